What follows belongs to an exercise in optimizing a design on an open flow for small area; a production flow would make more cautious choices.
RTL that was checked went through simulation tests only; none was proved equivalent to the original.
Runs are listed by start time; runs that overlapped did not see each other's results, and the first one shown may already differ from the original design.
Not every run is shown, and edits may drop behaviour that the tests do not exercise.
The RTL of run 1 was laid out without a check of its function.

==> flow/design.v <==
module distortion_correction #(
    parameter DATA_WIDTH = 16,
    parameter H_RES = 1280,
    parameter V_RES = 720
)(
    input clk,
    input rst_n,
    input [15:0] fx, fy,       
    input [15:0] cx, cy,       
    input [15:0] k1, k2, k3,   
    input valid_params,
    input [DATA_WIDTH-1:0] vin_data,
    input vin_de, vin_vs, vin_hs,
    input [9:0] pixel_x, pixel_y,
    output reg [DATA_WIDTH-1:0] vout_data,
    output reg vout_de, vout_vs, vout_hs,
    input [15:0] ram_rd_data,
    output reg [19:0] ram_rd_addr,
    output reg ram_rd_en
);
    localparam IDLE = 2'b00;
    localparam CALC = 2'b01;
    localparam WAIT = 2'b10;
    localparam OUT  = 2'b11;
    reg [1:0] state, next_state;
    reg signed [15:0] x_norm, y_norm;       
    reg signed [31:0] x2, y2, r2;           
    reg signed [31:0] r4, r6;               
    reg signed [31:0] distortion_factor;    
    reg signed [15:0] x_distorted, y_distorted;   
    reg [9:0] corrected_x, corrected_y;     
    reg [9:0] px_d1, py_d1, px_d2, py_d2;
    reg de_d1, vs_d1, hs_d1;
    reg de_d2, vs_d2, hs_d2;
    reg de_d3, vs_d3, hs_d3;
    reg [2:0] calc_cnt;
    always @(posedge clk or negedge rst_n) begin
        if (!rst_n) begin
            state <= IDLE;
        end else begin
            state <= next_state;
        end
    end
    always @(*) begin
        case (state)
            IDLE: next_state = (vin_de && valid_params) ? CALC : IDLE;
            CALC: next_state = (calc_cnt == 3'd4) ? WAIT : CALC;
            WAIT: next_state = OUT;
            OUT:  next_state = IDLE;
            default: next_state = IDLE;
        endcase
    end
    always @(posedge clk or negedge rst_n) begin
        if (!rst_n) begin
            calc_cnt <= 0;
            x_norm <= 0; y_norm <= 0;
            x2 <= 0; y2 <= 0; r2 <= 0;
            r4 <= 0; r6 <= 0;
            distortion_factor <= 0;
            x_distorted <= 0; y_distorted <= 0;
            corrected_x <= 0; corrected_y <= 0;
        end else begin
            case (state)
                IDLE: begin
                    calc_cnt <= 0;
                    if (vin_de && valid_params) begin
                        x_norm <= (pixel_x - cx);
                        y_norm <= (pixel_y - cy);
                    end
                end
                CALC: begin
                    calc_cnt <= calc_cnt + 1;
                    case (calc_cnt)
                        3'd0: begin
                            x2 <= x_norm * x_norm;
                            y2 <= y_norm * y_norm;
                        end
                        3'd1: begin
                            r2 <= x2 + y2;
                        end
                        3'd2: begin
                            r4 <= (r2 * r2) >> 16;   
                            r6 <= (r2 * r2 * r2) >> 24;
                        end
                        3'd3: begin
                            distortion_factor <= 32'h10000 + 
                                               ((k1 * r2) >> 8) + 
                                               ((k2 * r4) >> 8) + 
                                               ((k3 * r6) >> 8);
                        end
                        3'd4: begin
                            x_distorted <= (x_norm * distortion_factor) >> 16;
                            y_distorted <= (y_norm * distortion_factor) >> 16;
                        end
                    endcase
                end
                WAIT: begin
                    corrected_x <= cx + x_distorted;
                    corrected_y <= cy + y_distorted;
                end
                default: begin
                    calc_cnt <= 0;
                end
            endcase
        end
    end
    wire in_bounds = (corrected_x < H_RES) && (corrected_y < V_RES) && 
                    (corrected_x >= 0) && (corrected_y >= 0);
    always @(posedge clk or negedge rst_n) begin
        if (!rst_n) begin
            px_d1 <= 0; py_d1 <= 0; px_d2 <= 0; py_d2 <= 0;
            de_d1 <= 0; vs_d1 <= 0; hs_d1 <= 0;
            de_d2 <= 0; vs_d2 <= 0; hs_d2 <= 0;
            de_d3 <= 0; vs_d3 <= 0; hs_d3 <= 0;
            ram_rd_addr <= 0;
            ram_rd_en <= 0;
            vout_data <= 0;
            vout_de <= 0; vout_vs <= 0; vout_hs <= 0;
        end else begin
            px_d1 <= pixel_x; py_d1 <= pixel_y;
            px_d2 <= px_d1;   py_d2 <= py_d1;
            de_d1 <= vin_de; vs_d1 <= vin_vs; hs_d1 <= vin_hs;
            de_d2 <= de_d1;  vs_d2 <= vs_d1;  hs_d2 <= hs_d1;
            de_d3 <= de_d2;  vs_d3 <= vs_d2;  hs_d3 <= hs_d2;
            if (state == OUT) begin
                if (valid_params && de_d3 && in_bounds) begin
                    ram_rd_addr <= corrected_y * H_RES + corrected_x;
                    ram_rd_en <= 1'b1;
                end else begin
                    ram_rd_addr <= py_d2 * H_RES + px_d2;
                    ram_rd_en <= de_d3;
                end
            end else begin
                ram_rd_en <= 1'b0;
            end
            vout_data <= ram_rd_data;
            vout_de <= de_d3;
            vout_vs <= vs_d3;
            vout_hs <= hs_d3;
        end
    end
endmodule
==> flow/config.mk <==
export PLATFORM = sky130hd
export DESIGN_NAME = distortion_correction
export DESIGN_NICKNAME = distortion_correction
export VERILOG_FILES = /design/flow/design.v
export SDC_FILE = /design/flow/constraint.sdc
export NUM_CORES = 4
export LEC_CHECK = 0
export CAP_MARGIN = 20
export CORE_MARGIN = 2
export CORE_UTILIZATION = 40
export SLEW_MARGIN = 20
==> flow/run.sh <==
#!/bin/bash
# synth_recipe.tcl (not shown) runs the flow's synth.tcl, then flattens the netlist and writes it again
# the make line also repeats each setting of config.mk as NAME=value (left out here)
make -C /OpenROAD-flow-scripts/flow DESIGN_CONFIG=/design/flow/config.mk WORK_HOME=/design/flow/orfs CLKGATE_MAP_FILE= SYNTH_SCRIPT=/design/flow/synth_recipe.tcl finish
==> flow/constraint.sdc <==
create_clock -name core_clock -period 20.0 [get_ports {clk}]
set_input_delay 4.0000 -clock core_clock [delete_from_list [all_inputs] [get_ports {clk}]]
set_output_delay 4.0000 -clock core_clock [all_outputs]
set_load 0.01 [all_outputs]
==> results.cfg, run 1 <==
[worst_setup_path]
r2r_end = r6[7]
cp-start-kind = register
startpoint = r2[2]
slowest_stage = dfrtp_2
rr_startpoint = r2[2]
reg2regPathDepth = 51
arrival_ns = 17.00
cp_common_cell = fa_1
ff2ff_setup_slack_ns = 3.51
max_stage_delay_ns = 0.82
cp_max_fo = 47
cp_data_required_time_ns = 20.51
worst-setup-path-type = reg2reg
endpoint_kind = register

[sta]
finalWorstSetupSlack_ns = 3.506
relSlewSlack_pct = 21.45
whs_ns = 0.3373
tightest_slew_ns = 1.175
setup_violations = 0
min_period_ns = 16.49
fin_skew_ns = 0.04508
clock.fmax_mhz = 60.63
tns_ns = 0
slew_violations = 0
rsz0062_at_grt = false
period_share_pct = 82.47
hold_violations = 0

[logic_synthesis]
seq_area_frac_synth_pct = 7.697
synth_top_flop_cell = dfrtp_1
ys_ff_latch = 310
synth_edf_count = 0
async_flop_share_pct = 100.0
syn_area_per_cell_um2 = 9.100
yosys_warnings = 1
synthesis.instances = 11080
syn_area_mm2 = 0.1008
synth.distinct_cells = 65

[routing]
wl_per_cell_um = 18.25
drc = 0
dr.pass1.iters = 6
vias_per_cell = 4.975
drt-total-wl_mm = 261.4
num_vias = 71250
ant_nets = 0
drt_iter0_drc = 4122

[grt]
gr-usage-all-layers_pct = 21.21
grt_pass1_vias = 79800
grt_max_degree = 91
grt_pass1_wl_mm = 433.4
antenna_found_initial = 13
overflow = 0

[die]
core_mm2 = 0.2509
io_pins = 210
die_w_um = 506.0
dieArea_mm2 = 0.2560
initial_core_util_pct = 40.16
die_y_um = 506.0
num_rows = 184

[placed_design]
portBuffers = 161
place.gp.congestion = 0.8770
post-place-ws_ns = 3.598
dp_hpwl_mm = 205.2

[cts]
clockBufferDepth = 3
cts_sinks = 310
cts_hold_buf = 0
clock_latency_ns = 0.67
cts_tree = done
cts-htree-levels = 2
path_clk_slew_ns = 0.06
cts_resized = 0
root_buffer = clkbuf_16
cts_setup_buffers = 0
cts_buffers = 43

[layout]
drive_gt1_share_pct = 2.680
mostFrequentLayoutCells = 2761 x inv_1, 2271 x fa_1, 1670 x nand2_1
nets = 14330
area_delta_synth_final_pct = 6.599
final_common_cell = inv_1

[hold_path]
hp-class = reg2reg
min_path_cells = 0
holdPathEnd = hs_d3
hold_start = hs_d2

[flow_run]
cap_violations = 0

[run_status]
status = timing/DRC/antenna clean
[synth_stat cells, types with 137 or more instances]
cell type     n  area share, %
nand2_1    1672            6.2
xnor2_1     292            2.5
clkbuf_1    474            1.8
and2_1      881            5.5
o21ai_0     265            1.3
nor2_1      169           0.63
fa_1       2271             45
xor2_1      137            1.2
a21oi_1     175           0.87
ha_1        954             12
inv_1      2761             10
dfrtp_1     310            7.7
[registers in the layout, indices dropped and copies added, names as in the netlist, 20 cells and up, named ones only]
| signal | flops |
|---|---|
| ram_rd_addr | 20 |
| x2 | 31 |
| r2 | 32 |
| distortion_factor | 26 |
| y2 | 31 |
[metal layers]
metal | vias up | share of wire, % | global-route usage [%]
met3 | 421 | 5.6 | 2.560
li1 | 32020 | - | -
met5 | - | 0.031 | 0
met2 | 1849 | 50 | 36.86
met1 | 36940 | 42 | 27.86
met4 | 12 | 3.0 | 5.821
[cell families after synthesis]
family / count (synthesis) / synth area share [%]
compound gates: 769 / 4.708
fa+ha+maj: 3225 / 56.95
simple gates: 3047 / 14.28
buf+inv: 3253 / 12.12
flops: 310 / 7.697
mux: 36 / 0.3861
xor+xnor: 435 / 3.862
[metrics by stage]
stage,cells,cell area (µm²),util [%]
2_1_floorplan,11080,100800,-
4_1_cts,14320,107400,42.81
3_3_place_gp,14240,105900,42.21
5_1_grt,14320,107400,42.81
6_report,14320,107400,42.81
3_5_place_dp,14240,105900,42.21
[worst max-delay path, delay by kind of cell (launching register included)]
family / cells / cell delay [ns]
compound gates: 7 / 1.66
xor+xnor: 13 / 3.45
fa+ha+maj: 17 / 7.79
buf+inv: 10 / 1.28
flops: 1 / 0.82
simple gates: 4 / 1.31
[cell type report]
class | count | area, µm²
Sequential cell | 310 | 7780
Multi-Input combinational cell | 7512 | 80870
Clock buffer | 50 | 1112
Antenna cell | 4 | 10.01
Tap cell | 3348 | 4189
Inverter | 2762 | 10370
Fill cell | 24540 | 143500
Timing Repair Buffer | 306 | 2705
Clock inverter | 30 | 394.1
[how the worst max path moves through the flow]
stage	to	slack, ns	cells after the start
floorplan	r6[7]	6.08	50
global placement	r6[7]	3.74	51
detailed placement	r6[7]	3.60	51
CTS	r6[7]	3.55	51
global route	r6[7]	2.81	51
finish	r6[7]	3.51	51
Power of run 1 is left out: the tool's default activity adds up to more than one toggle a clock period on the data nets, which glitch-free logic cannot reach.
==> inputs of run 2 (changes only) <==
==> flow/design.v (replaced) <==
module distortion_correction #(
    parameter DATA_WIDTH = 16,
    parameter H_RES = 1280,
    parameter V_RES = 720
)(
    input clk,
    input rst_n,
    input [15:0] fx, fy,
    input [15:0] cx, cy,
    input [15:0] k1, k2, k3,
    input valid_params,
    input [DATA_WIDTH-1:0] vin_data,
    input vin_de, vin_vs, vin_hs,
    input [9:0] pixel_x, pixel_y,
    output reg [DATA_WIDTH-1:0] vout_data,
    output reg vout_de, vout_vs, vout_hs,
    input [15:0] ram_rd_data,
    output reg [19:0] ram_rd_addr,
    output reg ram_rd_en
);
    reg [2:0] cnt;
    wire start = vin_de && valid_params;
    always @(posedge clk or negedge rst_n) begin
        if (!rst_n) cnt <= 3'd0;
        else if (cnt != 3'd0 || start) cnt <= cnt + 3'd1;
    end
    wire s0 = (cnt == 3'd0);
    wire s1 = (cnt == 3'd1);
    wire s2 = (cnt == 3'd2);
    wire s3 = (cnt == 3'd3);
    wire s4 = (cnt == 3'd4);
    wire s5 = (cnt == 3'd5);
    wire s6 = (cnt == 3'd6);
    wire s7 = (cnt == 3'd7);
    reg [15:0] xr, yr;      
    reg [31:0] ra;          
    reg [31:0] sa;          
    wire [15:0] xin = pixel_x - cx;
    wire [15:0] yin = pixel_y - cy;
    wire [15:0] ra_lo = ra[15:0];
    wire [15:0] ra_hi = ra[31:16];
    wire [15:0] vp = s5 ? {8'd0, sa[7:0]} : ra_hi;
    wire [15:0] vq = s5 ? k3 : sa[15:0];
    wire [23:0] vadd = s5 ? ra[23:0] : 24'd0;
    wire [7:0]  vlo_hi = vp[15:8] * vq[7:0];
    wire [33:0] vsum = vp[7:0] * vq + {vlo_hi, 8'd0} + {vadd, 8'd0} + {s5, 24'd0};
    reg  [15:0] up;
    reg  [31:0] uq;
    reg  [33:0] uadd;
    reg         usg;
    always @(*) begin
        up = 16'd0; uq = 32'd0; uadd = 34'd0; usg = 1'b0;
        case (cnt)
            3'd0: begin up = xin; uq = {{16{xin[15]}}, xin}; usg = 1'b1; end           
            3'd1: begin up = yr;  uq = {{16{yr[15]}}, yr}; usg = 1'b1; uadd = {2'b0, ra}; end   
            3'd2: begin up = ra_lo; uq = {ra[30:16], 1'b0, ra_lo}; end                 
            3'd3: begin up = ra_lo; uq = sa; uadd = {2'b0, vsum[15:0], 16'd0}; end     
            3'd4: begin up = k1; uq = ra; end                                         
            3'd5: begin up = k2; uq = {16'd0, sa[31:16]}; uadd = {vsum[33:8], 8'd0}; end  
            3'd6: begin up = xr; uq = ra; usg = 1'b1; end                             
            3'd7: begin up = yr; uq = ra; usg = 1'b1; end                             
        endcase
    end
    wire [31:0] urow15 = up[15] ? ({15'd0, uq[16:0] ^ {17{usg}}} << 15) : 32'd0;
    wire [31:0] uprod = up[14:0] * uq;
    wire [33:0] usum = uprod + urow15 + {up[15] & usg, 15'd0} + uadd;
    wire [9:0] cxo = cx[9:0] + usum[25:16];
    wire [9:0] cyo = cy[9:0] + usum[25:16];
    always @(posedge clk) begin
        if (s0) begin
            xr <= xin;
            yr <= yin;
        end
        if (s0 | s1) ra <= usum[31:0];
        else if (s4) ra <= {8'd0, usum[31:8]};
        else if (s5) ra <= {6'd0, usum[33:8]};
        if (s2) sa <= usum[31:0];
        else if (s3) sa[7:0] <= usum[31:24];
        else if (s5) sa[31:12] <= {pixel_y, pixel_x};
        else if (s6) sa[9:0] <= cxo;
    end
    wire sel = valid_params && de_d3 && (cyo < V_RES);
    wire [9:0] ysel = sel ? cyo : sa[31:22];
    wire [9:0] xsel = sel ? sa[9:0] : sa[21:12];
    wire [11:0] ahi = {ysel, 2'b00} + {2'b00, ysel} + {10'd0, xsel[9:8]};
    reg de_d1, vs_d1, hs_d1;
    reg de_d2, vs_d2, hs_d2;
    reg de_d3, vs_d3, hs_d3;
    always @(posedge clk or negedge rst_n) begin
        if (!rst_n) begin
            de_d1 <= 0; vs_d1 <= 0; hs_d1 <= 0;
            de_d2 <= 0; vs_d2 <= 0; hs_d2 <= 0;
            de_d3 <= 0; vs_d3 <= 0; hs_d3 <= 0;
            ram_rd_addr <= 0;
            ram_rd_en <= 0;
            vout_data <= 0;
            vout_de <= 0; vout_vs <= 0; vout_hs <= 0;
        end else begin
            de_d1 <= vin_de; vs_d1 <= vin_vs; hs_d1 <= vin_hs;
            de_d2 <= de_d1;  vs_d2 <= vs_d1;  hs_d2 <= hs_d1;
            de_d3 <= de_d2;  vs_d3 <= vs_d2;  hs_d3 <= hs_d2;
            if (s7) ram_rd_addr <= {ahi, xsel[7:0]};
            ram_rd_en <= s7 & de_d3;
            vout_data <= ram_rd_data;
            vout_de <= de_d3;
            vout_vs <= vs_d3;
            vout_hs <= hs_d3;
        end
    end
endmodule
==> run 2 against run 1 <==
Still clean. Synthesized cell count is 69% lower. Wire length is 61% lower. Die area is 70% lower. Flip-flop and latch count is 162 lower. Highest routed layer unchanged.
==> results.cfg, run 2 <==
[run_status]
status = timing/DRC/antenna clean

[sta]
fin_skew_ns = 0.01672
slew_violations = 0
finalWorstSetupSlack_ns = 0.7876
tns_ns = 0
hold_violations = 0
setup_violations = 0
relSlewSlack_pct = 27.03
period_share_pct = 96.06
clock.fmax_mhz = 52.05
tightest_slew_ns = 1.064
min_period_ns = 19.21
rsz0062_at_grt = false

[routing]
vias_per_cell = 5.611
dr.pass1.iters = 9
drt-total-wl_mm = 102.5
num_vias = 25350
wl_per_cell_um = 22.69
ant_nets = 0
drt_iter0_drc = 2806
drc = 0

[logic_synthesis]
synth_top_flop_cell = edfxtp_1
synth_area_leaders = fa_1 29%, ha_1 11%, edfxtp_1 9.8%
async_flop_share_pct = 35.14
yosys_warnings = 1
synth_commonest_cells = 547 x inv_1, 496 x nand2_1, 433 x fa_1
synth.distinct_cells = 92
synth_edf_count = 96
synth_most_common_cell = inv_1
syn_area_mm2 = 0.02953
ys_ff_latch = 148
seq_area_frac_synth_pct = 14.17
synth_top_area_share_pct = 29.35
synthesis.instances = 3404
synth_top_area_cell = fa_1
syn_area_per_cell_um2 = 8.675

[die]
die_y_um = 275.7
initial_core_util_pct = 40.41
num_rows = 99
die_w_um = 275.7
io_pins = 210
core_mm2 = 0.07308
dieArea_mm2 = 0.07602

[layout]
nets = 4417
drive_gt1_share_pct = 5.932
mostFrequentLayoutCells = 546 x inv_1, 496 x nand2_1, 433 x fa_1
final_common_cell = inv_1
nFillCells = 7279
largest_registers = ra (32), sa (32), ram_rd_addr (20)
area_delta_synth_final_pct = 12.65

[flow_run]
cap_violations = 0

[cts]
cts_sinks = 148
cts_hold_buf = 0
path_clk_slew_ns = 0.08
cts-htree-levels = 4
clock_latency_ns = 0.45
cts_tree = done
clockBufferDepth = 2
root_buffer = clkbuf_16
cts_buffers = 17

[worst_setup_path]
rr_startpoint = cnt[2]
reg2regPathDepth = 61
endpoint_kind = register
max_stage_delay_ns = 0.62
ff2ff_setup_slack_ns = 4.14
cp_data_required_time_ns = 20.35
arrival_ns = 19.57
cp-start-kind = primary input
r2r_end = ram_rd_addr[19]
slowest_stage = clkdlybuf4s50_1
worst-setup-path-type = in2reg
cp_max_fo = 9

[grt]
grt_pass1_vias = 25150
gr-usage-all-layers_pct = 27.50
grt_pass1_wl_mm = 156.6
grt_max_degree = 72
overflow = 0
antenna_found_initial = 1

[hold_path]
min_path_cells = 0
holdPathEnd = hs_d2
hold_start = hs_d1
hp-class = reg2reg

[placed_design]
post-place-ws_ns = 0.1782
portBuffers = 161
dp_hpwl_mm = 83.24
place.gp.congestion = 0.9863
run 2: timing repair:
action	in CTS	in global routing
setup endpoints to repair	0	8
setup buffers	0	4
resized for setup	0	13
run 2: per-stage QoR:
step	util [%]	std cells	instance area [µm²]	hold slack, ns
after floorplan	-	3404	29530	0.3312
after global placement	44.56	4480	32570	0.3328
after detailed placement	44.56	4480	32570	0.3371
after CTS	45.39	4512	33180	0.3526
after global routing	45.51	4516	33260	0.3533
final	45.52	4517	33270	0.3503
run 2: worst max-delay path, delay by kind of cell:
family,cells,cell delay (ns)
buffers and inverters,13,1.84
AOI/OAI and AO/OA,23,5.10
and+or+nand+nor,9,1.41
adders and majority gates,14,5.78
xor gates and xnor gates,4,1.12
muxes,1,0.35
run 2: worst max path at each step:
stage	startpoint	endpoint	slack, ns	depth (start not counted)
6_report	cx[0]	ram_rd_addr[19]	0.79	64
3_3_place_gp	pixel_x[0]	ram_rd_addr[18]	0.23	65
4_1_cts	pixel_x[0]	ram_rd_addr[18]	0.57	65
5_1_grt	cx[0]	ram_rd_addr[17]	0.03	63
2_1_floorplan	pixel_x[0]	ram_rd_addr[18]	1.65	62
3_5_place_dp	pixel_x[0]	ram_rd_addr[18]	0.18	65
run 2: layout make-up:
type / instances / area (µm²) / area share (%)
flip-flops and latches: 148 / 4184 / 12.58
well taps: 959 / 1200 / 3.607
clock inverters: 15 / 183.9 / 0.5529
inverters: 549 / 2061 / 6.195
repair buffers: 254 / 2333 / 7.015
clock buffers: 17 / 425.4 / 1.279
multi-input cells: 2574 / 22880 / 68.77
diodes: 1 / 2.502 / 0.007522
run 2: per-layer routing:
metal / GRT usage [%] / part of all wire, %
met5: 0 / 0.0098
met4: 9.126 / 4.1
met3: 4.228 / 9.9
met2: 42.57 / 44
met1: 39.33 / 42
run 2: logic make-up (layout without fill, tap and decap cells):
| group | after synthesis | count (layout) | synth area share (%) |
|---|---|---|---|
| compound gates | 519 | 519 | 12.06 |
| xor+xnor | 167 | 167 | 5.241 |
| buf+inv | 682 | 835 | 8.703 |
| other cells | 0 | 1 | 0 |
| mux | 71 | 71 | 2.576 |
| fa+ha+maj | 704 | 704 | 40.83 |
| flops | 148 | 148 | 14.17 |
| simple gates | 1113 | 1113 | 16.42 |
Power of run 2 is left out for the same reason.
==> inputs of run 3 (changes only) <==
==> flow/design.v (replaced) <==
module distortion_correction #(
    parameter DATA_WIDTH = 16,
    parameter H_RES = 1280,
    parameter V_RES = 720
)(
    input clk,
    input rst_n,
    input [15:0] fx, fy,
    input [15:0] cx, cy,
    input [15:0] k1, k2, k3,
    input valid_params,
    input [DATA_WIDTH-1:0] vin_data,
    input vin_de, vin_vs, vin_hs,
    input [9:0] pixel_x, pixel_y,
    output reg [DATA_WIDTH-1:0] vout_data,
    output reg vout_de, vout_vs, vout_hs,
    input [15:0] ram_rd_data,
    output reg [19:0] ram_rd_addr,
    output reg ram_rd_en
);
    reg [2:0] cnt;
    wire start = vin_de && valid_params;
    always @(posedge clk or negedge rst_n) begin
        if (!rst_n) cnt <= 3'd0;
        else if (cnt != 3'd0 || start) cnt <= cnt + 3'd1;
    end
    wire s0 = (cnt == 3'd0);
    wire s1 = (cnt == 3'd1);
    wire s2 = (cnt == 3'd2);
    wire s3 = (cnt == 3'd3);
    wire s4 = (cnt == 3'd4);
    wire s5 = (cnt == 3'd5);
    wire s6 = (cnt == 3'd6);
    wire s7 = (cnt == 3'd7);
    reg [9:0]  pxr, pyr;    
    reg [31:0] ra;          
    reg [31:0] sa;          
    wire        suby = s1 | s6;
    wire [9:0]  sp = s0 ? pixel_x : (suby ? pyr : pxr);
    wire [15:0] sc = suby ? cy : cx;
    wire [15:0] dxy = {6'd0, sp} - sc;
    wire [15:0] ra_lo = ra[15:0];
    wire [15:0] vp = {ra[31:24] & {8{~s4}}, s4 ? sa[7:0] : ra[23:16]};
    wire [15:0] vq = s4 ? k3 : sa[15:0];
wire vt_1, vt_2, vt_3, vt_4, vt_5, vt_6, vt_7, vt_8, vt_9, vt_10, vt_11, vt_12, vt_13, vt_14, vt_15, vt_16, vt_17, vt_18, vt_19, vt_20, vt_21, vt_22, vt_23, vt_24, vt_25, vt_26, vt_27, vt_28, vt_29, vt_30, vt_31, vt_32, vt_33, vt_34, vt_35, vt_36, vt_37, vt_38, vt_39, vt_40, vt_41, vt_42, vt_43, vt_44, vt_45, vt_46, vt_47, vt_48, vt_49, vt_50, vt_51, vt_52, vt_53, vt_54, vt_55, vt_56, vt_57, vt_58, vt_59, vt_60, vt_61, vt_62, vt_63, vt_64, vt_65, vt_66, vt_67, vt_68, vt_69, vt_70, vt_71, vt_72, vt_73, vt_74, vt_75, vt_76, vt_77, vt_78, vt_79, vt_80, vt_81, vt_82, vt_83, vt_84, vt_85, vt_86, vt_87, vt_88, vt_89, vt_90, vt_91, vt_92, vt_93, vt_94, vt_95, vt_96, vt_97, vt_98, vt_99, vt_100, vt_101, vt_102, vt_103, vt_104, vt_105, vt_106, vt_107, vt_108, vt_109, vt_110, vt_111, vt_112, vt_113, vt_114, vt_115, vt_116, vt_117, vt_118, vt_119, vt_120, vt_121, vt_122, vt_123, vt_124, vt_125, vt_126, vt_127, vt_128, vt_129, vt_130, vt_131, vt_132, vt_133, vt_134, vt_135, vt_136, vt_137, vt_138, vt_139, vt_140, vt_141, vt_142, vt_143, vt_144, vt_145, vt_146, vt_147, vt_148, vt_149, vt_150, vt_151, vt_152, vt_153, vt_154, vt_155, vt_156, vt_157, vt_158, vt_159, vt_160, vt_161, vt_162, vt_163, vt_164, vt_165, vt_166, vt_167, vt_168, vt_169, vt_170, vt_171, vt_172, vt_173, vt_174, vt_175, vt_176, vt_177, vt_178, vt_179, vt_180, vt_181, vt_182, vt_183, vt_184, vt_185, vt_186, vt_187, vt_188, vt_189, vt_190, vt_191, vt_192, vt_193, vt_194, vt_195, vt_196, vt_197, vt_198, vt_199, vt_200, vt_201, vt_202, vt_203, vt_204, vt_205, vt_206, vt_207, vt_208, vt_209, vt_210, vt_211, vt_212, vt_213, vt_214, vt_215, vt_216, vt_217, vt_218, vt_219, vt_220, vt_221, vt_222, vt_223, vt_224, vt_225, vt_226, vt_227, vt_228, vt_229, vt_230, vt_231, vt_232, vt_233, vt_234, vt_235, vt_236, vt_237, vt_238, vt_239, vt_240, vt_241, vt_242, vt_243, vt_244, vt_245, vt_246, vt_247, vt_248, vt_249, vt_250, vt_251, vt_252, vt_253, vt_254, vt_255, vt_256, vt_257, vt_258, vt_259, vt_260, vt_261, vt_262, vt_263, vt_264, vt_265, vt_266, vt_267, vt_268, vt_269, vt_270, vt_271, vt_272, vt_273, vt_274;
dc_ha_n vt_c0 (.an(~(vp[0] & vq[13])), .bn(~(vp[1] & vq[12])), .sn(vt_1), .con(vt_2));
dc_fa vt_c1 (.a(~(vp[0] & vq[14])), .b(~(vp[1] & vq[13])), .c(~(vp[2] & vq[12])), .s(vt_3), .co(vt_4));
dc_ha_n vt_c2 (.an(~(vp[3] & vq[11])), .bn(~(vp[4] & vq[10])), .sn(vt_5), .con(vt_6));
dc_fa vt_c3 (.a(~(vp[0] & vq[15])), .b(~(vp[1] & vq[14])), .c(~(vp[2] & vq[13])), .s(vt_7), .co(vt_8));
dc_fa vt_c4 (.a(~(vp[3] & vq[12])), .b(~(vp[4] & vq[11])), .c(~(vp[5] & vq[10])), .s(vt_9), .co(vt_10));
dc_ha_n vt_c5 (.an(~(vp[6] & vq[9])), .bn(~(vp[7] & vq[8])), .sn(vt_11), .con(vt_12));
dc_ha_n vt_c6 (.an(~(vp[0] & vq[9])), .bn(~(vp[1] & vq[8])), .sn(vt_13), .con(vt_14));
dc_fa vt_c7 (.a(~(vp[0] & vq[10])), .b(~(vp[1] & vq[9])), .c(~(vp[2] & vq[8])), .s(vt_15), .co(vt_16));
dc_ha_n vt_c8 (.an(~(vp[3] & vq[7])), .bn(~(vp[4] & vq[6])), .sn(vt_17), .con(vt_18));
dc_fa vt_c9 (.a(~(vp[0] & vq[11])), .b(~(vp[1] & vq[10])), .c(~(vp[2] & vq[9])), .s(vt_19), .co(vt_20));
dc_fa vt_c10 (.a(~(vp[3] & vq[8])), .b(~(vp[4] & vq[7])), .c(~(vp[5] & vq[6])), .s(vt_21), .co(vt_22));
dc_ha_n vt_c11 (.an(~(vp[6] & vq[5])), .bn(~(vp[7] & vq[4])), .sn(vt_23), .con(vt_24));
dc_fa vt_c12 (.a(~(vp[0] & vq[12])), .b(~(vp[1] & vq[11])), .c(~(vp[2] & vq[10])), .s(vt_25), .co(vt_26));
dc_fa vt_c13 (.a(~(vp[3] & vq[9])), .b(~(vp[4] & vq[8])), .c(~(vp[5] & vq[7])), .s(vt_27), .co(vt_28));
dc_fa vt_c14 (.a(~(vp[6] & vq[6])), .b(~(vp[7] & vq[5])), .c(~(vp[8] & vq[4])), .s(vt_29), .co(vt_30));
dc_ha_n vt_c15 (.an(~(vp[9] & vq[3])), .bn(~(vp[10] & vq[2])), .sn(vt_31), .con(vt_32));
dc_fa vt_c16 (.a(~(vp[2] & vq[11])), .b(~(vp[3] & vq[10])), .c(~(vp[4] & vq[9])), .s(vt_33), .co(vt_34));
dc_fa vt_c17 (.a(~(vp[5] & vq[8])), .b(~(vp[6] & vq[7])), .c(~(vp[7] & vq[6])), .s(vt_35), .co(vt_36));
dc_fa vt_c18 (.a(~(vp[8] & vq[5])), .b(~(vp[9] & vq[4])), .c(~(vp[10] & vq[3])), .s(vt_37), .co(vt_38));
dc_fa vt_c19 (.a(~(vp[11] & vq[2])), .b(~(vp[12] & vq[1])), .c(~(vp[13] & vq[0])), .s(vt_39), .co(vt_40));
dc_fa vt_c20 (.a(~(vp[5] & vq[9])), .b(~(vp[6] & vq[8])), .c(~(vp[7] & vq[7])), .s(vt_41), .co(vt_42));
dc_fa vt_c21 (.a(~(vp[8] & vq[6])), .b(~(vp[9] & vq[5])), .c(~(vp[10] & vq[4])), .s(vt_43), .co(vt_44));
dc_fa vt_c22 (.a(~(vp[11] & vq[3])), .b(~(vp[12] & vq[2])), .c(~(vp[13] & vq[1])), .s(vt_45), .co(vt_46));
dc_fa vt_c23 (.a(~(vp[14] & vq[0])), .b(vt_3), .c(vt_5), .s(vt_47), .co(vt_48));
dc_fa vt_c24 (.a(~(vp[8] & vq[7])), .b(~(vp[9] & vq[6])), .c(~(vp[10] & vq[5])), .s(vt_49), .co(vt_50));
dc_fa vt_c25 (.a(~(vp[11] & vq[4])), .b(~(vp[12] & vq[3])), .c(~(vp[13] & vq[2])), .s(vt_51), .co(vt_52));
dc_fa vt_c26 (.a(~(vp[14] & vq[1])), .b(~(vp[15] & vq[0])), .c(vt_7), .s(vt_53), .co(vt_54));
dc_fa vt_c27 (.a(vt_9), .b(vt_11), .c(vt_4), .s(vt_55), .co(vt_56));
dc_fa vt_c28 (.a(~(vp[1] & vq[15])), .b(~(vp[2] & vq[14])), .c(~(vp[3] & vq[13])), .s(vt_57), .co(vt_58));
dc_fa vt_c29 (.a(~(vp[4] & vq[12])), .b(~(vp[5] & vq[11])), .c(~(vp[6] & vq[10])), .s(vt_59), .co(vt_60));
dc_ha_n vt_c30 (.an(~(vp[7] & vq[9])), .bn(vt_8), .sn(vt_61), .con(vt_62));
dc_ha_n vt_c31 (.an(~(vp[0] & vq[6])), .bn(~(vp[1] & vq[5])), .sn(vt_63), .con(vt_64));
dc_fa vt_c32 (.a(~(vp[0] & vq[7])), .b(~(vp[1] & vq[6])), .c(~(vp[2] & vq[5])), .s(vt_65), .co(vt_66));
dc_ha_n vt_c33 (.an(~(vp[3] & vq[4])), .bn(~(vp[4] & vq[3])), .sn(vt_67), .con(vt_68));
dc_fa vt_c34 (.a(~(vp[0] & vq[8])), .b(~(vp[1] & vq[7])), .c(~(vp[2] & vq[6])), .s(vt_69), .co(vt_70));
dc_fa vt_c35 (.a(~(vp[3] & vq[5])), .b(~(vp[4] & vq[4])), .c(~(vp[5] & vq[3])), .s(vt_71), .co(vt_72));
dc_ha_n vt_c36 (.an(~(vp[6] & vq[2])), .bn(~(vp[7] & vq[1])), .sn(vt_73), .con(vt_74));
dc_fa vt_c37 (.a(~(vp[2] & vq[7])), .b(~(vp[3] & vq[6])), .c(~(vp[4] & vq[5])), .s(vt_75), .co(vt_76));
dc_fa vt_c38 (.a(~(vp[5] & vq[4])), .b(~(vp[6] & vq[3])), .c(~(vp[7] & vq[2])), .s(vt_77), .co(vt_78));
dc_fa vt_c39 (.a(~(vp[8] & vq[1])), .b(~(vp[9] & vq[0])), .c(vt_13), .s(vt_79), .co(vt_80));
dc_fa vt_c40 (.a(~(vp[5] & vq[5])), .b(~(vp[6] & vq[4])), .c(~(vp[7] & vq[3])), .s(vt_81), .co(vt_82));
dc_fa vt_c41 (.a(~(vp[8] & vq[2])), .b(~(vp[9] & vq[1])), .c(~(vp[10] & vq[0])), .s(vt_83), .co(vt_84));
dc_fa vt_c42 (.a(vt_15), .b(vt_17), .c(vt_14), .s(vt_85), .co(vt_86));
dc_fa vt_c43 (.a(~(vp[8] & vq[3])), .b(~(vp[9] & vq[2])), .c(~(vp[10] & vq[1])), .s(vt_87), .co(vt_88));
dc_fa vt_c44 (.a(~(vp[11] & vq[0])), .b(vt_19), .c(vt_21), .s(vt_89), .co(vt_90));
dc_fa vt_c45 (.a(vt_23), .b(vt_16), .c(vt_18), .s(vt_91), .co(vt_92));
dc_fa vt_c46 (.a(~(vp[11] & vq[1])), .b(~(vp[12] & vq[0])), .c(vt_25), .s(vt_93), .co(vt_94));
dc_fa vt_c47 (.a(vt_27), .b(vt_29), .c(vt_31), .s(vt_95), .co(vt_96));
dc_fa vt_c48 (.a(vt_20), .b(vt_22), .c(vt_24), .s(vt_97), .co(vt_98));
dc_fa vt_c49 (.a(vt_1), .b(vt_33), .c(vt_35), .s(vt_99), .co(vt_100));
dc_fa vt_c50 (.a(vt_37), .b(vt_39), .c(vt_26), .s(vt_101), .co(vt_102));
dc_fa vt_c51 (.a(vt_28), .b(vt_30), .c(vt_32), .s(vt_103), .co(vt_104));
dc_fa vt_c52 (.a(vt_2), .b(vt_41), .c(vt_43), .s(vt_105), .co(vt_106));
dc_fa vt_c53 (.a(vt_45), .b(vt_47), .c(vt_34), .s(vt_107), .co(vt_108));
dc_fa vt_c54 (.a(vt_36), .b(vt_38), .c(vt_40), .s(vt_109), .co(vt_110));
dc_fa vt_c55 (.a(vt_6), .b(vt_49), .c(vt_51), .s(vt_111), .co(vt_112));
dc_fa vt_c56 (.a(vt_53), .b(vt_55), .c(vt_42), .s(vt_113), .co(vt_114));
dc_fa vt_c57 (.a(vt_44), .b(vt_46), .c(vt_48), .s(vt_115), .co(vt_116));
dc_fa vt_c58 (.a(vt_10), .b(vt_12), .c(vt_57), .s(vt_117), .co(vt_118));
dc_fa vt_c59 (.a(vt_59), .b(vt_61), .c(vt_50), .s(vt_119), .co(vt_120));
dc_fa vt_c60 (.a(vt_52), .b(vt_54), .c(vt_56), .s(vt_121), .co(vt_122));
dc_fa vt_c61 (.a(~(vp[2] & vq[15])), .b(~(vp[3] & vq[14])), .c(~(vp[4] & vq[13])), .s(vt_123), .co(vt_124));
dc_fa vt_c62 (.a(~(vp[5] & vq[12])), .b(~(vp[6] & vq[11])), .c(~(vp[7] & vq[10])), .s(vt_125), .co(vt_126));
dc_fa vt_c63 (.a(vt_58), .b(vt_60), .c(vt_62), .s(vt_127), .co(vt_128));
dc_fa vt_c64 (.a(~(vp[3] & vq[15])), .b(~(vp[4] & vq[14])), .c(~(vp[5] & vq[13])), .s(vt_129), .co(vt_130));
dc_ha_n vt_c65 (.an(~(vp[0] & vq[4])), .bn(~(vp[1] & vq[3])), .sn(vt_131), .con(vt_132));
dc_fa vt_c66 (.a(~(vp[0] & vq[5])), .b(~(vp[1] & vq[4])), .c(~(vp[2] & vq[3])), .s(vt_133), .co(vt_134));
dc_ha_n vt_c67 (.an(~(vp[3] & vq[2])), .bn(~(vp[4] & vq[1])), .sn(vt_135), .con(vt_136));
dc_fa vt_c68 (.a(~(vp[2] & vq[4])), .b(~(vp[3] & vq[3])), .c(~(vp[4] & vq[2])), .s(vt_137), .co(vt_138));
dc_fa vt_c69 (.a(~(vp[5] & vq[1])), .b(~(vp[6] & vq[0])), .c(vt_63), .s(vt_139), .co(vt_140));
dc_fa vt_c70 (.a(~(vp[5] & vq[2])), .b(~(vp[6] & vq[1])), .c(~(vp[7] & vq[0])), .s(vt_141), .co(vt_142));
dc_fa vt_c71 (.a(vt_65), .b(vt_67), .c(vt_64), .s(vt_143), .co(vt_144));
dc_fa vt_c72 (.a(~(vp[8] & vq[0])), .b(vt_69), .c(vt_71), .s(vt_145), .co(vt_146));
dc_fa vt_c73 (.a(vt_73), .b(vt_66), .c(vt_68), .s(vt_147), .co(vt_148));
dc_fa vt_c74 (.a(vt_75), .b(vt_77), .c(vt_79), .s(vt_149), .co(vt_150));
dc_fa vt_c75 (.a(vt_70), .b(vt_72), .c(vt_74), .s(vt_151), .co(vt_152));
dc_fa vt_c76 (.a(vt_81), .b(vt_83), .c(vt_85), .s(vt_153), .co(vt_154));
dc_fa vt_c77 (.a(vt_76), .b(vt_78), .c(vt_80), .s(vt_155), .co(vt_156));
dc_fa vt_c78 (.a(vt_87), .b(vt_89), .c(vt_91), .s(vt_157), .co(vt_158));
dc_fa vt_c79 (.a(vt_82), .b(vt_84), .c(vt_86), .s(vt_159), .co(vt_160));
dc_fa vt_c80 (.a(vt_93), .b(vt_95), .c(vt_97), .s(vt_161), .co(vt_162));
dc_fa vt_c81 (.a(vt_88), .b(vt_90), .c(vt_92), .s(vt_163), .co(vt_164));
dc_fa vt_c82 (.a(vt_99), .b(vt_101), .c(vt_103), .s(vt_165), .co(vt_166));
dc_fa vt_c83 (.a(vt_94), .b(vt_96), .c(vt_98), .s(vt_167), .co(vt_168));
dc_fa vt_c84 (.a(vt_105), .b(vt_107), .c(vt_109), .s(vt_169), .co(vt_170));
dc_fa vt_c85 (.a(vt_100), .b(vt_102), .c(vt_104), .s(vt_171), .co(vt_172));
dc_fa vt_c86 (.a(vt_111), .b(vt_113), .c(vt_115), .s(vt_173), .co(vt_174));
dc_fa vt_c87 (.a(vt_106), .b(vt_108), .c(vt_110), .s(vt_175), .co(vt_176));
dc_fa vt_c88 (.a(vt_117), .b(vt_119), .c(vt_121), .s(vt_177), .co(vt_178));
dc_fa vt_c89 (.a(vt_112), .b(vt_114), .c(vt_116), .s(vt_179), .co(vt_180));
dc_fa vt_c90 (.a(vt_123), .b(vt_125), .c(vt_127), .s(vt_181), .co(vt_182));
dc_fa vt_c91 (.a(vt_118), .b(vt_120), .c(vt_122), .s(vt_183), .co(vt_184));
dc_fa vt_c92 (.a(~(vp[6] & vq[12])), .b(~(vp[7] & vq[11])), .c(vt_129), .s(vt_185), .co(vt_186));
dc_fa vt_c93 (.a(vt_124), .b(vt_126), .c(vt_128), .s(vt_187), .co(vt_188));
dc_fa vt_c94 (.a(~(vp[4] & vq[15])), .b(~(vp[5] & vq[14])), .c(~(vp[6] & vq[13])), .s(vt_189), .co(vt_190));
dc_ha_n vt_c95 (.an(~(vp[7] & vq[12])), .bn(vt_130), .sn(vt_191), .con(vt_192));
dc_ha_n vt_c96 (.an(~(vp[5] & vq[15])), .bn(~(vp[6] & vq[14])), .sn(vt_193), .con(vt_194));
dc_ha_n vt_c97 (.an(~(vp[0] & vq[3])), .bn(~(vp[1] & vq[2])), .sn(vt_195), .con(vt_196));
dc_fa vt_c98 (.a(~(vp[2] & vq[2])), .b(~(vp[3] & vq[1])), .c(~(vp[4] & vq[0])), .s(vt_197), .co(vt_198));
dc_fa vt_c99 (.a(~(vp[5] & vq[0])), .b(vt_133), .c(vt_135), .s(vt_199), .co(vt_200));
dc_fa vt_c100 (.a(vt_137), .b(vt_139), .c(vt_134), .s(vt_201), .co(vt_202));
dc_fa vt_c101 (.a(vt_141), .b(vt_143), .c(vt_138), .s(vt_203), .co(vt_204));
dc_fa vt_c102 (.a(vt_145), .b(vt_147), .c(vt_142), .s(vt_205), .co(vt_206));
dc_fa vt_c103 (.a(vt_149), .b(vt_151), .c(vt_146), .s(vt_207), .co(vt_208));
dc_fa vt_c104 (.a(vt_153), .b(vt_155), .c(vt_150), .s(vt_209), .co(vt_210));
dc_fa vt_c105 (.a(vt_157), .b(vt_159), .c(vt_154), .s(vt_211), .co(vt_212));
dc_fa vt_c106 (.a(vt_161), .b(vt_163), .c(vt_158), .s(vt_213), .co(vt_214));
dc_fa vt_c107 (.a(vt_165), .b(vt_167), .c(vt_162), .s(vt_215), .co(vt_216));
dc_fa vt_c108 (.a(vt_169), .b(vt_171), .c(vt_166), .s(vt_217), .co(vt_218));
dc_fa vt_c109 (.a(vt_173), .b(vt_175), .c(vt_170), .s(vt_219), .co(vt_220));
dc_fa vt_c110 (.a(vt_177), .b(vt_179), .c(vt_174), .s(vt_221), .co(vt_222));
dc_fa vt_c111 (.a(vt_181), .b(vt_183), .c(vt_178), .s(vt_223), .co(vt_224));
dc_fa vt_c112 (.a(vt_185), .b(vt_187), .c(vt_182), .s(vt_225), .co(vt_226));
dc_fa vt_c113 (.a(vt_189), .b(vt_191), .c(vt_186), .s(vt_227), .co(vt_228));
dc_fa vt_c114 (.a(~(vp[7] & vq[13])), .b(vt_193), .c(vt_190), .s(vt_229), .co(vt_230));
dc_ha_n vt_c115 (.an(~(vp[6] & vq[15])), .bn(~(vp[7] & vq[14])), .sn(vt_231), .con(vt_232));
dc_ha_n vt_c116 (.an(~(vp[0] & vq[2])), .bn(~(vp[1] & vq[1])), .sn(vt_233), .con(vt_234));
dc_fa vt_c117 (.a(~(vp[2] & vq[1])), .b(~(vp[3] & vq[0])), .c(vt_195), .s(vt_235), .co(vt_236));
dc_fa vt_c118 (.a(vt_131), .b(vt_197), .c(vt_196), .s(vt_237), .co(vt_238));
dc_fa vt_c119 (.a(vt_132), .b(vt_199), .c(vt_198), .s(vt_239), .co(vt_240));
dc_fa vt_c120 (.a(vt_136), .b(vt_201), .c(vt_200), .s(vt_241), .co(vt_242));
dc_fa vt_c121 (.a(vt_140), .b(vt_203), .c(vt_202), .s(vt_243), .co(vt_244));
dc_fa vt_c122 (.a(vt_144), .b(vt_205), .c(vt_204), .s(vt_245), .co(vt_246));
dc_fa vt_c123 (.a(vt_148), .b(vt_207), .c(vt_206), .s(vt_247), .co(vt_248));
dc_fa vt_c124 (.a(vt_152), .b(vt_209), .c(vt_208), .s(vt_249), .co(vt_250));
dc_fa vt_c125 (.a(vt_156), .b(vt_211), .c(vt_210), .s(vt_251), .co(vt_252));
dc_fa vt_c126 (.a(vt_160), .b(vt_213), .c(vt_212), .s(vt_253), .co(vt_254));
dc_fa vt_c127 (.a(vt_164), .b(vt_215), .c(vt_214), .s(vt_255), .co(vt_256));
dc_fa vt_c128 (.a(vt_168), .b(vt_217), .c(vt_216), .s(vt_257), .co(vt_258));
dc_fa vt_c129 (.a(vt_172), .b(vt_219), .c(vt_218), .s(vt_259), .co(vt_260));
dc_fa vt_c130 (.a(vt_176), .b(vt_221), .c(vt_220), .s(vt_261), .co(vt_262));
dc_fa vt_c131 (.a(vt_180), .b(vt_223), .c(vt_222), .s(vt_263), .co(vt_264));
dc_fa vt_c132 (.a(vt_184), .b(vt_225), .c(vt_224), .s(vt_265), .co(vt_266));
dc_fa vt_c133 (.a(vt_188), .b(vt_227), .c(vt_226), .s(vt_267), .co(vt_268));
dc_fa vt_c134 (.a(vt_192), .b(vt_229), .c(vt_228), .s(vt_269), .co(vt_270));
dc_fa vt_c135 (.a(vt_194), .b(vt_231), .c(vt_230), .s(vt_271), .co(vt_272));
dc_ha_n vt_c136 (.an(~(vp[7] & vq[15])), .bn(vt_232), .sn(vt_273), .con(vt_274));
wire [23:0] vsum = {~(vt_274), ~(vt_273), ~(vt_271), ~(vt_269), ~(vt_267), ~(vt_265), ~(vt_263), ~(vt_261), ~(vt_259), ~(vt_257), ~(vt_255), ~(vt_253), ~(vt_251), ~(vt_249), ~(vt_247), ~(vt_245), ~(vt_243), ~(vt_241), ~(vt_239), ~(vt_237), ~(vt_235), ~(~(vp[2] & vq[0])), ~(~(vp[0] & vq[1])), ~(~(vp[0] & vq[0]))} + {1'b0, ~(vt_272), ~(vt_270), ~(vt_268), ~(vt_266), ~(vt_264), ~(vt_262), ~(vt_260), ~(vt_258), ~(vt_256), ~(vt_254), ~(vt_252), ~(vt_250), ~(vt_248), ~(vt_246), ~(vt_244), ~(vt_242), ~(vt_240), ~(vt_238), ~(vt_236), ~(vt_234), ~(vt_233), ~(~(vp[1] & vq[0])), 1'b0};
    reg  [15:0] up;
    reg  [31:0] uq;
    reg  [31:0] uadd;
    reg         usg;
    always @(*) begin
        up = 16'd0; uq = 32'd0; uadd = 32'd0; usg = 1'b0;
        case (cnt)
            3'd0: begin up = dxy; uq = {{16{dxy[15]}}, dxy}; usg = 1'b1; end                
            3'd1: begin up = dxy; uq = {{16{dxy[15]}}, dxy}; usg = 1'b1; uadd = ra; end     
            3'd2: begin up = ra_lo; uq = {ra[30:16], 1'b0, ra_lo}; end                      
            3'd3: begin up = ra_lo; uq = sa; uadd = {vsum[15:0], 16'd0}; end                
            3'd4: begin up = k1; uq = ra; uadd = {7'd0, 1'b1, vsum[23:8], 8'd0}; end        
            3'd5: begin up = k2; uq = {16'd0, sa[31:16]}; uadd = {ra[23:0], 8'd0}; end      
            3'd6: begin up = dxy; uq = ra; usg = 1'b1; end                                  
            3'd7: begin up = dxy; uq = ra; usg = 1'b1; end                                  
        endcase
    end
wire ut_1, ut_2, ut_3, ut_4, ut_5, ut_6, ut_7, ut_8, ut_9, ut_10, ut_11, ut_12, ut_13, ut_14, ut_15, ut_16, ut_17, ut_18, ut_19, ut_20, ut_21, ut_22, ut_23, ut_24, ut_25, ut_26, ut_27, ut_28, ut_29, ut_30, ut_31, ut_32, ut_33, ut_34, ut_35, ut_36, ut_37, ut_38, ut_39, ut_40, ut_41, ut_42, ut_43, ut_44, ut_45, ut_46, ut_47, ut_48, ut_49, ut_50, ut_51, ut_52, ut_53, ut_54, ut_55, ut_56, ut_57, ut_58, ut_59, ut_60, ut_61, ut_62, ut_63, ut_64, ut_65, ut_66, ut_67, ut_68, ut_69, ut_70, ut_71, ut_72, ut_73, ut_74, ut_75, ut_76, ut_77, ut_78, ut_79, ut_80, ut_81, ut_82, ut_83, ut_84, ut_85, ut_86, ut_87, ut_88, ut_89, ut_90, ut_91, ut_92, ut_93, ut_94, ut_95, ut_96, ut_97, ut_98, ut_99, ut_100, ut_101, ut_102, ut_103, ut_104, ut_105, ut_106, ut_107, ut_108, ut_109, ut_110, ut_111, ut_112, ut_113, ut_114, ut_115, ut_116, ut_117, ut_118, ut_119, ut_120, ut_121, ut_122, ut_123, ut_124, ut_125, ut_126, ut_127, ut_128, ut_129, ut_130, ut_131, ut_132, ut_133, ut_134, ut_135, ut_136, ut_137, ut_138, ut_139, ut_140, ut_141, ut_142, ut_143, ut_144, ut_145, ut_146, ut_147, ut_148, ut_149, ut_150, ut_151, ut_152, ut_153, ut_154, ut_155, ut_156, ut_157, ut_158, ut_159, ut_160, ut_161, ut_162, ut_163, ut_164, ut_165, ut_166, ut_167, ut_168, ut_169, ut_170, ut_171, ut_172, ut_173, ut_174, ut_175, ut_176, ut_177, ut_178, ut_179, ut_180, ut_181, ut_182, ut_183, ut_184, ut_185, ut_186, ut_187, ut_188, ut_189, ut_190, ut_191, ut_192, ut_193, ut_194, ut_195, ut_196, ut_197, ut_198, ut_199, ut_200, ut_201, ut_202, ut_203, ut_204, ut_205, ut_206, ut_207, ut_208, ut_209, ut_210, ut_211, ut_212, ut_213, ut_214, ut_215, ut_216, ut_217, ut_218, ut_219, ut_220, ut_221, ut_222, ut_223, ut_224, ut_225, ut_226, ut_227, ut_228, ut_229, ut_230, ut_231, ut_232, ut_233, ut_234, ut_235, ut_236, ut_237, ut_238, ut_239, ut_240, ut_241, ut_242, ut_243, ut_244, ut_245, ut_246, ut_247, ut_248, ut_249, ut_250, ut_251, ut_252, ut_253, ut_254, ut_255, ut_256, ut_257, ut_258, ut_259, ut_260, ut_261, ut_262, ut_263, ut_264, ut_265, ut_266, ut_267, ut_268, ut_269, ut_270, ut_271, ut_272, ut_273, ut_274, ut_275, ut_276, ut_277, ut_278, ut_279, ut_280, ut_281, ut_282, ut_283, ut_284, ut_285, ut_286, ut_287, ut_288, ut_289, ut_290, ut_291, ut_292, ut_293, ut_294, ut_295, ut_296, ut_297, ut_298, ut_299, ut_300, ut_301, ut_302, ut_303, ut_304, ut_305, ut_306, ut_307, ut_308, ut_309, ut_310, ut_311, ut_312, ut_313, ut_314, ut_315, ut_316, ut_317, ut_318, ut_319, ut_320, ut_321, ut_322, ut_323, ut_324, ut_325, ut_326, ut_327, ut_328, ut_329, ut_330, ut_331, ut_332, ut_333, ut_334, ut_335, ut_336, ut_337, ut_338, ut_339, ut_340, ut_341, ut_342, ut_343, ut_344, ut_345, ut_346, ut_347, ut_348, ut_349, ut_350, ut_351, ut_352, ut_353, ut_354, ut_355, ut_356, ut_357, ut_358, ut_359, ut_360, ut_361, ut_362, ut_363, ut_364, ut_365, ut_366, ut_367, ut_368, ut_369, ut_370, ut_371, ut_372, ut_373, ut_374, ut_375, ut_376, ut_377, ut_378, ut_379, ut_380, ut_381, ut_382, ut_383, ut_384, ut_385, ut_386, ut_387, ut_388, ut_389, ut_390, ut_391, ut_392, ut_393, ut_394, ut_395, ut_396, ut_397, ut_398, ut_399, ut_400, ut_401, ut_402, ut_403, ut_404, ut_405, ut_406, ut_407, ut_408, ut_409, ut_410, ut_411, ut_412, ut_413, ut_414, ut_415, ut_416, ut_417, ut_418, ut_419, ut_420, ut_421, ut_422, ut_423, ut_424, ut_425, ut_426, ut_427, ut_428, ut_429, ut_430, ut_431, ut_432, ut_433, ut_434, ut_435, ut_436, ut_437, ut_438, ut_439, ut_440, ut_441, ut_442, ut_443, ut_444, ut_445, ut_446, ut_447, ut_448, ut_449, ut_450, ut_451, ut_452, ut_453, ut_454, ut_455, ut_456, ut_457, ut_458, ut_459, ut_460, ut_461, ut_462, ut_463, ut_464, ut_465, ut_466, ut_467, ut_468, ut_469, ut_470, ut_471, ut_472, ut_473, ut_474, ut_475, ut_476, ut_477, ut_478, ut_479, ut_480, ut_481, ut_482, ut_483, ut_484, ut_485, ut_486, ut_487, ut_488, ut_489, ut_490, ut_491, ut_492, ut_493, ut_494, ut_495, ut_496, ut_497, ut_498, ut_499, ut_500, ut_501, ut_502, ut_503, ut_504, ut_505, ut_506, ut_507, ut_508, ut_509, ut_510, ut_511, ut_512, ut_513, ut_514, ut_515, ut_516, ut_517, ut_518, ut_519, ut_520, ut_521, ut_522, ut_523, ut_524, ut_525, ut_526, ut_527, ut_528, ut_529, ut_530, ut_531, ut_532, ut_533, ut_534, ut_535, ut_536, ut_537, ut_538, ut_539, ut_540, ut_541, ut_542, ut_543, ut_544, ut_545, ut_546, ut_547, ut_548, ut_549, ut_550, ut_551, ut_552, ut_553, ut_554, ut_555, ut_556, ut_557, ut_558, ut_559, ut_560, ut_561, ut_562, ut_563, ut_564, ut_565, ut_566, ut_567, ut_568, ut_569, ut_570, ut_571, ut_572, ut_573, ut_574, ut_575, ut_576, ut_577, ut_578, ut_579, ut_580, ut_581, ut_582, ut_583, ut_584, ut_585, ut_586, ut_587, ut_588, ut_589, ut_590, ut_591, ut_592, ut_593, ut_594, ut_595, ut_596, ut_597, ut_598, ut_599, ut_600, ut_601, ut_602, ut_603, ut_604, ut_605, ut_606, ut_607, ut_608, ut_609, ut_610, ut_611, ut_612, ut_613, ut_614, ut_615, ut_616, ut_617, ut_618, ut_619, ut_620, ut_621, ut_622, ut_623, ut_624, ut_625, ut_626, ut_627, ut_628, ut_629, ut_630, ut_631, ut_632, ut_633, ut_634, ut_635, ut_636, ut_637, ut_638, ut_639, ut_640, ut_641, ut_642, ut_643, ut_644, ut_645, ut_646, ut_647, ut_648, ut_649, ut_650, ut_651, ut_652, ut_653, ut_654, ut_655, ut_656, ut_657, ut_658, ut_659, ut_660, ut_661, ut_662, ut_663, ut_664, ut_665, ut_666, ut_667, ut_668, ut_669, ut_670, ut_671, ut_672, ut_673, ut_674, ut_675, ut_676, ut_677, ut_678, ut_679, ut_680, ut_681, ut_682, ut_683, ut_684, ut_685, ut_686, ut_687, ut_688, ut_689, ut_690, ut_691, ut_692, ut_693, ut_694, ut_695, ut_696, ut_697, ut_698, ut_699, ut_700, ut_701, ut_702, ut_703, ut_704, ut_705, ut_706, ut_707, ut_708, ut_709, ut_710, ut_711, ut_712, ut_713, ut_714, ut_715, ut_716, ut_717, ut_718, ut_719, ut_720;
dc_ha_n ut_c0 (.an(~(up[0] & uq[12])), .bn(~(up[1] & uq[11])), .sn(ut_1), .con(ut_2));
dc_fa ut_c1 (.a(~(up[0] & uq[13])), .b(~(up[1] & uq[12])), .c(~(up[2] & uq[11])), .s(ut_3), .co(ut_4));
dc_ha_n ut_c2 (.an(~(up[3] & uq[10])), .bn(~(up[4] & uq[9])), .sn(ut_5), .con(ut_6));
dc_fa ut_c3 (.a(~(up[0] & uq[14])), .b(~(up[1] & uq[13])), .c(~(up[2] & uq[12])), .s(ut_7), .co(ut_8));
dc_fa ut_c4 (.a(~(up[3] & uq[11])), .b(~(up[4] & uq[10])), .c(~(up[5] & uq[9])), .s(ut_9), .co(ut_10));
dc_ha_n ut_c5 (.an(~(up[6] & uq[8])), .bn(~(up[7] & uq[7])), .sn(ut_11), .con(ut_12));
dc_fa ut_c6 (.a(~(up[0] & uq[15])), .b(~(up[1] & uq[14])), .c(~(up[2] & uq[13])), .s(ut_13), .co(ut_14));
dc_fa ut_c7 (.a(~(up[3] & uq[12])), .b(~(up[4] & uq[11])), .c(~(up[5] & uq[10])), .s(ut_15), .co(ut_16));
dc_fa ut_c8 (.a(~(up[6] & uq[9])), .b(~(up[7] & uq[8])), .c(~(up[8] & uq[7])), .s(ut_17), .co(ut_18));
dc_fa ut_c9 (.a(~(up[9] & uq[6])), .b(~(up[10] & uq[5])), .c(~(up[11] & uq[4])), .s(ut_19), .co(ut_20));
dc_fa ut_c10 (.a(~(up[0] & uq[16])), .b(~(up[1] & uq[15])), .c(~(up[2] & uq[14])), .s(ut_21), .co(ut_22));
dc_fa ut_c11 (.a(~(up[3] & uq[13])), .b(~(up[4] & uq[12])), .c(~(up[5] & uq[11])), .s(ut_23), .co(ut_24));
dc_fa ut_c12 (.a(~(up[6] & uq[10])), .b(~(up[7] & uq[9])), .c(~(up[8] & uq[8])), .s(ut_25), .co(ut_26));
dc_fa ut_c13 (.a(~(up[9] & uq[7])), .b(~(up[10] & uq[6])), .c(~(up[11] & uq[5])), .s(ut_27), .co(ut_28));
dc_fa ut_c14 (.a(~(up[0] & uq[17])), .b(~(up[1] & uq[16])), .c(~(up[2] & uq[15])), .s(ut_29), .co(ut_30));
dc_fa ut_c15 (.a(~(up[3] & uq[14])), .b(~(up[4] & uq[13])), .c(~(up[5] & uq[12])), .s(ut_31), .co(ut_32));
dc_fa ut_c16 (.a(~(up[6] & uq[11])), .b(~(up[7] & uq[10])), .c(~(up[8] & uq[9])), .s(ut_33), .co(ut_34));
dc_fa ut_c17 (.a(~(up[9] & uq[8])), .b(~(up[10] & uq[7])), .c(~(up[11] & uq[6])), .s(ut_35), .co(ut_36));
dc_fa ut_c18 (.a(~(up[0] & uq[18])), .b(~(up[1] & uq[17])), .c(~(up[2] & uq[16])), .s(ut_37), .co(ut_38));
dc_fa ut_c19 (.a(~(up[3] & uq[15])), .b(~(up[4] & uq[14])), .c(~(up[5] & uq[13])), .s(ut_39), .co(ut_40));
dc_fa ut_c20 (.a(~(up[6] & uq[12])), .b(~(up[7] & uq[11])), .c(~(up[8] & uq[10])), .s(ut_41), .co(ut_42));
dc_fa ut_c21 (.a(~(up[9] & uq[9])), .b(~(up[10] & uq[8])), .c(~(up[11] & uq[7])), .s(ut_43), .co(ut_44));
dc_fa ut_c22 (.a(~(up[0] & uq[19])), .b(~(up[1] & uq[18])), .c(~(up[2] & uq[17])), .s(ut_45), .co(ut_46));
dc_fa ut_c23 (.a(~(up[3] & uq[16])), .b(~(up[4] & uq[15])), .c(~(up[5] & uq[14])), .s(ut_47), .co(ut_48));
dc_fa ut_c24 (.a(~(up[6] & uq[13])), .b(~(up[7] & uq[12])), .c(~(up[8] & uq[11])), .s(ut_49), .co(ut_50));
dc_fa ut_c25 (.a(~(up[9] & uq[10])), .b(~(up[10] & uq[9])), .c(~(up[11] & uq[8])), .s(ut_51), .co(ut_52));
dc_fa ut_c26 (.a(~(up[0] & uq[20])), .b(~(up[1] & uq[19])), .c(~(up[2] & uq[18])), .s(ut_53), .co(ut_54));
dc_fa ut_c27 (.a(~(up[3] & uq[17])), .b(~(up[4] & uq[16])), .c(~(up[5] & uq[15])), .s(ut_55), .co(ut_56));
dc_fa ut_c28 (.a(~(up[6] & uq[14])), .b(~(up[7] & uq[13])), .c(~(up[8] & uq[12])), .s(ut_57), .co(ut_58));
dc_fa ut_c29 (.a(~(up[9] & uq[11])), .b(~(up[10] & uq[10])), .c(~(up[11] & uq[9])), .s(ut_59), .co(ut_60));
dc_fa ut_c30 (.a(~(up[0] & uq[21])), .b(~(up[1] & uq[20])), .c(~(up[2] & uq[19])), .s(ut_61), .co(ut_62));
dc_fa ut_c31 (.a(~(up[3] & uq[18])), .b(~(up[4] & uq[17])), .c(~(up[5] & uq[16])), .s(ut_63), .co(ut_64));
dc_fa ut_c32 (.a(~(up[6] & uq[15])), .b(~(up[7] & uq[14])), .c(~(up[8] & uq[13])), .s(ut_65), .co(ut_66));
dc_fa ut_c33 (.a(~(up[9] & uq[12])), .b(~(up[10] & uq[11])), .c(~(up[11] & uq[10])), .s(ut_67), .co(ut_68));
dc_fa ut_c34 (.a(~(up[0] & uq[22])), .b(~(up[1] & uq[21])), .c(~(up[2] & uq[20])), .s(ut_69), .co(ut_70));
dc_fa ut_c35 (.a(~(up[3] & uq[19])), .b(~(up[4] & uq[18])), .c(~(up[5] & uq[17])), .s(ut_71), .co(ut_72));
dc_fa ut_c36 (.a(~(up[6] & uq[16])), .b(~(up[7] & uq[15])), .c(~(up[8] & uq[14])), .s(ut_73), .co(ut_74));
dc_fa ut_c37 (.a(~(up[9] & uq[13])), .b(~(up[10] & uq[12])), .c(~(up[11] & uq[11])), .s(ut_75), .co(ut_76));
dc_fa ut_c38 (.a(~(up[0] & uq[23])), .b(~(up[1] & uq[22])), .c(~(up[2] & uq[21])), .s(ut_77), .co(ut_78));
dc_fa ut_c39 (.a(~(up[3] & uq[20])), .b(~(up[4] & uq[19])), .c(~(up[5] & uq[18])), .s(ut_79), .co(ut_80));
dc_fa ut_c40 (.a(~(up[6] & uq[17])), .b(~(up[7] & uq[16])), .c(~(up[8] & uq[15])), .s(ut_81), .co(ut_82));
dc_fa ut_c41 (.a(~(up[9] & uq[14])), .b(~(up[10] & uq[13])), .c(~(up[11] & uq[12])), .s(ut_83), .co(ut_84));
dc_fa ut_c42 (.a(~(up[0] & uq[24])), .b(~(up[1] & uq[23])), .c(~(up[2] & uq[22])), .s(ut_85), .co(ut_86));
dc_fa ut_c43 (.a(~(up[3] & uq[21])), .b(~(up[4] & uq[20])), .c(~(up[5] & uq[19])), .s(ut_87), .co(ut_88));
dc_fa ut_c44 (.a(~(up[6] & uq[18])), .b(~(up[7] & uq[17])), .c(~(up[8] & uq[16])), .s(ut_89), .co(ut_90));
dc_fa ut_c45 (.a(~(up[9] & uq[15])), .b(~(up[10] & uq[14])), .c(~(up[11] & uq[13])), .s(ut_91), .co(ut_92));
dc_fa ut_c46 (.a(~(up[0] & uq[25])), .b(~(up[1] & uq[24])), .c(~(up[2] & uq[23])), .s(ut_93), .co(ut_94));
dc_fa ut_c47 (.a(~(up[3] & uq[22])), .b(~(up[4] & uq[21])), .c(~(up[5] & uq[20])), .s(ut_95), .co(ut_96));
dc_fa ut_c48 (.a(~(up[6] & uq[19])), .b(~(up[7] & uq[18])), .c(~(up[8] & uq[17])), .s(ut_97), .co(ut_98));
dc_fa ut_c49 (.a(~(up[9] & uq[16])), .b(~(up[10] & uq[15])), .c(~(up[11] & uq[14])), .s(ut_99), .co(ut_100));
dc_fa ut_c50 (.a(~(up[0] & uq[26])), .b(~(up[1] & uq[25])), .c(~(up[2] & uq[24])), .s(ut_101), .co(ut_102));
dc_fa ut_c51 (.a(~(up[3] & uq[23])), .b(~(up[4] & uq[22])), .c(~(up[5] & uq[21])), .s(ut_103), .co(ut_104));
dc_fa ut_c52 (.a(~(up[6] & uq[20])), .b(~(up[7] & uq[19])), .c(~(up[8] & uq[18])), .s(ut_105), .co(ut_106));
dc_fa ut_c53 (.a(~(up[9] & uq[17])), .b(~(up[10] & uq[16])), .c(~(up[11] & uq[15])), .s(ut_107), .co(ut_108));
dc_fa ut_c54 (.a(~(up[0] & uq[27])), .b(~(up[1] & uq[26])), .c(~(up[2] & uq[25])), .s(ut_109), .co(ut_110));
dc_fa ut_c55 (.a(~(up[3] & uq[24])), .b(~(up[4] & uq[23])), .c(~(up[5] & uq[22])), .s(ut_111), .co(ut_112));
dc_fa ut_c56 (.a(~(up[6] & uq[21])), .b(~(up[7] & uq[20])), .c(~(up[8] & uq[19])), .s(ut_113), .co(ut_114));
dc_fa ut_c57 (.a(~(up[9] & uq[18])), .b(~(up[10] & uq[17])), .c(~(up[11] & uq[16])), .s(ut_115), .co(ut_116));
dc_fa ut_c58 (.a(~(up[0] & uq[28])), .b(~(up[1] & uq[27])), .c(~(up[2] & uq[26])), .s(ut_117), .co(ut_118));
dc_fa ut_c59 (.a(~(up[3] & uq[25])), .b(~(up[4] & uq[24])), .c(~(up[5] & uq[23])), .s(ut_119), .co(ut_120));
dc_fa ut_c60 (.a(~(up[6] & uq[22])), .b(~(up[7] & uq[21])), .c(~(up[8] & uq[20])), .s(ut_121), .co(ut_122));
dc_fa ut_c61 (.a(~(up[9] & uq[19])), .b(~(up[10] & uq[18])), .c(~(up[11] & uq[17])), .s(ut_123), .co(ut_124));
dc_fa ut_c62 (.a(~(up[0] & uq[29])), .b(~(up[1] & uq[28])), .c(~(up[2] & uq[27])), .s(ut_125), .co(ut_126));
dc_fa ut_c63 (.a(~(up[3] & uq[26])), .b(~(up[4] & uq[25])), .c(~(up[5] & uq[24])), .s(ut_127), .co(ut_128));
dc_fa ut_c64 (.a(~(up[6] & uq[23])), .b(~(up[7] & uq[22])), .c(~(up[8] & uq[21])), .s(ut_129), .co(ut_130));
dc_fa ut_c65 (.a(~(up[9] & uq[20])), .b(~(up[10] & uq[19])), .c(~(up[11] & uq[18])), .s(ut_131), .co(ut_132));
dc_fa ut_c66 (.a(~(up[0] & uq[30])), .b(~(up[1] & uq[29])), .c(~(up[2] & uq[28])), .s(ut_133), .co(ut_134));
dc_fa ut_c67 (.a(~(up[3] & uq[27])), .b(~(up[4] & uq[26])), .c(~(up[5] & uq[25])), .s(ut_135), .co(ut_136));
dc_fa ut_c68 (.a(~(up[6] & uq[24])), .b(~(up[7] & uq[23])), .c(~(up[8] & uq[22])), .s(ut_137), .co(ut_138));
dc_fa ut_c69 (.a(~(up[9] & uq[21])), .b(~(up[10] & uq[20])), .c(~(up[11] & uq[19])), .s(ut_139), .co(ut_140));
dc_fa ut_c70 (.a(~(up[0] & uq[31])), .b(~(up[1] & uq[30])), .c(~(up[2] & uq[29])), .s(ut_141), .co(ut_142));
dc_fa ut_c71 (.a(~(up[3] & uq[28])), .b(~(up[4] & uq[27])), .c(~(up[5] & uq[26])), .s(ut_143), .co(ut_144));
dc_fa ut_c72 (.a(~(up[6] & uq[25])), .b(~(up[7] & uq[24])), .c(~(up[8] & uq[23])), .s(ut_145), .co(ut_146));
dc_fa ut_c73 (.a(~(up[9] & uq[22])), .b(~(up[10] & uq[21])), .c(~(up[11] & uq[20])), .s(ut_147), .co(ut_148));
dc_ha_n ut_c74 (.an(~(up[0] & uq[8])), .bn(~(up[1] & uq[7])), .sn(ut_149), .con(ut_150));
dc_fa ut_c75 (.a(~(up[0] & uq[9])), .b(~(up[1] & uq[8])), .c(~(up[2] & uq[7])), .s(ut_151), .co(ut_152));
dc_ha_n ut_c76 (.an(~(up[3] & uq[6])), .bn(~(up[4] & uq[5])), .sn(ut_153), .con(ut_154));
dc_fa ut_c77 (.a(~(up[0] & uq[10])), .b(~(up[1] & uq[9])), .c(~(up[2] & uq[8])), .s(ut_155), .co(ut_156));
dc_fa ut_c78 (.a(~(up[3] & uq[7])), .b(~(up[4] & uq[6])), .c(~(up[5] & uq[5])), .s(ut_157), .co(ut_158));
dc_ha_n ut_c79 (.an(~(up[6] & uq[4])), .bn(~(up[7] & uq[3])), .sn(ut_159), .con(ut_160));
dc_fa ut_c80 (.a(~(up[0] & uq[11])), .b(~(up[1] & uq[10])), .c(~(up[2] & uq[9])), .s(ut_161), .co(ut_162));
dc_fa ut_c81 (.a(~(up[3] & uq[8])), .b(~(up[4] & uq[7])), .c(~(up[5] & uq[6])), .s(ut_163), .co(ut_164));
dc_fa ut_c82 (.a(~(up[6] & uq[5])), .b(~(up[7] & uq[4])), .c(~(up[8] & uq[3])), .s(ut_165), .co(ut_166));
dc_ha_n ut_c83 (.an(~(up[9] & uq[2])), .bn(~(up[10] & uq[1])), .sn(ut_167), .con(ut_168));
dc_fa ut_c84 (.a(~(up[2] & uq[10])), .b(~(up[3] & uq[9])), .c(~(up[4] & uq[8])), .s(ut_169), .co(ut_170));
dc_fa ut_c85 (.a(~(up[5] & uq[7])), .b(~(up[6] & uq[6])), .c(~(up[7] & uq[5])), .s(ut_171), .co(ut_172));
dc_fa ut_c86 (.a(~(up[8] & uq[4])), .b(~(up[9] & uq[3])), .c(~(up[10] & uq[2])), .s(ut_173), .co(ut_174));
dc_fa ut_c87 (.a(~(up[11] & uq[1])), .b(~(up[12] & uq[0])), .c(~(uadd[12])), .s(ut_175), .co(ut_176));
dc_fa ut_c88 (.a(~(up[5] & uq[8])), .b(~(up[6] & uq[7])), .c(~(up[7] & uq[6])), .s(ut_177), .co(ut_178));
dc_fa ut_c89 (.a(~(up[8] & uq[5])), .b(~(up[9] & uq[4])), .c(~(up[10] & uq[3])), .s(ut_179), .co(ut_180));
dc_fa ut_c90 (.a(~(up[11] & uq[2])), .b(~(up[12] & uq[1])), .c(~(up[13] & uq[0])), .s(ut_181), .co(ut_182));
dc_fa ut_c91 (.a(~(uadd[13])), .b(ut_3), .c(ut_5), .s(ut_183), .co(ut_184));
dc_fa ut_c92 (.a(~(up[8] & uq[6])), .b(~(up[9] & uq[5])), .c(~(up[10] & uq[4])), .s(ut_185), .co(ut_186));
dc_fa ut_c93 (.a(~(up[11] & uq[3])), .b(~(up[12] & uq[2])), .c(~(up[13] & uq[1])), .s(ut_187), .co(ut_188));
dc_fa ut_c94 (.a(~(up[14] & uq[0])), .b(~(uadd[14])), .c(ut_7), .s(ut_189), .co(ut_190));
dc_fa ut_c95 (.a(ut_9), .b(ut_11), .c(ut_4), .s(ut_191), .co(ut_192));
dc_fa ut_c96 (.a(~(up[12] & uq[3])), .b(~(up[13] & uq[2])), .c(~(up[14] & uq[1])), .s(ut_193), .co(ut_194));
dc_fa ut_c97 (.a(~(up[15] & (uq[0] ^ usg))), .b(~(up[15] & usg)), .c(~(uadd[15])), .s(ut_195), .co(ut_196));
dc_fa ut_c98 (.a(ut_13), .b(ut_15), .c(ut_17), .s(ut_197), .co(ut_198));
dc_fa ut_c99 (.a(ut_19), .b(ut_8), .c(ut_10), .s(ut_199), .co(ut_200));
dc_fa ut_c100 (.a(~(up[12] & uq[4])), .b(~(up[13] & uq[3])), .c(~(up[14] & uq[2])), .s(ut_201), .co(ut_202));
dc_fa ut_c101 (.a(~(up[15] & (uq[1] ^ usg))), .b(~(uadd[16])), .c(ut_21), .s(ut_203), .co(ut_204));
dc_fa ut_c102 (.a(ut_23), .b(ut_25), .c(ut_27), .s(ut_205), .co(ut_206));
dc_fa ut_c103 (.a(ut_14), .b(ut_16), .c(ut_18), .s(ut_207), .co(ut_208));
dc_fa ut_c104 (.a(~(up[12] & uq[5])), .b(~(up[13] & uq[4])), .c(~(up[14] & uq[3])), .s(ut_209), .co(ut_210));
dc_fa ut_c105 (.a(~(up[15] & (uq[2] ^ usg))), .b(~(uadd[17])), .c(ut_29), .s(ut_211), .co(ut_212));
dc_fa ut_c106 (.a(ut_31), .b(ut_33), .c(ut_35), .s(ut_213), .co(ut_214));
dc_fa ut_c107 (.a(ut_22), .b(ut_24), .c(ut_26), .s(ut_215), .co(ut_216));
dc_fa ut_c108 (.a(~(up[12] & uq[6])), .b(~(up[13] & uq[5])), .c(~(up[14] & uq[4])), .s(ut_217), .co(ut_218));
dc_fa ut_c109 (.a(~(up[15] & (uq[3] ^ usg))), .b(~(uadd[18])), .c(ut_37), .s(ut_219), .co(ut_220));
dc_fa ut_c110 (.a(ut_39), .b(ut_41), .c(ut_43), .s(ut_221), .co(ut_222));
dc_fa ut_c111 (.a(ut_30), .b(ut_32), .c(ut_34), .s(ut_223), .co(ut_224));
dc_fa ut_c112 (.a(~(up[12] & uq[7])), .b(~(up[13] & uq[6])), .c(~(up[14] & uq[5])), .s(ut_225), .co(ut_226));
dc_fa ut_c113 (.a(~(up[15] & (uq[4] ^ usg))), .b(~(uadd[19])), .c(ut_45), .s(ut_227), .co(ut_228));
dc_fa ut_c114 (.a(ut_47), .b(ut_49), .c(ut_51), .s(ut_229), .co(ut_230));
dc_fa ut_c115 (.a(ut_38), .b(ut_40), .c(ut_42), .s(ut_231), .co(ut_232));
dc_fa ut_c116 (.a(~(up[12] & uq[8])), .b(~(up[13] & uq[7])), .c(~(up[14] & uq[6])), .s(ut_233), .co(ut_234));
dc_fa ut_c117 (.a(~(up[15] & (uq[5] ^ usg))), .b(~(uadd[20])), .c(ut_53), .s(ut_235), .co(ut_236));
dc_fa ut_c118 (.a(ut_55), .b(ut_57), .c(ut_59), .s(ut_237), .co(ut_238));
dc_fa ut_c119 (.a(ut_46), .b(ut_48), .c(ut_50), .s(ut_239), .co(ut_240));
dc_fa ut_c120 (.a(~(up[12] & uq[9])), .b(~(up[13] & uq[8])), .c(~(up[14] & uq[7])), .s(ut_241), .co(ut_242));
dc_fa ut_c121 (.a(~(up[15] & (uq[6] ^ usg))), .b(~(uadd[21])), .c(ut_61), .s(ut_243), .co(ut_244));
dc_fa ut_c122 (.a(ut_63), .b(ut_65), .c(ut_67), .s(ut_245), .co(ut_246));
dc_fa ut_c123 (.a(ut_54), .b(ut_56), .c(ut_58), .s(ut_247), .co(ut_248));
dc_fa ut_c124 (.a(~(up[12] & uq[10])), .b(~(up[13] & uq[9])), .c(~(up[14] & uq[8])), .s(ut_249), .co(ut_250));
dc_fa ut_c125 (.a(~(up[15] & (uq[7] ^ usg))), .b(~(uadd[22])), .c(ut_69), .s(ut_251), .co(ut_252));
dc_fa ut_c126 (.a(ut_71), .b(ut_73), .c(ut_75), .s(ut_253), .co(ut_254));
dc_fa ut_c127 (.a(ut_62), .b(ut_64), .c(ut_66), .s(ut_255), .co(ut_256));
dc_fa ut_c128 (.a(~(up[12] & uq[11])), .b(~(up[13] & uq[10])), .c(~(up[14] & uq[9])), .s(ut_257), .co(ut_258));
dc_fa ut_c129 (.a(~(up[15] & (uq[8] ^ usg))), .b(~(uadd[23])), .c(ut_77), .s(ut_259), .co(ut_260));
dc_fa ut_c130 (.a(ut_79), .b(ut_81), .c(ut_83), .s(ut_261), .co(ut_262));
dc_fa ut_c131 (.a(ut_70), .b(ut_72), .c(ut_74), .s(ut_263), .co(ut_264));
dc_fa ut_c132 (.a(~(up[12] & uq[12])), .b(~(up[13] & uq[11])), .c(~(up[14] & uq[10])), .s(ut_265), .co(ut_266));
dc_fa ut_c133 (.a(~(up[15] & (uq[9] ^ usg))), .b(~(uadd[24])), .c(ut_85), .s(ut_267), .co(ut_268));
dc_fa ut_c134 (.a(ut_87), .b(ut_89), .c(ut_91), .s(ut_269), .co(ut_270));
dc_fa ut_c135 (.a(ut_78), .b(ut_80), .c(ut_82), .s(ut_271), .co(ut_272));
dc_fa ut_c136 (.a(~(up[12] & uq[13])), .b(~(up[13] & uq[12])), .c(~(up[14] & uq[11])), .s(ut_273), .co(ut_274));
dc_fa ut_c137 (.a(~(up[15] & (uq[10] ^ usg))), .b(~(uadd[25])), .c(ut_93), .s(ut_275), .co(ut_276));
dc_fa ut_c138 (.a(ut_95), .b(ut_97), .c(ut_99), .s(ut_277), .co(ut_278));
dc_fa ut_c139 (.a(ut_86), .b(ut_88), .c(ut_90), .s(ut_279), .co(ut_280));
dc_fa ut_c140 (.a(~(up[12] & uq[14])), .b(~(up[13] & uq[13])), .c(~(up[14] & uq[12])), .s(ut_281), .co(ut_282));
dc_fa ut_c141 (.a(~(up[15] & (uq[11] ^ usg))), .b(~(uadd[26])), .c(ut_101), .s(ut_283), .co(ut_284));
dc_fa ut_c142 (.a(ut_103), .b(ut_105), .c(ut_107), .s(ut_285), .co(ut_286));
dc_fa ut_c143 (.a(ut_94), .b(ut_96), .c(ut_98), .s(ut_287), .co(ut_288));
dc_fa ut_c144 (.a(~(up[12] & uq[15])), .b(~(up[13] & uq[14])), .c(~(up[14] & uq[13])), .s(ut_289), .co(ut_290));
dc_fa ut_c145 (.a(~(up[15] & (uq[12] ^ usg))), .b(~(uadd[27])), .c(ut_109), .s(ut_291), .co(ut_292));
dc_fa ut_c146 (.a(ut_111), .b(ut_113), .c(ut_115), .s(ut_293), .co(ut_294));
dc_fa ut_c147 (.a(ut_102), .b(ut_104), .c(ut_106), .s(ut_295), .co(ut_296));
dc_fa ut_c148 (.a(~(up[12] & uq[16])), .b(~(up[13] & uq[15])), .c(~(up[14] & uq[14])), .s(ut_297), .co(ut_298));
dc_fa ut_c149 (.a(~(up[15] & (uq[13] ^ usg))), .b(~(uadd[28])), .c(ut_117), .s(ut_299), .co(ut_300));
dc_fa ut_c150 (.a(ut_119), .b(ut_121), .c(ut_123), .s(ut_301), .co(ut_302));
dc_fa ut_c151 (.a(ut_110), .b(ut_112), .c(ut_114), .s(ut_303), .co(ut_304));
dc_fa ut_c152 (.a(~(up[12] & uq[17])), .b(~(up[13] & uq[16])), .c(~(up[14] & uq[15])), .s(ut_305), .co(ut_306));
dc_fa ut_c153 (.a(~(up[15] & (uq[14] ^ usg))), .b(~(uadd[29])), .c(ut_125), .s(ut_307), .co(ut_308));
dc_fa ut_c154 (.a(ut_127), .b(ut_129), .c(ut_131), .s(ut_309), .co(ut_310));
dc_fa ut_c155 (.a(ut_118), .b(ut_120), .c(ut_122), .s(ut_311), .co(ut_312));
dc_fa ut_c156 (.a(~(up[12] & uq[18])), .b(~(up[13] & uq[17])), .c(~(up[14] & uq[16])), .s(ut_313), .co(ut_314));
dc_fa ut_c157 (.a(~(up[15] & (uq[15] ^ usg))), .b(~(uadd[30])), .c(ut_133), .s(ut_315), .co(ut_316));
dc_fa ut_c158 (.a(ut_135), .b(ut_137), .c(ut_139), .s(ut_317), .co(ut_318));
dc_fa ut_c159 (.a(ut_126), .b(ut_128), .c(ut_130), .s(ut_319), .co(ut_320));
dc_fa ut_c160 (.a(~(up[12] & uq[19])), .b(~(up[13] & uq[18])), .c(~(up[14] & uq[17])), .s(ut_321), .co(ut_322));
dc_fa ut_c161 (.a(~(up[15] & (uq[16] ^ usg))), .b(~(uadd[31])), .c(ut_141), .s(ut_323), .co(ut_324));
dc_fa ut_c162 (.a(ut_143), .b(ut_145), .c(ut_147), .s(ut_325), .co(ut_326));
dc_fa ut_c163 (.a(ut_134), .b(ut_136), .c(ut_138), .s(ut_327), .co(ut_328));
dc_ha_n ut_c164 (.an(~(up[0] & uq[5])), .bn(~(up[1] & uq[4])), .sn(ut_329), .con(ut_330));
dc_fa ut_c165 (.a(~(up[0] & uq[6])), .b(~(up[1] & uq[5])), .c(~(up[2] & uq[4])), .s(ut_331), .co(ut_332));
dc_ha_n ut_c166 (.an(~(up[3] & uq[3])), .bn(~(up[4] & uq[2])), .sn(ut_333), .con(ut_334));
dc_fa ut_c167 (.a(~(up[0] & uq[7])), .b(~(up[1] & uq[6])), .c(~(up[2] & uq[5])), .s(ut_335), .co(ut_336));
dc_fa ut_c168 (.a(~(up[3] & uq[4])), .b(~(up[4] & uq[3])), .c(~(up[5] & uq[2])), .s(ut_337), .co(ut_338));
dc_ha_n ut_c169 (.an(~(up[6] & uq[1])), .bn(~(up[7] & uq[0])), .sn(ut_339), .con(ut_340));
dc_fa ut_c170 (.a(~(up[2] & uq[6])), .b(~(up[3] & uq[5])), .c(~(up[4] & uq[4])), .s(ut_341), .co(ut_342));
dc_fa ut_c171 (.a(~(up[5] & uq[3])), .b(~(up[6] & uq[2])), .c(~(up[7] & uq[1])), .s(ut_343), .co(ut_344));
dc_fa ut_c172 (.a(~(up[8] & uq[0])), .b(~(uadd[8])), .c(ut_149), .s(ut_345), .co(ut_346));
dc_fa ut_c173 (.a(~(up[5] & uq[4])), .b(~(up[6] & uq[3])), .c(~(up[7] & uq[2])), .s(ut_347), .co(ut_348));
dc_fa ut_c174 (.a(~(up[8] & uq[1])), .b(~(up[9] & uq[0])), .c(~(uadd[9])), .s(ut_349), .co(ut_350));
dc_fa ut_c175 (.a(ut_151), .b(ut_153), .c(ut_150), .s(ut_351), .co(ut_352));
dc_fa ut_c176 (.a(~(up[8] & uq[2])), .b(~(up[9] & uq[1])), .c(~(up[10] & uq[0])), .s(ut_353), .co(ut_354));
dc_fa ut_c177 (.a(~(uadd[10])), .b(ut_155), .c(ut_157), .s(ut_355), .co(ut_356));
dc_fa ut_c178 (.a(ut_159), .b(ut_152), .c(ut_154), .s(ut_357), .co(ut_358));
dc_fa ut_c179 (.a(~(up[11] & uq[0])), .b(~(uadd[11])), .c(ut_161), .s(ut_359), .co(ut_360));
dc_fa ut_c180 (.a(ut_163), .b(ut_165), .c(ut_167), .s(ut_361), .co(ut_362));
dc_fa ut_c181 (.a(ut_156), .b(ut_158), .c(ut_160), .s(ut_363), .co(ut_364));
dc_fa ut_c182 (.a(ut_1), .b(ut_169), .c(ut_171), .s(ut_365), .co(ut_366));
dc_fa ut_c183 (.a(ut_173), .b(ut_175), .c(ut_162), .s(ut_367), .co(ut_368));
dc_fa ut_c184 (.a(ut_164), .b(ut_166), .c(ut_168), .s(ut_369), .co(ut_370));
dc_fa ut_c185 (.a(ut_2), .b(ut_177), .c(ut_179), .s(ut_371), .co(ut_372));
dc_fa ut_c186 (.a(ut_181), .b(ut_183), .c(ut_170), .s(ut_373), .co(ut_374));
dc_fa ut_c187 (.a(ut_172), .b(ut_174), .c(ut_176), .s(ut_375), .co(ut_376));
dc_fa ut_c188 (.a(ut_6), .b(ut_185), .c(ut_187), .s(ut_377), .co(ut_378));
dc_fa ut_c189 (.a(ut_189), .b(ut_191), .c(ut_178), .s(ut_379), .co(ut_380));
dc_fa ut_c190 (.a(ut_180), .b(ut_182), .c(ut_184), .s(ut_381), .co(ut_382));
dc_fa ut_c191 (.a(ut_12), .b(ut_193), .c(ut_195), .s(ut_383), .co(ut_384));
dc_fa ut_c192 (.a(ut_197), .b(ut_199), .c(ut_186), .s(ut_385), .co(ut_386));
dc_fa ut_c193 (.a(ut_188), .b(ut_190), .c(ut_192), .s(ut_387), .co(ut_388));
dc_fa ut_c194 (.a(ut_20), .b(ut_201), .c(ut_203), .s(ut_389), .co(ut_390));
dc_fa ut_c195 (.a(ut_205), .b(ut_207), .c(ut_194), .s(ut_391), .co(ut_392));
dc_fa ut_c196 (.a(ut_196), .b(ut_198), .c(ut_200), .s(ut_393), .co(ut_394));
dc_fa ut_c197 (.a(ut_28), .b(ut_209), .c(ut_211), .s(ut_395), .co(ut_396));
dc_fa ut_c198 (.a(ut_213), .b(ut_215), .c(ut_202), .s(ut_397), .co(ut_398));
dc_fa ut_c199 (.a(ut_204), .b(ut_206), .c(ut_208), .s(ut_399), .co(ut_400));
dc_fa ut_c200 (.a(ut_36), .b(ut_217), .c(ut_219), .s(ut_401), .co(ut_402));
dc_fa ut_c201 (.a(ut_221), .b(ut_223), .c(ut_210), .s(ut_403), .co(ut_404));
dc_fa ut_c202 (.a(ut_212), .b(ut_214), .c(ut_216), .s(ut_405), .co(ut_406));
dc_fa ut_c203 (.a(ut_44), .b(ut_225), .c(ut_227), .s(ut_407), .co(ut_408));
dc_fa ut_c204 (.a(ut_229), .b(ut_231), .c(ut_218), .s(ut_409), .co(ut_410));
dc_fa ut_c205 (.a(ut_220), .b(ut_222), .c(ut_224), .s(ut_411), .co(ut_412));
dc_fa ut_c206 (.a(ut_52), .b(ut_233), .c(ut_235), .s(ut_413), .co(ut_414));
dc_fa ut_c207 (.a(ut_237), .b(ut_239), .c(ut_226), .s(ut_415), .co(ut_416));
dc_fa ut_c208 (.a(ut_228), .b(ut_230), .c(ut_232), .s(ut_417), .co(ut_418));
dc_fa ut_c209 (.a(ut_60), .b(ut_241), .c(ut_243), .s(ut_419), .co(ut_420));
dc_fa ut_c210 (.a(ut_245), .b(ut_247), .c(ut_234), .s(ut_421), .co(ut_422));
dc_fa ut_c211 (.a(ut_236), .b(ut_238), .c(ut_240), .s(ut_423), .co(ut_424));
dc_fa ut_c212 (.a(ut_68), .b(ut_249), .c(ut_251), .s(ut_425), .co(ut_426));
dc_fa ut_c213 (.a(ut_253), .b(ut_255), .c(ut_242), .s(ut_427), .co(ut_428));
dc_fa ut_c214 (.a(ut_244), .b(ut_246), .c(ut_248), .s(ut_429), .co(ut_430));
dc_fa ut_c215 (.a(ut_76), .b(ut_257), .c(ut_259), .s(ut_431), .co(ut_432));
dc_fa ut_c216 (.a(ut_261), .b(ut_263), .c(ut_250), .s(ut_433), .co(ut_434));
dc_fa ut_c217 (.a(ut_252), .b(ut_254), .c(ut_256), .s(ut_435), .co(ut_436));
dc_fa ut_c218 (.a(ut_84), .b(ut_265), .c(ut_267), .s(ut_437), .co(ut_438));
dc_fa ut_c219 (.a(ut_269), .b(ut_271), .c(ut_258), .s(ut_439), .co(ut_440));
dc_fa ut_c220 (.a(ut_260), .b(ut_262), .c(ut_264), .s(ut_441), .co(ut_442));
dc_fa ut_c221 (.a(ut_92), .b(ut_273), .c(ut_275), .s(ut_443), .co(ut_444));
dc_fa ut_c222 (.a(ut_277), .b(ut_279), .c(ut_266), .s(ut_445), .co(ut_446));
dc_fa ut_c223 (.a(ut_268), .b(ut_270), .c(ut_272), .s(ut_447), .co(ut_448));
dc_fa ut_c224 (.a(ut_100), .b(ut_281), .c(ut_283), .s(ut_449), .co(ut_450));
dc_fa ut_c225 (.a(ut_285), .b(ut_287), .c(ut_274), .s(ut_451), .co(ut_452));
dc_fa ut_c226 (.a(ut_276), .b(ut_278), .c(ut_280), .s(ut_453), .co(ut_454));
dc_fa ut_c227 (.a(ut_108), .b(ut_289), .c(ut_291), .s(ut_455), .co(ut_456));
dc_fa ut_c228 (.a(ut_293), .b(ut_295), .c(ut_282), .s(ut_457), .co(ut_458));
dc_fa ut_c229 (.a(ut_284), .b(ut_286), .c(ut_288), .s(ut_459), .co(ut_460));
dc_fa ut_c230 (.a(ut_116), .b(ut_297), .c(ut_299), .s(ut_461), .co(ut_462));
dc_fa ut_c231 (.a(ut_301), .b(ut_303), .c(ut_290), .s(ut_463), .co(ut_464));
dc_fa ut_c232 (.a(ut_292), .b(ut_294), .c(ut_296), .s(ut_465), .co(ut_466));
dc_fa ut_c233 (.a(ut_124), .b(ut_305), .c(ut_307), .s(ut_467), .co(ut_468));
dc_fa ut_c234 (.a(ut_309), .b(ut_311), .c(ut_298), .s(ut_469), .co(ut_470));
dc_fa ut_c235 (.a(ut_300), .b(ut_302), .c(ut_304), .s(ut_471), .co(ut_472));
dc_fa ut_c236 (.a(ut_132), .b(ut_313), .c(ut_315), .s(ut_473), .co(ut_474));
dc_fa ut_c237 (.a(ut_317), .b(ut_319), .c(ut_306), .s(ut_475), .co(ut_476));
dc_fa ut_c238 (.a(ut_308), .b(ut_310), .c(ut_312), .s(ut_477), .co(ut_478));
dc_fa ut_c239 (.a(ut_140), .b(ut_321), .c(ut_323), .s(ut_479), .co(ut_480));
dc_fa ut_c240 (.a(ut_325), .b(ut_327), .c(ut_314), .s(ut_481), .co(ut_482));
dc_fa ut_c241 (.a(ut_316), .b(ut_318), .c(ut_320), .s(ut_483), .co(ut_484));
dc_ha_n ut_c242 (.an(~(up[0] & uq[3])), .bn(~(up[1] & uq[2])), .sn(ut_485), .con(ut_486));
dc_fa ut_c243 (.a(~(up[0] & uq[4])), .b(~(up[1] & uq[3])), .c(~(up[2] & uq[2])), .s(ut_487), .co(ut_488));
dc_ha_n ut_c244 (.an(~(up[3] & uq[1])), .bn(~(up[4] & uq[0])), .sn(ut_489), .con(ut_490));
dc_fa ut_c245 (.a(~(up[2] & uq[3])), .b(~(up[3] & uq[2])), .c(~(up[4] & uq[1])), .s(ut_491), .co(ut_492));
dc_fa ut_c246 (.a(~(up[5] & uq[0])), .b(~(uadd[5])), .c(ut_329), .s(ut_493), .co(ut_494));
dc_fa ut_c247 (.a(~(up[5] & uq[1])), .b(~(up[6] & uq[0])), .c(~(uadd[6])), .s(ut_495), .co(ut_496));
dc_fa ut_c248 (.a(ut_331), .b(ut_333), .c(ut_330), .s(ut_497), .co(ut_498));
dc_fa ut_c249 (.a(~(uadd[7])), .b(ut_335), .c(ut_337), .s(ut_499), .co(ut_500));
dc_fa ut_c250 (.a(ut_339), .b(ut_332), .c(ut_334), .s(ut_501), .co(ut_502));
dc_fa ut_c251 (.a(ut_341), .b(ut_343), .c(ut_345), .s(ut_503), .co(ut_504));
dc_fa ut_c252 (.a(ut_336), .b(ut_338), .c(ut_340), .s(ut_505), .co(ut_506));
dc_fa ut_c253 (.a(ut_347), .b(ut_349), .c(ut_351), .s(ut_507), .co(ut_508));
dc_fa ut_c254 (.a(ut_342), .b(ut_344), .c(ut_346), .s(ut_509), .co(ut_510));
dc_fa ut_c255 (.a(ut_353), .b(ut_355), .c(ut_357), .s(ut_511), .co(ut_512));
dc_fa ut_c256 (.a(ut_348), .b(ut_350), .c(ut_352), .s(ut_513), .co(ut_514));
dc_fa ut_c257 (.a(ut_359), .b(ut_361), .c(ut_363), .s(ut_515), .co(ut_516));
dc_fa ut_c258 (.a(ut_354), .b(ut_356), .c(ut_358), .s(ut_517), .co(ut_518));
dc_fa ut_c259 (.a(ut_365), .b(ut_367), .c(ut_369), .s(ut_519), .co(ut_520));
dc_fa ut_c260 (.a(ut_360), .b(ut_362), .c(ut_364), .s(ut_521), .co(ut_522));
dc_fa ut_c261 (.a(ut_371), .b(ut_373), .c(ut_375), .s(ut_523), .co(ut_524));
dc_fa ut_c262 (.a(ut_366), .b(ut_368), .c(ut_370), .s(ut_525), .co(ut_526));
dc_fa ut_c263 (.a(ut_377), .b(ut_379), .c(ut_381), .s(ut_527), .co(ut_528));
dc_fa ut_c264 (.a(ut_372), .b(ut_374), .c(ut_376), .s(ut_529), .co(ut_530));
dc_fa ut_c265 (.a(ut_383), .b(ut_385), .c(ut_387), .s(ut_531), .co(ut_532));
dc_fa ut_c266 (.a(ut_378), .b(ut_380), .c(ut_382), .s(ut_533), .co(ut_534));
dc_fa ut_c267 (.a(ut_389), .b(ut_391), .c(ut_393), .s(ut_535), .co(ut_536));
dc_fa ut_c268 (.a(ut_384), .b(ut_386), .c(ut_388), .s(ut_537), .co(ut_538));
dc_fa ut_c269 (.a(ut_395), .b(ut_397), .c(ut_399), .s(ut_539), .co(ut_540));
dc_fa ut_c270 (.a(ut_390), .b(ut_392), .c(ut_394), .s(ut_541), .co(ut_542));
dc_fa ut_c271 (.a(ut_401), .b(ut_403), .c(ut_405), .s(ut_543), .co(ut_544));
dc_fa ut_c272 (.a(ut_396), .b(ut_398), .c(ut_400), .s(ut_545), .co(ut_546));
dc_fa ut_c273 (.a(ut_407), .b(ut_409), .c(ut_411), .s(ut_547), .co(ut_548));
dc_fa ut_c274 (.a(ut_402), .b(ut_404), .c(ut_406), .s(ut_549), .co(ut_550));
dc_fa ut_c275 (.a(ut_413), .b(ut_415), .c(ut_417), .s(ut_551), .co(ut_552));
dc_fa ut_c276 (.a(ut_408), .b(ut_410), .c(ut_412), .s(ut_553), .co(ut_554));
dc_fa ut_c277 (.a(ut_419), .b(ut_421), .c(ut_423), .s(ut_555), .co(ut_556));
dc_fa ut_c278 (.a(ut_414), .b(ut_416), .c(ut_418), .s(ut_557), .co(ut_558));
dc_fa ut_c279 (.a(ut_425), .b(ut_427), .c(ut_429), .s(ut_559), .co(ut_560));
dc_fa ut_c280 (.a(ut_420), .b(ut_422), .c(ut_424), .s(ut_561), .co(ut_562));
dc_fa ut_c281 (.a(ut_431), .b(ut_433), .c(ut_435), .s(ut_563), .co(ut_564));
dc_fa ut_c282 (.a(ut_426), .b(ut_428), .c(ut_430), .s(ut_565), .co(ut_566));
dc_fa ut_c283 (.a(ut_437), .b(ut_439), .c(ut_441), .s(ut_567), .co(ut_568));
dc_fa ut_c284 (.a(ut_432), .b(ut_434), .c(ut_436), .s(ut_569), .co(ut_570));
dc_fa ut_c285 (.a(ut_443), .b(ut_445), .c(ut_447), .s(ut_571), .co(ut_572));
dc_fa ut_c286 (.a(ut_438), .b(ut_440), .c(ut_442), .s(ut_573), .co(ut_574));
dc_fa ut_c287 (.a(ut_449), .b(ut_451), .c(ut_453), .s(ut_575), .co(ut_576));
dc_fa ut_c288 (.a(ut_444), .b(ut_446), .c(ut_448), .s(ut_577), .co(ut_578));
dc_fa ut_c289 (.a(ut_455), .b(ut_457), .c(ut_459), .s(ut_579), .co(ut_580));
dc_fa ut_c290 (.a(ut_450), .b(ut_452), .c(ut_454), .s(ut_581), .co(ut_582));
dc_fa ut_c291 (.a(ut_461), .b(ut_463), .c(ut_465), .s(ut_583), .co(ut_584));
dc_fa ut_c292 (.a(ut_456), .b(ut_458), .c(ut_460), .s(ut_585), .co(ut_586));
dc_fa ut_c293 (.a(ut_467), .b(ut_469), .c(ut_471), .s(ut_587), .co(ut_588));
dc_fa ut_c294 (.a(ut_462), .b(ut_464), .c(ut_466), .s(ut_589), .co(ut_590));
dc_fa ut_c295 (.a(ut_473), .b(ut_475), .c(ut_477), .s(ut_591), .co(ut_592));
dc_fa ut_c296 (.a(ut_468), .b(ut_470), .c(ut_472), .s(ut_593), .co(ut_594));
dc_fa ut_c297 (.a(ut_479), .b(ut_481), .c(ut_483), .s(ut_595), .co(ut_596));
dc_fa ut_c298 (.a(ut_474), .b(ut_476), .c(ut_478), .s(ut_597), .co(ut_598));
dc_ha_n ut_c299 (.an(~(up[0] & uq[2])), .bn(~(up[1] & uq[1])), .sn(ut_599), .con(ut_600));
dc_fa ut_c300 (.a(~(up[2] & uq[1])), .b(~(up[3] & uq[0])), .c(~(uadd[3])), .s(ut_601), .co(ut_602));
dc_fa ut_c301 (.a(~(uadd[4])), .b(ut_487), .c(ut_489), .s(ut_603), .co(ut_604));
dc_fa ut_c302 (.a(ut_491), .b(ut_493), .c(ut_488), .s(ut_605), .co(ut_606));
dc_fa ut_c303 (.a(ut_495), .b(ut_497), .c(ut_492), .s(ut_607), .co(ut_608));
dc_fa ut_c304 (.a(ut_499), .b(ut_501), .c(ut_496), .s(ut_609), .co(ut_610));
dc_fa ut_c305 (.a(ut_503), .b(ut_505), .c(ut_500), .s(ut_611), .co(ut_612));
dc_fa ut_c306 (.a(ut_507), .b(ut_509), .c(ut_504), .s(ut_613), .co(ut_614));
dc_fa ut_c307 (.a(ut_511), .b(ut_513), .c(ut_508), .s(ut_615), .co(ut_616));
dc_fa ut_c308 (.a(ut_515), .b(ut_517), .c(ut_512), .s(ut_617), .co(ut_618));
dc_fa ut_c309 (.a(ut_519), .b(ut_521), .c(ut_516), .s(ut_619), .co(ut_620));
dc_fa ut_c310 (.a(ut_523), .b(ut_525), .c(ut_520), .s(ut_621), .co(ut_622));
dc_fa ut_c311 (.a(ut_527), .b(ut_529), .c(ut_524), .s(ut_623), .co(ut_624));
dc_fa ut_c312 (.a(ut_531), .b(ut_533), .c(ut_528), .s(ut_625), .co(ut_626));
dc_fa ut_c313 (.a(ut_535), .b(ut_537), .c(ut_532), .s(ut_627), .co(ut_628));
dc_fa ut_c314 (.a(ut_539), .b(ut_541), .c(ut_536), .s(ut_629), .co(ut_630));
dc_fa ut_c315 (.a(ut_543), .b(ut_545), .c(ut_540), .s(ut_631), .co(ut_632));
dc_fa ut_c316 (.a(ut_547), .b(ut_549), .c(ut_544), .s(ut_633), .co(ut_634));
dc_fa ut_c317 (.a(ut_551), .b(ut_553), .c(ut_548), .s(ut_635), .co(ut_636));
dc_fa ut_c318 (.a(ut_555), .b(ut_557), .c(ut_552), .s(ut_637), .co(ut_638));
dc_fa ut_c319 (.a(ut_559), .b(ut_561), .c(ut_556), .s(ut_639), .co(ut_640));
dc_fa ut_c320 (.a(ut_563), .b(ut_565), .c(ut_560), .s(ut_641), .co(ut_642));
dc_fa ut_c321 (.a(ut_567), .b(ut_569), .c(ut_564), .s(ut_643), .co(ut_644));
dc_fa ut_c322 (.a(ut_571), .b(ut_573), .c(ut_568), .s(ut_645), .co(ut_646));
dc_fa ut_c323 (.a(ut_575), .b(ut_577), .c(ut_572), .s(ut_647), .co(ut_648));
dc_fa ut_c324 (.a(ut_579), .b(ut_581), .c(ut_576), .s(ut_649), .co(ut_650));
dc_fa ut_c325 (.a(ut_583), .b(ut_585), .c(ut_580), .s(ut_651), .co(ut_652));
dc_fa ut_c326 (.a(ut_587), .b(ut_589), .c(ut_584), .s(ut_653), .co(ut_654));
dc_fa ut_c327 (.a(ut_591), .b(ut_593), .c(ut_588), .s(ut_655), .co(ut_656));
dc_fa ut_c328 (.a(ut_595), .b(ut_597), .c(ut_592), .s(ut_657), .co(ut_658));
dc_ha_n ut_c329 (.an(~(up[0] & uq[1])), .bn(~(up[1] & uq[0])), .sn(ut_659), .con(ut_660));
dc_fa ut_c330 (.a(~(up[2] & uq[0])), .b(~(uadd[2])), .c(ut_599), .s(ut_661), .co(ut_662));
dc_fa ut_c331 (.a(ut_485), .b(ut_601), .c(ut_600), .s(ut_663), .co(ut_664));
dc_fa ut_c332 (.a(ut_486), .b(ut_603), .c(ut_602), .s(ut_665), .co(ut_666));
dc_fa ut_c333 (.a(ut_490), .b(ut_605), .c(ut_604), .s(ut_667), .co(ut_668));
dc_fa ut_c334 (.a(ut_494), .b(ut_607), .c(ut_606), .s(ut_669), .co(ut_670));
dc_fa ut_c335 (.a(ut_498), .b(ut_609), .c(ut_608), .s(ut_671), .co(ut_672));
dc_fa ut_c336 (.a(ut_502), .b(ut_611), .c(ut_610), .s(ut_673), .co(ut_674));
dc_fa ut_c337 (.a(ut_506), .b(ut_613), .c(ut_612), .s(ut_675), .co(ut_676));
dc_fa ut_c338 (.a(ut_510), .b(ut_615), .c(ut_614), .s(ut_677), .co(ut_678));
dc_fa ut_c339 (.a(ut_514), .b(ut_617), .c(ut_616), .s(ut_679), .co(ut_680));
dc_fa ut_c340 (.a(ut_518), .b(ut_619), .c(ut_618), .s(ut_681), .co(ut_682));
dc_fa ut_c341 (.a(ut_522), .b(ut_621), .c(ut_620), .s(ut_683), .co(ut_684));
dc_fa ut_c342 (.a(ut_526), .b(ut_623), .c(ut_622), .s(ut_685), .co(ut_686));
dc_fa ut_c343 (.a(ut_530), .b(ut_625), .c(ut_624), .s(ut_687), .co(ut_688));
dc_fa ut_c344 (.a(ut_534), .b(ut_627), .c(ut_626), .s(ut_689), .co(ut_690));
dc_fa ut_c345 (.a(ut_538), .b(ut_629), .c(ut_628), .s(ut_691), .co(ut_692));
dc_fa ut_c346 (.a(ut_542), .b(ut_631), .c(ut_630), .s(ut_693), .co(ut_694));
dc_fa ut_c347 (.a(ut_546), .b(ut_633), .c(ut_632), .s(ut_695), .co(ut_696));
dc_fa ut_c348 (.a(ut_550), .b(ut_635), .c(ut_634), .s(ut_697), .co(ut_698));
dc_fa ut_c349 (.a(ut_554), .b(ut_637), .c(ut_636), .s(ut_699), .co(ut_700));
dc_fa ut_c350 (.a(ut_558), .b(ut_639), .c(ut_638), .s(ut_701), .co(ut_702));
dc_fa ut_c351 (.a(ut_562), .b(ut_641), .c(ut_640), .s(ut_703), .co(ut_704));
dc_fa ut_c352 (.a(ut_566), .b(ut_643), .c(ut_642), .s(ut_705), .co(ut_706));
dc_fa ut_c353 (.a(ut_570), .b(ut_645), .c(ut_644), .s(ut_707), .co(ut_708));
dc_fa ut_c354 (.a(ut_574), .b(ut_647), .c(ut_646), .s(ut_709), .co(ut_710));
dc_fa ut_c355 (.a(ut_578), .b(ut_649), .c(ut_648), .s(ut_711), .co(ut_712));
dc_fa ut_c356 (.a(ut_582), .b(ut_651), .c(ut_650), .s(ut_713), .co(ut_714));
dc_fa ut_c357 (.a(ut_586), .b(ut_653), .c(ut_652), .s(ut_715), .co(ut_716));
dc_fa ut_c358 (.a(ut_590), .b(ut_655), .c(ut_654), .s(ut_717), .co(ut_718));
dc_fa ut_c359 (.a(ut_594), .b(ut_657), .c(ut_656), .s(ut_719), .co(ut_720));
wire [31:0] usum = {~(ut_719), ~(ut_717), ~(ut_715), ~(ut_713), ~(ut_711), ~(ut_709), ~(ut_707), ~(ut_705), ~(ut_703), ~(ut_701), ~(ut_699), ~(ut_697), ~(ut_695), ~(ut_693), ~(ut_691), ~(ut_689), ~(ut_687), ~(ut_685), ~(ut_683), ~(ut_681), ~(ut_679), ~(ut_677), ~(ut_675), ~(ut_673), ~(ut_671), ~(ut_669), ~(ut_667), ~(ut_665), ~(ut_663), ~(ut_661), ~(~(uadd[1])), ~(~(up[0] & uq[0]))} + {~(ut_718), ~(ut_716), ~(ut_714), ~(ut_712), ~(ut_710), ~(ut_708), ~(ut_706), ~(ut_704), ~(ut_702), ~(ut_700), ~(ut_698), ~(ut_696), ~(ut_694), ~(ut_692), ~(ut_690), ~(ut_688), ~(ut_686), ~(ut_684), ~(ut_682), ~(ut_680), ~(ut_678), ~(ut_676), ~(ut_674), ~(ut_672), ~(ut_670), ~(ut_668), ~(ut_666), ~(ut_664), ~(ut_662), ~(ut_660), ~(ut_659), ~(~(uadd[0]))};
    wire ucarry = usum[31:8] < uadd[31:8];
    wire [25:0] dnew = s4 ? {1'b0, ucarry, usum[31:8]}
                          : {ra[24] & ucarry, ra[24] ^ ucarry, usum[31:8]};
    wire [9:0] cxyo = (suby ? cy[9:0] : cx[9:0]) + usum[25:16];
    always @(posedge clk) begin
        if (s0) begin
            pxr <= pixel_x;
            pyr <= pixel_y;
        end
        if (s0 | s1) ra <= usum;
        else if (s4 | s5) ra <= {6'd0, dnew};
        if (s2) sa <= usum;
        else if (s3) sa[7:0] <= usum[31:24];
        else if (s5) sa[31:12] <= {pixel_y, pixel_x};
        else if (s6) sa[9:0] <= cxyo;
    end
    reg de_d1, vs_d1, hs_d1;
    reg de_d2, vs_d2, hs_d2;
    reg de_d3, vs_d3, hs_d3;
    wire sel = valid_params && de_d3 && (sa[9:0] < V_RES);
    wire [9:0] ysel = sel ? sa[9:0] : sa[31:22];
    wire [9:0] xsel = sel ? cxyo : sa[21:12];
    wire [11:0] ahi = {ysel, 2'b00} + {2'b00, ysel} + {10'd0, xsel[9:8]};
    always @(posedge clk or negedge rst_n) begin
        if (!rst_n) begin
            de_d1 <= 0; vs_d1 <= 0; hs_d1 <= 0;
            de_d2 <= 0; vs_d2 <= 0; hs_d2 <= 0;
            de_d3 <= 0; vs_d3 <= 0; hs_d3 <= 0;
            ram_rd_addr <= 0;
            ram_rd_en <= 0;
            vout_data <= 0;
            vout_de <= 0; vout_vs <= 0; vout_hs <= 0;
        end else begin
            de_d1 <= vin_de; vs_d1 <= vin_vs; hs_d1 <= vin_hs;
            de_d2 <= de_d1;  vs_d2 <= vs_d1;  hs_d2 <= hs_d1;
            de_d3 <= de_d2;  vs_d3 <= vs_d2;  hs_d3 <= hs_d2;
            if (s7) ram_rd_addr <= {ahi, xsel[7:0]};
            ram_rd_en <= s7 & de_d3;
            vout_data <= ram_rd_data;
            vout_de <= de_d3;
            vout_vs <= vs_d3;
            vout_hs <= hs_d3;
        end
    end
endmodule
module dc_fa(input a, input b, input c, output s, output co);
    assign s = a ^ b ^ c;
    assign co = (a & b) | (a & c) | (b & c);
endmodule
module dc_ha_n(input an, input bn, output sn, output con);
    assign sn = ~(an ^ bn);
    assign con = an | bn;
endmodule
module dc_ha(input a, input b, output s, output co);
    assign s = a ^ b;
    assign co = a & b;
endmodule
--- a/flow/config.mk
+++ b/flow/config.mk
@@ -9,3 +9,4 @@
 export CORE_MARGIN = 2
-export CORE_UTILIZATION = 40
+export CORE_UTILIZATION = 55
 export SLEW_MARGIN = 20
+export SYNTH_HIERARCHICAL = 1
==> run 3 against run 2 <==
Still clean. First-iteration DRC count is 12% lower. Synthesized cell count shrank 19%. Clock-buffer cell count is the same. Worst hold slack improved by 0.0030 ns. Cell count shrank 23%. Maximum frequency is 2.0% higher. Design area shrank 15%. Sequential share of layout area up 0.92 points. Die area is 37% lower. Via count down 14%.
==> results.cfg, run 3 <==
[grt]
overflow = 0
gr-usage-all-layers_pct = 38.99
grt_pass1_wl_mm = 137.4
grt_max_degree = 61
grt_pass1_vias = 22800
antenna_found_initial = 2

[worst_setup_path]
crit_end = ram_rd_addr[17]
cp-start-kind = primary input
ff2ff_setup_slack_ns = 3.24
r2r_end = ram_rd_addr[17]
cp_data_required_time_ns = 20.28
worst-setup-path-type = in2reg
max_stage_delay_ns = 0.86
reg2regPathDepth = 52
slowest_stage = a221oi_1
rr_startpoint = cnt[0]
cp_common_cell = fa_1
endpoint_kind = register
arrival_ns = 19.13
startpoint = k3[11]
cp_max_fo = 9

[logic_synthesis]
synthesis.instances = 2760
synth_most_common_cell = nand2_1
synth.distinct_cells = 83
synth_top_area_cell = fa_1
yosys_warnings = 7
ys_ff_latch = 136
synth_area_leaders = fa_1 37%, nand2_1 11%, edfxtp_1 9.9%
synth_commonest_cells = 725 x nand2_1, 469 x fa_1, 296 x inv_1
syn_area_per_cell_um2 = 9.227
async_flop_share_pct = 38.24
syn_area_mm2 = 0.02547
seq_area_frac_synth_pct = 15.01
synth_edf_count = 84
synth_top_flop_cell = edfxtp_1
synth_top_area_share_pct = 36.87

[routing]
num_vias = 21860
drt_iter0_drc = 2480
vias_per_cell = 6.323
drt-total-wl_mm = 91.08
ant_nets = 0
dr.pass1.iters = 12
drc = 0
wl_per_cell_um = 26.35

[sta]
tns_ns = 0
min_period_ns = 18.84
setup_violations = 0
hold_violations = 0
rsz0062_at_grt = false
slew_violations = 0
fin_skew_ns = 0.01007
tightest_slew_ns = 1.157
period_share_pct = 94.21
relSlewSlack_pct = 22.19
clock.fmax_mhz = 53.07

[die]
die_w_um = 219.2
die_y_um = 219.2
num_rows = 78
initial_core_util_pct = 55.88
dieArea_mm2 = 0.04804
core_mm2 = 0.04558
io_pins = 210

[cts]
cts_sinks = 136
cts_buffers = 17
cts-htree-levels = 4
clockBufferDepth = 2
cts_resized = 0
path_clk_slew_ns = 0.07
cts_tree = done
clock_latency_ns = 0.44
root_buffer = clkbuf_16
cts_hold_buf = 0
cts_setup_buffers = 0

[layout]
largest_registers = ra (32), sa (32), ram_rd_addr (20)
multiInputGateArea_mm2 = 0.01999
antenna_cells = 0
stdcell_area_mm2 = 0.02832
nets = 3629
register_area_mm2 = 0.003824
postLayoutCoreUtil_pct = 62.15
nFillCells = 3973
drive_gt1_share_pct = 6.475
area_delta_synth_final_pct = 11.22
mostFrequentLayoutCells = 725 x nand2_1, 469 x fa_1, 296 x inv_1
final_common_cell = nand2_1

[run_status]
status = timing/DRC/antenna clean

[placed_design]
dp_hpwl_mm = 69.02
portBuffers = 161
place.gp.congestion = 1.003
place_area_mm2 = 0.02770

[flow_run]
cap_violations = 0

[hold_path]
hp-class = reg2reg
hold_start = de_d1
[run 3: cell types whose count changed after synthesis, sizes merged, moves of 24 or more]
cell    delta
ha       -124
nor2     -245
inv      -252
and3      -41
a22oi     -31
buf       +32
xor2      -24
nand2    +229
xnor2     -60
a222oi    +33
fa        +36
[run 3: cells by family (layout without fill, tap and decap cells)]
logic type               after synthesis  count (layout)  share of synthesized area (%)
adder cells (fa/ha/maj)              615             615                          44.04
multiplexers                          66              66                          2.810
XOR/XNOR                              79              79                          2.800
AO/OA/AOI/OAI                        439             439                          12.51
buffers and inverters                450             547                          6.986
AND/OR/NAND/NOR                      975             975                          15.84
flip-flops                           136             136                          15.01
[run 3: area by class of cell]
cell class / instances / area share, %
tap: 600 / 2.650
clock inverter: 15 / 0.6935
sequential: 136 / 13.50
inverter: 299 / 3.962
multi-input combinational: 2174 / 70.56
clock buffer: 17 / 1.502
timing repair buffer: 216 / 7.130
[run 3: how the worst min path moves through the flow]
stage / endpoint / slack [ns] / cells past startpoint
floorplan: de_d2 / 0.33 / 0
finish: de_d2 / 0.35 / 0
detailed placement: hs_d2 / 0.34 / 0
global route: de_d3 / 0.36 / 0
global placement: vs_d3 / 0.33 / 0
CTS: de_d2 / 0.36 / 0
[run 3: per-module statistics from Yosys, one instance, submodules excluded]
module                 flops+latches  copies in the design  area [µm²]  cells
dc_fa                              0                   464       20.02      1
dc_ha_n                            0                    33       27.53      5
distortion_correction            136                     1       15270   2131
[run 3: metrics by stage]
| stage | hold slack, ns | setup slack (ns) | std cells |
|---|---|---|---|
| final | 0.3533 | 1.158 | 3457 |
| after global routing | 0.3606 | 0.6141 | 3457 |
| after CTS | 0.3554 | 1.479 | 3457 |
| after detailed placement | 0.3371 | 1.097 | 3425 |
| after global placement | 0.3317 | 1.068 | 3425 |
| after floorplan | 0.3312 | 3.626 | 2760 |
[run 3: critical path: cells and delay by family]
family	cells	cell delay, ns
AND/OR/NAND/NOR	6	1.08
buffers and inverters	5	0.86
adder cells (fa/ha/maj)	14	6.76
multiplexers	1	0.31
XOR/XNOR	3	1.02
AO/OA/AOI/OAI	20	5.06
[run 3: metal layers]
| metal | part of all wire (%) | vias up | global-route usage (%) |
|---|---|---|---|
| li1 | - | 9221 | - |
| met3 | 11 | 319 | 8.261 |
| met5 | 0.026 | - | 0 |
| met4 | 5.2 | 4 | 17.73 |
| met2 | 46 | 1427 | 62.24 |
| met1 | 38 | 10890 | 51.31 |
Power of run 3 is left out for the same reason.
==> inputs of run 4 (changes only) <==
==> flow/flow/run.sh (new file) <==
#!/bin/bash
# Standard layout, with the port buffers made from the smallest buffer cell.
set -e
cp standard.sh standard_sh.txt
cp config.mk config_orig.txt
echo 'export BUFFER_PORTS_ARGS = -buffer_cell sky130_fd_sc_hd__buf_1' >> config.mk
bash standard.sh > standard.log 2>&1
==> flow/standard.sh (new file) <==
#!/bin/bash
# synth_recipe.tcl (not shown) runs the flow's synth.tcl, then flattens the netlist and writes it again
# the make line also repeats each setting of config.mk as NAME=value (left out here)
make -C /OpenROAD-flow-scripts/flow DESIGN_CONFIG=/design/flow/config.mk WORK_HOME=/design/flow/orfs CLKGATE_MAP_FILE= SYNTH_SCRIPT=/design/flow/synth_recipe.tcl "${@:-finish}"
--- a/flow/config.mk
+++ b/flow/config.mk
@@ -12 +12,2 @@
 export SYNTH_HIERARCHICAL = 1
+export BUFFER_PORTS_ARGS = -buffer_cell sky130_fd_sc_hd__buf_1
removed: flow/run.sh
==> run 4 against run 3 <==
Still clean. Flip-flop and latch count did not move. Worst setup slack improved by 0.42 ns. Design area fell by 3.5%. Via count is essentially flat. Cell count barely moved. Wire length shrank 1.3%. Clock skew shrank 0.0026 ns. Synthesized area unchanged. Clock-buffer cell count unchanged. Synthesized cell count unchanged. Die area is the same. Core utilization shrank 2.2 points. Critical endpoint unchanged. Largest cell class unchanged.
==> results.cfg, run 4 <==
[die]
io_pins = 210
num_rows = 78
dieArea_mm2 = 0.04804
die_w_um = 219.2
initial_core_util_pct = 55.88
die_y_um = 219.2
core_mm2 = 0.04558

[routing]
drt_iter0_drc = 2723
ant_nets = 0
vias_per_cell = 6.317
drt-total-wl_mm = 89.92
wl_per_cell_um = 25.99
drc = 0
num_vias = 21860
dr.pass1.iters = 10

[sta]
clock.fmax_mhz = 54.30
rsz0062_at_grt = false
period_share_pct = 92.09
fin_skew_ns = 0.007472
tns_ns = 0
tightest_slew_ns = 1.246
slew_violations = 0
hold_violations = 0
setup_violations = 0
min_period_ns = 18.42
relSlewSlack_pct = 16.63

[logic_synthesis]
synth_edf_count = 84
synth_most_common_cell = nand2_1
synthesis.instances = 2760
async_flop_share_pct = 38.24
seq_area_frac_synth_pct = 15.01
synth.distinct_cells = 83
synth_top_area_cell = fa_1
synth_commonest_cells = 725 x nand2_1, 469 x fa_1, 296 x inv_1
synth_top_area_share_pct = 36.87
yosys_warnings = 7
ys_ff_latch = 136
synth_area_leaders = fa_1 37%, nand2_1 11%, edfxtp_1 9.9%
syn_area_per_cell_um2 = 9.227
syn_area_mm2 = 0.02547
synth_top_flop_cell = edfxtp_1

[worst_setup_path]
critPathTopFamily = adder cells
r2r_end = ram_rd_addr[17]
cp_max_fo = 9
crit_end = ram_rd_addr[17]
arrival_ns = 18.70
cp_common_cell = fa_1
startpoint = k3[11]
cp-start-kind = primary input
slowest_stage = a221oi_1
worst-setup-path-type = in2reg
cp_num_cells = 48
worst-path-buf-inv = 4
rr_startpoint = cnt[0]
ff2ff_setup_slack_ns = 3.38
endpoint_kind = register
reg2regPathDepth = 51
cp_data_required_time_ns = 20.28
max_stage_delay_ns = 0.92

[cts]
root_buffer = clkbuf_16
cts_resized = 0
clockBufferDepth = 2
cts-htree-levels = 4
cts_hold_buf = 0
path_clk_slew_ns = 0.07
cts_buffers = 17
cts_setup_buffers = 0
cts_tree = done
clock_latency_ns = 0.43
cts_sinks = 136

[grt]
grt_max_degree = 61
antenna_found_initial = 2
gr-usage-all-layers_pct = 38.61
use_met3_pct = 9.286
busiest_layer = met2
grt_pass1_wl_mm = 136.2
grtUsageMet2_pct = 61.05
grt_pass1_vias = 22380
overflow = 0
grtUsageMet1_pct = 50.80

[layout]
largest_registers = ra (32), sa (32), ram_rd_addr (20)
drive_gt1_share_pct = 6.508
mostFrequentLayoutCells = 725 x nand2_1, 469 x fa_1, 296 x inv_1
area_delta_synth_final_pct = 7.345
nets = 3630
final-instance-count-excl-fill = 3460
final_common_cell = nand2_1

[flow_run]
cap_violations = 0

[placed_design]
dpl.cell_count = 3426
dp_hpwl_mm = 69.59
place.gp.congestion = 0.9875
portBuffers = 161

[run_status]
status = timing/DRC/antenna clean

[hold_path]
hp-class = reg2reg
[run 4: changes by cell type in the layout (fill, tap and decap cells not counted), sizes merged]
cell,before,now
clkinv,9,7
clkdlybuf4s50,160,0
buf,56,216
diode,0,2
clkbuf,17,18
inv,305,307
[run 4: per-module statistics from Yosys, one instance, submodules excluded]
| module | times used | flip-flops and latches | cell area [µm²] |
|---|---|---|---|
| distortion_correction | 1 | 136 | 15270 |
| dc_fa | 464 | 0 | 20.02 |
| dc_ha_n | 33 | 0 | 27.53 |
[run 4: worst min-delay path by stage]
stage | depth (start not counted) | to | slack [ns] | start
finish | 0 | de_d2 | 0.35 | de_d1
global route | 0 | vout_vs | 0.36 | vs_d3
CTS | 0 | de_d2 | 0.35 | de_d1
detailed placement | 0 | de_d2 | 0.33 | de_d1
global placement | 0 | vout_vs | 0.33 | vs_d3
floorplan | 0 | de_d2 | 0.33 | de_d1
[run 4: cell families (layout without fill, tap and decap cells)]
group | after synthesis | in the layout | share of synthesized area [%]
buffers and inverters | 450 | 548 | 6.986
adder cells (fa/ha/maj) | 615 | 615 | 44.04
XOR/XNOR | 79 | 79 | 2.800
AND/OR/NAND/NOR | 975 | 975 | 15.84
multiplexers | 66 | 66 | 2.810
flip-flops | 136 | 136 | 15.01
other | 0 | 2 | 0
AO/OA/AOI/OAI | 439 | 439 | 12.51
[run 4: worst reg2reg max path, delay by kind of cell (launching register included)]
family | cells | cell delay (ns)
fa+ha+maj | 15 | 7.10
compound gates | 19 | 4.86
simple gates | 8 | 2.17
buf+inv | 5 | 0.93
mux | 2 | 0.52
xor+xnor | 2 | 0.46
flops | 1 | 0.45
[run 4: per-layer routing]
metal | vias to the layer above | routed length (µm)
met5 | - | 13
met4 | 2 | 4368
met3 | 294 | 10100
met2 | 1399 | 41130
met1 | 10940 | 34300
li1 | 9220 | -
[run 4: layout make-up]
| class | count | area, µm² |
|---|---|---|
| Timing Repair Buffer | 217 | 1026 |
| Clock buffer | 17 | 425.4 |
| Fill cell | 4041 | 18240 |
| Multi-Input combinational cell | 2174 | 19990 |
| Sequential cell | 136 | 3824 |
| Inverter | 299 | 1122 |
| Clock inverter | 15 | 191.4 |
| Antenna cell | 2 | 5.005 |
| Tap cell | 600 | 750.7 |
[run 4: through the flow]
stage / area [µm²] / worst slack, ns / hold WS (ns) / util (%)
after CTS: 27320 / 1.706 / 0.3506 / 59.95
after global routing: 27330 / 0.8541 / 0.3610 / 59.97
after detailed placement: 26710 / 1.367 / 0.3347 / 58.60
after floorplan: 25470 / 3.626 / 0.3312 / -
after global placement: 26710 / 1.404 / 0.3314 / 58.60
final: 27340 / 1.583 / 0.3504 / 59.98
Power of run 4 is left out for the same reason.
## Run 5: large edit since run 4, in outline
flow/design.v: 619 -> 960 lines; modules unchanged: 3
  distortion_correction: edited, 607 -> 934 lines, shown in part
  dc_xnor: new, 3 lines
  dc_xor: new, 3 lines
  dc_ao: new, 3 lines
  dc_bsel_n: new, 5 lines
==> module distortion_correction, changes in run 5, first 14 of 1070 lines <==
@@ -182,3 +182,113 @@
 dc_ha_n vt_c136 (.an(~(vp[7] & vq[15])), .bn(vt_232), .sn(vt_273), .con(vt_274));
-wire [23:0] vsum = {~(vt_274), ~(vt_273), ~(vt_271), ~(vt_269), ~(vt_267), ~(vt_265), ~(vt_263), ~(vt_261), ~(vt_259), ~(vt_257), ~(vt_255), ~(vt_253), ~(vt_251), ~(vt_249), ~(vt_247), ~(vt_245), ~(vt_243), ~(vt_241), ~(vt_239), ~(vt_237), ~(vt_235), ~(~(vp[2] & vq[0])), ~(~(vp[0] & vq[1])), ~(~(vp[0] & vq[0]))} + {1'b0, ~(vt_272), ~(vt_270), ~(vt_268), ~(vt_266), ~(vt_264), ~(vt_262), ~(vt_260), ~(vt_258), ~(vt_256), ~(vt_254), ~(vt_252), ~(vt_250), ~(vt_248), ~(vt_246), ~(vt_244), ~(vt_242), ~(vt_240), ~(vt_238), ~(vt_236), ~(vt_234), ~(vt_233), ~(~(vp[1] & vq[0])), 1'b0};
+wire [23:0] vt_xn = {vt_274, vt_273, vt_271, vt_269, vt_267, vt_265, vt_263, vt_261, vt_259, vt_257, vt_255, vt_253, vt_251, vt_249, vt_247, vt_245, vt_243, vt_241, vt_239, vt_237, vt_235, ~(vp[2] & vq[0]), ~(vp[0] & vq[1]), ~(vp[0] & vq[0])};
+wire [23:0] vt_yn = {1'b1, vt_272, vt_270, vt_268, vt_266, vt_264, vt_262, vt_260, vt_258, vt_256, vt_254, vt_252, vt_250, vt_248, vt_246, vt_244, vt_242, vt_240, vt_238, vt_236, vt_234, vt_233, ~(vp[1] & vq[0]), 1'b1};
+wire [23:0] va_p, va_g0;
+dc_ha va_c0 (.a(vt_xn[0]), .b(vt_yn[0]), .s(va_p[0]), .co(va_g0[0]));
+dc_ha va_c1 (.a(vt_xn[1]), .b(vt_yn[1]), .s(va_p[1]), .co(va_g0[1]));
+dc_ha va_c2 (.a(vt_xn[2]), .b(vt_yn[2]), .s(va_p[2]), .co(va_g0[2]));
+dc_ha va_c3 (.a(vt_xn[3]), .b(vt_yn[3]), .s(va_p[3]), .co(va_g0[3]));
+dc_ha va_c4 (.a(vt_xn[4]), .b(vt_yn[4]), .s(va_p[4]), .co(va_g0[4]));
+dc_ha va_c5 (.a(vt_xn[5]), .b(vt_yn[5]), .s(va_p[5]), .co(va_g0[5]));
+dc_ha va_c6 (.a(vt_xn[6]), .b(vt_yn[6]), .s(va_p[6]), .co(va_g0[6]));
+dc_ha va_c7 (.a(vt_xn[7]), .b(vt_yn[7]), .s(va_p[7]), .co(va_g0[7]));
==> module dc_xnor as of run 5 <==
module dc_xnor(input a, input b, output y);
    assign y = ~(a ^ b);
endmodule
==> module dc_xor as of run 5 <==
module dc_xor(input a, input b, output y);
    assign y = a ^ b;
endmodule
==> module dc_ao as of run 5 <==
module dc_ao(input a, input b, input c, input d, output y);
    assign y = (a & b) | (c & d);
endmodule
==> module dc_bsel_n as of run 5 <==
module dc_bsel_n(input one, input two, input neg, input q1, input q0, output ppn);
    wire sel;
    dc_ao u_ao (.a(one), .b(q1), .c(two), .d(q0), .y(sel));
    assign ppn = ~(sel ^ neg);
endmodule
==> flow/flow/run.sh (replaced) <==
#!/bin/bash
# The standard layout (standard.sh: standard synthesis and ORFS flow), with one
# change: the port buffers that ORFS inserts at global placement use the smallest
# buffer cell (sky130_fd_sc_hd__buf_1) instead of the default choice.
set -e
echo 'export BUFFER_PORTS_ARGS = -buffer_cell sky130_fd_sc_hd__buf_1' >> config.mk
bash standard.sh > standard.log 2>&1
--- a/flow/config.mk
+++ b/flow/config.mk
@@ -9,3 +9,3 @@
 export CORE_MARGIN = 2
-export CORE_UTILIZATION = 55
+export CORE_UTILIZATION = 60
 export SLEW_MARGIN = 20
==> run 5 against run 4 <==
Still clean on timing, DRC and antenna. Die area down 19%. First-iteration DRC count decreased by 4.6%. Via count down 9.7%. Wire length decreased by 12%. Worst setup slack improved by 1.3 ns. Sequential share of layout area is 1.6 points higher. Clock-buffer cell count stayed put. Synthesized area fell by 12%. Register-to-register slack gained 1.0 ns. Non-clock buffer count decreased by 6. Flip-flop and latch count stayed put. Global-route usage grew 2.3 points.
==> results.cfg, run 5 <==
[sta]
tightest_slew_ns = 1.322
hold_violations = 0
min_period_ns = 17.09
setup_violations = 0
whs_ns = 0.3481
rsz0062_at_grt = false
tns_ns = 0
clock.fmax_mhz = 58.52
period_share_pct = 85.45
slew_violations = 0
finalWorstSetupSlack_ns = 2.911
relSlewSlack_pct = 11.20
fin_skew_ns = 0.01444

[cts]
cts_setup_buffers = 0
cts_resized = 0
cts_sinks = 136
cts_hold_buf = 0
root_buffer = clkbuf_16
cts_buffers = 17
path_clk_slew_ns = 0.07
clockBufferDepth = 2
clock_latency_ns = 0.44
cts-htree-levels = 4
cts_tree = done

[worst_setup_path]
slowest_stage = xnor2_1
arrival_ns = 17.28
cp-start-kind = primary input
worst-path-buf-inv = 1
worst-setup-path-type = in2reg
cp_common_cell = fa_1
cp_data_required_time_ns = 20.19
critPathTopFamily = adder cells
max_stage_delay_ns = 0.88
endpoint_kind = register
cp_max_fo = 8

[routing]
top_layer_used = met4
wl_per_cell_um = 26.98
drt_iter0_drc = 2599
num_vias = 19730
drt-total-wl_mm = 78.97
vias_per_cell = 6.740
dr.pass1.iters = 10
met3_length_mm = 8.923
ant_nets = 0
met2_length_mm = 35.38
route.layer.met1.wl_mm = 30.11
drc = 0

[logic_synthesis]
syn_area_mm2 = 0.02253
synth_xor_area_share_pct = 10.96
synthesis.instances = 2286
synth_top_flop_cell = edfxtp_1
yosys_warnings = 7
ys_ff_latch = 136
synth_compound_area_share_pct = 17.96
async_flop_share_pct = 38.24
synth_top_area_cell = fa_1
synth_area_leaders = fa_1 27%, edfxtp_1 11%, xnor2_1 11%
synth_edf_count = 84
synthAdderAreaFrac_pct = 34.85
synth_commonest_cells = 400 x nand2_1, 304 x fa_1, 271 x xnor2_1
muxShareOfSynthArea_pct = 4.338
synth_top_area_share_pct = 27.02
synth_most_common_cell = nand2_1
seq_area_frac_synth_pct = 16.97
syn_area_per_cell_um2 = 9.854
yosys.area_share.simple_pct = 10.60
synth_top_family_by_area = adder cells
synth.distinct_cells = 73

[grt]
antenna_found_initial = 1
grt_pass1_vias = 19600
overflow = 0
gr-usage-all-layers_pct = 40.96
grt_pass1_wl_mm = 118.4
grt_max_degree = 60

[die]
die_w_um = 197.8
io_pins = 210
core_mm2 = 0.03679
dieArea_mm2 = 0.03911
num_rows = 70
initial_core_util_pct = 61.24
die_y_um = 197.8

[flow_run]
cap_violations = 0

[hold_path]
hp-class = reg2reg

[placed_design]
dp_hpwl_mm = 58.04
portBuffers = 161
post-place-ws_ns = 2.700
place.gp.congestion = 1.020

[layout]
multiInputGateArea_mm2 = 0.01788
final_common_cell = nand2_1
nFillCells = 3037
area_delta_synth_final_pct = 8.815
nets = 3060
largest_registers = ra (32), sa (32), ram_rd_addr (20)
drive_gt1_share_pct = 6.998
register_area_mm2 = 0.003824
mostFrequentLayoutCells = 400 x nand2_1, 304 x fa_1, 267 x xnor2_1

[run_status]
status = timing/DRC/antenna clean
==> run 5: cell count changes in the layout (fill, tap and decap cells not counted), moves of 20 or more <==
| cell | previous run | this run |
|---|---|---|
| fa_1 | 469 | 304 |
| a21oi_1 | 83 | 51 |
| a22o_1 | 3 | 208 |
| a21o_1 | 38 | 67 |
| xnor2_1 | 54 | 267 |
| a21oi_2 | 20 | 0 |
| nor2_1 | 86 | 47 |
| o21ai_0 | 93 | 56 |
| nand2_1 | 725 | 400 |
| inv_1 | 296 | 165 |
| mux2_2 | 23 | 46 |
==> run 5: cell type report <==
class                   count  area share [%]
diodes                      1         0.01021
clock buffers              17           1.735
clock inverters            15          0.7248
inverters                 170           2.613
multi-input cells        1909           72.94
flip-flops and latches    136           15.60
well taps                 468           2.389
repair buffers            211           3.992
==> run 5: metrics by stage <==
step                cell area [µm²]  instances  utilization [%]
floorplan                     22560       2294                -
global placement              23900       2893            64.96
detailed placement            23900       2893            64.96
CTS                           24500       2925            66.60
global route                  24510       2926            66.63
finish                        24510       2927            66.64
==> run 5: logic make-up after synthesis <==
family / Yosys count
AOI/OAI and AO/OA: 516
xor gates and xnor gates: 282
adders and majority gates: 445
buffers and inverters: 249
DFF: 136
muxes: 91
other: 2
and+or+nand+nor: 565
==> run 5: path summary, 6_finish.rpt <==
kind / cells after the start / slack (ns) / startpoint / end
worst max-delay path: 46 / 2.91 / k3[12] / ra[24]
worst min-delay path: 0 / 0.35 / vs_d3 / vout_vs
worst max register to register: 51 / 4.42 / cnt[0] / ra[24]
worst min register to register: 0 / 0.35 / vs_d3 / vout_vs
max in group asynchronous: 2 / 15.91 / rst_n / vs_d3
min in group asynchronous: 2 / 3.67 / rst_n / ram_rd_addr[3]
==> run 5: layer usage <==
layer | up-vias | track usage [%]
met3 | 267 | 7.341
li1 | 8336 | -
met1 | 9809 | 55.11
met4 | 0 | 19.94
met5 | - | 0
met2 | 1317 | 64.37
==> run 5: per-module statistics from Yosys, one instance, submodules excluded <==
module                 cells  flip-flops and latches
dc_bsel_n                  1                       0
dc_fa                      1                       0
dc_ao                      1                       0
dc_ha                      1                       0
dc_xnor                    1                       0
dc_ha_n                    5                       0
distortion_correction   1299                     136
==> run 5: worst register-to-register path, delay by kind of cell, from the launching register on <==
kind / cells / cell delay (ns)
AO/OA/AOI/OAI: 16 / 3.14
XOR/XNOR: 2 / 1.12
adder cells (fa/ha/maj): 15 / 7.04
flip-flops: 1 / 0.46
buffers and inverters: 4 / 1.12
AND/OR/NAND/NOR: 14 / 2.44
Power of run 5 is left out for the same reason.
==> run 6: too many edits to list; what changed since run 5 <==
flow/design.v: 960 -> 1239 lines; modules unchanged: 6
  distortion_correction: edited, 934 -> 1201 lines, shown in part
  dc_ha_n: edited, 4 -> 4 lines
  dc_or: new, 3 lines
  dc_xor3: new, 3 lines
  dc_aoi222: new, 3 lines
  dc_ao222: new, 3 lines
==> module distortion_correction, changes in run 6, first 38 of 1821 lines <==
@@ -40,195 +40,296 @@
     wire [15:0] sc = suby ? cy : cx;
-    wire [15:0] dxy = {6'd0, sp} - sc;
+    wire [15:0] scn = ~sc;
+wire sx_p0, sx_g0; dc_ha sx_c0 (.a(sp[0]), .b(scn[0]), .s(sx_p0), .co(sx_g0));
+wire sx_p1, sx_g1; dc_ha sx_c1 (.a(sp[1]), .b(scn[1]), .s(sx_p1), .co(sx_g1));
+wire sx_p2, sx_g2; dc_ha sx_c2 (.a(sp[2]), .b(scn[2]), .s(sx_p2), .co(sx_g2));
+wire sx_p3, sx_g3; dc_ha sx_c3 (.a(sp[3]), .b(scn[3]), .s(sx_p3), .co(sx_g3));
+wire sx_p4, sx_g4; dc_ha sx_c4 (.a(sp[4]), .b(scn[4]), .s(sx_p4), .co(sx_g4));
+wire sx_p5, sx_g5; dc_ha sx_c5 (.a(sp[5]), .b(scn[5]), .s(sx_p5), .co(sx_g5));
+wire sx_p6, sx_g6; dc_ha sx_c6 (.a(sp[6]), .b(scn[6]), .s(sx_p6), .co(sx_g6));
+wire sx_p7, sx_g7; dc_ha sx_c7 (.a(sp[7]), .b(scn[7]), .s(sx_p7), .co(sx_g7));
+wire sx_p8, sx_g8; dc_ha sx_c8 (.a(sp[8]), .b(scn[8]), .s(sx_p8), .co(sx_g8));
+wire sx_p9, sx_g9; dc_ha sx_c9 (.a(sp[9]), .b(scn[9]), .s(sx_p9), .co(sx_g9));
+wire sx_G1 = sx_g1 | (sx_p1 & (sx_g0 | sx_p0));
+wire sx_G2 = sx_g3 | (sx_p3 & sx_g2);
+wire sx_P2 = sx_p3 & sx_p2;
+wire sx_G3 = sx_g5 | (sx_p5 & sx_g4);
+wire sx_P3 = sx_p5 & sx_p4;
+wire sx_G4 = sx_g7 | (sx_p7 & sx_g6);
+wire sx_P4 = sx_p7 & sx_p6;
+wire sx_G5 = sx_g9 | (sx_p9 & sx_g8);
+wire sx_P5 = sx_p9 & sx_p8;
+wire sx_G6 = scn[11] & 1'b0;
+wire sx_P6 = scn[11] & scn[10];
+wire sx_G7 = scn[13] & 1'b0;
+wire sx_P7 = scn[13] & scn[12];
+wire sx_G8 = scn[15] & 1'b0;
+wire sx_P8 = scn[15] & scn[14];
+wire sx_G9 = sx_G2 | (sx_P2 & sx_G1);
+wire sx_G10 = sx_G4 | (sx_P4 & sx_G3);
+wire sx_P10 = sx_P4 & sx_P3;
+wire sx_G11 = sx_G6 | (sx_P6 & sx_G5);
+wire sx_P11 = sx_P6 & sx_P5;
+wire sx_G12 = sx_G8 | (sx_P8 & sx_G7);
+wire sx_P12 = sx_P8 & sx_P7;
+wire sx_G13 = sx_G10 | (sx_P10 & sx_G9);
+wire sx_G14 = sx_G12 | (sx_P12 & sx_G11);
==> module dc_ha_n as of run 6 <==
module dc_ha_n(input an, input bn, output sn, output con);
    dc_xnor u_x (.a(an), .b(bn), .y(sn));
    dc_or u_o (.a(an), .b(bn), .y(con));
endmodule
==> module dc_or as of run 6 <==
module dc_or(input a, input b, output y);
    assign y = a | b;
endmodule
==> module dc_xor3 as of run 6 <==
module dc_xor3(input a, input b, input c, output y);
    assign y = a ^ b ^ c;
endmodule
==> module dc_aoi222 as of run 6 <==
module dc_aoi222(input a, input b, input c, input d, input e, input f, output y);
    assign y = ~((a & b) | (c & d) | (e & f));
endmodule
==> module dc_ao222 as of run 6 <==
module dc_ao222(input a, input b, input c, input d, input e, input f, output y);
    assign y = (a & b) | (c & d) | (e & f);
endmodule
--- a/flow/config.mk
+++ b/flow/config.mk
@@ -9,3 +9,4 @@
 export CORE_MARGIN = 2
-export CORE_UTILIZATION = 60
+export CORE_UTILIZATION = 65
+export CTS_BUF_LIST = sky130_fd_sc_hd__clkbuf_8
 export SLEW_MARGIN = 20
==> run 6 against run 5 <==
Still clean on timing, DRC and antenna. Critical path depth is 7 higher. Design area down 11%. Worst setup slack worse by 0.54 ns. Cell count fell by 17%. First-iteration DRC count up 110%. Synthesized cell count shrank 20%. Non-clock buffer count grew 18. Global-route usage grew 5.0 points. Flip-flop and latch count unchanged. Critical endpoint unchanged. Largest cell class unchanged.
==> results.cfg, run 6 <==
[worst_setup_path]
worst-path-buf-inv = 1
cp_max_fo = 20
worst-setup-path-type = reg2reg
cp_common_cell = fa_1
reg2regPathDepth = 53
max_stage_delay_ns = 0.71
endpoint_kind = register
arrival_ns = 17.83
cp_data_required_time_ns = 20.20
cp-start-kind = register
cp_num_cells = 53
critPathTopFamily = adder cells
slowest_stage = xnor2_1

[placed_design]
dp_hpwl_mm = 55.56
place.gp.congestion = 1.012
portBuffers = 161

[die]
initial_core_util_pct = 65.76
num_rows = 64
dieArea_mm2 = 0.03220
die_w_um = 179.5
die_y_um = 179.5
core_mm2 = 0.03043
io_pins = 210

[logic_synthesis]
synth_area_leaders = fa_1 24%, a222oi_1 18%, edfxtp_1 13%
yosys_warnings = 7
yosys.area_share.simple_pct = 8.798
synth.distinct_cells = 65
ys_ff_latch = 136
synth_top_family_by_area = adder cells
synth_top_flop_cell = edfxtp_1
async_flop_share_pct = 38.24
synth_top_area_share_pct = 23.81
syn_area_per_cell_um2 = 10.92
synth_commonest_cells = 360 x a222oi_1, 238 x fa_1, 118 x ha_1
synthesis.instances = 1832
synth_xor_area_share_pct = 5.734
synth_edf_count = 84
syn_area_mm2 = 0.02001
synth_most_common_cell = a222oi_1
muxShareOfSynthArea_pct = 6.041
synth_compound_area_share_pct = 26.96
synthAdderAreaFrac_pct = 31.19
seq_area_frac_synth_pct = 19.11
synth_top_area_cell = fa_1

[grt]
grt_pass1_vias = 19350
grt_max_degree = 66
antenna_found_initial = 3
gr-usage-all-layers_pct = 45.95
overflow = 0
grt_pass1_wl_mm = 114.9

[hold_path]
min_path_cells = 0
hp-class = reg2reg

[cts]
cts_setup_buffers = 0
cts_resized = 0
cts_tree = done
root_buffer = clkbuf_8
clock_latency_ns = 0.46
cts-htree-levels = 4
clockBufferDepth = 2
cts_sinks = 136
path_clk_slew_ns = 0.09
cts_hold_buf = 0
cts_buffers = 17

[sta]
fin_skew_ns = 0.01575
min_period_ns = 17.63
slew_violations = 0
clock.fmax_mhz = 56.74
setup_violations = 0
tns_ns = 0
rsz0062_at_grt = false
tightest_slew_ns = 1.240
period_share_pct = 88.13
hold_violations = 0
relSlewSlack_pct = 17.35

[routing]
ant_nets = 0
vias_per_cell = 8.254
num_vias = 20170
drc = 0
wl_per_cell_um = 31.31
drt_iter0_drc = 5414
dr.pass1.iters = 17
drt-total-wl_mm = 76.53

[layout]
drive_gt1_share_pct = 10.65
nets = 2560
final_common_cell = a222oi_1
largest_registers = ra (32), sa (32), ram_rd_addr (20)
area_delta_synth_final_pct = 9.280
mostFrequentLayoutCells = 360 x a222oi_1, 238 x fa_1, 160 x buf_1

[run_status]
status = timing/DRC/antenna clean

[flow_run]
cap_violations = 0
-- run 6: cell count changes after synthesis, moves of 26 or more --
cell	previous run	this run
inv_1	165	42
a222oi_1	57	360
nand2_1	400	116
a22o_1	208	1
xnor2_1	271	55
fa_1	304	238
o21ai_0	59	85
xor2_1	11	76
-- run 6: worst register-to-register path, delay by kind of cell, from the launching register on --
kind / cells / cell delay, ns
AO/OA/AOI/OAI: 18 / 3.77
AND/OR/NAND/NOR: 5 / 0.61
XOR/XNOR: 2 / 0.84
flip-flops: 1 / 0.37
buffers and inverters: 1 / 0.24
adder cells (fa/ha/maj): 27 / 11.59
-- run 6: metrics by stage --
stage	setup slack (ns)	util, %	cells	hold WS (ns)	area, µm²
CTS	2.578	71.83	2443	0.3486	21860
global placement	2.831	70.59	2411	0.3342	21480
finish	2.375	71.86	2444	0.3421	21870
floorplan	4.059	-	1849	0.3312	20070
global route	1.803	71.85	2443	0.3605	21860
detailed placement	2.645	70.59	2411	0.3347	21480
-- run 6: area by class of cell --
class	count	area (µm²)
fillers	2328	8563
flip-flops and latches	136	3824
well taps	396	495.5
clock inverters	14	130.1
inverters	42	157.7
clock buffers	18	247.7
repair buffers	229	1116
diodes	1	2.502
multi-input cells	1608	15890
-- run 6: logic make-up after synthesis --
kind of cell,count (synthesis)
AO/OA/AOI/OAI,640
adder cells (fa/ha/maj),356
AND/OR/NAND/NOR,350
flip-flops,136
XOR/XNOR,131
multiplexers,112
buffers and inverters,105
other,2
-- run 6: routing by layer --
layer  global-route usage (%)  wire, µm  up-vias
met5                        0       123        -
met3                    16.82     12640      470
met2                    68.72     32290     2077
met4                    21.07      5089        6
met1                    59.91     26390     9587
li1                         -         -     8033
-- run 6: Yosys stat by module, one instance, submodules excluded --
module	cells inside	copies in the design	cell area, µm²
distortion_correction	1084	1	10080
dc_fa	1	238	20.02
dc_ha	1	88	12.51
dc_aoi222	1	292	10.01
dc_xnor	1	54	8.758
dc_xor	1	76	8.758
-- run 6: path summary, 6_finish.rpt --
path	startpoint	end	slack, ns
setup / recovery	sa[1]	ra[24]	2.37
hold / removal	vs_d2	vs_d3	0.34
setup reg to reg	sa[1]	ra[24]	2.37
hold reg to reg	vs_d2	vs_d3	0.34
max in group asynchronous	rst_n	de_d3	15.95
min in group asynchronous	rst_n	vs_d1	3.64
Power of run 6 is left out for the same reason.
==> inputs of run 7 (changes only) <==
--- a/flow/design.v
+++ b/flow/design.v
@@ -1120,7 +1120,6 @@
         if (s0 | s1) ra <= usum;
-        else if (s4 | s5) ra <= {6'd0, dnew};
-        if (s2) sa <= usum;
-        else if (s3) sa[7:0] <= usum[31:24];
+        else if (s4 | s5) ra[25:0] <= dnew;
+        if (s2) sa[31:10] <= usum[31:10];
         else if (s5) sa[31:12] <= {pixel_y, pixel_x};
-        else if (s6) sa[9:0] <= cxyo;
+        sa[9:0] <= s2 ? usum[9:0] : (s3 ? {2'b00, usum[31:24]} : cxyo);
     end
--- a/flow/config.mk
+++ b/flow/config.mk
@@ -8,4 +8,6 @@
 export CAP_MARGIN = 20
+export CELL_PAD_IN_SITES_DETAIL_PLACEMENT = 1
+export CELL_PAD_IN_SITES_GLOBAL_PLACEMENT = 1
 export CORE_MARGIN = 2
-export CORE_UTILIZATION = 65
+export CORE_UTILIZATION = 45
 export CTS_BUF_LIST = sky130_fd_sc_hd__clkbuf_8
==> run 7 against run 6 <==
Still clean. Register-to-register slack worse by 0.32 ns. Cell count rose by 9.0%. Clock-buffer cell count shrank 1. Wire length up 12%. Via count fell by 2.0%. Clock skew rose by 0.0046 ns. Design area rose by 0.59%. Sequential share of layout area decreased by 0.56 points.
==> results.cfg, run 7 <==
[layout]
mostFrequentLayoutCells = 360 x a222oi_1, 238 x fa_1, 161 x nand2_1
nets = 2592
antenna_cells = 0
postLayoutCoreUtil_pct = 50.84
largest_registers = ra (32), sa (32), ram_rd_addr (20)
drive_gt1_share_pct = 9.095
nFillCells = 4853
area_delta_synth_final_pct = 11.10
final_common_cell = a222oi_1

[worst_setup_path]
arrival_ns = 18.18
slowest_stage = fa_1
worst-setup-path-type = reg2reg
cp_data_required_time_ns = 20.24
cp-start-kind = register
rr_startpoint = sa[1]
cp_max_fo = 20
startpoint = sa[1]
ff2ff_setup_slack_ns = 2.05
reg2regPathDepth = 50
endpoint_kind = register
cp_common_cell = fa_1
max_stage_delay_ns = 0.59
crit_end = ra[24]
r2r_end = ra[24]

[cts]
cts_buffers = 17
cts_hold_buf = 0
clockBufferDepth = 2
root_buffer = clkbuf_8
clock_latency_ns = 0.47
path_clk_slew_ns = 0.10
cts_resized = 0
cts-htree-levels = 4
cts_sinks = 136
cts_setup_buffers = 0
cts_tree = done

[sta]
period_share_pct = 89.73
hold_violations = 0
tns_ns = 0
relSlewSlack_pct = 18.51
clock.fmax_mhz = 55.72
fin_skew_ns = 0.02033
setup_violations = 0
slew_violations = 0
rsz0062_at_grt = false
min_period_ns = 17.95
tightest_slew_ns = 1.222

[die]
num_rows = 76
dieArea_mm2 = 0.04569
core_mm2 = 0.04327
initial_core_util_pct = 45.76
io_pins = 210
die_w_um = 213.8
die_y_um = 213.8

[routing]
route.layer.met1.wl_mm = 34.34
dr.pass1.iters = 14
drt-total-wl_mm = 85.88
vias_per_cell = 7.421
met3_length_mm = 10.13
drt_iter0_drc = 4463
drc = 0
num_vias = 19760
wl_per_cell_um = 32.25
top_layer_used = met4
ant_nets = 0
met2_length_mm = 38.74

[flow_run]
cap_violations = 0

[logic_synthesis]
async_flop_share_pct = 38.24
syn_area_per_cell_um2 = 10.65
synth.distinct_cells = 72
synth_edf_count = 74
synthesis.instances = 1859
synth_top_area_cell = fa_1
yosys_warnings = 7
ys_ff_latch = 136
synth_top_area_share_pct = 24.07
synth_most_common_cell = a222oi_1
synth_top_flop_cell = edfxtp_1
synth_area_leaders = fa_1 24%, a222oi_1 18%, edfxtp_1 11%
synth_commonest_cells = 360 x a222oi_1, 238 x fa_1, 161 x nand2_1
syn_area_mm2 = 0.01980
seq_area_frac_synth_pct = 18.81

[placed_design]
dp_hpwl_mm = 65.56
portBuffers = 161
place.gp.congestion = 0.9554

[grt]
grt_pass1_vias = 19850
grt_max_degree = 62
overflow = 0
gr-usage-all-layers_pct = 37.49
grt_pass1_wl_mm = 127.3
antenna_found_initial = 0

[run_status]
status = timing/DRC/antenna clean

[hold_path]
hp-class = reg2reg
-- run 7: through the flow --
step / area, µm² / setup WS, ns / instances / hold slack (ns)
5_1_grt: 22000 / 1.085 / 2663 / 0.3651
6_report: 22000 / 2.053 / 2663 / 0.3502
3_5_place_dp: 21550 / 2.066 / 2631 / 0.3363
4_1_cts: 21960 / 2.029 / 2662 / 0.3521
2_1_floorplan: 19860 / 4.023 / 1876 / 0.3312
3_3_place_gp: 21540 / 2.399 / 2630 / 0.3325
-- run 7: worst max-delay path, delay by kind of cell (launching register included) --
kind                     cells  cell delay (ns)
adder cells (fa/ha/maj)     27            11.54
AO/OA/AOI/OAI               12             3.52
XOR/XNOR                     2             0.37
flip-flops                   1             0.31
AND/OR/NAND/NOR              8             1.73
buffers and inverters        1             0.22
-- run 7: logic make-up after synthesis --
kind of cell | share of synthesized area [%]
xor gates and xnor gates | 5.795
and+or+nand+nor | 10.04
AOI/OAI and AO/OA | 27.18
muxes | 4.626
other | 0.03793
buffers and inverters | 1.984
DFF | 18.81
adders and majority gates | 31.52
-- run 7: worst min-delay path by stage --
stage,cells after the start,end,start
4_1_cts,0,vs_d3,vs_d2
5_1_grt,0,vout_vs,vs_d3
6_report,0,vs_d3,vs_d2
3_5_place_dp,0,hs_d2,hs_d1
3_3_place_gp,0,vs_d2,vs_d1
2_1_floorplan,0,de_d2,de_d1
-- run 7: layer usage --
layer  track usage, %  up-vias
met5                0        -
met4            10.01        0
met3            7.894      185
met2            59.16     1402
met1            52.43    10090
li1                 -     8083
-- run 7: cell type report --
| class | instances | area [µm²] | area share (%) |
|---|---|---|---|
| clock buffer | 17 | 234.0 | 1.064 |
| clock inverter | 14 | 175.2 | 0.7964 |
| inverter | 38 | 142.6 | 0.6485 |
| multi-input combinational | 1639 | 15820 | 71.90 |
| sequential | 136 | 3724 | 16.93 |
| tap | 585 | 732.0 | 3.328 |
| timing repair buffer | 234 | 1174 | 5.336 |
-- run 7: modules after synthesis, one instance, submodules excluded --
module,cells,copies in the design,flip-flops and latches,cell area [µm²]
distortion_correction,1111,1,136,9871
dc_xor,1,76,0,8.758
dc_xnor,1,54,0,8.758
dc_ha,1,88,0,12.51
dc_fa,1,238,0,20.02
dc_aoi222,1,292,0,10.01
Power of run 7 is left out for the same reason.
==> inputs of run 8 (changes only) <==
--- a/flow/config.mk
+++ b/flow/config.mk
@@ -7,3 +7,3 @@
 export LEC_CHECK = 0
-export CAP_MARGIN = 20
+export CAP_MARGIN = 10
 export CELL_PAD_IN_SITES_DETAIL_PLACEMENT = 1
@@ -13,3 +13,3 @@
 export CTS_BUF_LIST = sky130_fd_sc_hd__clkbuf_8
-export SLEW_MARGIN = 20
+export SLEW_MARGIN = 10
 export SYNTH_HIERARCHICAL = 1
==> run 8 against run 7 <==
Still clean. Design area decreased by 0.23%. Synthesized area is the same. Critical path depth unchanged. Via count decreased by 0.33%. Worst hold slack got worse by 0.0057 ns.
==> results.cfg, run 8 <==
[logic_synthesis]
synth_commonest_cells = 360 x a222oi_1, 238 x fa_1, 161 x nand2_1
seq_area_frac_synth_pct = 18.81
synthesis.instances = 1859
synth_top_flop_cell = edfxtp_1
syn_area_mm2 = 0.01980
synth_edf_count = 74
synth_area_leaders = fa_1 24%, a222oi_1 18%, edfxtp_1 11%
synth.distinct_cells = 72
async_flop_share_pct = 38.24
synth_top_area_cell = fa_1
synth_most_common_cell = a222oi_1
yosys_warnings = 7
ys_ff_latch = 136
syn_area_per_cell_um2 = 10.65
synth_top_area_share_pct = 24.07

[hold_path]
hp-class = reg2reg
min_path_cells = 0

[run_status]
status = timing/DRC/antenna clean

[worst_setup_path]
endpoint_kind = register
worst-setup-path-type = reg2reg
cp_max_fo = 20
slowest_stage = fa_1
cp_data_required_time_ns = 20.24
cp-start-kind = register
arrival_ns = 18.40
cp_common_cell = fa_1
reg2regPathDepth = 50
max_stage_delay_ns = 0.58

[routing]
vias_per_cell = 7.393
dr.pass1.iters = 11
ant_nets = 0
drt_iter0_drc = 4353
wl_per_cell_um = 32.31
drt-total-wl_mm = 86.06
drc = 0
num_vias = 19700

[sta]
hold_violations = 0
slew_violations = 0
rsz0062_at_grt = false
tns_ns = 0
min_period_ns = 18.15
period_share_pct = 90.77
tightest_slew_ns = 1.349
fin_skew_ns = 0.02177
relSlewSlack_pct = 10.09
setup_violations = 0
clock.fmax_mhz = 55.09

[grt]
grt_max_degree = 62
grt_pass1_wl_mm = 127.3
gr-usage-all-layers_pct = 37.63
antenna_found_initial = 3
grt_pass1_vias = 19920
overflow = 0

[cts]
cts_buffers = 17
cts_tree = done
cts-htree-levels = 4
cts_resized = 0
cts_sinks = 136
cts_hold_buf = 0
cts_setup_buffers = 0
clockBufferDepth = 2
clock_latency_ns = 0.48
root_buffer = clkbuf_8
path_clk_slew_ns = 0.10

[die]
io_pins = 210
dieArea_mm2 = 0.04569
die_y_um = 213.8
num_rows = 76
die_w_um = 213.8
initial_core_util_pct = 45.76
core_mm2 = 0.04327

[layout]
largest_registers = ra (32), sa (32), ram_rd_addr (20)
drive_gt1_share_pct = 9.043
area_delta_synth_final_pct = 10.85
nets = 2592
mostFrequentLayoutCells = 360 x a222oi_1, 238 x fa_1, 161 x nand2_1
nFillCells = 4838
antenna_cells = 0
final_common_cell = a222oi_1

[placed_design]
place.gp.congestion = 0.9554
dp_hpwl_mm = 65.63
portBuffers = 161

[flow_run]
cap_violations = 0
==> run 8: cell types whose count changed in the layout (fill, tap and decap cells not counted), moves of 2 or more <==
| cell | previous run | this run |
|---|---|---|
| clkbuf_8 | 17 | 19 |
| inv_4 | 2 | 4 |
| inv_6 | 2 | 5 |
| bufinv_16 | 3 | 1 |
| clkinv_4 | 4 | 1 |
==> run 8: metal layers <==
metal	share of wire [%]	track usage, %	up-vias
met1	40	52.36	9993
met2	45	59.28	1425
met5	0.030	0	-
li1	-	-	8086
met3	12	8.289	188
met4	3.2	10.34	4
==> run 8: logic make-up (layout without fill, tap and decap cells) <==
kind of cell | Yosys count | after routing | synth area share (%)
other | 2 | 19 | 0.03793
and+or+nand+nor | 410 | 410 | 10.04
xor gates and xnor gates | 131 | 131 | 5.795
muxes | 86 | 86 | 4.626
AOI/OAI and AO/OA | 637 | 637 | 27.18
adders and majority gates | 356 | 356 | 31.52
DFF | 136 | 136 | 18.81
buffers and inverters | 101 | 304 | 1.984
==> run 8: modules after synthesis (local to each module, per instance) <==
module,flops+latches,cells inside,copies in the design
dc_ha,0,1,88
dc_xor,0,1,76
dc_fa,0,1,238
dc_xnor,0,1,54
distortion_correction,136,1111,1
dc_aoi222,0,1,292
==> run 8: metrics by stage <==
stage	setup WS, ns	cells	hold WS, ns	utilization (%)	cell area, µm²
after global routing	0.9188	2664	0.3680	50.72	21950
after detailed placement	2.060	2630	0.3363	49.79	21540
after global placement	2.399	2630	0.3325	49.79	21540
after floorplan	4.023	1876	0.3312	-	19860
after CTS	2.019	2662	0.3546	50.69	21930
final	1.847	2664	0.3445	50.72	21950
==> run 8: final timing paths <==
path,from,endpoint,slack [ns]
max in group asynchronous,rst_n,ram_rd_addr[2],15.90
setup / recovery,sa[1],ra[24],1.85
hold / removal,vs_d2,vs_d3,0.34
min in group asynchronous,rst_n,cnt[2],3.65
setup reg to reg,sa[1],ra[24],1.85
hold reg to reg,vs_d2,vs_d3,0.34
==> run 8: worst max-delay path, delay by kind of cell (launching register included) <==
| family | cells | cell delay (ns) |
|---|---|---|
| compound gates | 12 | 3.68 |
| fa+ha+maj | 27 | 11.55 |
| flops | 1 | 0.31 |
| xor+xnor | 2 | 0.39 |
| buf+inv | 1 | 0.23 |
| simple gates | 8 | 1.72 |
==> run 8: layout make-up <==
type	count	area, µm²	area share, %
clock buffer	19	261.5	1.192
clock inverter	13	130.1	0.5929
inverter	38	142.6	0.6499
multi-input combinational	1639	15810	72.02
sequential	136	3724	16.97
tap	585	732.0	3.335
timing repair buffer	234	1151	5.245
Power of run 8 is left out for the same reason.

## re-timing with driven ports
In the flow no input, the clock included, has a driving cell. The finished layouts below were timed again as built, in two steps. Step 1: set_driving_cell puts a clkbuf_16 on clk and a buf_2 on each other input, an assumption about the parent block. Step 2 adds t to the input delays and takes it off the output delays; t is the mean of the earliest and latest rising clock arrival at the registers after step 1. Input paths then give back, and output paths get back, about the clock's delay inside the block. Slacks: no drivers / after step 1 / after step 2; pairs: no drivers / after step 1.
run | t (ns) | slack for setup (ns) | hold WS [ns] | worst setup path at the end | worst data-port slew with drivers (ns)
run 1 | 0.734 | 3.506 / 3.506 / 3.506 | 0.337 / 0.337 / 0.337 | register to register | 0.22
run 2 | 0.486 | 0.788 / 0.809 / 0.323 | 0.350 / 0.350 / 0.350 | input to register | 0.05
run 3 | 0.476 | 1.158 / 1.175 / 0.699 | 0.353 / 0.353 / 0.353 | input to register | 0.08
run 4 | 0.472 | 1.583 / 1.601 / 1.129 | 0.350 / 0.350 / 0.350 | input to register | 0.08
run 5 | 0.480 | 2.911 / 2.937 / 2.456 | 0.348 / 0.348 / 0.348 | input to register | 0.07
run 6 | 0.487 | 2.375 / 2.375 / 2.375 | 0.342 / 0.342 / 0.342 | register to register | 0.04
run 7 | 0.503 | 2.053 / 2.053 / 2.053 | 0.350 / 0.350 / 0.350 | register to register | 0.07
run 8 | 0.509 | 1.847 / 1.847 / 1.847 | 0.345 / 0.345 / 0.345 | register to register | 0.07
After both steps every run listed still meets setup and hold. The setup slack of run 2, which loses most, moves by +0.021 ns with the drivers and by -0.465 ns with both steps.
